What follows belongs to an exercise in optimizing a design on an open flow for small area; a production flow would make more cautious choices.
RTL that was checked went through simulation tests only; none was proved equivalent to the original.
Runs are listed by start time; runs that overlapped did not see each other's results, and the first one shown may already differ from the original design.
Some runs may be left out. An edit can pass the tests and still lose a function that they never use.
For runs 2, 3 and 7 to 9, only the layout was checked, not whether the RTL still works.
The clock cells of runs 12 to 16 come from the design's own scripts or RTL, not from TritonCTS.
The flow treats the clock pin as an ideal source. Dropping or thinning the clock tree relies on that and would not hold on a real chip.

## design/flow/config.mk

```make
export PLATFORM = sky130hd
export DESIGN_NAME = slotmachine
export DESIGN_NICKNAME = slotmachine
export VERILOG_FILES = /design/flow/design.v
export SDC_FILE = /design/flow/constraint.sdc
export NUM_CORES = 4
export LEC_CHECK = 0
export CAP_MARGIN = 20
export CORE_MARGIN = 2
export CORE_UTILIZATION = 40
export SLEW_MARGIN = 20
```

## design/flow/constraint.sdc

```tcl
create_clock -name core_clock -period 10.0 [get_ports {MAX10_CLK1_50}]
set_input_delay 2.0000 -clock core_clock [delete_from_list [all_inputs] [get_ports {MAX10_CLK1_50}]]
set_output_delay 2.0000 -clock core_clock [all_outputs]
set_load 0.01 [all_outputs]
```

## design/flow/design.v

```verilog
module SEG7_LUT	(	oSEG,iDIG	);
input	[3:0]	iDIG;
output	[6:0]	oSEG;
reg		[6:0]	oSEG;
always @(iDIG)
begin
		case(iDIG)
		4'h1: oSEG = 7'b1111001;	 
		4'h2: oSEG = 7'b0100100; 	 
		4'h3: oSEG = 7'b0110000; 	 
		4'h4: oSEG = 7'b0011001; 	 
		4'h5: oSEG = 7'b0010010; 	 
		4'h6: oSEG = 7'b0000010; 	 
		4'h7: oSEG = 7'b1111000; 	 
		4'h8: oSEG = 7'b0000000; 	 
		4'h9: oSEG = 7'b0011000; 	 
		4'ha: oSEG = 7'b0001000;
		4'hb: oSEG = 7'b0000011;
		4'hc: oSEG = 7'b1000110;
		4'hd: oSEG = 7'b0100001;
		4'he: oSEG = 7'b0000110;
		4'hf: oSEG = 7'b0001110;
		4'h0: oSEG = 7'b1000000;
		endcase
end
endmodule
module lfsr(
clk,
reset,
lfsr_out
);
parameter	lfsr_length = 15;
input clk;
input reset;
output [lfsr_length-1 : 0] lfsr_out;
reg [lfsr_length-1 : 0] lfsr_out;
wire linear_feedback;
assign linear_feedback = !(lfsr_out[lfsr_length-1] ^ lfsr_out[lfsr_length-2] );
always @ (posedge clk or negedge reset)
begin: LFSR_INTERN
	if(reset == 0) begin
		lfsr_out <= 0;
	end
	else begin
		lfsr_out[lfsr_length-1 : 1] <= lfsr_out[lfsr_length-2 : 0];
		lfsr_out[0] <= linear_feedback;
	end
end
endmodule
module slot(
start,
stop,
clk,
reset,
lfsr_in,
slot_out0,
slot_out1,
slot_out2
);
parameter IDLE			= 2'b00;
parameter RUNNING		= 2'b01;
parameter STOPPING		= 2'b10;
parameter MUX_ADDR0		= 2'b00;
parameter MUX_ADDR1		= 2'b01;
parameter MUX_ADDR2		= 2'b10;
parameter clk_val		= 24'h989680;
parameter debounce_max	= 32'h004C4B40;
parameter stop_val0		= 32'h05F5E100;
parameter stop_val1		= 32'h0BEBC200;
parameter stop_val2		= 32'h11E1A300;
parameter lfsr_length = 10;
input start;
input stop;
input clk;
input reset;
input [lfsr_length-1 : 0] lfsr_in;
output [3:0] slot_out0;
output [3:0] slot_out1;
output [3:0] slot_out2;
reg [3:0] slot_out0; 
reg [3:0] slot_out1; 
reg [3:0] slot_out2;
reg [1:0] state; 
reg [1:0] mux_sel;
reg running;
reg stopping;
reg start_flag;
reg stop_flag;
reg [31:0] debounce;
reg [31:0] stop_cnt;
reg [23:0] clk_cnt;
wire clk_flag;
wire clk_cond;
wire slot_cond0;
wire slot_cond1;
wire slot_cond2;
wire mux_cond0;
wire mux_cond1;
wire mux_cond2;
wire finish_flag0;
wire finish_flag1;
wire finish_flag2;
assign clk_flag = (clk_cnt == clk_val) ? 1'b1 : 1'b0;
assign clk_cond = (clk_flag & (running | stopping));
assign mux_cond0 = (~finish_flag0 & clk_cond);
assign mux_cond1 = (~finish_flag1 & clk_cond);
assign mux_cond2 = (~finish_flag2 & clk_cond);
assign finish_flag0 = (stop_cnt > stop_val0) ? 1'b1 : 1'b0;
assign finish_flag1 = (stop_cnt > stop_val1) ? 1'b1 : 1'b0;
assign finish_flag2 = (stop_cnt > stop_val2) ? 1'b1 : 1'b0;
always @ (posedge clk or negedge reset)
begin: CLK_COUNT
	if (reset == 0) begin
		clk_cnt <= 24'h000000;
	end
	else if (clk_cnt == clk_val) begin
		clk_cnt <= 24'h000000;
	end 
	else begin
		clk_cnt <= clk_cnt + 1'b1;	
	end
end
always @ (posedge clk or negedge reset)
begin: MAIN_STATE_MACHINE
	if (reset == 0) begin
		state <= IDLE;
		running <= 1'b0;		
		stopping <= 1'b0;
	end
	else begin
		case (state)
			IDLE	:	if (start_flag == 1) begin
							state 		<= RUNNING;
							running 	<= 1'b1;
						end else begin
							state 		<= IDLE;
						end
			RUNNING	:	if (stop_flag == 1) begin
							state 		<= STOPPING;
							running 	<= 1'b0;
							stopping 	<= 1'b1;
						end else begin
							state 		<= RUNNING;
						end
			STOPPING:  	if (finish_flag2 == 1) begin
							state 		<= IDLE;
							stopping 	<= 1'b0;
						end else begin
							state 		<= STOPPING;
						end
		endcase
	end
end
always @ (posedge clk or negedge reset)
begin: MUX_STATE_MACHINE0
	if(reset == 0) begin
		mux_sel <= MUX_ADDR0;
	end
	else begin
		case (mux_sel) 
			MUX_ADDR0 	: 	if (clk_cond == 1) mux_sel <= MUX_ADDR1;
								else mux_sel <=  MUX_ADDR0;
			MUX_ADDR1	: 	if (clk_cond == 1) mux_sel <= MUX_ADDR2; 
								else mux_sel <=  MUX_ADDR1;
			MUX_ADDR2 	: 	if (clk_cond == 1) mux_sel <= MUX_ADDR0; 
								else mux_sel <=  MUX_ADDR2;
		endcase
	end
end
always @ (posedge clk or negedge reset)
begin: SLOT_OUT0
	if (reset == 0) begin
		slot_out0 <= 4'b0000;
	end
	else if (mux_cond0 == 1) begin
		case (mux_sel)
			MUX_ADDR0	: slot_out0 <= {1'b0, lfsr_in[2:0]};
			MUX_ADDR1	: slot_out0 <= {1'b0, lfsr_in[5:3]};
			MUX_ADDR2	: slot_out0 <= {1'b0, lfsr_in[8:6]};
		endcase
	end
end
always @ (posedge clk or negedge reset)
begin: SLOT_OUT1
	if (reset == 0) begin
		slot_out1 <= 4'b0000;
	end
	else if (mux_cond1 == 1) begin
		case (mux_sel)
			MUX_ADDR1	: slot_out1 <= {1'b0, lfsr_in[2:0]};
			MUX_ADDR2	: slot_out1 <= {1'b0, lfsr_in[5:3]};
			MUX_ADDR0	: slot_out1 <= {1'b0, lfsr_in[8:6]};
		endcase
	end
end
always @ (posedge clk or negedge reset)
begin: SLOT_OUT2
	if (reset == 0) begin
		slot_out2 <= 4'b0000;
	end
	else if (mux_cond2 == 1) begin
		case (mux_sel)
			MUX_ADDR2	: slot_out2 <= {1'b0, lfsr_in[2:0]};
			MUX_ADDR0	: slot_out2 <= {1'b0, lfsr_in[5:3]};
			MUX_ADDR1	: slot_out2 <= {1'b0, lfsr_in[8:6]};
		endcase
	end
end
always @ (posedge clk or negedge reset)
begin: STOP_CNT
	if (reset == 0 ) begin
		stop_cnt <= 10'b0000000000;
	end
	else if (stopping == 1) begin
		stop_cnt <= stop_cnt +1'b1;
	end
	else begin 
		stop_cnt <= 10'b0000000000;
	end
end
always @ (posedge clk or negedge reset)
begin: DEBOUNCE
	if (reset == 0) begin
		debounce <= 32'h00000000;
		start_flag <= 1'b0;
		stop_flag <= 1'b0;
	end
	else if (debounce == debounce_max) begin
		debounce <= 32'h00000000;
		start_flag <= (start == 0) ? 1'b1 : 1'b0;
		stop_flag <= (stop == 0) ? 1'b1 : 1'b0;
	end
	else begin 
		debounce <= debounce + 1'b1;
	end
end
endmodule
module slotmachine(
	MAX10_CLK1_50,
	HEX0,
	HEX1,
	HEX2,
	KEY,
	SW
);
	input 		          		MAX10_CLK1_50;
	output		     [7:0]		HEX0;
	output		     [7:0]		HEX1;
	output		     [7:0]		HEX2;
	input 		     [1:0]		KEY;
	input 		     [0:0]		SW;
parameter lfsr_length = 10;
defparam slot_inst.IDLE = 'b00;
defparam slot_inst.RUNNING = 'b01;
defparam slot_inst.STOPPING = 'b10;
defparam slot_inst.MUX_ADDR0 = 'b00;
defparam slot_inst.MUX_ADDR1 = 'b01;
defparam slot_inst.MUX_ADDR2 = 'b10;
defparam slot_inst.clk_val = 24'd1000;
defparam slot_inst.debounce_max = 32'd500;
defparam slot_inst.stop_val0 = 32'd10000;
defparam slot_inst.stop_val1 = 32'd20000;
defparam slot_inst.stop_val2 = 32'd30000;
defparam slot_inst.lfsr_length = lfsr_length;
defparam lfsr_inst.lfsr_length = lfsr_length;
wire								start;
wire								stop;
wire								clk;
wire								reset;
wire [6:0] 						oSEG0;
wire [6:0]						oSEG1;
wire [6:0]						oSEG2;
wire [lfsr_length-1 : 0]	lfsr_out;
wire [3:0]						slot_out0;
wire [3:0]						slot_out1;
wire [3:0]						slot_out2;
wire								enable;
wire								rst_out;
reg								rst_ff0;
reg								rst_ff1;
reg								rst_ff2;	
assign	start = KEY[0];
assign	stop 	= KEY[1];
assign	reset = SW[0];
assign	clk	= MAX10_CLK1_50;
assign	HEX0[6:0] = oSEG0;
assign	HEX1[6:0] = oSEG1;
assign	HEX2[6:0] = oSEG2;
assign	HEX0[7] = 'b1;
assign	HEX1[7] = 'b1;
assign	HEX2[7] = 'b1;
always @ (posedge clk)
begin: RESET_SYNCH
	rst_ff0 <= reset;
	rst_ff1 <= rst_ff0;
	rst_ff2 <= rst_ff1 && rst_ff0;
end
assign	rst_out = rst_ff2;
slot slot_inst
(
	.start(start) ,	 
	.stop(stop) ,	 
	.clk(clk) ,	 
	.reset(rst_out) ,	 
	.lfsr_in(lfsr_out) ,	 
	.slot_out0(slot_out0) ,	 
	.slot_out1(slot_out1) ,	 
	.slot_out2(slot_out2) 	 
);
lfsr lfsr_inst
(
	.clk(clk) ,	 
	.reset(rst_out) ,	 
	.lfsr_out(lfsr_out) 	 
);
SEG7_LUT SEG7_LUT_inst0
(
	.oSEG(oSEG0) ,	 
	.iDIG(slot_out2) 	 
);
SEG7_LUT SEG7_LUT_inst1
(
	.oSEG(oSEG1) ,	 
	.iDIG(slot_out1) 	 
);
SEG7_LUT SEG7_LUT_inst2
(
	.oSEG(oSEG2) ,	 
	.iDIG(slot_out0) 	 
);
endmodule
```

## design/flow/run.sh

```bash
#!/bin/bash
# synth_recipe.tcl (not shown) runs the flow's synth.tcl, then flattens the netlist and writes it again
# the make line also repeats each setting of config.mk as NAME=value (left out here)
make -C /OpenROAD-flow-scripts/flow DESIGN_CONFIG=/design/flow/config.mk WORK_HOME=/design/flow/orfs CLKGATE_MAP_FILE= SYNTH_SCRIPT=/design/flow/synth_recipe.tcl finish
```

==> flow_summary.yaml, run 1 <==
critical_path:
  arrival_ps: 2020
  cp-startpoint: "slot_inst.slot_out2[0]$_DFFE_PN0P_"
  critPathKind: "reg2out"
  ff2ff_path_depth: 5
  cp_max_fo: 4
  rr_startpoint: "slot_inst.clk_cnt[10]$_DFF_PN0_"
  path_delay_family: "buffers and inverters"
  cp.depth: 5
  worstPathBufferInverterCount: 2
  slowest_delay_ps: 530
  worstPathRequired_ps: 8000
  cp-end-kind: "output pin"
  critical_path.startpoint_type: "register"
  cp_slowest_cell: "clkdlybuf4s50_1"
  cp_cell_sequence: "inv_1, ha_1, and2_1, nor2_1, clkdlybuf4s50_1"
placed_design:
  gp_congestion: 0.795
  numPortBuffers: 24
  place_ws_ps: 6390
  hpwl_um: 8020
  postPlaceCellArea_um2: 6560
global_route:
  gr-total-overflow: 0
  grt_max_degree: 68
  antenna_found_initial: 0
  grt_pass1_wl_um: 20700
  grt_pass1_vias: 4526
  track_usage_pct: 15.6
layout:
  diodes: 0
  fin_nets: 683
  syn_to_final_growth_pct: 14.8
  final_area_um2: 7090
  layout-drive-gt1-share_pct: 5.88
yosys:
  ys_seq_area_share_pct: 47.6
  synth_seq_cells: 118
  synth.most_common_cell: "dfrtp_1"
  synth_top_area_share_pct: 46.6
  synth_top_cell_by_area: "dfrtp_1"
  ys_top_cells_by_count: "115 x dfrtp_1, 71 x nor2_1, 51 x nand2_1"
  yosys_warnings: 4
  synthesis.area_um2: 6170
  synthTopCellsByArea: "dfrtp_1 47%, xnor2_1 6.5%, ha_1 5.9%, nor2_1 4.3%, xor2_1 3.5%"
  synth_ff_type: "dfrtp_1"
  ys_async_sr_fraction_pct: 97.5
  synth_edf_count: 0
  syn_inst: 627
  yosys.cell_types.count: 57
  syn_area_per_cell_um2: 9.85
timing:
  setup_tns_ps: 0
  rsz0062_at_grt: "false"
  whs_ps: 341
  period_share_pct: 40.2
  setup_viol: 0
  slew_violations: 0
  finalHoldViolCount: 0
  max_slew_margin_pct: 34.1
  worst_pin_slew_ps: 981
  fin_ws_ps: 5980
  final.min_clock_period_ps: 4020
  maxClockFrequency_mhz: 249
  skew_ps: 11.1
clocking:
  root_buffer: "clkbuf_16"
  htreeDepth: 4
  cts_setup_buffers: 0
  cts-buffers-inserted: 17
  clock-sinks: 118
  clk_pin_slew_ps: 50
  cts_resized: 0
  cts_hold_buffers: 0
  clock_latency_ps: 410
  clk_path_buf_depth: 2
  cts_tree: "yes"
detailed_routing:
  drt_iter0_drc: 215
  firstDrtPassIters: 4
  num_vias: 4487
  drc: 0
  routed_wl_um: 11600
  ant_nets: 0
  wl_per_cell_um: 13.7
  viasPerCell: 5.27
die:
  dieWidth_um: 128
  die_y_um: 128
  die_area_um2: 16400
  io_pins: 28
  core_um2: 15100
  rows: 45
  start_util_pct: 40.8
worst_hold_path:
  hold_class: "reg2reg"
  hold_start: "rst_ff0$_DFF_P_"
  holdPathStages: 0
outcome:
  status: "no timing/DRC/antenna violations"
run:
  cap_violations: 0
## logic make-up (layout without fill, tap and decap cells)
kind of cell	Yosys count	count (layout)	share of synthesized area, %
other cells	1	3	0.0607
fa+ha+maj	29	29	5.88
mux	16	16	2.70
simple gates	268	268	23.2
xor+xnor	71	71	10.1
buf+inv	58	92	3.93
compound gates	66	66	6.57
flops	118	118	47.6
## area by class of cell
cell class | count | area (um^2)
clock buffers | 28 | 507
clock inverters | 4 | 22.5
fillers | 1400 | 8060
inverters | 35 | 131
multi-input cells | 453 | 3000
flip-flops and latches | 118 | 2940
well taps | 188 | 235
repair buffers | 25 | 248
## worst paths after layout
kind,slack [ps],end
worst max-delay path,5980,HEX0[3]
worst min-delay path,340,rst_ff1$_DFF_P_
worst max register to register,7580,slot_inst.slot_out2[2]$_DFFE_PN0P_
worst min register to register,340,rst_ff1$_DFF_P_
max in group asynchronous,8490,slot_inst.stop_cnt[13]$_DFF_PN0_
min in group asynchronous,360,slot_inst.debounce[17]$_DFF_PN0_
## cells in the final DEF (no fill, tap or decap), types with 4 or more instances in the layout
cell type and count:
dfrtp_1 115, nor2_1 71, nand2_1 51, xnor2_1 46, inv_1 35, nand3_1 30
ha_1 29, xor2_1 25, a21oi_1 24, clkdlybuf4s50_1 24, o21ai_0 19, nor4_1 17
nand4_1 17, clkbuf_16 17, and3_1 12, and4_1 11, mux2i_1 11, nor3_1 9
or4_1 8, nor2b_1 7, and2_1 7, clkbuf_1 7, a22o_1 6, mux2_2 5
or3_1 4, a22oi_1 4, clkbuf_8 4
## layer usage
layer | GRT usage [%] | vias up | part of all wire [%]
met5 | 0 | - | 0
met4 | 7.37 | 0 | 2.0
met3 | 3.38 | 18 | 2.4
met2 | 25.4 | 56 | 48
met1 | 19.7 | 2206 | 48
li1 | - | 2207 | -
## registers in the layout (all words and copies together) (netlist names)
name                  flops
slot_inst.clk_cnt        24
slot_inst.stop_cnt       32
lfsr_inst.lfsr_out       10
slot_inst.stop_flag       1
slot_inst.slot_out0       3
slot_inst.running         1
rst_ff2                   1
slot_inst.slot_out2       3
slot_inst.start_flag      1
rst_ff1                   1
rst_ff0                   1
slot_inst.slot_out1       3
slot_inst.debounce       32
slot_inst.stopping        1
slot_inst.mux_sel         2
slot_inst.state           2
## metrics by stage
step | utilization [%] | instances
6_report | 46.8 | 851
5_1_grt | 46.8 | 851
4_1_cts | 46.8 | 851
3_5_place_dp | 43.3 | 819
3_3_place_gp | 43.3 | 819
2_1_floorplan | - | 629
## worst register-to-register path, cell delays in order (launching register included)
cell,delay (ps)
dfrtp_1,410
or4_1,510
or4_1,470
nor2_4,320
nand3_1,260
mux2_2,330
Power of run 1 is not shown: the default activity estimate is doubtful for this run.
==> run 2: changes to the inputs <==
==> design/flow/design.v (replaced) <==
module SEG7_LUT(oSEG, iDIG);
input  [2:0] iDIG;
output [6:0] oSEG;
wire a = iDIG[0], b = iDIG[1], c = iDIG[2];
assign oSEG[0] = ~b & (a ^ c);               
assign oSEG[1] = c & (a ^ b);                
assign oSEG[2] = ~c & b & ~a;                
assign oSEG[3] = oSEG[0] | (a & b & c);      
assign oSEG[4] = a | (c & ~b);               
assign oSEG[5] = (~c & (a | b)) | (a & b);   
assign oSEG[6] = (~c & ~b) | (a & b & c);    
endmodule
module slotmachine(
	input        MAX10_CLK1_50,
	output [7:0] HEX0,
	output [7:0] HEX1,
	output [7:0] HEX2,
	input  [1:0] KEY,
	input  [0:0] SW
);
wire clk = MAX10_CLK1_50;
reg [1:0] rc;
always @(posedge clk) rc <= SW[0] ? {rc[1] | rc[0], rc[1] | ~rc[0]} : 2'b00;
wire rst = ~(rc[1] & rc[0]);
reg [8:0] kc;
wire kev = (kc == 9'b001000011);
always @(posedge clk)
	if (rst | kev) kc <= 9'd0;
	else kc <= {kc[7:0], ~(kc[8] ^ kc[4])};
reg [9:0] tc;
wire tick = (tc == 10'b0101100100);
always @(posedge clk)
	if (rst | tick) tc <= 10'd0;
	else tc <= {tc[8:0], ~(tc[9] ^ tc[6])};
reg [9:0] L;
always @(posedge clk)
	if (rst) L <= 10'd0;
	else L <= {L[8:0], ~(L[9] ^ L[8])};
reg sf, pf;
always @(posedge clk)
	if (rst) begin sf <= 1'b0; pf <= 1'b0; end
	else if (kev) begin sf <= ~KEY[0]; pf <= ~KEY[1]; end
localparam IDLE = 3'd0, RUN = 3'd1, S0 = 3'd2, S1 = 3'd3, S2 = 3'd4;
reg [2:0] st;
reg [14:0] sc;
wire stopping = (st == S0) | (st == S1) | (st == S2);
wire d1 = (sc == 15'b001001010111010);
wire d2 = (sc == 15'b100010111100110);
wire d3 = (sc == 15'b100101010011001);
always @(posedge clk)
	if (rst) st <= IDLE;
	else case (st)
		IDLE: if (sf) st <= RUN;
		RUN:  if (pf) st <= S0;
		S0:   if (d1) st <= S1;
		S1:   if (d2) st <= S2;
		S2:   if (d3) st <= IDLE;
		default: st <= IDLE;
	endcase
always @(posedge clk)
	if (rst | ~stopping) sc <= 15'd0;
	else sc <= {sc[13:0], ~(sc[14] ^ sc[13])};
wire active = (st == RUN) | stopping;
wire adv = tick & active;
wire en0 = tick & ((st == RUN) | (st == S0));
wire en1 = tick & ((st == RUN) | (st == S0) | (st == S1));
wire en2 = adv & ~((st == S2) & d3);
reg [1:0] p;
always @(posedge clk)
	if (rst) p <= 2'd0;
	else if (adv) p <= (p == 2'd2) ? 2'd0 : p + 2'd1;
wire [2:0] sl0 = L[2:0], sl1 = L[5:3], sl2 = L[8:6];
reg [2:0] r0, r1, r2;
always @(posedge clk)
	if (rst) begin r0 <= 3'd0; r1 <= 3'd0; r2 <= 3'd0; end
	else begin
		if (en0) r0 <= (p == 2'd0) ? sl0 : (p == 2'd1) ? sl1 : sl2;
		if (en1) r1 <= (p == 2'd0) ? sl2 : (p == 2'd1) ? sl0 : sl1;
		if (en2) r2 <= (p == 2'd0) ? sl1 : (p == 2'd1) ? sl2 : sl0;
	end
SEG7_LUT u0(.oSEG(HEX0[6:0]), .iDIG(r2));
SEG7_LUT u1(.oSEG(HEX1[6:0]), .iDIG(r1));
SEG7_LUT u2(.oSEG(HEX2[6:0]), .iDIG(r0));
assign HEX0[7] = 1'b1;
assign HEX1[7] = 1'b1;
assign HEX2[7] = 1'b1;
endmodule
--- a/design/flow/config.mk
+++ b/design/flow/config.mk
@@ -8,4 +8,7 @@
 export CAP_MARGIN = 20
 export CORE_MARGIN = 2
-export CORE_UTILIZATION = 40
+export CORE_UTILIZATION = 60
+export CTS_BUF_LIST = sky130_fd_sc_hd__clkbuf_2 sky130_fd_sc_hd__clkbuf_4
+export CTS_CLUSTER_DIAMETER = 100
+export CTS_CLUSTER_SIZE = 20
 export SLEW_MARGIN = 20
==> run 2 against run 1 <==
Still clean. Synthesized area shrank 58%. First-iteration DRC count is 60% lower. Die area down 71%. Critical path depth fell by 1. Sequential share of layout area increased by 0.81 points. Final area fell by 59%. Largest cell class is now registers.
==> flow_summary.yaml, run 2 <==
timing:
  setup_viol: 0
  setup_tns_ps: 0
  finalHoldViolCount: 0
  final.min_clock_period_ps: 3850
  skew_ps: 5.97
  worst_pin_slew_ps: 731
  maxClockFrequency_mhz: 260
  slew_violations: 0
  max_slew_margin_pct: 51.2
  period_share_pct: 38.5
  rsz0062_at_grt: "false"
yosys:
  syn_area_per_cell_um2: 9.49
  yosys_warnings: 1
  synthesis.area_um2: 2570
  synth_edf_count: 0
  ys_top_cells_by_count: "62 x dfxtp_1, 26 x and2_1, 19 x and3_1, 19 x nor2_1, 18 x mux2i_1"
  yosys.cell_types.count: 43
  synth.most_common_cell: "dfxtp_1"
  synth_top_cell_by_area: "dfxtp_1"
  synthTopCellsByArea: "dfxtp_1 48%, mux2i_1 7.0%, and2_1 6.3%, and3_1 4.6%, o21ai_0 3.1%"
  synth_ff_type: "dfxtp_1"
  syn_inst: 271
  synth_seq_cells: 62
  ys_seq_area_share_pct: 48.3
  ys_async_sr_fraction_pct: 0
  synth_top_area_share_pct: 48.3
layout:
  layout-drive-gt1-share_pct: 4.75
  fin_util_pct: 72.3
  top_register: "sc"
  seq_area_um2: 1240
  multi_input_area_um2: 1230
  fin_nets: 300
  diodes: 0
  final_area_um2: 2930
  reg_top3: "sc: 15 flops, L: 10 flops, tc: 10 flops"
  final_cell_mix: "62 x dfxtp_1, 26 x and2_1, 24 x clkdlybuf4s50_1"
  largest_reg_flops: 15
  syn_to_final_growth_pct: 14.1
  num-fill-cells: 327
  mostFrequentLayoutCell: "dfxtp_1"
clocking:
  clk_path_buf_depth: 2
  htreeDepth: 3
  cts-buffers-inserted: 9
  clock_latency_ps: 400
  cts_hold_buffers: 0
  cts_tree: "yes"
  cts_setup_buffers: 0
  clock-sinks: 62
  root_buffer: "clkbuf_4"
  cts_resized: 0
  clk_pin_slew_ps: 100
detailed_routing:
  wl_per_cell_um: 12.6
  routed_wl_um: 4360
  num_vias: 1862
  firstDrtPassIters: 4
  viasPerCell: 5.40
  drt_iter0_drc: 87
  ant_nets: 0
  drc: 0
critical_path:
  cp-end-kind: "output pin"
  cp_slowest_cell: "clkdlybuf4s50_1"
  rr_startpoint: "rc[1]$_SDFF_PN0_"
  cp_cell_sequence: "inv_1, ha_1, and2_1, clkdlybuf4s50_1"
  worstPathBufferInverterCount: 2
  critPathKind: "reg2out"
  slowest_delay_ps: 530
  r2r_end: "sc[2]$_SDFF_PP0_"
  cp_max_fo: 6
  cp-startpoint: "r0[1]$_SDFFE_PN0P_"
  ff2ff_path_depth: 3
  worstPathRequired_ps: 8000
  arrival_ps: 1850
  critical_path.startpoint_type: "register"
  path_delay_family: "buffers and inverters"
  regToRegSetupSlack_ps: 7850
worst_hold_path:
  hold_start: "kc[1]$_SDFF_PP0_"
  hold_end: "kc[2]$_SDFF_PP0_"
  hold_class: "reg2reg"
  holdPathStages: 1
global_route:
  top_usage_layer: "met2"
  met1_usage_pct: 27.4
  track_usage_pct: 19.9
  antenna_found_initial: 0
  use_met3_pct: 8.58
  grt_pass1_wl_um: 7580
  grt_util_met2_pct: 27.7
  grt_pass1_vias: 1664
  grt_max_degree: 22
  gr-total-overflow: 0
die:
  rows: 23
  die_y_um: 69.5
  io_pins: 28
  die_area_um2: 4820
  dieWidth_um: 69.5
  core_um2: 4060
  start_util_pct: 63.4
placed_design:
  gp_congestion: 0.755
  hpwl_um: 3090
  postPlaceCellArea_um2: 2800
  numPortBuffers: 24
run:
  cap_violations: 0
outcome:
  status: "no timing/DRC/antenna violations"
run 2: changes by cell type in the layout (fill, tap and decap cells not counted), moves of 20 or more:
| cell | previous run | this run |
|---|---|---|
| nand3_1 | 30 | 0 |
| nor2_1 | 71 | 19 |
| a21oi_1 | 24 | 4 |
| dfxtp_1 | 2 | 62 |
| xnor2_1 | 46 | 4 |
| nand2_1 | 51 | 17 |
| xor2_1 | 25 | 4 |
| dfrtp_1 | 115 | 0 |
| ha_1 | 29 | 6 |
| inv_1 | 35 | 8 |
run 2: worst register-to-register path, cell delays in order, from the launching register on:
cell and delay (ps):
dfxtp_1 600, nand2_1 560, nor2_1 720, and2_1 230
run 2: metrics by stage:
| step | setup WS, ps | hold slack [ps] | cells |
|---|---|---|---|
| 2_1_floorplan | 7090 | 430 | 273 |
| 3_3_place_gp | 6630 | 439 | 329 |
| 3_5_place_dp | 6580 | 442 | 329 |
| 4_1_cts | 6120 | 465 | 345 |
| 5_1_grt | 6020 | 490 | 345 |
| 6_report | 6150 | 463 | 345 |
run 2: how the worst max path moves through the flow:
stage,endpoint,slack [ps],cells after the start
after floorplan,HEX2[3],7090,3
after global placement,HEX0[1],6630,4
after detailed placement,HEX2[1],6580,4
after CTS,HEX2[1],6120,4
after global routing,HEX2[1],6020,4
final,HEX2[1],6150,4
run 2: cell type report:
type | instances | share of cell area, %
sequential | 62 | 42.3
multi-input combinational | 185 | 41.8
timing repair buffer | 24 | 8.19
clock buffer | 11 | 2.82
tap | 50 | 2.13
clock inverter | 5 | 1.71
inverter | 8 | 1.02
run 2: cells by family (layout without fill, tap and decap cells):
logic type | after synthesis | after routing | synth area share [%]
AO/OA/AOI/OAI | 38 | 38 | 9.20
buffers and inverters | 26 | 48 | 4.33
adder cells (fa/ha/maj) | 6 | 6 | 2.92
XOR/XNOR | 8 | 8 | 2.72
AND/OR/NAND/NOR | 111 | 111 | 25.0
multiplexers | 19 | 19 | 7.45
flip-flops | 62 | 62 | 48.3
other | 1 | 3 | 0.146
run 2: per-layer routing:
metal	up-vias	part of all wire, %
met5	-	0
met4	0	2.4
met3	11	3.5
met2	30	42
met1	851	52
li1	970	-
Power of run 2 is not shown: the default activity estimate is doubtful for this run.
==> run 3: changes to the inputs <==
==> design/flow/config.mk (replaced) <==
export PLATFORM = sky130hd
export DESIGN_NAME = slotmachine
export DESIGN_NICKNAME = slotmachine
export VERILOG_FILES = /design/flow/design.v
export SDC_FILE = /design/flow/constraint.sdc
export NUM_CORES = 4
export LEC_CHECK = 0
export CAP_MARGIN = 20
export CORE_MARGIN = 2
export CORE_UTILIZATION = 40
export SLEW_MARGIN = 20
==> run 3 against run 2 <==
Critical path type unchanged. Sequential share of layout area shrank 1.3 points. Still clean on timing, DRC and antenna. Critical endpoint is now HEX0[1]. Critical path depth is the same. Via count grew 1.6%.
==> flow_summary.yaml, run 3 <==
critical_path:
  slowest_delay_ps: 530
  regToRegSetupSlack_ps: 7820
  r2r_end: "sc[13]$_SDFF_PP0_"
  critical_path.startpoint_type: "register"
  worstPathRequired_ps: 8000
  cp_cell_sequence: "inv_1, ha_1, and2_1, clkdlybuf4s50_1"
  cp-end-kind: "output pin"
  rr_startpoint: "rc[0]$_SDFF_PN0_"
  ff2ff_path_depth: 3
  arrival_ps: 1760
  critPathKind: "reg2out"
  cp_slowest_cell: "clkdlybuf4s50_1"
  cp_max_fo: 6
timing:
  final.min_clock_period_ps: 3760
  rsz0062_at_grt: "false"
  setup_tns_ps: 0
  worst_pin_slew_ps: 760
  maxClockFrequency_mhz: 266
  finalHoldViolCount: 0
  setup_viol: 0
  max_slew_margin_pct: 49.2
  period_share_pct: 37.6
  slew_violations: 0
  skew_ps: 7.66
yosys:
  synthTopCellsByArea: "dfxtp_1 48%, mux2i_1 7.0%, and2_1 6.3%, and3_1 4.6%, o21ai_0 3.1%"
  synthesis.area_um2: 2570
  ys_top_cells_by_count: "62 x dfxtp_1, 26 x and2_1, 19 x and3_1, 19 x nor2_1, 18 x mux2i_1"
  yosys.cell_types.count: 43
  syn_area_per_cell_um2: 9.49
  synth_top_area_share_pct: 48.3
  ys_seq_area_share_pct: 48.3
  synth.most_common_cell: "dfxtp_1"
  ys_async_sr_fraction_pct: 0
  synth_seq_cells: 62
  syn_inst: 271
  yosys_warnings: 1
  synth_edf_count: 0
  synth_top_cell_by_area: "dfxtp_1"
  synth_ff_type: "dfxtp_1"
detailed_routing:
  wl_per_cell_um: 12.3
  routed_wl_um: 4570
  firstDrtPassIters: 4
  viasPerCell: 5.08
  num_vias: 1891
  drc: 0
  ant_nets: 0
  drt_iter0_drc: 77
clocking:
  cts_resized: 0
  cts_setup_buffers: 0
  root_buffer: "clkbuf_8"
  cts-buffers-inserted: 9
  cts_tree: "yes"
  cts_hold_buffers: 0
  clk_path_buf_depth: 2
  clock_latency_ps: 340
  htreeDepth: 3
  clk_pin_slew_ps: 70
  clock-sinks: 62
layout:
  reg_top3: "sc: 15 flops, L: 10 flops, tc: 10 flops"
  mostFrequentLayoutCell: "dfxtp_1"
  fin_cells: 372
  syn_to_final_growth_pct: 17.6
  diodes: 0
  largest_reg_flops: 15
  top_register: "sc"
  layout-drive-gt1-share_pct: 5.08
  final_cell_mix: "62 x dfxtp_1, 26 x and2_1, 24 x clkdlybuf4s50_1"
  fin_nets: 300
global_route:
  grt_max_degree: 22
  antenna_found_initial: 0
  gr-total-overflow: 0
  track_usage_pct: 13.9
  grt_pass1_vias: 1707
  grt_pass1_wl_um: 7800
placed_design:
  hpwl_um: 3070
  place_inst: 356
  gp_congestion: 0.746
  numPortBuffers: 24
worst_hold_path:
  hold_end: "kc[1]$_SDFF_PP0_"
  hold_class: "reg2reg"
  hold_start: "kc[0]$_SDFF_PP0_"
  holdPathStages: 1
die:
  io_pins: 28
  rows: 29
  die_y_um: 84.2
  start_util_pct: 41.0
  die_area_um2: 7090
  core_um2: 6280
  dieWidth_um: 84.2
outcome:
  status: "no timing/DRC/antenna violations"
run:
  cap_violations: 0
-- run 3: cell counts after synthesis --
No cell type changed its count.
-- run 3: cells by family after synthesis --
kind of cell | share of synthesized area [%]
mux | 7.45
xor+xnor | 2.72
other cells | 0.146
fa+ha+maj | 2.92
buf+inv | 4.33
flops | 48.3
simple gates | 25.0
compound gates | 9.20
-- run 3: layout make-up --
cell class	count	area [um^2]
clock buffer	10	128
clock inverter	6	62.6
fill	592	3250
inverter	8	30.0
multi-input combinational	185	1230
sequential	62	1240
tap	77	96.3
timing repair buffer	24	240
-- run 3: critical path: cells and delay by family (launching register included) --
kind / cells / cell delay, ps
simple gates: 1 / 120
buf+inv: 2 / 600
fa+ha+maj: 1 / 270
flops: 1 / 430
-- run 3: worst max-delay path by stage --
stage | start | endpoint | slack, ps | cells past startpoint
2_1_floorplan | r0[2]$_SDFFE_PN0P_ | HEX2[3] | 7090 | 3
3_3_place_gp | r1[1]$_SDFFE_PN0P_ | HEX1[1] | 6630 | 4
3_5_place_dp | r2[0]$_SDFFE_PN0P_ | HEX0[1] | 6580 | 4
4_1_cts | r2[0]$_SDFFE_PN0P_ | HEX0[1] | 6210 | 4
5_1_grt | r2[0]$_SDFFE_PN0P_ | HEX0[1] | 6140 | 4
6_report | r2[0]$_SDFFE_PN0P_ | HEX0[1] | 6240 | 4
-- run 3: stage by stage --
step | area [um^2] | utilization, % | hold slack [ps] | worst slack (ps)
after floorplan | 2580 | - | 430 | 7090
after global placement | 2830 | 45.1 | 435 | 6630
after detailed placement | 2830 | 45.1 | 445 | 6580
after CTS | 3020 | 48.2 | 464 | 6210
after global routing | 3020 | 48.2 | 479 | 6140
final | 3020 | 48.2 | 461 | 6240
-- run 3: routing by layer --
layer	part of all wire (%)	wire [um]	global-route usage (%)	vias to the layer above
met4	1.9	87	6.30	0
met5	0	0	0	-
met2	43	1970	20.2	39
li1	-	-	-	969
met3	4.8	218	5.90	8
met1	50	2290	17.9	875
Power of run 3 is not shown: the default activity estimate is doubtful for this run.
==> run 4: changes to the inputs <==
--- a/design/flow/design.v
+++ b/design/flow/design.v
@@ -23,29 +23,32 @@
 always @(posedge clk) rc <= SW[0] ? {rc[1] | rc[0], rc[1] | ~rc[0]} : 2'b00;
 wire rst = ~(rc[1] & rc[0]);
-reg [8:0] kc;
-wire kev = (kc == 9'b001000011);
-always @(posedge clk)
-	if (rst | kev) kc <= 9'd0;
-	else kc <= {kc[7:0], ~(kc[8] ^ kc[4])};
-reg [9:0] tc;
-wire tick = (tc == 10'b0101100100);
-always @(posedge clk)
-	if (rst | tick) tc <= 10'd0;
-	else tc <= {tc[8:0], ~(tc[9] ^ tc[6])};
-reg [9:0] L;
-always @(posedge clk)
-	if (rst) L <= 10'd0;
-	else L <= {L[8:0], ~(L[9] ^ L[8])};
+reg [8:0] kq;
+wire [8:0] kc = kq ^ 9'd170;
+wire kev = (kc == 9'd67);
+wire [8:0] kn = (rst | kev) ? 9'd0 : {kc[7:0], ~(kc[8] ^ kc[4])};
+always @(posedge clk) kq <= kn ^ 9'd170;
+reg [9:0] tq;
+wire [9:0] tc = tq ^ 10'd682;
+wire tick = (tc == 10'd356);
+wire [9:0] tn = (rst | tick) ? 10'd0 : {tc[8:0], ~(tc[9] ^ tc[6])};
+always @(posedge clk) tq <= tn ^ 10'd682;
+reg [9:0] Lq;
+wire [9:0] L = Lq ^ 10'd682;
+wire [9:0] Ln = rst ? 10'd0 : {L[8:0], ~(L[9] ^ L[8])};
+always @(posedge clk) Lq <= Ln ^ 10'd682;
 reg sf, pf;
 always @(posedge clk)
 	if (rst) begin sf <= 1'b0; pf <= 1'b0; end
 	else if (kev) begin sf <= ~KEY[0]; pf <= ~KEY[1]; end
-localparam IDLE = 3'd0, RUN = 3'd1, S0 = 3'd2, S1 = 3'd3, S2 = 3'd4;
+localparam IDLE = 3'd0, RUN = 3'd1, S0 = 3'd2, S1 = 3'd3, S2 = 3'd4, S3 = 3'd5;
 reg [2:0] st;
-reg [14:0] sc;
-wire stopping = (st == S0) | (st == S1) | (st == S2);
-wire d1 = (sc == 15'b001001010111010);
-wire d2 = (sc == 15'b100010111100110);
-wire d3 = (sc == 15'b100101010011001);
+reg [13:0] lq;
+reg w;
+wire [13:0] lo = lq ^ 14'd10922;
+wire wrap = (lo == 14'd3109);
+wire stopping = (st == S0) | (st == S1) | (st == S2) | (st == S3);
+wire [13:0] lon = (rst | ~stopping | wrap) ? 14'd0 : {lo[12:0], ~(lo[13] ^ lo[12])};
+always @(posedge clk) lq <= lon ^ 14'd10922;
+always @(posedge clk) w <= wrap;
 always @(posedge clk)
 	if (rst) st <= IDLE;
@@ -53,17 +56,14 @@
 		IDLE: if (sf) st <= RUN;
 		RUN:  if (pf) st <= S0;
-		S0:   if (d1) st <= S1;
-		S1:   if (d2) st <= S2;
-		S2:   if (d3) st <= IDLE;
+		S0:   if (wrap) st <= S1;
+		S1:   if (wrap) st <= S2;
+		S2:   if (wrap) st <= S3;
+		S3:   if (~w) st <= IDLE;
 		default: st <= IDLE;
 	endcase
-always @(posedge clk)
-	if (rst | ~stopping) sc <= 15'd0;
-	else sc <= {sc[13:0], ~(sc[14] ^ sc[13])};
-wire active = (st == RUN) | stopping;
-wire adv = tick & active;
-wire en0 = tick & ((st == RUN) | (st == S0));
-wire en1 = tick & ((st == RUN) | (st == S0) | (st == S1));
-wire en2 = adv & ~((st == S2) & d3);
+wire adv = tick & (st != IDLE);
+wire en0 = tick & ((st == RUN) | (st == S0) | ((st == S1) & w));
+wire en1 = tick & ((st == RUN) | (st == S0) | (st == S1) | ((st == S2) & w));
+wire en2 = tick & ((st == RUN) | (st == S0) | (st == S1) | (st == S2) | ((st == S3) & w));
 reg [1:0] p;
 always @(posedge clk)
==> design/flow/flow/run.sh (new file) <==
#!/bin/bash
set -e
export BUFFER_PORTS_ARGS="-buffer_cell sky130_fd_sc_hd__buf_1"
export CTS_ARGS="-sink_clustering_enable -repair_clock_nets -dont_use_dummy_load -sink_clustering_size 32 -sink_clustering_max_diameter 100 -buf_list {sky130_fd_sc_hd__clkbuf_2 sky130_fd_sc_hd__clkbuf_4 sky130_fd_sc_hd__clkbuf_8}"
bash standard.sh > standard.log 2>&1
==> design/flow/standard.sh (new file) <==
#!/bin/bash
# synth_recipe.tcl (not shown) runs the flow's synth.tcl, then flattens the netlist and writes it again
# the make line also repeats each setting of config.mk as NAME=value (left out here)
make -C /OpenROAD-flow-scripts/flow DESIGN_CONFIG=/design/flow/config.mk WORK_HOME=/design/flow/orfs CLKGATE_MAP_FILE= SYNTH_SCRIPT=/design/flow/synth_recipe.tcl "${@:-finish}"
--- a/design/flow/config.mk
+++ b/design/flow/config.mk
@@ -8,4 +8,4 @@
 export CAP_MARGIN = 20
 export CORE_MARGIN = 2
-export CORE_UTILIZATION = 40
+export CORE_UTILIZATION = 60
 export SLEW_MARGIN = 20
removed: design/flow/run.sh
==> run 4 against run 3 <==
Still clean on timing, DRC and antenna. Sequential cell count unchanged. Wire length down 4.4%. Cell count down 6.2%. Sequential share of layout area up 3.7 points. Die area down 32%. Clock skew up 7.1 ps. First-iteration DRC count up 29%. Synthesized cell count up 3.3%. Fmax up 11%. Register-to-register slack better by 360 ps. Core utilization up 20 points.
==> flow_summary.yaml, run 4 <==
yosys:
  yosys_warnings: 1
  synthesis.area_um2: 2560
  synth_edf_count: 0
  synthMuxAreaShare_pct: 2.73
  synth_top_area_share_pct: 48.4
  synth_xor_area_share_pct: 2.39
  ys_seq_area_share_pct: 48.4
  synth_top_family_by_area: "simple AND/OR/NAND/NOR gates"
  ys_async_sr_fraction_pct: 0
  yosys.cell_types.count: 44
  syn_inst: 280
  synth_top_cell_by_area: "dfxtp_1"
  synth_ff_type: "dfxtp_1"
  synthAdderAreaFrac_pct: 3.42
  yosys.area_share.simple_pct: 24.7
  synthTopCellsByArea: "dfxtp_1 48%, nor2_1 5.6%, nand2_1 5.4%, ha_1 3.4%, mux2i_1 2.7%"
  syn_area_per_cell_um2: 9.16
  ys_top_cells_by_count: "62 x dfxtp_1, 38 x nor2_1, 37 x nand2_1"
  synth.most_common_cell: "dfxtp_1"
  synth_seq_cells: 62
  synth-compound-area-share_pct: 14.0
timing:
  rsz0062_at_grt: "false"
  max_slew_margin_pct: 35.9
  final.min_clock_period_ps: 3390
  period_share_pct: 33.9
  maxClockFrequency_mhz: 295
  slew_violations: 0
  finalHoldViolCount: 0
  worst_pin_slew_ps: 959
  skew_ps: 14.8
  setup_tns_ps: 0
  setup_viol: 0
critical_path:
  critical_path.startpoint_type: "register"
  worstPathRequired_ps: 8000
  arrival_ps: 1390
  critPathKind: "reg2out"
  cp-end-kind: "output pin"
  cp_max_fo: 6
layout:
  fin_nets: 312
  reg_top3: "lq: 14 flops, Lq: 10 flops, tq: 10 flops"
  layout-drive-gt1-share_pct: 6.69
  diodes: 0
  mostFrequentLayoutCell: "dfxtp_1"
  largest_reg_flops: 14
  syn_to_final_growth_pct: 8.15
  final_cell_mix: "62 x dfxtp_1, 38 x nor2_1, 37 x nand2_1"
  top_register: "lq"
global_route:
  grt_pass1_vias: 1636
  grt_pass1_wl_um: 7380
  track_usage_pct: 19.6
  grt_max_degree: 29
  gr-total-overflow: 0
  antenna_found_initial: 0
clocking:
  cts_resized: 0
  clk_pin_slew_ps: 60
  clock-sinks: 62
  cts-buffers-inserted: 9
  cts_hold_buffers: 0
  root_buffer: "clkbuf_8"
  htreeDepth: 3
  cts_tree: "yes"
  clock_latency_ps: 330
  cts_setup_buffers: 0
  clk_path_buf_depth: 2
die:
  die_y_um: 69.4
  start_util_pct: 63.2
  io_pins: 28
  dieWidth_um: 69.4
  core_um2: 4060
  die_area_um2: 4810
  rows: 23
detailed_routing:
  drc: 0
  drt_iter0_drc: 99
  firstDrtPassIters: 4
  wl_per_cell_um: 12.5
  num_vias: 1896
  viasPerCell: 5.43
  ant_nets: 0
  routed_wl_um: 4370
placed_design:
  hpwl_um: 3040
  numPortBuffers: 24
  gp_congestion: 0.757
run:
  cap_violations: 0
worst_hold_path:
  hold_class: "reg2reg"
outcome:
  status: "no timing/DRC/antenna violations"
-- run 4: cell count changes after synthesis, sizes merged, moves of 8 or more --
cell,change
nor2,+19
and3,-19
mux2i,-11
and2,-22
a21oi,+8
nand2,+20
-- run 4: logic make-up (layout without fill, tap and decap cells) --
family | after synthesis | in the layout
xor gates and xnor gates | 7 | 7
buffers and inverters | 25 | 42
adders and majority gates | 7 | 7
AOI/OAI and AO/OA | 52 | 52
and+or+nand+nor | 119 | 119
other | 1 | 3
muxes | 7 | 7
DFF | 62 | 62
-- run 4: cell type report --
type	instances	area, um^2
flip-flops and latches	62	1240
fillers	347	1280
clock buffers	9	124
multi-input cells	195	1220
repair buffers	24	90.1
well taps	50	62.6
inverters	9	33.8
-- run 4: critical path, cell delays in order (launching register included) --
cell and delay (ps):
dfxtp_1 420, inv_1 70, ha_1 290, and2_1 160
buf_1 120
-- run 4: worst paths after layout --
path	start	endpoint	slack (ps)	cells after the start
hold / removal	kq[0]$_SDFF_PP0_	kq[1]$_DFF_P_	370	1
hold reg to reg	kq[0]$_SDFF_PP0_	kq[1]$_DFF_P_	370	1
setup / recovery	r0[0]$_SDFFE_PP0P_	HEX2[1]	6610	4
setup reg to reg	st[1]$_SDFFE_PP0P_	r1[1]$_SDFFE_PP0P_	8180	4
-- run 4: per-layer routing --
metal / GRT usage [%] / share of wire (%) / wire (um) / vias to the layer above
met5: 0 / 0 / 0 / -
met4: 7.84 / 1.6 / 72 / 0
met3: 8.43 / 4.9 / 215 / 7
met2: 27.7 / 43 / 1880 / 41
met1: 26.4 / 50 / 2200 / 860
li1: - / - / - / 988
-- run 4: through the flow --
step	setup WS (ps)	std cells	area [um^2]	util [%]	hold WS [ps]
6_report	6610	349	2770	68.3	369
5_1_grt	6530	349	2770	68.3	389
4_1_cts	6600	349	2770	68.3	370
3_5_place_dp	6950	340	2650	65.3	361
3_3_place_gp	7000	340	2650	65.3	358
2_1_floorplan	7090	282	2570	-	353
Power of run 4 is not shown: the default activity estimate is doubtful for this run.
==> run 5: changes to the inputs <==
==> design/flow/run.sh (new file) <==
#!/bin/bash
# synth_recipe.tcl (not shown) runs the flow's synth.tcl, then flattens the netlist and writes it again
# the make line also repeats each setting of config.mk as NAME=value (left out here)
make -C /OpenROAD-flow-scripts/flow DESIGN_CONFIG=/design/flow/config.mk WORK_HOME=/design/flow/orfs CLKGATE_MAP_FILE= SYNTH_SCRIPT=/design/flow/synth_recipe.tcl finish
--- a/design/flow/config.mk
+++ b/design/flow/config.mk
@@ -9,3 +9,6 @@
 export CORE_MARGIN = 2
 export CORE_UTILIZATION = 60
+export CTS_BUF_LIST = sky130_fd_sc_hd__clkbuf_2 sky130_fd_sc_hd__clkbuf_4
+export CTS_CLUSTER_DIAMETER = 100
+export CTS_CLUSTER_SIZE = 20
 export SLEW_MARGIN = 20
removed: design/flow/flow/run.sh
removed: design/flow/standard.sh
==> run 5 against run 4 <==
Critical endpoint is now HEX1[1]. Wire length grew 2.6%. Still clean on timing, DRC and antenna. Fmax shrank 12%. Setup slack lost 460 ps.
==> flow_summary.yaml, run 5 <==
clocking:
  clock_latency_ps: 380
  cts_resized: 0
  cts_setup_buffers: 0
  cts_tree: "yes"
  cts_hold_buffers: 0
  clk_pin_slew_ps: 100
  clk_path_buf_depth: 2
  cts-buffers-inserted: 9
  clock-sinks: 62
  root_buffer: "clkbuf_4"
  htreeDepth: 3
global_route:
  track_usage_pct: 19.7
  gr-total-overflow: 0
  antenna_found_initial: 0
  grt_pass1_wl_um: 7590
  grt_max_degree: 29
  grt_pass1_vias: 1668
layout:
  fin_cells: 356
  top_register: "lq"
  fin_nets: 312
  largest_reg_flops: 14
  mostFrequentLayoutCell: "dfxtp_1"
  diodes: 0
  syn_to_final_growth_pct: 15.5
  layout-drive-gt1-share_pct: 8.82
  reg_top3: "lq: 14 flops, Lq: 10 flops, tq: 10 flops"
  final_cell_mix: "62 x dfxtp_1, 38 x nor2_1, 37 x nand2_1"
  fin_util_pct: 73.0
detailed_routing:
  drc: 0
  num_vias: 1897
  wl_per_cell_um: 12.6
  drt_iter0_drc: 80
  ant_nets: 0
  viasPerCell: 5.33
  routed_wl_um: 4480
  firstDrtPassIters: 4
timing:
  slew_violations: 0
  max_slew_margin_pct: 36.4
  finalHoldViolCount: 0
  rsz0062_at_grt: "false"
  setup_tns_ps: 0
  fin_ws_ps: 6160
  worst_pin_slew_ps: 952
  period_share_pct: 38.4
  setup_viol: 0
  maxClockFrequency_mhz: 260
  final.min_clock_period_ps: 3840
  skew_ps: 9.05
placed_design:
  numPortBuffers: 24
  hpwl_um: 3200
  place_inst: 340
  gp_congestion: 0.745
  place_ws_ps: 6570
die:
  io_pins: 28
  die_y_um: 69.4
  rows: 23
  start_util_pct: 63.2
  dieWidth_um: 69.4
  die_area_um2: 4810
  core_um2: 4060
yosys:
  synth_seq_cells: 62
  yosys_warnings: 1
  synth.most_common_cell: "dfxtp_1"
  syn_inst: 280
  synthesis.area_um2: 2560
  yosys.cell_types.count: 44
  synth_top_area_share_pct: 48.4
  synth_top_cell_by_area: "dfxtp_1"
  synthTopCellsByArea: "dfxtp_1 48%, nor2_1 5.6%, nand2_1 5.4%, ha_1 3.4%, mux2i_1 2.7%"
  ys_async_sr_fraction_pct: 0
  ys_seq_area_share_pct: 48.4
  ys_top_cells_by_count: "62 x dfxtp_1, 38 x nor2_1, 37 x nand2_1"
  synth_ff_type: "dfxtp_1"
  synth_edf_count: 0
  syn_area_per_cell_um2: 9.16
critical_path:
  r2r_end: "r0[1]$_SDFFE_PP0P_"
  ff2ff_path_depth: 4
  critical_path.startpoint_type: "register"
  critPathKind: "reg2out"
  arrival_ps: 1840
  cp_max_fo: 6
  cp-end-kind: "output pin"
  worstPathRequired_ps: 8000
  rr_startpoint: "tq[6]$_SDFF_PP0_"
  regToRegSetupSlack_ps: 8170
worst_hold_path:
  holdPathStages: 1
  hold_start: "lq[10]$_SDFF_PP0_"
  hold_class: "reg2reg"
  hold_end: "lq[11]$_DFF_P_"
run:
  cap_violations: 0
outcome:
  status: "no timing/DRC/antenna violations"
==> run 5: cell counts after synthesis <==
No cell type changed its count.
==> run 5: routing by layer <==
| metal | vias to the layer above | wire, um | GRT usage, % |
|---|---|---|---|
| met4 | 0 | 79 | 7.84 |
| met3 | 7 | 228 | 4.94 |
| met1 | 851 | 2150 | 26.7 |
| met2 | 41 | 2030 | 30.1 |
| met5 | - | 0 | 0 |
| li1 | 998 | - | - |
==> run 5: final cells by class <==
class,instances,area [um^2]
sequential,62,1240
multi-input combinational,195,1220
inverter,9,33.8
clock buffer,10,75.1
tap,50,62.6
clock inverter,6,86.3
fill,324,1100
timing repair buffer,24,240
==> run 5: cells by family after synthesis <==
kind of cell	Yosys count	synth area share (%)
simple gates	119	24.7
other cells	1	0.146
fa+ha+maj	7	3.42
flops	62	48.4
mux	7	2.73
xor+xnor	7	2.39
compound gates	52	14.0
buf+inv	25	4.25
==> run 5: how the worst max path moves through the flow <==
stage | slack [ps] | end | startpoint | cells after the start
2_1_floorplan | 7090 | HEX1[3] | r1[2]$_SDFFE_PP0P_ | 3
3_3_place_gp | 6640 | HEX1[1] | r1[0]$_SDFFE_PP0P_ | 4
3_5_place_dp | 6570 | HEX1[1] | r1[1]$_SDFFE_PP0P_ | 4
4_1_cts | 6130 | HEX1[1] | r1[1]$_SDFFE_PP0P_ | 4
5_1_grt | 6080 | HEX2[1] | r0[0]$_SDFFE_PP0P_ | 4
6_report | 6160 | HEX1[1] | r1[1]$_SDFFE_PP0P_ | 4
==> run 5: critical path, cell delays in order (launching register included) <==
cell and delay, ps:
dfxtp_1 420, inv_1 100, ha_1 280, and2_1 130, clkdlybuf4s50_1 530
==> run 5: through the flow <==
step / hold WS (ps) / instance area [um^2]
final: 387 / 2960
after global placement: 357 / 2800
after detailed placement: 364 / 2800
after floorplan: 353 / 2570
after CTS: 388 / 2960
after global routing: 411 / 2960
Power of run 5 is not shown: the default activity estimate is doubtful for this run.
==> run 6: changes to the inputs <==
==> design/flow/flow/run.sh (new file) <==
#!/bin/bash
# The standard layout (standard.sh) with three changes:
#  - synthesis uses flow/my_synth.tcl: the standard script with an
#    area-recovering ABC mapping (flow/area.abc) and no adder extraction;
#  - the port buffers are the smallest buffer cell;
#  - the clock tree uses small clock buffers and no dummy balancing loads.
set -euo pipefail
W=$PWD
export MY_ABC_SCRIPT=$W/flow/area.abc
export BUFFER_PORTS_ARGS="-buffer_cell sky130_fd_sc_hd__buf_1"
export CTS_ARGS="-sink_clustering_enable -repair_clock_nets -dont_use_dummy_load -sink_clustering_size 20 -sink_clustering_max_diameter 100 -buf_list {sky130_fd_sc_hd__clkbuf_2 sky130_fd_sc_hd__clkbuf_4}"
sed -e "s#SYNTH_SCRIPT=[^ ]*#SYNTH_SCRIPT=$W/flow/my_synth.tcl ADDER_MAP_FILE=#" standard.sh > my_standard.sh
bash my_standard.sh > standard.log 2>&1
==> design/flow/flow/area.abc (new file) <==
&get -n
&st
&dch -f
&nf -R 1000 -p
&put
==> design/flow/flow/my_synth.tcl (new file) <==
# synth_recipe.tcl with a different ABC script (area-recovering mapping);
# everything else, including the registers, is as in the standard synthesis.
proc synth {args} { yosys synth -nofsm -noshare {*}$args }
proc abc {args} {
  set i [lsearch $args -script]
  if {$i >= 0} { lset args [expr {$i+1}] $::env(MY_ABC_SCRIPT) }
  yosys abc {*}$args
}
source $::env(SCRIPTS_DIR)/synth.tcl
# left out here: clear keep_hierarchy, flatten, clean up, hide names made inside functions, write 1_2_yosys.v
==> design/flow/standard.sh (new file) <==
#!/bin/bash
# synth_recipe.tcl (not shown) runs the flow's synth.tcl, then flattens the netlist and writes it again
# the make line also repeats each setting of config.mk as NAME=value (left out here)
make -C /OpenROAD-flow-scripts/flow DESIGN_CONFIG=/design/flow/config.mk WORK_HOME=/design/flow/orfs CLKGATE_MAP_FILE= SYNTH_SCRIPT=/design/flow/synth_recipe.tcl "${@:-finish}"
--- a/design/flow/config.mk
+++ b/design/flow/config.mk
@@ -9,6 +9,3 @@
 export CORE_MARGIN = 2
 export CORE_UTILIZATION = 60
-export CTS_BUF_LIST = sky130_fd_sc_hd__clkbuf_2 sky130_fd_sc_hd__clkbuf_4
-export CTS_CLUSTER_DIAMETER = 100
-export CTS_CLUSTER_SIZE = 20
 export SLEW_MARGIN = 20
removed: design/flow/run.sh
==> run 6 against run 5 <==
Sequential cell count unchanged. Setup slack better by 420 ps. Core utilization is 5.2 points lower. Non-clock buffer count increased by 2. Count of clock-buffer cells in the layout shrank 1. Hold slack got worse by 25 ps. Register-to-register slack worse by 390 ps. Critical endpoint is now HEX1[3]. Synthesized area shrank 13%. Cell count fell by 4.2%.
==> flow_summary.yaml, run 6 <==
timing:
  finalHoldViolCount: 0
  fin_ws_ps: 6570
  setup_viol: 0
  final.min_clock_period_ps: 3430
  worst_pin_slew_ps: 772
  period_share_pct: 34.3
  setup_tns_ps: 0
  max_slew_margin_pct: 48.1
  maxClockFrequency_mhz: 292
  slew_violations: 0
  skew_ps: 21.2
  rsz0062_at_grt: "false"
yosys:
  synth_seq_cells: 62
  synth.most_common_cell: "dfxtp_1"
  ys_seq_area_share_pct: 55.8
  syn_area_per_cell_um2: 8.59
  synth_top_area_share_pct: 55.8
  synth_top_cell_by_area: "dfxtp_1"
  synth_ff_type: "dfxtp_1"
  syn_inst: 259
  synthesis.area_um2: 2230
  yosys_warnings: 1
  synthTopCellsByArea: "dfxtp_1 56%, nor2_1 8.1%, nand2_1 6.6%, o21ai_0 5.2%, a21oi_1 4.5%"
  synth_edf_count: 0
  ys_async_sr_fraction_pct: 0
  ys_top_cells_by_count: "62 x dfxtp_1, 48 x nor2_1, 39 x nand2_1"
  yosys.cell_types.count: 33
worst_hold_path:
  holdPathStages: 1
  hold_start: "tq[4]$_SDFF_PP0_"
  hold_class: "reg2reg"
critical_path:
  rr_startpoint: "lq[6]$_SDFF_PP0_"
  cp-startpoint: "r1[0]$_SDFFE_PP0P_"
  cp-end-kind: "output pin"
  critPathKind: "reg2out"
  cp_max_fo: 7
  regToRegSetupSlack_ps: 7780
  ff2ff_path_depth: 8
  arrival_ps: 1430
  critical_path.startpoint_type: "register"
  worstPathRequired_ps: 8000
clocking:
  clock-sinks: 62
  root_buffer: "clkbuf_4"
  clk_pin_slew_ps: 100
  cts_resized: 0
  cts_setup_buffers: 0
  htreeDepth: 3
  cts-buffers-inserted: 9
  clock_latency_ps: 390
  cts_tree: "yes"
  cts_hold_buffers: 0
  clk_path_buf_depth: 2
detailed_routing:
  drc: 0
  routed_wl_um: 3930
  firstDrtPassIters: 4
  num_vias: 1804
  ant_nets: 0
  drt_iter0_drc: 98
  wl_per_cell_um: 11.5
  viasPerCell: 5.29
placed_design:
  place_ws_ps: 6990
  numPortBuffers: 24
  postPlaceCellArea_um2: 2380
  gp_congestion: 0.881
  hpwl_um: 2760
layout:
  fin_nets: 299
  diodes: 0
  top_register: "lq"
  syn_to_final_growth_pct: 9.78
  mostFrequentLayoutCell: "dfxtp_1"
  layout-drive-gt1-share_pct: 3.75
  largest_reg_flops: 14
  num-fill-cells: 318
  final_cell_mix: "62 x dfxtp_1, 48 x nor2_1, 39 x nand2_1"
  final_area_um2: 2440
  reg_top3: "lq: 14 flops, Lq: 10 flops, tq: 10 flops"
global_route:
  antenna_found_initial: 0
  grt_pass1_wl_um: 6700
  grt_max_degree: 26
  grt_pass1_vias: 1557
  gr-total-overflow: 0
  track_usage_pct: 20.9
die:
  die_area_um2: 4210
  rows: 22
  dieWidth_um: 64.9
  die_y_um: 64.9
  io_pins: 28
  core_um2: 3610
  start_util_pct: 61.7
run:
  cap_violations: 0
outcome:
  status: "no timing/DRC/antenna violations"
## run 6: area by class of cell
type	count	area, um^2	area share (%)
timing repair buffer	26	105	4.30
inverter	7	26.3	1.08
tap	48	60.1	2.46
clock buffer	9	67.6	2.76
sequential	62	1240	50.8
multi-input combinational	189	943	38.6
## run 6: kinds of logic (layout without fill, tap and decap cells)
kind of cell / after synthesis / count (layout) / synth area share (%)
AO/OA/AOI/OAI: 60 / 60 / 15.8
flip-flops: 62 / 62 / 55.8
XOR/XNOR: 4 / 4 / 1.57
other: 1 / 3 / 0.168
AND/OR/NAND/NOR: 122 / 122 / 24.5
buffers and inverters: 10 / 42 / 2.19
## run 6: worst max-delay path, stage by stage (launching register included)
cell	delay, ps
dfxtp_1	380
and2_0	200
nor3_1	190
nand2b_1	140
buf_1	140
## run 6: path summary, 6_finish.rpt
path                        end
max                     HEX1[3]
min               tq[5]$_DFF_P_
max reg2reg  st[0]$_SDFFE_PP0P_
min reg2reg       tq[5]$_DFF_P_
## run 6: per-stage QoR
stage	instances	hold slack [ps]	utilization (%)
CTS	341	365	67.8
global placement	332	363	65.9
finish	341	361	67.8
global route	341	376	67.8
detailed placement	332	366	65.9
floorplan	261	353	-
## run 6: metal layers
metal  routed length [um]  GRT usage, %  share of wire, %
met1                 1950          27.0                50
met2                 1700          30.9                43
met3                  193          6.77               4.9
met4                   87          11.4               2.2
met5                    0             0                 0
Power of run 6 is not shown: the default activity estimate is doubtful for this run.
==> run 7: changes to the inputs <==
--- a/design/flow/design.v
+++ b/design/flow/design.v
@@ -39,7 +39,8 @@
 reg sf, pf;
 always @(posedge clk)
-	if (rst) begin sf <= 1'b0; pf <= 1'b0; end
-	else if (kev) begin sf <= ~KEY[0]; pf <= ~KEY[1]; end
-localparam IDLE = 3'd0, RUN = 3'd1, S0 = 3'd2, S1 = 3'd3, S2 = 3'd4, S3 = 3'd5;
+	if (rst) sf <= 1'b0;
+	else if (kev) sf <= ~KEY[0];
+always @(posedge clk)
+	if (kev) pf <= ~KEY[1];
 reg [2:0] st;
 reg [13:0] lq;
@@ -47,36 +48,34 @@
 wire [13:0] lo = lq ^ 14'd10922;
 wire wrap = (lo == 14'd3109);
-wire stopping = (st == S0) | (st == S1) | (st == S2) | (st == S3);
-wire [13:0] lon = (rst | ~stopping | wrap) ? 14'd0 : {lo[12:0], ~(lo[13] ^ lo[12])};
+wire idle = ~st[2] & ~st[0];
+wire run = ~st[1] & st[0];
+wire stopping = st[1] | st[2];
+wire go = (idle & sf) | (run & pf) | (st[1] & wrap) | (st[2] & ~st[1] & ~w);
+wire [13:0] lon = (~stopping | wrap) ? 14'd0 : {lo[12:0], ~(lo[13] ^ lo[12])};
 always @(posedge clk) lq <= lon ^ 14'd10922;
 always @(posedge clk) w <= wrap;
 always @(posedge clk)
-	if (rst) st <= IDLE;
-	else case (st)
-		IDLE: if (sf) st <= RUN;
-		RUN:  if (pf) st <= S0;
-		S0:   if (wrap) st <= S1;
-		S1:   if (wrap) st <= S2;
-		S2:   if (wrap) st <= S3;
-		S3:   if (~w) st <= IDLE;
-		default: st <= IDLE;
-	endcase
-wire adv = tick & (st != IDLE);
-wire en0 = tick & ((st == RUN) | (st == S0) | ((st == S1) & w));
-wire en1 = tick & ((st == RUN) | (st == S0) | (st == S1) | ((st == S2) & w));
-wire en2 = tick & ((st == RUN) | (st == S0) | (st == S1) | (st == S2) | ((st == S3) & w));
+	if (rst) st <= 3'b000;
+	else if (go) st <= {st[1:0], ~st[2]};
+wire adv = tick & (st[0] | st[2]);
+wire en0 = tick & st[0] & (~st[2] | w);
+wire en1 = tick & (st[0] | (st[1] & w));
+wire en2 = tick & (st[0] | st[1] | (st[2] & w));
 reg [1:0] p;
 always @(posedge clk)
 	if (rst) p <= 2'd0;
-	else if (adv) p <= (p == 2'd2) ? 2'd0 : p + 2'd1;
+	else if (adv) p <= {p[0], ~p[0] & ~p[1]};
 wire [2:0] sl0 = L[2:0], sl1 = L[5:3], sl2 = L[8:6];
-reg [2:0] r0, r1, r2;
-always @(posedge clk)
-	if (rst) begin r0 <= 3'd0; r1 <= 3'd0; r2 <= 3'd0; end
-	else begin
-		if (en0) r0 <= (p == 2'd0) ? sl0 : (p == 2'd1) ? sl1 : sl2;
-		if (en1) r1 <= (p == 2'd0) ? sl2 : (p == 2'd1) ? sl0 : sl1;
-		if (en2) r2 <= (p == 2'd0) ? sl1 : (p == 2'd1) ? sl2 : sl0;
-	end
+wire c0 = ~p[0] & ~p[1], c1 = p[0], c2 = p[1];
+wire nr = ~rst;
+wire [2:0] g0 = {c2, c1, c0} & {3{en0 & nr}}, g1 = {c2, c1, c0} & {3{en1 & nr}}, g2 = {c2, c1, c0} & {3{en2 & nr}};
+wire h0 = ~en0 & nr, h1 = ~en1 & nr, h2 = ~en2 & nr;
+reg [2:0] q0, q1, q2;
+wire [2:0] r0 = q0 ^ 3'b111, r1 = q1 ^ 3'b111, r2 = q2 ^ 3'b111;
+always @(posedge clk) begin
+	q0 <= 3'b111 ^ (({3{g0[0]}} & sl0) | ({3{g0[1]}} & sl1) | ({3{g0[2]}} & sl2) | ({3{h0}} & r0));
+	q1 <= 3'b111 ^ (({3{g1[0]}} & sl2) | ({3{g1[1]}} & sl0) | ({3{g1[2]}} & sl1) | ({3{h1}} & r1));
+	q2 <= 3'b111 ^ (({3{g2[0]}} & sl1) | ({3{g2[1]}} & sl2) | ({3{g2[2]}} & sl0) | ({3{h2}} & r2));
+end
 SEG7_LUT u0(.oSEG(HEX0[6:0]), .iDIG(r2));
 SEG7_LUT u1(.oSEG(HEX1[6:0]), .iDIG(r1));
--- a/design/flow/flow/run.sh
+++ b/design/flow/flow/run.sh
@@ -2,5 +2,5 @@
 # The standard layout (standard.sh) with three changes:
 #  - synthesis uses flow/my_synth.tcl: the standard script with an
-#    area-recovering ABC mapping (flow/area.abc) and no adder extraction;
+#    area-oriented ABC mapping (flow/area.abc) and no adder extraction;
 #  - the port buffers are the smallest buffer cell;
 #  - the clock tree uses small clock buffers and no dummy balancing loads.
==> design/flow/flow/area.abc (replaced) <==
&get -n
&st
&deepsyn -T 20
&dch -f
&nf -R 1000 -p -a
&put
--- a/design/flow/config.mk
+++ b/design/flow/config.mk
@@ -6,6 +6,6 @@
 export NUM_CORES = 4
 export LEC_CHECK = 0
-export CAP_MARGIN = 20
+export CAP_MARGIN = 0
 export CORE_MARGIN = 2
 export CORE_UTILIZATION = 60
-export SLEW_MARGIN = 20
+export SLEW_MARGIN = 0
==> run 7 against run 6 <==
Synthesized cell count is 0.77% lower. Core utilization is 0.45 points lower. Count of clock-buffer cells in the layout stayed put. Via count is 0.44% lower. Clock skew is 3.3 ps lower. Cell count is 1.2% lower. Setup slack better by 13 ps. Highest routed layer unchanged. Wire length is 0.76% higher. Sequential share of layout area is 0.75 points higher. Sequential cell count stayed put.
==> flow_summary.yaml, run 7 <==
die:
  start_util_pct: 61.7
  core_um2: 3610
  rows: 22
  die_area_um2: 4210
  die_y_um: 64.9
  dieWidth_um: 64.9
  io_pins: 28
global_route:
  antenna_found_initial: 0
  gr-total-overflow: 0
  track_usage_pct: 22.1
  grt_pass1_vias: 1652
  grt_pass1_wl_um: 7040
  grt_max_degree: 22
layout:
  layout-drive-gt1-share_pct: 3.11
  final_area_um2: 2430
  largest_reg_flops: 14
  num-fill-cells: 321
  syn_to_final_growth_pct: 9.11
  top_register: "lq"
  diodes: 0
  reg_top3: "lq: 14 flops, Lq: 10 flops, tq: 10 flops"
  fin_nets: 295
  fin_cells: 337
  final_cell_mix: "61 x dfxtp_1, 60 x nand2_1, 36 x nor2_1"
  mostFrequentLayoutCell: "dfxtp_1"
timing:
  setup_tns_ps: 0
  period_share_pct: 34.2
  final.min_clock_period_ps: 3420
  setup_viol: 0
  skew_ps: 17.9
  finalHoldViolCount: 0
  rsz0062_at_grt: "false"
  slew_violations: 0
  worst_pin_slew_ps: 769
  maxClockFrequency_mhz: 293
  max_slew_margin_pct: 48.2
clocking:
  cts-buffers-inserted: 9
  cts_resized: 0
  cts_tree: "yes"
  cts_hold_buffers: 0
  clock_latency_ps: 390
  cts_setup_buffers: 0
  root_buffer: "clkbuf_4"
  clk_path_buf_depth: 2
  clk_pin_slew_ps: 90
  htreeDepth: 3
  clock-sinks: 62
critical_path:
  ff2ff_path_depth: 7
  cp_max_fo: 6
  cp-end-kind: "output pin"
  arrival_ps: 1420
  critPathKind: "reg2out"
  critical_path.startpoint_type: "register"
  regToRegSetupSlack_ps: 7960
  rr_startpoint: "tq[8]$_SDFF_PP0_"
  r2r_end: "q1[2]$_DFF_P_"
  worstPathRequired_ps: 8000
yosys:
  yosys_warnings: 1
  ys_async_sr_fraction_pct: 0
  synth.most_common_cell: "dfxtp_1"
  synth_edf_count: 1
  syn_area_per_cell_um2: 8.66
  synthesis.area_um2: 2220
  synth_seq_cells: 62
  yosys.cell_types.count: 33
  synth_ff_type: "dfxtp_1"
  synth_top_cell_by_area: "dfxtp_1"
  synth_top_area_share_pct: 54.9
  synthTopCellsByArea: "dfxtp_1 55%, nand2_1 10%, nor2_1 6.1%, nor3_1 2.9%, o21ai_0 2.5%"
  syn_inst: 257
  ys_seq_area_share_pct: 56.2
  ys_top_cells_by_count: "61 x dfxtp_1, 60 x nand2_1, 36 x nor2_1"
detailed_routing:
  routed_wl_um: 3960
  wl_per_cell_um: 11.8
  viasPerCell: 5.33
  firstDrtPassIters: 6
  drc: 0
  num_vias: 1796
  ant_nets: 0
  drt_iter0_drc: 50
placed_design:
  place_inst: 328
  gp_congestion: 0.788
  hpwl_um: 2830
  numPortBuffers: 24
  postPlaceCellArea_um2: 2360
worst_hold_path:
  hold_start: "kq[2]$_SDFF_PP0_"
  holdPathStages: 1
  hold_end: "kq[3]$_DFF_P_"
  hold_class: "reg2reg"
run:
  cap_violations: 0
outcome:
  status: "no timing/DRC/antenna violations"
run 7: worst max-delay path, stage by stage, from the launching register on:
cell and delay, ps:
dfxtp_1 370, or3_1 380, nand2_1 100, nor2_1 50, buf_1 130
run 7: metrics by stage:
step	util, %	hold slack [ps]	setup slack, ps
3_5_place_dp	65.4	364	7010
6_report	67.3	382	6580
4_1_cts	67.3	385	6560
3_3_place_gp	65.4	357	7040
2_1_floorplan	-	353	7090
5_1_grt	67.3	388	6490
run 7: worst max path at each step:
stage / from / to / slack (ps) / cells after the start
final: q2[0]$_DFF_P_ / HEX0[1] / 6580 / 4
after global routing: q0[2]$_DFF_P_ / HEX2[1] / 6490 / 5
after CTS: q2[0]$_DFF_P_ / HEX0[1] / 6560 / 4
after detailed placement: q2[0]$_DFF_P_ / HEX0[1] / 7010 / 4
after global placement: q2[1]$_DFF_P_ / HEX0[1] / 7040 / 4
after floorplan: q1[1]$_DFF_P_ / HEX1[1] / 7090 / 3
run 7: routing by layer:
metal  track usage [%]  vias up  part of all wire (%)
met4              11.2        0                   2.1
met5                 0        -                     0
met2              34.3       54                    43
li1                  -      931                     -
met3              8.51        8                   6.3
met1              26.7      803                    48
run 7: final cells by class:
| type | count | area, um^2 | share of cell area, % |
|---|---|---|---|
| Tap cell | 48 | 60.1 | 2.47 |
| Timing Repair Buffer | 24 | 90.1 | 3.71 |
| Clock buffer | 9 | 67.6 | 2.78 |
| Inverter | 13 | 48.8 | 2.01 |
| Multi-Input combinational cell | 181 | 910 | 37.5 |
| Sequential cell | 62 | 1250 | 51.5 |
run 7: kinds of logic after synthesis:
| family | count (synthesis) | synth area share (%) |
|---|---|---|
| simple gates | 135 | 27.3 |
| flops | 62 | 56.2 |
| compound gates | 35 | 9.79 |
| buf+inv | 16 | 3.21 |
| xor+xnor | 5 | 1.97 |
| fa+ha+maj | 3 | 1.35 |
| other cells | 1 | 0.169 |
Power of run 7 is not shown: the default activity estimate is doubtful for this run.
==> run 8: changes to the inputs <==
--- a/design/flow/config.mk
+++ b/design/flow/config.mk
@@ -6,6 +6,6 @@
 export NUM_CORES = 4
 export LEC_CHECK = 0
-export CAP_MARGIN = 0
+export CAP_MARGIN = 20
 export CORE_MARGIN = 2
 export CORE_UTILIZATION = 60
-export SLEW_MARGIN = 0
+export SLEW_MARGIN = 20
==> run 8 against run 7 <==
Sequential cell count did not move. Critical path type unchanged. Still clean. Sequential share of layout area is the same. Count of clock-buffer cells in the layout did not move. Non-clock buffer count did not move. Cell count did not move. Global-route usage unchanged. Final area is the same. Die area unchanged. Hold slack unchanged.
==> flow_summary.yaml, run 8 <==
outcome:
  status: "no timing/DRC/antenna violations"
placed_design:
  postPlaceCellArea_um2: 2360
  gp_congestion: 0.788
  place_inst: 328
  place_ws_ps: 7010
  hpwl_um: 2830
  numPortBuffers: 24
layout:
  fin_cells: 337
  reg_top3: "lq: 14 flops, Lq: 10 flops, tq: 10 flops"
  fin_nets: 295
  mostFrequentLayoutCell: "dfxtp_1"
  syn_to_final_growth_pct: 9.11
  diodes: 0
  layout-drive-gt1-share_pct: 3.11
  largest_reg_flops: 14
  top_register: "lq"
  final_area_um2: 2430
  final_cell_mix: "61 x dfxtp_1, 60 x nand2_1, 36 x nor2_1"
timing:
  worst_pin_slew_ps: 769
  period_share_pct: 34.2
  setup_tns_ps: 0
  rsz0062_at_grt: "false"
  fin_ws_ps: 6580
  setup_viol: 0
  final.min_clock_period_ps: 3420
  slew_violations: 0
  skew_ps: 17.9
  finalHoldViolCount: 0
  maxClockFrequency_mhz: 293
  max_slew_margin_pct: 48.2
yosys:
  syn_inst: 257
  synthTopCellsByArea: "dfxtp_1 55%, nand2_1 10%, nor2_1 6.1%, nor3_1 2.9%, o21ai_0 2.5%"
  yosys.cell_types.count: 33
  ys_seq_area_share_pct: 56.2
  synth.most_common_cell: "dfxtp_1"
  synth_ff_type: "dfxtp_1"
  ys_top_cells_by_count: "61 x dfxtp_1, 60 x nand2_1, 36 x nor2_1"
  yosys_warnings: 1
  synth_seq_cells: 62
  ys_async_sr_fraction_pct: 0
  synth_top_cell_by_area: "dfxtp_1"
  synthesis.area_um2: 2220
  syn_area_per_cell_um2: 8.66
  synth_edf_count: 1
  synth_top_area_share_pct: 54.9
critical_path:
  ff2ff_path_depth: 7
  rr_startpoint: "tq[8]$_SDFF_PP0_"
  cp-startpoint: "q2[0]$_DFF_P_"
  regToRegSetupSlack_ps: 7960
  r2r_end: "q1[2]$_DFF_P_"
  critical_path.startpoint_type: "register"
  cp_max_fo: 6
  critPathKind: "reg2out"
  worstPathRequired_ps: 8000
  cp-endpoint: "HEX0[1]"
  cp-end-kind: "output pin"
  arrival_ps: 1420
clocking:
  cts-buffers-inserted: 9
  cts_setup_buffers: 0
  clk_pin_slew_ps: 90
  root_buffer: "clkbuf_4"
  cts_tree: "yes"
  cts_hold_buffers: 0
  clock_latency_ps: 390
  htreeDepth: 3
  clk_path_buf_depth: 2
  cts_resized: 0
  clock-sinks: 62
die:
  core_um2: 3610
  rows: 22
  io_pins: 28
  die_y_um: 64.9
  dieWidth_um: 64.9
  start_util_pct: 61.7
  die_area_um2: 4210
detailed_routing:
  viasPerCell: 5.33
  firstDrtPassIters: 6
  wl_per_cell_um: 11.8
  ant_nets: 0
  drt_iter0_drc: 50
  routed_wl_um: 3960
  num_vias: 1796
  drc: 0
global_route:
  antenna_found_initial: 0
  grt_pass1_wl_um: 7040
  gr-total-overflow: 0
  grt_pass1_vias: 1652
  track_usage_pct: 22.1
  grt_max_degree: 22
run:
  cap_violations: 0
worst_hold_path:
  hold_class: "reg2reg"
==> run 8: layout make-up <==
| class | count | area (um^2) |
|---|---|---|
| clock buffers | 9 | 67.6 |
| fillers | 321 | 1180 |
| inverters | 13 | 48.8 |
| multi-input cells | 181 | 910 |
| flip-flops and latches | 62 | 1250 |
| well taps | 48 | 60.1 |
| repair buffers | 24 | 90.1 |
==> run 8: metrics by stage <==
| stage | hold WS (ps) | utilization [%] |
|---|---|---|
| after global placement | 357 | 65.4 |
| after CTS | 385 | 67.3 |
| after global routing | 388 | 67.3 |
| after floorplan | 353 | - |
| final | 382 | 67.3 |
| after detailed placement | 364 | 65.4 |
==> run 8: cells by family after synthesis <==
logic type / share of synthesized area [%]
flip-flops: 56.2
buffers and inverters: 3.21
AO/OA/AOI/OAI: 9.79
adder cells (fa/ha/maj): 1.35
other: 0.169
AND/OR/NAND/NOR: 27.3
XOR/XNOR: 1.97
==> run 8: worst max-delay path, stage by stage, from the launching register on <==
cell and delay, ps:
dfxtp_1 370, or3_1 380, nand2_1 100, nor2_1 50, buf_1 130
==> run 8: worst min path at each step <==
| stage | startpoint | to | slack, ps | cells after the start |
|---|---|---|---|---|
| 5_1_grt | kq[2]$_SDFF_PP0_ | kq[3]$_DFF_P_ | 390 | 1 |
| 6_report | kq[2]$_SDFF_PP0_ | kq[3]$_DFF_P_ | 380 | 1 |
| 4_1_cts | kq[2]$_SDFF_PP0_ | kq[3]$_DFF_P_ | 390 | 1 |
| 2_1_floorplan | lq[10]$_SDFF_PP0_ | lq[11]$_DFF_P_ | 350 | 1 |
| 3_5_place_dp | tq[2]$_SDFF_PP0_ | tq[3]$_DFF_P_ | 360 | 1 |
| 3_3_place_gp | tq[2]$_SDFF_PP0_ | tq[3]$_DFF_P_ | 360 | 1 |
==> run 8: routing by layer <==
metal / up-vias / wire length [um] / global-route usage [%]
li1: 931 / - / -
met1: 803 / 1910 / 26.7
met2: 54 / 1720 / 34.3
met3: 8 / 251 / 8.51
met4: 0 / 84 / 11.2
met5: - / 0 / 0
Power of run 8 is not shown: the default activity estimate is doubtful for this run.
==> run 9: changes to the inputs <==
==> design/flow/flow/run.sh (replaced) <==
#!/bin/bash
# The standard layout (standard.sh) with three changes:
#  - synthesis uses flow/my_synth.tcl: the standard script, but ABC is run
#    with each area-oriented script in flow/abc/ and the smallest mapping is
#    kept; no adder extraction;
#  - the port buffers are the smallest buffer cell;
#  - the clock tree uses small clock buffers and no dummy balancing loads.
set -euo pipefail
W=$PWD
export MY_ABC_DIR=$W/flow/abc
export BUFFER_PORTS_ARGS="-buffer_cell sky130_fd_sc_hd__buf_1"
export CTS_ARGS="-sink_clustering_enable -repair_clock_nets -dont_use_dummy_load -sink_clustering_size 20 -sink_clustering_max_diameter 100 -buf_list {sky130_fd_sc_hd__clkbuf_2 sky130_fd_sc_hd__clkbuf_4}"
sed -e "s#SYNTH_SCRIPT=[^ ]*#SYNTH_SCRIPT=$W/flow/my_synth.tcl ADDER_MAP_FILE=#" standard.sh > my_standard.sh
bash my_standard.sh > standard.log 2>&1
==> design/flow/flow/abc/a1.abc (new file) <==
&get -n
&st
&dch
&nf -R 1000
&put
topo
dnsize -c
==> design/flow/flow/abc/a2.abc (new file) <==
&get -n
&st
&dch -f
&nf -R 1000 -p
&put
==> design/flow/flow/abc/a3.abc (new file) <==
&get -n
&st
&deepsyn -T 20
&dch
&nf -R 1000
&put
==> design/flow/flow/abc/a4.abc (new file) <==
&get -n
&st
&deepsyn -T 20
&dch -f
&nf -R 1000 -p -a
&put
==> design/flow/flow/abc/a5.abc (new file) <==
&get -n
&st
&deepsyn -T 20 -S 7
&dch -f
&nf -R 1000 -p -a
&put
==> design/flow/flow/abc/a6.abc (new file) <==
&get -n
&st
&dc2
&dch
&nf -R 1000 -E 100
&put
==> design/flow/flow/abc/b11.abc (new file) <==
&get -n
&st
&deepsyn -T 20 -S 11
&dch -f
&nf -R 1000 -p -a
&put
==> design/flow/flow/abc/b19.abc (new file) <==
&get -n
&st
&deepsyn -T 20 -S 19
&dch -f
&nf -R 1000 -p -a
&put
==> design/flow/flow/abc/b3.abc (new file) <==
&get -n
&st
&deepsyn -T 20 -S 3
&dch -f
&nf -R 1000 -p -a
&put
==> design/flow/flow/my_synth.tcl (replaced) <==
# synth_recipe.tcl with a different technology mapping: ABC is run with each
# script in flow/abc/ (area-oriented mappings) and the smallest result is
# kept. Everything else, including the registers, is as in the standard
# synthesis.
proc synth {args} { yosys synth -nofsm -noshare {*}$args }
proc abc {args} {
  set i [lsearch $args -script]
  set li [lsearch $args -liberty]
  set lib [lindex $args [expr {$li+1}]]
  yosys design -save pre_abc
  set best 1e30
  set bestname ""
  foreach s [lsort [glob $::env(MY_ABC_DIR)/*.abc]] {
    yosys design -load pre_abc
    lset args [expr {$i+1}] $s
    yosys abc {*}$args
    yosys tee -q -o $::env(RESULTS_DIR)/abc_try.txt stat -liberty $lib
    set f [open $::env(RESULTS_DIR)/abc_try.txt r]; set txt [read $f]; close $f
    regexp {Chip area for module[^:]*:\s*([0-9.]+)} $txt -> area
    puts "ABC script [file tail $s]: area $area"
    if {$area < $best} { set best $area; set bestname $s; yosys design -save best_abc }
  }
  puts "ABC: keeping [file tail $bestname] ($best)"
  yosys design -load best_abc
}
source $::env(SCRIPTS_DIR)/synth.tcl
# left out here: clear keep_hierarchy, flatten, clean up, hide names made inside functions, write 1_2_yosys.v
--- a/design/flow/config.mk
+++ b/design/flow/config.mk
@@ -6,6 +6,6 @@
 export NUM_CORES = 4
 export LEC_CHECK = 0
-export CAP_MARGIN = 20
+export CAP_MARGIN = 0
 export CORE_MARGIN = 2
 export CORE_UTILIZATION = 60
-export SLEW_MARGIN = 20
+export SLEW_MARGIN = 0
removed: design/flow/flow/area.abc
==> run 9 against run 8 <==
Critical endpoint is now HEX1[5]. First-iteration DRC count shrank 4.0%. Register-to-register slack improved by 160 ps. Critical path type unchanged. Sequential share of layout area rose by 0.76 points. Still clean on timing, DRC and antenna. Count of clock-buffer cells in the layout unchanged. Sequential cell count did not move.
==> flow_summary.yaml, run 9 <==
yosys:
  synthTopCellsByArea: "dfxtp_1 56%, nand2_1 8.4%, nor2_1 7.2%, a21oi_1 3.2%, o21ai_0 2.3%"
  synth_edf_count: 1
  synthesis.area_um2: 2190
  yosys.area_share.simple_pct: 23.1
  synth_top_area_share_pct: 55.7
  ys_seq_area_share_pct: 57.1
  ys_async_sr_fraction_pct: 0
  ys_top_cells_by_count: "61 x dfxtp_1, 49 x nand2_1, 42 x nor2_1"
  synth.most_common_cell: "dfxtp_1"
  syn_area_per_cell_um2: 8.91
  synthAdderAreaFrac_pct: 0.913
  yosys_warnings: 1
  synth_top_cell_by_area: "dfxtp_1"
  yosys.cell_types.count: 37
  synthMuxAreaShare_pct: 0
  syn_inst: 246
  synth-compound-area-share_pct: 13.5
  synth_top_family_by_area: "simple AND/OR/NAND/NOR gates"
  synth_seq_cells: 62
  synth_xor_area_share_pct: 2.00
  synth_ff_type: "dfxtp_1"
clocking:
  cts-buffers-inserted: 9
  clock-sinks: 62
  cts_resized: 0
  clk_path_buf_depth: 2
  cts_setup_buffers: 0
  cts_tree: "yes"
  clk_pin_slew_ps: 80
  cts_hold_buffers: 0
  htreeDepth: 3
  clock_latency_ps: 380
  root_buffer: "clkbuf_4"
layout:
  multi_input_area_um2: 877
  num-fill-cells: 295
  top_register: "lq"
  syn_to_final_growth_pct: 9.13
  diodes: 0
  fin_nets: 284
  fin_cells: 324
  mostFrequentLayoutCell: "dfxtp_1"
  seq_area_um2: 1250
  final_cell_mix: "61 x dfxtp_1, 49 x nand2_1, 42 x nor2_1"
  largest_reg_flops: 14
  reg_top3: "lq: 14 flops, Lq: 10 flops, tq: 10 flops"
  layout-drive-gt1-share_pct: 3.24
critical_path:
  path_delay_family: "compound AO/OA/AOI/OAI gates"
  cp-end-kind: "output pin"
  arrival_ps: 1600
  path_common_cell: "a21oi_1"
  critPathKind: "reg2out"
  r2r_end: "p[0]$_SDFFE_PN0P_"
  worstPathRequired_ps: 8000
  critical_path.startpoint_type: "register"
  slowest_delay_ps: 430
  ff2ff_path_depth: 5
  cp_max_fo: 7
  cp_cell_sequence: "o21ai_0, a21oi_1, nand2b_1, nor2_1, a21oi_1, buf_1"
  cp_slowest_cell: "dfxtp_1"
  regToRegSetupSlack_ps: 8120
  worstPathBufferInverterCount: 1
  rr_startpoint: "rc[0]$_SDFF_PN0_"
placed_design:
  place_inst: 315
  numPortBuffers: 24
  gp_congestion: 0.885
  hpwl_um: 2680
global_route:
  gr-total-overflow: 0
  grt_pass1_vias: 1534
  use_met3_pct: 6.77
  antenna_found_initial: 0
  grt_max_degree: 18
  met1_usage_pct: 25.1
  track_usage_pct: 20.3
  grt_pass1_wl_um: 6430
  grt_util_met2_pct: 32.3
  top_usage_layer: "met2"
timing:
  skew_ps: 36.2
  maxClockFrequency_mhz: 278
  whs_ps: 376
  max_slew_margin_pct: 41.8
  setup_viol: 0
  worst_pin_slew_ps: 865
  setup_tns_ps: 0
  finalHoldViolCount: 0
  slew_violations: 0
  period_share_pct: 36.0
  final.min_clock_period_ps: 3600
  rsz0062_at_grt: "false"
die:
  rows: 21
  core_um2: 3420
  dieWidth_um: 64.4
  die_area_um2: 4150
  die_y_um: 64.4
  start_util_pct: 64.2
  io_pins: 28
detailed_routing:
  ant_nets: 0
  wl_per_cell_um: 11.6
  num_vias: 1684
  firstDrtPassIters: 4
  drc: 0
  viasPerCell: 5.20
  routed_wl_um: 3750
  drt_iter0_drc: 48
outcome:
  status: "no timing/DRC/antenna violations"
run:
  cap_violations: 0
worst_hold_path:
  hold_start: "tq[0]$_SDFF_PP0_"
  hold_end: "tq[1]$_DFF_P_"
  hold_class: "reg2reg"
  holdPathStages: 1
run 9: changes by cell type in the layout (fill, tap and decap cells not counted), moves of 3 or more:
cell / delta
nor4_1: -3
nand2_1: -11
o32ai_1: -3
a22oi_1: +4
a211oi_1: -4
nor3_1: -11
o22a_1: +4
a21oi_1: +5
nor2_1: +6
run 9: cell families (layout without fill, tap and decap cells):
family,after synthesis,in the layout
and+or+nand+nor,114,114
DFF,62,62
AOI/OAI and AO/OA,46,46
buffers and inverters,16,46
xor gates and xnor gates,5,5
adders and majority gates,2,2
other,1,3
run 9: cell type report:
cell class,instances,share of cell area (%)
Multi-Input combinational cell,170,36.7
Clock buffer,9,2.82
Tap cell,46,2.41
Inverter,13,2.04
Sequential cell,62,52.3
Timing Repair Buffer,24,3.77
run 9: how the worst max path moves through the flow:
stage | start | to | slack, ps | cells after the start
after floorplan | q1[2]$_DFF_P_ | HEX1[5] | 6730 | 5
after global placement | q1[1]$_DFF_P_ | HEX1[5] | 6870 | 5
after detailed placement | q1[0]$_DFF_P_ | HEX1[5] | 6820 | 6
after CTS | q1[0]$_DFF_P_ | HEX1[5] | 6400 | 6
after global routing | q1[2]$_DFF_P_ | HEX1[5] | 6230 | 6
final | q1[0]$_DFF_P_ | HEX1[5] | 6400 | 6
run 9: routing by layer:
metal  part of all wire (%)  wire, um
met1                     50      1870
met2                     44      1640
met3                    5.0       187
met4                    1.5        55
met5                      0         0
run 9: worst register-to-register path, cell delays in order, from the launching register on:
cell and delay [ps]:
dfxtp_1 380, and2_0 670, nand2_1 200, nor2_1 250, nor2_1 90, o22a_1 200
run 9: stage by stage:
stage / cell area, um^2 / worst slack, ps / utilization [%]
6_report: 2390 / 6400 / 70.0
2_1_floorplan: 2200 / 6730 / -
3_5_place_dp: 2320 / 6820 / 68.1
3_3_place_gp: 2320 / 6870 / 68.1
5_1_grt: 2390 / 6230 / 70.0
4_1_cts: 2390 / 6400 / 70.0
Power of run 9 is not shown: the default activity estimate is doubtful for this run.
==> run 10: changes to the inputs <==
--- a/design/flow/design.v
+++ b/design/flow/design.v
@@ -20,7 +20,8 @@
 );
 wire clk = MAX10_CLK1_50;
-reg [1:0] rc;
-always @(posedge clk) rc <= SW[0] ? {rc[1] | rc[0], rc[1] | ~rc[0]} : 2'b00;
-wire rst = ~(rc[1] & rc[0]);
+reg rst;
+wire adv;
+reg [1:0] p;
+always @(posedge clk) rst <= ~SW[0] | (rst & ~p[1]);
 reg [8:0] kq;
 wire [8:0] kc = kq ^ 9'd170;
@@ -45,25 +46,23 @@
 reg [2:0] st;
 reg [13:0] lq;
-reg w;
 wire [13:0] lo = lq ^ 14'd10922;
-wire wrap = (lo == 14'd3109);
-wire idle = ~st[2] & ~st[0];
-wire run = ~st[1] & st[0];
-wire stopping = st[1] | st[2];
-wire go = (idle & sf) | (run & pf) | (st[1] & wrap) | (st[2] & ~st[1] & ~w);
-wire [13:0] lon = (~stopping | wrap) ? 14'd0 : {lo[12:0], ~(lo[13] ^ lo[12])};
+wire wrap = (lo == 14'd8528);
+wire idle = (st == 3'b000), run = (st == 3'b001), sx = (st == 3'b011), s0 = (st == 3'b010);
+wire s1 = (st == 3'b110), s2 = (st == 3'b111);
+wire hold = ~st[1] & ~st[2];
+wire [13:0] lon = hold ? 14'd8528 : {lo[12] | wrap, lo[11:0], ~(lo[13] ^ lo[12])};
 always @(posedge clk) lq <= lon ^ 14'd10922;
-always @(posedge clk) w <= wrap;
+wire [2:0] stn;
+assign stn[0] = (idle & sf) | run | (s1 & wrap) | s2;
+assign stn[1] = (run & pf) | sx | s0 | s1 | (s2 & ~wrap);
+assign stn[2] = (s0 & wrap) | s1 | s2;
+always @(posedge clk) st <= rst ? 3'b000 : stn;
+assign adv = tick & ~idle;
+wire en0 = tick & (run | sx | s0);
+wire en1 = tick & (run | sx | s0 | s1);
+wire en2 = tick & (run | sx | s0 | s1 | s2);
 always @(posedge clk)
-	if (rst) st <= 3'b000;
-	else if (go) st <= {st[1:0], ~st[2]};
-wire adv = tick & (st[0] | st[2]);
-wire en0 = tick & st[0] & (~st[2] | w);
-wire en1 = tick & (st[0] | (st[1] & w));
-wire en2 = tick & (st[0] | st[1] | (st[2] & w));
-reg [1:0] p;
-always @(posedge clk)
-	if (rst) p <= 2'd0;
-	else if (adv) p <= {p[0], ~p[0] & ~p[1]};
+	if (~SW[0]) p <= 2'd0;
+	else if (rst | adv) p <= {p[0], ~p[0] & ~p[1]};
 wire [2:0] sl0 = L[2:0], sl1 = L[5:3], sl2 = L[8:6];
 wire c0 = ~p[0] & ~p[1], c1 = p[0], c2 = p[1];
==> run 10 against run 9 <==
Still clean. Die area decreased by 4.6%. Global-route usage up 0.12 points. Synthesized area decreased by 4.9%. Hold slack better by 4.5 ps. Sequential cell count is 2 lower. Count of clock-buffer cells in the layout is the same. Largest cell class unchanged. Highest routed layer unchanged.
==> flow_summary.yaml, run 10 <==
critical_path:
  cp-end-kind: "output pin"
  worstPathBufferInverterCount: 1
  slowest_delay_ps: 420
  ff2ff_path_depth: 8
  regToRegSetupSlack_ps: 7860
  r2r_end: "q0[0]$_DFF_P_"
  rr_startpoint: "tq[0]$_SDFF_PP0_"
  cp_cell_sequence: "nor2_1, nor2_1, a21boi_0, a21o_1, o21ai_0, buf_1"
  cp-startpoint: "q2[0]$_DFF_P_"
  critical_path.startpoint_type: "register"
  cp.depth: 6
  critPathKind: "reg2out"
  cp_max_fo: 7
  arrival_ps: 1670
  path_delay_family: "compound AO/OA/AOI/OAI gates"
  path_common_cell: "nor2_1"
  worstPathRequired_ps: 8000
  cp_slowest_cell: "dfxtp_1"
layout:
  syn_to_final_growth_pct: 9.60
  diodes: 0
  num-fill-cells: 281
  multi_input_area_um2: 837
  final_cell_mix: "59 x dfxtp_1, 39 x nor2_1, 36 x nand2_1"
  fin_util_pct: 68.5
  reg_top3: "lq: 14 flops, Lq: 10 flops, tq: 10 flops"
  mostFrequentLayoutCell: "dfxtp_1"
  top_register: "lq"
  seq_area_um2: 1210
  largest_reg_flops: 14
  fin_nets: 266
  layout-drive-gt1-share_pct: 3.46
timing:
  setup_tns_ps: 0
  finalHoldViolCount: 0
  rsz0062_at_grt: "false"
  worst_pin_slew_ps: 663
  max_slew_margin_pct: 55.7
  fin_ws_ps: 6330
  setup_viol: 0
  whs_ps: 380
  slew_violations: 0
  maxClockFrequency_mhz: 273
  final.min_clock_period_ps: 3670
  skew_ps: 15.1
  period_share_pct: 36.7
yosys:
  yosys_warnings: 1
  synth_seq_cells: 60
  synth.most_common_cell: "dfxtp_1"
  ys_seq_area_share_pct: 58.1
  synth_ff_type: "dfxtp_1"
  synth_edf_count: 1
  synthTopCellsByArea: "dfxtp_1 57%, nor2_1 7.0%, nand2_1 6.5%, a21oi_1 3.6%, nor2b_1 2.7%"
  synthesis.area_um2: 2090
  syn_area_per_cell_um2: 9.15
  ys_top_cells_by_count: "59 x dfxtp_1, 39 x nor2_1, 36 x nand2_1"
  synth_top_cell_by_area: "dfxtp_1"
  yosys.cell_types.count: 37
  synth_top_area_share_pct: 56.6
  syn_inst: 228
  ys_async_sr_fraction_pct: 0
clocking:
  root_buffer: "clkbuf_4"
  htreeDepth: 3
  cts_tree: "yes"
  clock-sinks: 60
  cts-buffers-inserted: 9
  cts_resized: 0
  clk_pin_slew_ps: 80
  clk_path_buf_depth: 2
  clock_latency_ps: 370
  cts_hold_buffers: 0
  cts_setup_buffers: 0
worst_hold_path:
  hold_start: "tq[0]$_SDFF_PP0_"
  hold_class: "reg2reg"
  holdPathStages: 1
  hold_end: "tq[1]$_DFF_P_"
detailed_routing:
  wl_met1_um: 1670
  drt_iter0_drc: 148
  viasPerCell: 5.40
  ant_nets: 0
  drc: 0
  top_layer: "met4"
  wl_met3_um: 140
  num_vias: 1653
  firstDrtPassIters: 5
  routed-wl-met2_um: 1740
  routed_wl_um: 3580
  wl_per_cell_um: 11.7
die:
  core_um2: 3340
  start_util_pct: 62.5
  io_pins: 28
  dieWidth_um: 63.0
  die_y_um: 63.0
  die_area_um2: 3960
  rows: 21
global_route:
  grt_pass1_wl_um: 6270
  grt_max_degree: 20
  gr-total-overflow: 0
  track_usage_pct: 20.4
  antenna_found_initial: 0
  grt_pass1_vias: 1517
placed_design:
  hpwl_um: 2600
  numPortBuffers: 24
  gp_congestion: 0.852
  place_ws_ps: 6750
outcome:
  status: "no timing/DRC/antenna violations"
run:
  cap_violations: 0
## run 10: metal layers
| metal | GRT usage [%] | vias to the layer above |
|---|---|---|
| met5 | 0 | - |
| met4 | 11.7 | 0 |
| met3 | 5.77 | 4 |
| met2 | 32.4 | 34 |
| met1 | 24.6 | 765 |
| li1 | - | 850 |
## run 10: cell families after synthesis
family,synth area share [%]
other,0.180
DFF,58.1
AOI/OAI and AO/OA,15.4
buffers and inverters,2.16
xor gates and xnor gates,0.840
and+or+nand+nor,23.3
## run 10: metrics by stage
step	cell area, um^2	cells
after floorplan	2090	230
after global routing	2290	306
final	2290	306
after global placement	2220	297
after CTS	2290	306
after detailed placement	2220	297
## run 10: how the worst max path moves through the flow
| stage | endpoint |
|---|---|
| floorplan | HEX0[4] |
| global placement | HEX1[4] |
| detailed placement | HEX0[4] |
| CTS | HEX0[4] |
| global route | HEX0[4] |
| finish | HEX0[4] |
## run 10: worst reg2reg max path, delay by kind of cell, from the launching register on
family | cells | cell delay [ps]
AO/OA/AOI/OAI | 2 | 420
flip-flops | 1 | 310
AND/OR/NAND/NOR | 6 | 1350
## run 10: area by class of cell
cell class / count / area share [%]
Tap cell: 46 / 2.52
Clock buffer: 9 / 2.96
Inverter: 6 / 0.985
Multi-Input combinational cell: 161 / 36.6
Sequential cell: 60 / 53.0
Timing Repair Buffer: 24 / 3.94
Power of run 10 is not shown: the default activity estimate is doubtful for this run.
==> run 11: changes to the inputs <==
--- a/design/flow/config.mk
+++ b/design/flow/config.mk
@@ -6,6 +6,6 @@
 export NUM_CORES = 4
 export LEC_CHECK = 0
-export CAP_MARGIN = 0
+export CAP_MARGIN = 20
 export CORE_MARGIN = 2
-export CORE_UTILIZATION = 60
-export SLEW_MARGIN = 0
+export CORE_UTILIZATION = 75
+export SLEW_MARGIN = 20
==> run 11 against run 10 <==
Critical path type unchanged. Largest cell class unchanged. Final area down 0.82%. Still clean. Count of clock-buffer cells in the layout unchanged. Synthesized cell count unchanged.
==> flow_summary.yaml, run 11 <==
timing:
  final.min_clock_period_ps: 3740
  rsz0062_at_grt: "false"
  setup_tns_ps: 0
  slew_violations: 0
  period_share_pct: 37.4
  setup_viol: 0
  skew_ps: 22.0
  worst_pin_slew_ps: 716
  max_slew_margin_pct: 52.2
  finalHoldViolCount: 0
  maxClockFrequency_mhz: 267
die:
  io_pins: 28
  core_um2: 2690
  rows: 19
  die_y_um: 56.7
  start_util_pct: 77.6
  die_area_um2: 3220
  dieWidth_um: 56.7
detailed_routing:
  routed_wl_um: 4280
  firstDrtPassIters: 5
  num_vias: 1764
  viasPerCell: 6.06
  ant_nets: 0
  wl_per_cell_um: 14.7
  drc: 0
  drt_iter0_drc: 115
layout:
  top_register: "lq"
  layout-drive-gt1-share_pct: 3.46
  largest_reg_flops: 14
  reg_top3: "lq: 14 flops, Lq: 10 flops, tq: 10 flops"
  final_cell_mix: "59 x dfxtp_1, 39 x nor2_1, 36 x nand2_1"
  mostFrequentLayoutCell: "dfxtp_1"
  syn_to_final_growth_pct: 8.70
  fin_nets: 266
  diodes: 0
placed_design:
  gp_congestion: 0.845
  hpwl_um: 3090
  numPortBuffers: 24
global_route:
  grt_pass1_vias: 1710
  grt_max_degree: 20
  antenna_found_initial: 0
  gr-total-overflow: 0
  track_usage_pct: 29.8
  grt_pass1_wl_um: 7200
critical_path:
  path_common_cell: "nor2_1"
  critPathKind: "reg2out"
  cp_max_fo: 7
  critical_path.startpoint_type: "register"
  worstPathRequired_ps: 8000
  cp-end-kind: "output pin"
  cp_cell_sequence: "nor2_1, nor2_1, a21boi_0, a21o_1, o21ai_0, buf_1"
  path_delay_family: "compound AO/OA/AOI/OAI gates"
  worstPathBufferInverterCount: 1
  arrival_ps: 1740
  cp_slowest_cell: "dfxtp_1"
  slowest_delay_ps: 430
outcome:
  status: "no timing/DRC/antenna violations"
worst_hold_path:
  hold_class: "reg2reg"
yosys:
  synth_top_area_share_pct: 56.6
  synthesis.area_um2: 2090
  synth_ff_type: "dfxtp_1"
  ys_top_cells_by_count: "59 x dfxtp_1, 39 x nor2_1, 36 x nand2_1"
  synth_top_cell_by_area: "dfxtp_1"
  synth.most_common_cell: "dfxtp_1"
  syn_inst: 228
  yosys_warnings: 1
  synth_edf_count: 1
  synth_seq_cells: 60
  syn_area_per_cell_um2: 9.15
  synthTopCellsByArea: "dfxtp_1 57%, nor2_1 7.0%, nand2_1 6.5%, a21oi_1 3.6%, nor2b_1 2.7%"
  yosys.cell_types.count: 37
  ys_async_sr_fraction_pct: 0
  ys_seq_area_share_pct: 58.1
clocking:
  cts-buffers-inserted: 9
  clk_pin_slew_ps: 80
  cts_hold_buffers: 0
  cts_tree: "yes"
  clock_latency_ps: 390
  cts_resized: 0
  root_buffer: "clkbuf_4"
  htreeDepth: 3
  clock-sinks: 60
  cts_setup_buffers: 0
  clk_path_buf_depth: 2
run:
  cap_violations: 0
-- run 11: cell counts after synthesis --
Identical to the previous run, type by type.
-- run 11: cell families after synthesis --
family	count (synthesis)	synth area share, %
and+or+nand+nor	107	23.3
DFF	60	58.1
AOI/OAI and AO/OA	49	15.4
buffers and inverters	9	2.16
xor gates and xnor gates	2	0.840
other	1	0.180
-- run 11: routing by layer --
metal / up-vias / share of wire (%) / track usage, %
li1: 848 / - / -
met1: 831 / 39 / 31.7
met2: 63 / 52 / 49.7
met3: 22 / 4.8 / 9.22
met4: 0 / 3.8 / 20.9
met5: - / 0 / 0
-- run 11: cell type report --
| type | count | area [um^2] |
|---|---|---|
| flip-flops and latches | 60 | 1210 |
| multi-input cells | 161 | 837 |
| fillers | 152 | 419 |
| repair buffers | 24 | 90.1 |
| clock buffers | 9 | 67.6 |
| well taps | 31 | 38.8 |
| inverters | 6 | 22.5 |
-- run 11: worst reg2reg max path, stage by stage, from the launching register on --
cell and delay [ps]:
dfxtp_1 320, and4b_1 230, nand3_1 70, nor4_1 500, o21a_1 320, nor2b_1 290, nand2b_1 220, nor2_1 70
a21oi_1 140
-- run 11: path summary, 6_finish.rpt --
path / from / endpoint / depth (start not counted) / slack [ps]
min reg2reg: kq[2]$_SDFF_PP0_ / kq[3]$_DFF_P_ / 1 / 380
max: q2[0]$_DFF_P_ / HEX0[4] / 6 / 6260
max reg2reg: tq[0]$_SDFF_PP0_ / q0[0]$_DFF_P_ / 8 / 7760
min: kq[2]$_SDFF_PP0_ / kq[3]$_DFF_P_ / 1 / 380
-- run 11: stage by stage --
| stage | setup WS (ps) | cells | cell area [um^2] | hold slack [ps] | util, % |
|---|---|---|---|---|---|
| 6_report | 6260 | 291 | 2270 | 378 | 84.4 |
| 5_1_grt | 6150 | 291 | 2270 | 392 | 84.4 |
| 4_1_cts | 6270 | 291 | 2270 | 383 | 84.4 |
| 3_5_place_dp | 6680 | 282 | 2200 | 367 | 81.9 |
| 3_3_place_gp | 6860 | 282 | 2200 | 362 | 81.9 |
| 2_1_floorplan | 6750 | 230 | 2090 | 353 | - |
Power of run 11 is not shown: the default activity estimate is doubtful for this run.
==> run 12: changes to the inputs <==
--- a/design/flow/flow/run.sh
+++ b/design/flow/flow/run.sh
@@ -5,9 +5,17 @@
 #    kept; no adder extraction;
 #  - the port buffers are the smallest buffer cell;
-#  - the clock tree uses small clock buffers and no dummy balancing loads.
+#  - the clock tree is built by flow/manual_cts.tcl (hooked in as
+#    PRE_CTS_TCL, it replaces clock_tree_synthesis): the clock port drives
+#    MY_CTS_NBUF clock buffers, each driving the flip-flops of one
+#    placement cluster; ORFS's CTS step does the rest as usual (legalizing,
+#    timing repair).
 set -euo pipefail
 W=$PWD
 export MY_ABC_DIR=$W/flow/abc
 export BUFFER_PORTS_ARGS="-buffer_cell sky130_fd_sc_hd__buf_1"
+export PRE_CTS_TCL=$W/flow/manual_cts.tcl
+export MY_CLK_PORT=MAX10_CLK1_50
+export MY_CTS_NBUF=2
+export MY_CTS_BUF=sky130_fd_sc_hd__clkbuf_16
 export CTS_ARGS="-sink_clustering_enable -repair_clock_nets -dont_use_dummy_load -sink_clustering_size 20 -sink_clustering_max_diameter 100 -buf_list {sky130_fd_sc_hd__clkbuf_2 sky130_fd_sc_hd__clkbuf_4}"
 sed -e "s#SYNTH_SCRIPT=[^ ]*#SYNTH_SCRIPT=$W/flow/my_synth.tcl ADDER_MAP_FILE=#" standard.sh > my_standard.sh
==> design/flow/flow/abc/b27.abc (new file) <==
&get -n
&st
&deepsyn -T 20 -S 27
&dch -f
&nf -R 1000 -p -a
&put
==> design/flow/flow/abc/b42.abc (new file) <==
&get -n
&st
&deepsyn -T 20 -S 42
&dch -f
&nf -R 1000 -p -a
&put
==> design/flow/flow/abc/b5.abc (new file) <==
&get -n
&st
&deepsyn -T 20 -S 5
&dch -f
&nf -R 1000 -p -a
&put
==> design/flow/flow/abc/b77.abc (new file) <==
&get -n
&st
&deepsyn -T 20 -S 77
&dch -f
&nf -R 1000 -p -a
&put
==> design/flow/flow/manual_cts.tcl (new file) <==
# Replaces clock_tree_synthesis by a one-level clock tree: the flip-flops
# are split into CTS_NBUF groups by position (k-means) and each group is
# driven by one clock buffer placed at its centre; the clock port drives
# only those buffers, or (MY_CTS_ROOT set) one root buffer driving them.
proc clock_tree_synthesis {args} {
  set nbuf [expr {[info exists ::env(MY_CTS_NBUF)] ? $::env(MY_CTS_NBUF) : 4}]
  set bufcell [expr {[info exists ::env(MY_CTS_BUF)] ? $::env(MY_CTS_BUF) : "sky130_fd_sc_hd__clkbuf_4"}]
  set block [ord::get_db_block]
  set clk_net [$block findNet $::env(MY_CLK_PORT)]
  set sinks {}
  foreach it [$clk_net getITerms] {
    if {[$it isInputSignal]} { lappend sinks $it }
  }
  set pts {}
  foreach it $sinks {
    set b [[$it getInst] getBBox]
    lappend pts [list [expr {([$b xMin]+[$b xMax])/2.0}] [expr {([$b yMin]+[$b yMax])/2.0}]]
  }
  # k-means, seeded by sorting on x
  set n [llength $pts]
  set idx [lsort -integer -command {apply {{a b} {upvar pts pts; expr {[lindex $pts $a 0] < [lindex $pts $b 0] ? -1 : 1}}}} [lsearch -all $pts *]]
  set cent {}
  for {set c 0} {$c < $nbuf} {incr c} {
    lappend cent [lindex $pts [lindex $idx [expr {int(($c + 0.5) * $n / $nbuf)}]]]
  }
  for {set iter 0} {$iter < 50} {incr iter} {
    set asg {}
    foreach p $pts {
      set best 0; set bd 1e30
      for {set c 0} {$c < $nbuf} {incr c} {
        set d [expr {abs([lindex $p 0]-[lindex $cent $c 0]) + abs([lindex $p 1]-[lindex $cent $c 1])}]
        if {$d < $bd} { set bd $d; set best $c }
      }
      lappend asg $best
    }
    set nc {}
    for {set c 0} {$c < $nbuf} {incr c} {
      set sx 0; set sy 0; set k 0
      foreach p $pts a $asg { if {$a == $c} { set sx [expr {$sx+[lindex $p 0]}]; set sy [expr {$sy+[lindex $p 1]}]; incr k } }
      if {$k > 0} { lappend nc [list [expr {$sx/$k}] [expr {$sy/$k}]] } else { lappend nc [lindex $cent $c] }
    }
    set cent $nc
  }
  set master [[ord::get_db] findMaster $bufcell]
  set drv_net $clk_net
  if {[info exists ::env(MY_CTS_ROOT)] && $::env(MY_CTS_ROOT) ne ""} {
    set rinst [odb::dbInst_create $block [[ord::get_db] findMaster $::env(MY_CTS_ROOT)] "clkbuf_manual_root"]
    set drv_net [odb::dbNet_create $block "clknet_manual_root"]
    $drv_net setSigType CLOCK
    [$rinst findITerm A] connect $clk_net
    [$rinst findITerm X] connect $drv_net
    set sx 0; set sy 0
    foreach c $cent { set sx [expr {$sx+[lindex $c 0]}]; set sy [expr {$sy+[lindex $c 1]}] }
    $rinst setLocation [expr {int($sx/$nbuf)}] [expr {int($sy/$nbuf)}]
    $rinst setPlacementStatus PLACED
  }
  for {set c 0} {$c < $nbuf} {incr c} {
    set inst [odb::dbInst_create $block $master "clkbuf_manual_$c"]
    set net [odb::dbNet_create $block "clknet_manual_$c"]
    $net setSigType CLOCK
    [$inst findITerm A] connect $drv_net
    [$inst findITerm X] connect $net
    foreach it $sinks a $asg { if {$a == $c} { $it disconnect; $it connect $net } }
    $inst setLocation [expr {int([lindex $cent $c 0])}] [expr {int([lindex $cent $c 1])}]
    $inst setPlacementStatus PLACED
    puts "manual CTS: buffer $c ($bufcell) drives [llength [lsearch -all $asg $c]] sinks"
  }
  set_propagated_clock [all_clocks]
}
--- a/design/flow/config.mk
+++ b/design/flow/config.mk
@@ -8,4 +8,4 @@
 export CAP_MARGIN = 20
 export CORE_MARGIN = 2
-export CORE_UTILIZATION = 75
+export CORE_UTILIZATION = 60
 export SLEW_MARGIN = 20
==> run 12 against run 11 <==
Global-route usage is 12 points lower. Synthesized cell count stayed put. Cell count is 2.7% higher. Fmax is 7.8% higher.
==> flow_summary.yaml, run 12 <==
yosys:
  ys_seq_area_share_pct: 58.1
  syn_area_per_cell_um2: 9.15
  synth_seq_cells: 60
  yosys_warnings: 1
  yosys.cell_types.count: 37
  synth_top_area_share_pct: 56.6
  syn_inst: 228
  synthesis.area_um2: 2090
  synth.most_common_cell: "dfxtp_1"
  synth_top_cell_by_area: "dfxtp_1"
  synthTopCellsByArea: "dfxtp_1 57%, nor2_1 7.0%, nand2_1 6.5%, a21oi_1 3.6%, nor2b_1 2.7%"
  ys_async_sr_fraction_pct: 0
  ys_top_cells_by_count: "59 x dfxtp_1, 39 x nor2_1, 36 x nand2_1"
  synth_ff_type: "dfxtp_1"
  synth_edf_count: 1
die:
  core_um2: 3340
  die_y_um: 63.0
  io_pins: 28
  die_area_um2: 3960
  start_util_pct: 62.5
  dieWidth_um: 63.0
  rows: 21
placed_design:
  gp_congestion: 0.852
  numPortBuffers: 24
  place_ws_ps: 6750
  hpwl_um: 2600
  postPlaceCellArea_um2: 2220
layout:
  multi_input_area_um2: 837
  reg_top3: "lq: 14 flops, Lq: 10 flops, tq: 10 flops"
  final_cell_mix: "59 x dfxtp_1, 39 x nor2_1, 36 x nand2_1"
  seq_area_um2: 1210
  layout-drive-gt1-share_pct: 0.791
  diodes: 0
  final_area_um2: 2270
  syn_to_final_growth_pct: 8.76
  fin_nets: 259
  num-fill-cells: 282
  largest_reg_flops: 14
  top_register: "lq"
  mostFrequentLayoutCell: "dfxtp_1"
timing:
  setup_viol: 0
  skew_ps: 12.8
  final.min_clock_period_ps: 3470
  worst_pin_slew_ps: 673
  setup_tns_ps: 0
  whs_ps: 376
  max_slew_margin_pct: 55.1
  rsz0062_at_grt: "false"
  finalHoldViolCount: 0
  slew_violations: 0
  fin_ws_ps: 6530
  maxClockFrequency_mhz: 288
  period_share_pct: 34.7
global_route:
  antenna_found_initial: 0
  track_usage_pct: 18.0
  gr-total-overflow: 0
  grt_pass1_vias: 1483
  grt_pass1_wl_um: 6150
  grt_max_degree: 32
critical_path:
  cp-endpoint: "HEX0[4]"
  worstPathRequired_ps: 8000
  r2r_end: "q0[0]$_DFF_P_"
  ff2ff_path_depth: 8
  critical_path.startpoint_type: "register"
  regToRegSetupSlack_ps: 7840
  cp-end-kind: "output pin"
  cp_max_fo: 7
  cp-startpoint: "q2[0]$_DFF_P_"
  arrival_ps: 1470
  critPathKind: "reg2out"
  rr_startpoint: "tq[1]$_DFF_P_"
detailed_routing:
  firstDrtPassIters: 4
  viasPerCell: 5.35
  routed_wl_um: 3520
  ant_nets: 0
  wl_per_cell_um: 11.8
  drc: 0
  drt_iter0_drc: 140
  num_vias: 1600
outcome:
  status: "no timing/DRC/antenna violations"
worst_hold_path:
  hold_class: "reg2reg"
  holdPathStages: 1
clocking:
  cts_resized: 0
  clk_pin_slew_ps: 110
  cts_setup_buffers: 0
  clock_latency_ps: 170
  cts_hold_buffers: 0
run:
  cap_violations: 0
-- run 12: cell counts after synthesis --
Identical to the previous run, type by type.
-- run 12: kinds of logic (layout without fill, tap and decap cells) --
group / count (synthesis) / after routing / synth area share (%)
xor gates and xnor gates: 2 / 2 / 0.840
DFF: 60 / 60 / 58.1
other: 1 / 3 / 0.180
and+or+nand+nor: 107 / 107 / 23.3
buffers and inverters: 9 / 32 / 2.16
AOI/OAI and AO/OA: 49 / 49 / 15.4
-- run 12: per-layer routing --
metal  part of all wire, %  GRT usage, %
met1                    47          23.4
met2                    49          34.2
met3                   3.2         0.901
met4                  0.82          1.39
met5                     0             0
-- run 12: stage by stage --
stage | cells | utilization [%]
6_report | 299 | 68.0
5_1_grt | 299 | 68.0
4_1_cts | 299 | 68.0
3_5_place_dp | 297 | 66.5
3_3_place_gp | 297 | 66.5
2_1_floorplan | 230 | -
-- run 12: final cells by class --
| type | instances | area share, % |
|---|---|---|
| repair buffers | 24 | 3.97 |
| flip-flops and latches | 60 | 53.4 |
| well taps | 46 | 2.54 |
| inverters | 6 | 0.993 |
| multi-input cells | 161 | 36.9 |
| plain buffers | 2 | 2.21 |
-- run 12: how the worst min path moves through the flow --
stage	endpoint	start	slack [ps]
floorplan	lq[11]$_DFF_P_	lq[10]$_SDFF_PP0_	350
global placement	tq[1]$_DFF_P_	tq[0]$_SDFF_PP0_	360
detailed placement	tq[1]$_DFF_P_	tq[0]$_SDFF_PP0_	360
CTS	tq[1]$_DFF_P_	tq[0]$_SDFF_PP0_	380
global route	tq[9]$_DFF_P_	tq[8]$_SDFF_PP0_	400
finish	tq[1]$_DFF_P_	tq[0]$_SDFF_PP0_	380
-- run 12: worst max-delay path, stage by stage, from the launching register on --
cell and delay [ps]:
dfxtp_1 430, nor2_1 60, nor2_1 150, a21boi_0 290, a21o_1 150, o21ai_0 90, buf_1 140
Power of run 12 is not shown: the default activity estimate is doubtful for this run.
==> run 13: changes to the inputs <==
--- a/design/flow/design.v
+++ b/design/flow/design.v
@@ -26,11 +26,11 @@
 reg [8:0] kq;
 wire [8:0] kc = kq ^ 9'd170;
-wire kev = (kc == 9'd67);
-wire [8:0] kn = (rst | kev) ? 9'd0 : {kc[7:0], ~(kc[8] ^ kc[4])};
+wire kev = ((kc & 9'd477) == 9'd477);    
+wire [8:0] kn = (rst | kev) ? 9'd503 : {kc[7:0], ~(kc[8] ^ kc[4])};    
 always @(posedge clk) kq <= kn ^ 9'd170;
 reg [9:0] tq;
 wire [9:0] tc = tq ^ 10'd682;
-wire tick = (tc == 10'd356);
-wire [9:0] tn = (rst | tick) ? 10'd0 : {tc[8:0], ~(tc[9] ^ tc[6])};
+wire tick = ((tc & 10'd893) == 10'd877);    
+wire [9:0] tn = (rst | tick) ? 10'd878 : {tc[8:0], ~(tc[9] ^ tc[6])};    
 always @(posedge clk) tq <= tn ^ 10'd682;
 reg [9:0] Lq;
@@ -47,9 +47,9 @@
 reg [13:0] lq;
 wire [13:0] lo = lq ^ 14'd10922;
-wire wrap = (lo == 14'd8528);
+wire wrap = ((lo & 14'd15103) == 14'd8416);    
 wire idle = (st == 3'b000), run = (st == 3'b001), sx = (st == 3'b011), s0 = (st == 3'b010);
 wire s1 = (st == 3'b110), s2 = (st == 3'b111);
 wire hold = ~st[1] & ~st[2];
-wire [13:0] lon = hold ? 14'd8528 : {lo[12] | wrap, lo[11:0], ~(lo[13] ^ lo[12])};
+wire [13:0] lon = hold ? 14'd8416 : {lo[12:8], lo[7] & ~wrap, lo[6:0], ~(lo[13] ^ lo[12])};
 always @(posedge clk) lq <= lon ^ 14'd10922;
 wire [2:0] stn;
==> run 13 against run 12 <==
Setup slack worse by 220 ps. Critical path type unchanged. Cell count down 2.3%. Highest routed layer unchanged. Via count decreased by 0.25%. Sequential share of layout area increased by 0.87 points. Hold slack worse by 32 ps. Die area is 1.6% lower. Still clean. Wire length rose by 5.4%. Synthesized cell count shrank 3.1%. Synthesized area down 1.7%. Final area shrank 1.6%. Sequential cell count stayed put. Fmax fell by 5.9%.
==> flow_summary.yaml, run 13 <==
timing:
  setup_tns_ps: 0
  rsz0062_at_grt: "false"
  skew_ps: 24.1
  period_share_pct: 36.9
  setup_viol: 0
  max_slew_margin_pct: 37.1
  maxClockFrequency_mhz: 271
  slew_violations: 0
  final.min_clock_period_ps: 3690
  finalHoldViolCount: 0
  worst_pin_slew_ps: 933
critical_path:
  cp_max_fo: 7
  critical_path.startpoint_type: "register"
  cp-end-kind: "output pin"
  arrival_ps: 1690
  worstPathRequired_ps: 8000
  rr_startpoint: "tq[9]$_DFF_P_"
  cp-startpoint: "q2[1]$_DFF_P_"
  ff2ff_path_depth: 7
  critPathKind: "reg2out"
layout:
  num-fill-cells: 286
  syn_to_final_growth_pct: 8.91
  fin_nets: 252
  diodes: 0
  layout-drive-gt1-share_pct: 0.813
  largest_reg_flops: 14
  mostFrequentLayoutCell: "dfxtp_1"
  reg_top3: "lq: 14 flops, Lq: 10 flops, tq: 10 flops"
  top_register: "lq"
  final_cell_mix: "59 x dfxtp_1, 48 x nor2_1, 31 x nand2_1"
outcome:
  status: "no timing/DRC/antenna violations"
worst_hold_path:
  holdPathStages: 1
  hold_start: "lq[10]$_SDFF_PP0_"
  hold_class: "reg2reg"
yosys:
  synth_top_cell_by_area: "dfxtp_1"
  synth_seq_cells: 60
  synth.most_common_cell: "dfxtp_1"
  ys_async_sr_fraction_pct: 0
  ys_top_cells_by_count: "59 x dfxtp_1, 48 x nor2_1, 31 x nand2_1"
  syn_inst: 221
  synthesis.area_um2: 2050
  ys_seq_area_share_pct: 59.1
  syn_area_per_cell_um2: 9.27
  synth_top_area_share_pct: 57.6
  yosys.cell_types.count: 34
  yosys_warnings: 1
  synthTopCellsByArea: "dfxtp_1 58%, nor2_1 8.8%, nand2_1 5.7%, a21oi_1 3.2%, o21ai_0 2.2%"
  synth_ff_type: "dfxtp_1"
  synth_edf_count: 1
detailed_routing:
  drc: 0
  routed_wl_um: 3710
  firstDrtPassIters: 4
  viasPerCell: 5.47
  ant_nets: 0
  drt_iter0_drc: 98
  wl_per_cell_um: 12.7
  num_vias: 1596
global_route:
  grt_pass1_vias: 1498
  grt_max_degree: 37
  gr-total-overflow: 0
  grt_pass1_wl_um: 6360
  track_usage_pct: 18.9
  antenna_found_initial: 0
run:
  cap_violations: 0
placed_design:
  hpwl_um: 2770
  numPortBuffers: 24
  gp_congestion: 0.919
clocking:
  cts_setup_buffers: 0
  clk_pin_slew_ps: 120
  cts_hold_buffers: 0
  cts_resized: 0
  clock_latency_ps: 170
die:
  core_um2: 3310
  start_util_pct: 61.9
  io_pins: 28
  rows: 21
  dieWidth_um: 62.4
  die_y_um: 62.4
  die_area_um2: 3900
==> run 13: cell types whose count changed in the layout (fill, tap and decap cells not counted), sizes merged, moves of 3 or more <==
cell    change
o221ai      -3
nor3b       +3
o21a        -3
nor2        +9
nand2       -5
nor2b       -5
a221oi      +3
nor3        -3
o32a        +3
==> run 13: cell families (layout without fill, tap and decap cells) <==
logic type	Yosys count	count (layout)	synth area share, %
XOR/XNOR	2	2	0.855
AND/OR/NAND/NOR	106	106	23.6
flip-flops	60	60	59.1
other	1	3	0.183
buffers and inverters	8	31	2.01
AO/OA/AOI/OAI	44	44	14.2
==> run 13: worst paths after layout <==
path,end,slack (ps)
worst max-delay path,HEX0[4],6310
worst min-delay path,lq[11]$_DFF_P_,340
worst max register to register,q1[2]$_DFF_P_,7410
worst min register to register,lq[11]$_DFF_P_,340
==> run 13: worst max-delay path, cell delays in order, from the launching register on <==
cell and delay (ps):
dfxtp_1 440, nor2_1 80, nor2_1 160, a21boi_0 280, nor3b_1 120, and2_0 190
nand2b_1 140, buf_1 130
==> run 13: layout make-up <==
cell class / instances / area (um^2) / share of cell area (%)
Buffer: 2 / 50.0 / 2.24
Inverter: 5 / 18.8 / 0.841
Multi-Input combinational cell: 155 / 805 / 36.0
Sequential cell: 60 / 1210 / 54.3
Tap cell: 46 / 57.6 / 2.58
Timing Repair Buffer: 24 / 90.1 / 4.04
==> run 13: through the flow <==
step	instance area [um^2]	hold WS [ps]	utilization, %	instances	setup slack, ps
after floorplan	2060	343	-	223	6430
after global placement	2180	345	65.9	290	6680
after detailed placement	2180	350	65.9	290	6500
after global routing	2230	366	67.4	292	6120
final	2230	343	67.4	292	6310
after CTS	2230	348	67.4	292	6320
==> run 13: metal layers <==
metal | track usage [%] | share of wire, % | up-vias
li1 | - | - | 805
met1 | 23.8 | 45 | 762
met2 | 36.7 | 51 | 26
met3 | 0.721 | 2.9 | 3
met4 | 2.50 | 1.2 | 0
met5 | 0 | 0 | -
Power of run 13 is not shown: the default activity estimate is doubtful for this run.
==> run 14: changes to the inputs <==
--- a/design/flow/design.v
+++ b/design/flow/design.v
@@ -48,18 +48,18 @@
 wire [13:0] lo = lq ^ 14'd10922;
 wire wrap = ((lo & 14'd15103) == 14'd8416);    
-wire idle = (st == 3'b000), run = (st == 3'b001), sx = (st == 3'b011), s0 = (st == 3'b010);
-wire s1 = (st == 3'b110), s2 = (st == 3'b111);
-wire hold = ~st[1] & ~st[2];
+wire idle = (st == 3'b000), run = (st == 3'b001), sx = (st == 3'b011), s0 = (st == 3'b111);
+wire s1 = (st == 3'b110), s2 = (st == 3'b010);
+wire hold = ~st[2] & ~st[1];
 wire [13:0] lon = hold ? 14'd8416 : {lo[12:8], lo[7] & ~wrap, lo[6:0], ~(lo[13] ^ lo[12])};
 always @(posedge clk) lq <= lon ^ 14'd10922;
 wire [2:0] stn;
-assign stn[0] = (idle & sf) | run | (s1 & wrap) | s2;
+assign stn[0] = (idle & sf) | run | sx | (s0 & ~wrap);
 assign stn[1] = (run & pf) | sx | s0 | s1 | (s2 & ~wrap);
-assign stn[2] = (s0 & wrap) | s1 | s2;
+assign stn[2] = sx | s0 | (s1 & ~wrap) | (s2 & wrap);
 always @(posedge clk) st <= rst ? 3'b000 : stn;
 assign adv = tick & ~idle;
-wire en0 = tick & (run | sx | s0);
-wire en1 = tick & (run | sx | s0 | s1);
-wire en2 = tick & (run | sx | s0 | s1 | s2);
+wire en0 = tick & st[0];
+wire en1 = tick & (st[0] | (st[1] & st[2]));
+wire en2 = tick & (st[0] | st[1]);
 always @(posedge clk)
 	if (~SW[0]) p <= 2'd0;
==> run 14 against run 13 <==
Register-to-register slack improved by 40 ps. Cell count rose by 4.5%. Fmax rose by 9.3%. Hold slack improved by 32 ps. Sequential share of layout area fell by 0.21 points. Synthesized cell count rose by 5.9%. Wire length fell by 6.5%. Global-route usage fell by 0.56 points. Clock skew fell by 12 ps. Still clean on timing, DRC and antenna.
==> flow_summary.yaml, run 14 <==
outcome:
  status: "no timing/DRC/antenna violations"
yosys:
  yosys.cell_types.count: 29
  synth_edf_count: 1
  synth_ff_type: "dfxtp_1"
  syn_area_per_cell_um2: 8.80
  synthesis.area_um2: 2060
  ys_async_sr_fraction_pct: 0
  synth_seq_cells: 60
  yosys_warnings: 1
  syn_inst: 234
  ys_seq_area_share_pct: 58.8
  synth_top_cell_by_area: "dfxtp_1"
  synth.most_common_cell: "dfxtp_1"
  synthTopCellsByArea: "dfxtp_1 57%, nand2_1 9.1%, nor2_1 6.6%, o21ai_0 4.6%, a21oi_1 3.2%"
  ys_top_cells_by_count: "59 x dfxtp_1, 50 x nand2_1, 36 x nor2_1"
  synth_top_area_share_pct: 57.4
global_route:
  track_usage_pct: 18.3
  grt_pass1_vias: 1467
  grt_max_degree: 32
  grt_pass1_wl_um: 6220
  gr-total-overflow: 0
  antenna_found_initial: 0
die:
  core_um2: 3310
  rows: 21
  die_area_um2: 3920
  start_util_pct: 62.2
  dieWidth_um: 62.6
  io_pins: 28
  die_y_um: 62.6
clocking:
  cts_hold_buffers: 0
  cts_setup_buffers: 0
  cts_resized: 0
  clock_latency_ps: 170
  clk_pin_slew_ps: 110
layout:
  reg_top3: "lq: 14 flops, Lq: 10 flops, tq: 10 flops"
  final_cell_mix: "59 x dfxtp_1, 50 x nand2_1, 36 x nor2_1"
  layout-drive-gt1-share_pct: 0.772
  mostFrequentLayoutCell: "dfxtp_1"
  diodes: 0
  fin_nets: 265
  top_register: "lq"
  largest_reg_flops: 14
  num-fill-cells: 284
  syn_to_final_growth_pct: 8.88
  final_area_um2: 2240
worst_hold_path:
  hold_class: "reg2reg"
placed_design:
  gp_congestion: 0.797
  numPortBuffers: 24
  hpwl_um: 2480
  postPlaceCellArea_um2: 2190
detailed_routing:
  firstDrtPassIters: 4
  routed_wl_um: 3470
  viasPerCell: 5.16
  num_vias: 1575
  drc: 0
  ant_nets: 0
  drt_iter0_drc: 117
  wl_per_cell_um: 11.4
critical_path:
  cp_max_fo: 5
  cp-end-kind: "output pin"
  critical_path.startpoint_type: "register"
  cp_cell_sequence: "or2_0, nand3_1, o21ai_0, nor2_1, a21oi_1, buf_1"
  slowest_delay_ps: 400
  path_delay_family: "flip-flops"
  worstPathBufferInverterCount: 1
  worstPathRequired_ps: 8000
  arrival_ps: 1380
  critPathKind: "reg2out"
  cp_slowest_cell: "dfxtp_1"
run:
  cap_violations: 0
timing:
  period_share_pct: 33.8
  skew_ps: 12.5
  worst_pin_slew_ps: 741
  setup_viol: 0
  final.min_clock_period_ps: 3380
  max_slew_margin_pct: 50.5
  slew_violations: 0
  setup_tns_ps: 0
  whs_ps: 376
  rsz0062_at_grt: "false"
  finalHoldViolCount: 0
  maxClockFrequency_mhz: 296
-- run 14: through the flow --
stage	worst slack [ps]	cells	util, %
floorplan	6710	236	-
global placement	6890	303	66.2
detailed placement	6830	303	66.2
CTS	6620	305	67.7
global route	6480	305	67.7
finish	6620	305	67.7
-- run 14: layout make-up --
type                            instances  area [um^2]  area share, %
Inverter                               11         41.3           1.84
Timing Repair Buffer                   24         90.1           4.02
Buffer                                  2         50.0           2.23
Tap cell                               46         57.6           2.57
Multi-Input combinational cell        162          791           35.3
Sequential cell                        60         1210           54.0
-- run 14: cell families (layout without fill, tap and decap cells) --
group / after synthesis / after routing / share of synthesized area [%]
and+or+nand+nor: 110 / 110 / 23.1
buffers and inverters: 14 / 37 / 3.10
AOI/OAI and AO/OA: 43 / 43 / 12.1
adders and majority gates: 2 / 2 / 0.973
other: 1 / 3 / 0.182
DFF: 60 / 60 / 58.8
xor gates and xnor gates: 4 / 4 / 1.70
-- run 14: worst paths after layout --
kind	start	endpoint	slack, ps	cells past startpoint
worst min-delay path	kq[1]$_DFF_P_	kq[2]$_SDFF_PP1_	380	1
worst max register to register	rst$_DFF_P_	q1[0]$_DFF_P_	7450	5
worst max-delay path	q2[0]$_DFF_P_	HEX0[5]	6620	6
worst min register to register	kq[1]$_DFF_P_	kq[2]$_SDFF_PP1_	380	1
-- run 14: worst reg2reg max path: cells and delay by family, from the launching register on --
kind	cells	cell delay, ps
buffers and inverters	1	670
AO/OA/AOI/OAI	4	930
flip-flops	1	820
-- run 14: per-layer routing --
| layer | GRT usage (%) | vias up | part of all wire (%) |
|---|---|---|---|
| met2 | 32.0 | 30 | 45 |
| li1 | - | 829 | - |
| met1 | 26.4 | 713 | 50 |
| met4 | 1.11 | 0 | 0.86 |
| met5 | 0 | - | 0 |
| met3 | 1.08 | 3 | 3.8 |
Power of run 14 is not shown: the default activity estimate is doubtful for this run.
==> run 15: changes to the inputs <==
--- a/design/flow/design.v
+++ b/design/flow/design.v
@@ -48,18 +48,18 @@
 wire [13:0] lo = lq ^ 14'd10922;
 wire wrap = ((lo & 14'd15103) == 14'd8416);    
-wire idle = (st == 3'b000), run = (st == 3'b001), sx = (st == 3'b011), s0 = (st == 3'b111);
-wire s1 = (st == 3'b110), s2 = (st == 3'b010);
-wire hold = ~st[2] & ~st[1];
+wire idle = (st == 3'b000), run = (st == 3'b001), sx = (st == 3'b011), s0 = (st == 3'b010);
+wire s1 = (st == 3'b110), s2 = (st == 3'b111);
+wire hold = ~st[1] & ~st[2];
 wire [13:0] lon = hold ? 14'd8416 : {lo[12:8], lo[7] & ~wrap, lo[6:0], ~(lo[13] ^ lo[12])};
 always @(posedge clk) lq <= lon ^ 14'd10922;
 wire [2:0] stn;
-assign stn[0] = (idle & sf) | run | sx | (s0 & ~wrap);
+assign stn[0] = (idle & sf) | run | (s1 & wrap) | s2;
 assign stn[1] = (run & pf) | sx | s0 | s1 | (s2 & ~wrap);
-assign stn[2] = sx | s0 | (s1 & ~wrap) | (s2 & wrap);
+assign stn[2] = (s0 & wrap) | s1 | s2;
 always @(posedge clk) st <= rst ? 3'b000 : stn;
 assign adv = tick & ~idle;
-wire en0 = tick & st[0];
-wire en1 = tick & (st[0] | (st[1] & st[2]));
-wire en2 = tick & (st[0] | st[1]);
+wire en0 = tick & (run | sx | s0);
+wire en1 = tick & (run | sx | s0 | s1);
+wire en2 = tick & (run | sx | s0 | s1 | s2);
 always @(posedge clk)
 	if (~SW[0]) p <= 2'd0;
==> design/flow/flow/abc/b1.abc (new file) <==
&get -n
&st
&deepsyn -T 20 -S 1
&dch -f
&nf -R 1000 -p -a
&put
==> design/flow/flow/abc/b10.abc (new file) <==
&get -n
&st
&deepsyn -T 20 -S 10
&dch -f
&nf -R 1000 -p -a
&put
==> design/flow/flow/abc/b12.abc (new file) <==
&get -n
&st
&deepsyn -T 20 -S 12
&dch -f
&nf -R 1000 -p -a
&put
==> design/flow/flow/abc/b2.abc (new file) <==
&get -n
&st
&deepsyn -T 20 -S 2
&dch -f
&nf -R 1000 -p -a
&put
==> design/flow/flow/abc/b4.abc (new file) <==
&get -n
&st
&deepsyn -T 20 -S 4
&dch -f
&nf -R 1000 -p -a
&put
==> design/flow/flow/abc/b6.abc (new file) <==
&get -n
&st
&deepsyn -T 20 -S 6
&dch -f
&nf -R 1000 -p -a
&put
==> design/flow/flow/abc/b8.abc (new file) <==
&get -n
&st
&deepsyn -T 20 -S 8
&dch -f
&nf -R 1000 -p -a
&put
==> design/flow/flow/abc/b9.abc (new file) <==
&get -n
&st
&deepsyn -T 20 -S 9
&dch -f
&nf -R 1000 -p -a
&put
==> design/flow/flow/abc/d31.abc (new file) <==
&get -n
&st
&deepsyn -T 40 -S 31
&dch -f
&nf -R 1000 -p -a
&put
==> design/flow/flow/abc/d63.abc (new file) <==
&get -n
&st
&deepsyn -T 40 -S 63
&dch -f
&nf -R 1000 -p -a
&put
==> run 15 against run 14 <==
Setup slack got worse by 310 ps. Core utilization fell by 0.26 points. Hold slack got worse by 32 ps. Wire length rose by 7.0%. Die area fell by 0.40%. Largest cell class unchanged. Via count rose by 1.3%. Global-route usage rose by 0.56 points. Sequential cell count did not move. Sequential share of layout area rose by 0.21 points.
==> flow_summary.yaml, run 15 <==
critical_path:
  cp_max_fo: 7
  cp_cell_sequence: "nor2_1, nor2_1, a21boi_0, nor3b_1, and2_0, nand2b_1, buf_1"
  cp_slowest_cell: "dfxtp_1"
  path_common_cell: "nor2_1"
  arrival_ps: 1690
  rr_startpoint: "tq[9]$_DFF_P_"
  ff2ff_path_depth: 7
  worstPathRequired_ps: 8000
  regToRegSetupSlack_ps: 7410
  critPathKind: "reg2out"
  cp-startpoint: "q2[1]$_DFF_P_"
  critical_path.startpoint_type: "register"
  slowest_delay_ps: 440
  cp-end-kind: "output pin"
  r2r_end: "q1[2]$_DFF_P_"
  cp-endpoint: "HEX0[4]"
layout:
  multi_input_area_um2: 805
  syn_to_final_growth_pct: 8.91
  reg_top3: "lq: 14 flops, Lq: 10 flops, tq: 10 flops"
  top_register: "lq"
  num-fill-cells: 286
  diodes: 0
  layout-drive-gt1-share_pct: 0.813
  fin_nets: 252
  fin_util_pct: 67.4
  mostFrequentLayoutCell: "dfxtp_1"
  final_cell_mix: "59 x dfxtp_1, 48 x nor2_1, 31 x nand2_1"
  largest_reg_flops: 14
  seq_area_um2: 1210
placed_design:
  hpwl_um: 2770
  gp_congestion: 0.919
  numPortBuffers: 24
worst_hold_path:
  hold_class: "reg2reg"
timing:
  max_slew_margin_pct: 37.1
  worst_pin_slew_ps: 933
  setup_viol: 0
  maxClockFrequency_mhz: 271
  period_share_pct: 36.9
  rsz0062_at_grt: "false"
  final.min_clock_period_ps: 3690
  setup_tns_ps: 0
  skew_ps: 24.1
  finalHoldViolCount: 0
  slew_violations: 0
detailed_routing:
  drc: 0
  routed_wl_um: 3710
  firstDrtPassIters: 4
  num_vias: 1596
  drt_iter0_drc: 98
  ant_nets: 0
  wl_per_cell_um: 12.7
  viasPerCell: 5.47
yosys:
  yosys_warnings: 1
  synth_top_family_by_area: "simple AND/OR/NAND/NOR gates"
  synth_top_cell_by_area: "dfxtp_1"
  yosys.cell_types.count: 34
  synth_xor_area_share_pct: 0.855
  ys_async_sr_fraction_pct: 0
  synthesis.area_um2: 2050
  synth.most_common_cell: "dfxtp_1"
  ys_seq_area_share_pct: 59.1
  synth_ff_type: "dfxtp_1"
  synth-compound-area-share_pct: 14.2
  synth_top_area_share_pct: 57.6
  synthAdderAreaFrac_pct: 0
  yosys.area_share.simple_pct: 23.6
  synth_seq_cells: 60
  synth_edf_count: 1
  ys_top_cells_by_count: "59 x dfxtp_1, 48 x nor2_1, 31 x nand2_1"
  syn_inst: 221
  synthTopCellsByArea: "dfxtp_1 58%, nor2_1 8.8%, nand2_1 5.7%, a21oi_1 3.2%, o21ai_0 2.2%"
  syn_area_per_cell_um2: 9.27
  synthMuxAreaShare_pct: 0
die:
  dieWidth_um: 62.4
  core_um2: 3310
  io_pins: 28
  rows: 21
  start_util_pct: 61.9
  die_y_um: 62.4
  die_area_um2: 3900
clocking:
  cts_resized: 0
  clock_latency_ps: 170
  clk_pin_slew_ps: 120
  cts_setup_buffers: 0
  cts_hold_buffers: 0
global_route:
  antenna_found_initial: 0
  grt_pass1_wl_um: 6360
  track_usage_pct: 18.9
  grt_pass1_vias: 1498
  grt_max_degree: 37
  gr-total-overflow: 0
run:
  cap_violations: 0
outcome:
  status: "no timing/DRC/antenna violations"
-- run 15: cells by family (layout without fill, tap and decap cells) --
family,after synthesis,after routing
AND/OR/NAND/NOR,106,106
other,1,3
flip-flops,60,60
buffers and inverters,8,31
XOR/XNOR,2,2
AO/OA/AOI/OAI,44,44
-- run 15: critical path: cells and delay by family (launching register included) --
| kind | cells | cell delay [ps] |
|---|---|---|
| flops | 1 | 440 |
| simple gates | 5 | 690 |
| buf+inv | 1 | 130 |
| compound gates | 1 | 280 |
-- run 15: worst min-delay path by stage --
| stage | endpoint | cells after the start | slack [ps] | start |
|---|---|---|---|---|
| 2_1_floorplan | kq[2]$_SDFF_PP1_ | 1 | 340 | kq[1]$_DFF_P_ |
| 3_3_place_gp | lq[9]$_DFF_P_ | 1 | 350 | lq[8]$_SDFF_PP0_ |
| 3_5_place_dp | lq[9]$_DFF_P_ | 1 | 350 | lq[8]$_SDFF_PP0_ |
| 4_1_cts | lq[11]$_DFF_P_ | 1 | 350 | lq[10]$_SDFF_PP0_ |
| 5_1_grt | lq[11]$_DFF_P_ | 1 | 370 | lq[10]$_SDFF_PP0_ |
| 6_report | lq[11]$_DFF_P_ | 1 | 340 | lq[10]$_SDFF_PP0_ |
-- run 15: final cells by class --
class                           count  area share, %
Sequential cell                    60           54.3
Multi-Input combinational cell    155           36.0
Timing Repair Buffer               24           4.04
Tap cell                           46           2.58
Buffer                              2           2.24
Inverter                            5          0.841
-- run 15: per-stage QoR --
stage	setup WS, ps	std cells	instance area (um^2)	hold WS [ps]
3_5_place_dp	6500	290	2180	350
3_3_place_gp	6680	290	2180	345
6_report	6310	292	2230	343
2_1_floorplan	6430	223	2060	343
5_1_grt	6120	292	2230	366
4_1_cts	6320	292	2230	348
-- run 15: metal layers --
| metal | routed length [um] | up-vias | part of all wire [%] | track usage [%] |
|---|---|---|---|---|
| li1 | - | 805 | - | - |
| met1 | 1660 | 762 | 45 | 23.8 |
| met2 | 1900 | 26 | 51 | 36.7 |
| met3 | 106 | 3 | 2.9 | 0.721 |
| met4 | 44 | 0 | 1.2 | 2.50 |
| met5 | 0 | - | 0 | 0 |
Power of run 15 is not shown: the default activity estimate is doubtful for this run.
==> run 16: changes to the inputs <==
--- a/design/flow/design.v
+++ b/design/flow/design.v
@@ -48,18 +48,18 @@
 wire [13:0] lo = lq ^ 14'd10922;
 wire wrap = ((lo & 14'd15103) == 14'd8416);    
-wire idle = (st == 3'b000), run = (st == 3'b001), sx = (st == 3'b011), s0 = (st == 3'b010);
-wire s1 = (st == 3'b110), s2 = (st == 3'b111);
-wire hold = ~st[1] & ~st[2];
+wire idle = (st == 3'b000), run = (st == 3'b001), sx = (st == 3'b011), s0 = (st == 3'b111);
+wire s1 = (st == 3'b010), s2 = (st == 3'b110);
+wire hold = ~st[2] & ~st[1];
 wire [13:0] lon = hold ? 14'd8416 : {lo[12:8], lo[7] & ~wrap, lo[6:0], ~(lo[13] ^ lo[12])};
 always @(posedge clk) lq <= lon ^ 14'd10922;
 wire [2:0] stn;
-assign stn[0] = (idle & sf) | run | (s1 & wrap) | s2;
+assign stn[0] = (idle & sf) | run | sx | (s0 & ~wrap);
 assign stn[1] = (run & pf) | sx | s0 | s1 | (s2 & ~wrap);
-assign stn[2] = (s0 & wrap) | s1 | s2;
+assign stn[2] = sx | (s0 & ~wrap) | (s1 & wrap) | s2;
 always @(posedge clk) st <= rst ? 3'b000 : stn;
 assign adv = tick & ~idle;
-wire en0 = tick & (run | sx | s0);
-wire en1 = tick & (run | sx | s0 | s1);
-wire en2 = tick & (run | sx | s0 | s1 | s2);
+wire en0 = tick & st[0];
+wire en1 = tick & (st[0] | (st[1] & ~st[2]));
+wire en2 = tick & (st[0] | st[1]);
 always @(posedge clk)
 	if (~SW[0]) p <= 2'd0;
==> run 16 against run 15 <==
Still clean. Critical path depth down 1. Via count is 1.4% higher. Highest routed layer unchanged. Wire length shrank 3.8%. Fmax up 9.8%. Setup slack improved by 330 ps. First-iteration DRC count is 4.1% higher.
==> flow_summary.yaml, run 16 <==
timing:
  max_slew_margin_pct: 51.1
  worst_pin_slew_ps: 732
  finalHoldViolCount: 0
  rsz0062_at_grt: "false"
  final.min_clock_period_ps: 3360
  period_share_pct: 33.6
  slew_violations: 0
  whs_ps: 378
  skew_ps: 27.6
  setup_viol: 0
  setup_tns_ps: 0
  maxClockFrequency_mhz: 297
yosys:
  synth_ff_type: "dfxtp_1"
  synth_top_cell_by_area: "dfxtp_1"
  ys_top_cells_by_count: "59 x dfxtp_1, 48 x nand2_1, 39 x nor2_1"
  synth_top_area_share_pct: 57.5
  ys_seq_area_share_pct: 59.0
  syn_area_per_cell_um2: 8.89
  ys_async_sr_fraction_pct: 0
  synth.most_common_cell: "dfxtp_1"
  synthTopCellsByArea: "dfxtp_1 58%, nand2_1 8.8%, nor2_1 7.1%, a21oi_1 3.4%, o21ai_0 2.9%"
  yosys.cell_types.count: 32
  synth_edf_count: 1
  synthesis.area_um2: 2050
  yosys_warnings: 1
  syn_inst: 231
  synth_seq_cells: 60
critical_path:
  cp-end-kind: "output pin"
  worstPathRequired_ps: 8000
  slowest_delay_ps: 400
  critPathKind: "reg2out"
  r2r_end: "q2[0]$_DFF_P_"
  rr_startpoint: "rst$_DFF_P_"
  critical_path.startpoint_type: "register"
  cp_cell_sequence: "or2_0, nand3_1, o21ai_0, nor2_1, a21oi_1, buf_1"
  arrival_ps: 1360
  cp_slowest_cell: "dfxtp_1"
  ff2ff_path_depth: 3
  cp_max_fo: 5
  regToRegSetupSlack_ps: 7840
worst_hold_path:
  hold_start: "tq[7]$_DFF_P_"
  hold_end: "tq[8]$_SDFF_PP1_"
  hold_class: "reg2reg"
  holdPathStages: 1
die:
  core_um2: 3310
  io_pins: 28
  die_area_um2: 3910
  rows: 21
  die_y_um: 62.5
  start_util_pct: 62.0
  dieWidth_um: 62.5
layout:
  layout-drive-gt1-share_pct: 1.17
  diodes: 0
  final_area_um2: 2240
  mostFrequentLayoutCell: "dfxtp_1"
  largest_reg_flops: 14
  fin_cells: 303
  reg_top3: "lq: 14 flops, Lq: 10 flops, tq: 10 flops"
  top_register: "lq"
  fin_nets: 263
  syn_to_final_growth_pct: 9.26
  final_cell_mix: "59 x dfxtp_1, 48 x nand2_1, 39 x nor2_1"
placed_design:
  numPortBuffers: 24
  gp_congestion: 0.905
  place_inst: 301
  postPlaceCellArea_um2: 2190
  hpwl_um: 2600
run:
  cap_violations: 0
clocking:
  cts_setup_buffers: 0
  clk_pin_slew_ps: 120
  clock_latency_ps: 170
  cts_resized: 0
  cts_hold_buffers: 0
global_route:
  antenna_found_initial: 0
  track_usage_pct: 18.8
  grt_pass1_wl_um: 6370
  grt_max_degree: 37
  gr-total-overflow: 0
  grt_pass1_vias: 1525
detailed_routing:
  routed_wl_um: 3570
  wl_per_cell_um: 11.8
  viasPerCell: 5.34
  wl_met3_um: 148
  drc: 0
  top_layer: "met4"
  num_vias: 1618
  wl_met1_um: 1670
  ant_nets: 0
  routed-wl-met2_um: 1720
  drt_iter0_drc: 102
  firstDrtPassIters: 4
outcome:
  status: "no timing/DRC/antenna violations"
[run 16: cell count changes after synthesis, sizes merged, moves of 3 or more]
| cell | change |
|---|---|
| nor2 | -9 |
| nand2 | +17 |
| nor3b | -4 |
| o32a | -3 |
| nor2b | -3 |
| and2 | -3 |
| a21boi | -3 |
| a32oi | +3 |
| o21ai | +3 |
| nand2b | -3 |
| clkinv | +7 |
[run 16: logic make-up after synthesis]
family          synth area share, %
other cells                   0.183
xor+xnor                       1.71
simple gates                   21.9
fa+ha+maj                     0.975
buf+inv                        3.29
flops                          59.0
compound gates                 13.0
[run 16: worst max-delay path by stage]
stage / startpoint / to / slack [ps] / cells after the start
floorplan: q0[0]$_DFF_P_ / HEX2[5] / 6710 / 4
global placement: q0[0]$_DFF_P_ / HEX2[5] / 6880 / 6
detailed placement: q0[0]$_DFF_P_ / HEX2[5] / 6820 / 6
CTS: q0[0]$_DFF_P_ / HEX2[5] / 6640 / 6
global route: q0[0]$_DFF_P_ / HEX2[5] / 6490 / 6
finish: q0[0]$_DFF_P_ / HEX2[5] / 6640 / 6
[run 16: layout make-up]
type	instances	area, um^2
Fill cell	293	1070
Timing Repair Buffer	25	97.6
Tap cell	46	57.6
Multi-Input combinational cell	158	782
Buffer	2	50.0
Sequential cell	60	1210
Inverter	12	45.0
[run 16: per-stage QoR]
step,worst slack [ps],util [%]
floorplan,6710,-
global placement,6880,66.3
detailed placement,6820,66.3
CTS,6640,67.8
global route,6490,67.8
finish,6640,67.8
[run 16: worst max-delay path: cells and delay by family, from the launching register on]
kind / cells / cell delay, ps
simple gates: 3 / 410
flops: 1 / 400
buf+inv: 1 / 160
compound gates: 2 / 250
[run 16: metal layers]
layer | global-route usage (%) | up-vias
li1 | - | 827
met1 | 24.3 | 752
met2 | 35.5 | 36
met3 | 1.08 | 3
met4 | 2.22 | 0
met5 | 0 | -
Power of run 16 is not shown: the default activity estimate is doubtful for this run.

-- port drivers added, routing unchanged --
Ports are ideal in the flow. The routed layouts listed here were re-timed in OpenROAD.
Step 1 assumes that a clkbuf_16 drives the clock port and a buf_2 every other input.
Step 2 times the ports against the registers' clock, not the clock port: input delays grow and output delays shrink by t, the midpoint of the rising clock arrivals with the driver on.
Three values: no drivers, after step 1, after step 2; two values: the first two.
| run | shift t [ns] | setup WS [ns] | worst data-port slew with drivers (ns) |
|---|---|---|---|
| run 1 | 0.450 | 5.981 / 5.939 / 6.388 | 0.03 |
| run 2 | 0.422 | 6.154 / 6.129 / 6.551 | 0.03 |
| run 3 | 0.365 | 6.240 / 6.212 / 6.577 | 0.03 |
| run 4 | 0.348 | 6.614 / 6.586 / 6.934 | 0.03 |
| run 5 | 0.403 | 6.156 / 6.131 / 6.534 | 0.03 |
| run 6 | 0.401 | 6.571 / 6.547 / 6.948 | 0.03 |
| run 7 | 0.404 | 6.583 / 6.559 / 6.963 | 0.03 |
| run 8 | 0.404 | 6.583 / 6.559 / 6.963 | 0.03 |
| run 9 | 0.387 | 6.400 / 6.374 / 6.761 | 0.03 |
| run 10 | 0.383 | 6.335 / 6.315 / 6.698 | 0.03 |
| run 11 | 0.398 | 6.255 / 6.233 / 6.631 | 0.03 |
| run 12 | 0.206 | 6.526 / 6.481 / 6.687 | 0.03 |
| run 13 | 0.206 | 6.309 / 6.264 / 6.470 | 0.03 |
| run 14 | 0.209 | 6.623 / 6.578 / 6.787 | 0.03 |
| run 15 | 0.206 | 6.309 / 6.264 / 6.470 | 0.03 |
| run 16 | 0.208 | 6.638 / 6.592 / 6.800 | 0.03 |
After both steps every run listed still meets setup and hold.
